What follows belongs to an exercise in optimizing a design on an open flow for small area and a short achievable clock period; a production flow would make more cautious choices. Where RTL was checked, it was by simulation tests only, not by an equivalence proof against the original. The runs stand in the order in which they began. Some may have run side by side, so a run need not build on the results above it, and the first need not be the original design. Some runs may be left out. An edit can pass the tests and still lose a function that they never use. Function not checked in runs 5 to 11, 14, 15, 21, 23, 25 and 29: the RTL went through the layout flow alone. Power figures rest on the tool's default switching activity, not on a simulated workload.

### design/flow/config.mk
export PLATFORM = sky130hd
export DESIGN_NAME = QPU_V
export DESIGN_NICKNAME = QPU_V
export VERILOG_FILES = /design/flow/design.v
export SDC_FILE = /design/flow/constraint.sdc
export NUM_CORES = 4
export LEC_CHECK = 0
export CAP_MARGIN = 20
export CORE_MARGIN = 2
export CORE_UTILIZATION = 40
export SLEW_MARGIN = 20
### design/flow/run.sh
#!/bin/bash
# synth_recipe.tcl (not shown) runs the flow's synth.tcl, then flattens the netlist and writes it again
# the make line also repeats each setting of config.mk as NAME=value (left out here)
make -C /OpenROAD-flow-scripts/flow DESIGN_CONFIG=/design/flow/config.mk WORK_HOME=/design/flow/orfs CLKGATE_MAP_FILE= SYNTH_SCRIPT=/design/flow/synth_recipe.tcl finish
### design/flow/design.v
module QPU_V(
  input clk,reset,RDY,
  input [15:0]IR,
  input IRQ1,IRQ2,
  input [7:0] A_result,
  input A_vin,A_cin,
  input [7:0] M_Din,
  input I1,I2,I3,I4,
  output [11:0] pc_out,
  output [9:0]  W_AddrO,
  output [7:0]  W_DoutO,
  output [9:0]  M_AddrO,
  output M_WEO,M_IO,
  output A_adc_sbc,A_cout,
  output [7:0] Op1,Op2,
  output [7:0] ST,OPS,RA,RF,RSP
);
parameter [2:0] S0 = 3'b001,  
        S1 = 3'b010,  
        S2 = 3'b100;
parameter [7:0] OP_AND=8'b00000001,
                OP_ORL=8'b00000010,
                OP_XOR=8'b00000100,
                OP_ASC=8'b00001000,
                OP_SRI=8'b00010000,
                OP_LDR=8'b00100000,          
                OP_STR=8'b01000000,
                OP_TMP=8'b10000000,
                OP_NOP=8'b00000000;
reg [9:0] W_Addr,M_Addr;
reg [7:0] W_Dout;
reg [2:0]  st;
reg [11:0] pc,pc_next;
reg [9:0]  WAddr;
reg [15:0] SP,RX,RY;
reg [7:0]  OP_TYPE,LAB;
reg [2:0]  IR_TYPE,LIR_TYPE,COP_TYPE,LOP_TYPE;
reg COut,IOMode,MWE0,MWE1,OP_ADC_SBC,M_WE,C_NEXT,OP_PSH_POP,LOP_PSH_POP;
reg [7:0]  Acc,Flags,LAH;
reg [7:0]  OP1A,OP2A,OPB;
wire[7:0]  OP1,OP2;
reg [3:0]  LWx,LLWx;
reg[7:0]  OP_MUX;
reg F1,F2,LMWE0;
reg[1:0] FS;
wire[2:0]  IR_CMD;
wire[3:0]  IR_REG,PK_REG;
wire[3:0]  IR_REGB,PK_REGB;
reg [2:0]  n_st;
reg [11:0] n_pc,n_pc_next;
reg [9:0]  n_WAddr;
reg [15:0] n_SP,n_RX,n_RY;
reg [7:0]  n_OP_TYPE,n_LAB;
reg [2:0]  n_IR_TYPE,n_COP_TYPE;
reg n_COut,n_IOMode,n_MWE0,n_MWE1,n_OP_ADC_SBC,n_OP_PSH_POP;
reg [7:0]  n_Acc,n_Flags;
reg [7:0]  n_OP1A,n_OP2A,n_OPB;
reg [3:0]  n_LWx;
reg n_F1,n_F2;
assign IR_CMD=IR[14:12];
assign IR_REG=IR[11:8];
assign IR_REGB=IR[3:0];
assign PK_REG= (IR_REG >4'b1001)? 4'b1000:IR_REG;
assign PK_REGB=(IR_REGB>4'b1001)? 4'b1000:IR_REGB;
assign W_AddrO=W_Addr;
assign M_AddrO=M_Addr;
assign W_DoutO=W_Dout;
assign M_IO=IOMode;
assign pc_out=pc;
assign Op1=OP1;
assign Op2=OP2;
assign A_cout=Flags[0];
assign A_adc_sbc=OP_ADC_SBC;
assign ST= {LLWx,F2,LOP_TYPE}; 
assign OPS=OP_TYPE;
assign RA=Acc;
assign RF=Flags;
assign RSP=SP[7:0];
always @*
begin
    n_OPB=OPB;
    n_LAB=LAB;
    n_IR_TYPE=IR_TYPE;
    n_OP_ADC_SBC=OP_ADC_SBC;
    n_COut=COut;
    n_COP_TYPE=COP_TYPE;
    n_st=st;
    n_OP_TYPE=OP_TYPE;
    n_IOMode=IOMode;
    n_MWE0=MWE0;
    n_MWE1=MWE1;
    n_LWx=LWx;
    n_pc=pc;
    n_pc_next=pc_next;
    n_SP=SP;
    n_RX=RX;
    n_RY=RY;
    n_Flags=Flags;
    n_Acc=Acc;
    n_OP1A=OP1A;
    n_F1=F1;
    n_OP2A=OP2A;
    n_F2=F2;
    n_WAddr=WAddr;
    n_OP_PSH_POP=OP_PSH_POP;
    n_OPB=M_Din;
    n_LAB=IR[7:0];
    n_IR_TYPE=IR[10:8];
    n_OP_ADC_SBC=~IR[14];               
    n_COut=n_Flags[0];
    n_COP_TYPE=IR[14:12];
    if (reset)
    begin
        n_st=S0;
        n_OP_TYPE=OP_NOP;
        n_IOMode=1'b0;
        n_MWE0=1'b0;
        n_MWE1=1'b0;
        n_LWx=4'b1111;
        n_pc=12'd0;
        n_SP=16'h0100;
        n_RX=10'd0;
        n_RY=10'd0;
        n_Flags=8'd0;
        n_Acc=8'hA5;     
        n_pc_next=10'd0;      
    end
    else
    begin
    case(n_st) 
      S0:
      begin
        if (~IR[15])
        begin
            if (IR_CMD==3'b000)
                n_OP_TYPE=OP_AND;
            else if (IR_CMD==3'b001)
                n_OP_TYPE=OP_ORL;
            else if (IR_CMD==3'b010)
                n_OP_TYPE=OP_XOR;
            else if (IR_CMD==3'b011)
                n_OP_TYPE=OP_ASC;
            else if (IR_CMD==3'b100)
                n_OP_TYPE=OP_SRI;
            else if (IR_CMD==3'b101)
                n_OP_TYPE=OP_ASC;
            else if (IR_CMD==3'b110)
                n_OP_TYPE=OP_LDR;
            else  
                n_OP_TYPE=OP_STR;
            if (n_LWx==PK_REG)
            begin
                n_OP1A=OP_MUX;
                n_F1=1'b0;
            end                         
            else if(IR_REG==4'b1001)
            begin
                n_OP1A=n_Flags;
                n_F1=1'b0;
            end    
            else if((IR_REG[3])|(IR_CMD>=3'b110))
            begin
                n_OP1A=n_Acc;
                n_F1=1'b0;
            end        
            else
            begin        
                n_OP1A=8'd0; 
                n_F1=1'b1;
            end 
            if(IR_REG[3:1]==3'b101)
            begin
                if(n_LWx==PK_REGB)
                begin
                    n_OP2A=OP_MUX;
                    n_F2=1'b0;
                end                          
                else if(IR_REGB==4'b1001)
                begin
                    n_OP2A=n_Flags;
                    n_F2=1'b0;
                end
                else if(IR_REGB[3])
                begin
                    n_OP2A=n_Acc;
                    n_F2=1'b0;
                end
                else
                begin
                    n_OP2A=8'd0; 
                    n_F2=1'b1;
                end    
            end
            else
            begin
                n_OP2A=IR[7:0];
                n_F2=1'b0;
            end 
            if (IR_REG>=4'b1100)
            begin
                if (IR[9:8]==2'b00)      
                        n_WAddr={2'd0,IR[7:0]};
                else if (IR[9:8]==2'b01)
                begin
                        n_WAddr=n_SP-{IR[7],IR[7],IR[7],IR[7],IR[7],IR[7],IR[7:0]};
                end
                else if (IR[9:8]==2'b10)
                        n_WAddr=n_RX;
                else
                        n_WAddr=n_RY;
                n_OP_PSH_POP=(IR[9:7]==3'b010) & (IR_CMD>=3'b110);         
                n_IOMode=(IR[7:6]==2'b00);
                n_MWE1=(IR_CMD==3'b111);     
                n_MWE0=1'b0;
                n_LWx=4'b1000;
                n_st=S1;                
            end
            else
            begin
                n_WAddr=6'd0+PK_REG;
                n_OP_PSH_POP=1'b0;    
                n_IOMode=1'b0;
                n_MWE1=1'b0;
                if ((IR_CMD==3'b100)&(IR_REG>4'b1000))   
                begin
                    n_st=S1;
                    n_MWE0=1'b0;
                end
                else
                begin
                    n_MWE0=1'b1;
                    n_pc=n_pc+1;    
                end
                n_LWx=PK_REG; 
            end
            if (LMWE0)
            begin
                if (LLWx==4'b1001)
                    n_Flags=OP_MUX;
                else
                begin    
                    if (LLWx>=4'b1000)
                        n_Acc=OP_MUX;
                    n_Flags[0]=C_NEXT;
                    n_Flags[1]=(OP_MUX==8'd0);
                    if (n_OP_TYPE[3])            
                        n_Flags[2]=A_vin;
                    n_Flags[3]=OP_MUX[7];   
                end                    
            end
        end  
        else
        begin
            n_LWx=4'b1110;
            n_MWE0=1'b0;
            n_MWE1=1'b0;
            n_OP_TYPE=3'b000;
            n_pc=n_pc+1;
        end  
      end
      S1:
      begin    
          if(LOP_TYPE==4'b100)
          begin
              begin
              	  if (LIR_TYPE[2:1]==2'b01)
              	      n_SP={M_Din,n_Acc};
                  else if (LIR_TYPE==3'b101)
                      n_SP=n_SP-{IR[7],IR[7],IR[7],IR[7],IR[7],IR[7],IR[7:0]};
                  else if (LIR_TYPE==3'b110)
                      n_RX=n_RX-{IR[7],IR[7],IR[7],IR[7],IR[7],IR[7],IR[7:0]};
                  else if (LIR_TYPE==3'b111)
                      n_RY=n_RY-{IR[7],IR[7],IR[7],IR[7],IR[7],IR[7],IR[7:0]};
              end
              n_LWx=4'b1110;
              n_MWE0=1'b0;
              n_MWE1=1'b0;          
          end
          else if(LOP_TYPE<4'b110)
          begin
              n_WAddr=6'd0+4'b1000;
              n_LWx=4'b1000;
              n_MWE0=1'b1;
              n_MWE1=1'b0;              
          end   
          else 
          begin
              if(LOP_TYPE==4'b110)    
                  n_Acc=M_Din;
              n_LWx=4'b1110;
              n_MWE0=1'b0;
              n_MWE1=1'b0;                                
          end
          if((LOP_PSH_POP))  
          begin
              if (LOP_TYPE[0])   
                  n_SP=n_WAddr;
              else               
                  n_SP=n_SP+1;
          end 
          n_OP_PSH_POP=1'b0;
          n_IOMode=1'b0;
          n_pc=n_pc+1;              
          n_st=S0;    
      end
      default:
      begin
          n_st=S0;
          n_IOMode=1'b0;
          n_LWx=4'b1110;
          n_MWE0=1'b0;
          n_MWE1=1'b0;
          n_pc=12'd0;
      end
    endcase
    end
end
always @(posedge clk)
begin
    OPB<=n_OPB;
    LAB<=n_LAB;
    IR_TYPE<=n_IR_TYPE;
    OP_ADC_SBC<=n_OP_ADC_SBC;
    COut<=n_COut;
    COP_TYPE<=n_COP_TYPE;
    st<=n_st;
    OP_TYPE<=n_OP_TYPE;
    IOMode<=n_IOMode;
    MWE0<=n_MWE0;
    MWE1<=n_MWE1;
    LWx<=n_LWx;
    pc<=n_pc;
    pc_next<=n_pc_next;
    SP<=n_SP;
    RX<=n_RX;
    RY<=n_RY;
    Flags<=n_Flags;
    Acc<=n_Acc;
    OP1A<=n_OP1A;
    F1<=n_F1;
    OP2A<=n_OP2A;
    F2<=n_F2;
    WAddr<=n_WAddr;
    OP_PSH_POP<=n_OP_PSH_POP;
end
always @(negedge clk)
begin
    if (reset)
    begin
        LLWx=4'b1110;
        LOP_TYPE<=3'b000;
        LIR_TYPE<=3'b000;
        LMWE0=1'b0;
        LOP_PSH_POP<=1'b0;
    end
    else 
    begin
        LLWx=LWx;
        LOP_TYPE<=COP_TYPE;
        LIR_TYPE<=IR_TYPE;
        LMWE0=MWE0;
        LOP_PSH_POP<=OP_PSH_POP;
    end
end
assign M_WEO=MWE0 | MWE1;  
assign OP1=(F1)? OPB:OP1A;
assign OP2=(F2)? OPB:OP2A;
always @*
begin
        case(OP_TYPE) 
        OP_AND:
        begin
            OP_MUX=OP1 & OP2;
            C_NEXT=Flags[0];
        end
        OP_ORL:
        begin
            OP_MUX=OP1 | OP2;
            C_NEXT=Flags[0];
        end
        OP_XOR:
        begin
            OP_MUX=OP1 ^ OP2;
            C_NEXT=Flags[0];
        end
        OP_ASC:
        begin
            OP_MUX=A_result;
            C_NEXT=A_cin;
        end
        OP_SRI:
        begin
            if (~LAB[7])
            begin
                OP_MUX={Flags[0],OP1[7:1]};
                C_NEXT=OP1[0];
            end
            else
            begin
                OP_MUX=OP1+1;
                C_NEXT=Flags[0];
            end
        end        
        OP_LDR:
        begin
            OP_MUX=OP2;
            C_NEXT=Flags[0];
        end    
        default:
        begin 
            OP_MUX=Acc;
            C_NEXT=Flags[0];
        end
        endcase
    if(st==S0)
    begin
        if (IR_REG[3])  
            M_Addr={6'd0,PK_REGB};
        else
            M_Addr={6'd0,PK_REG};
        W_Addr=WAddr;
        W_Dout=OP_MUX;    
    end
    else
    begin
        W_Addr=WAddr;
        M_Addr=WAddr;
        W_Dout=Acc;
    end   
end
endmodule
### design/flow/constraint.sdc
create_clock -name core_clock -period 6.0 [get_ports {clk}]
set_input_delay 1.2000 -clock core_clock [delete_from_list [all_inputs] [get_ports {clk}]]
set_output_delay 1.2000 -clock core_clock [all_outputs]
set_load 0.01 [all_outputs]
==> impl_metrics.ini, run 1 <==
[yosys]
synth_cells = 1049
synth_fa_ha_area_share_pct = 7.49
synth_top_area_share_pct = 23.2
synth.area.mux_share_pct = 5.92
netlist_top_cells_area = dfxtp_1 23%, edfxtp_1 9.9%, ha_1 6.8%
synth.largest_area_cell = dfxtp_1
synth_simple_gate_area_share_pct = 21.8
synthArstFlopShare_pct = 0
synth-edff-count = 29
yosys.area_share.xor_xnor_pct = 3.18
synth-compound-area-share_pct = 23.3
yosysSeqAreaShare_pct = 33.0
syn_area_mm2 = 0.00882
avgSynthCellArea_um2 = 8.41
synthFlopType = dfxtp_1
ys_types = 92
yosysWarningCount = 1
synth-seq-cells = 131
synth_top_family_by_area = compound AO/OA/AOI/OAI gates

[worst_setup_path]
critPathBufInv = 1
critical-path-top-delay-family = buffers and inverters
max_stage_delay_ns = 0.66
cp-start-kind = flop
end_kind = primary output
path_class = flop to primary output
crit_slowest_cell = clkdlybuf4s50_1
required_ns = 4.80
crit_fanout = 6
path_cells = clkdlybuf4s50_1
worstPathArrival_ns = 4.57

[global_routing]
use_met2_pct = 39.3
grt_busiest_layer = met2
grt_max_degree = 35
grt_pass1_vias = 7875
grt_util_all_layers_pct = 24.8
grt_pass1_wl_um = 45400
grt_use_met1_pct = 35.3
grt_remaining_overflow = 0
use_met3_pct = 4.07
antenna_found_initial = 0

[drt]
vias = 8535
drt_iter0_markers = 847
finalWirelength_um = 29500
wl_per_cell_um = 20.0
firstDrtPassIters = 6
ant_nets = 0
avgViaCountPerCell = 5.80
post-route-drc-count = 0

[layout]
final_common_cell = clkdlybuf4s50_1
finalNetCount = 1273
num_antenna_cells = 0
fillers = 2069
final_util_pct = 50.8
final_cell_mix = 133 x clkdlybuf4s50_1, 105 x nand2_1, 102 x dfxtp_1
syn_to_final_growth_pct = 25.2
drive_gt1_share_pct = 8.98

[sta]
slew_headroom_pct = 32.2
worst_pin_slew_ns = 1.01
drv_slew = 0
finClkSkew_ns = 0.0349
fin_setup_tns_ns = 0
fin_hold_ws_ns = 0.477
setup_viol = 0
final_hold_viol_count = 0
rsz0062_at_grt = no

[power]
clkPwrFrac_pct = 42.0
p_per_area_mw_per_mm2 = 231
power_uw = 2550
irDropWorstVdd_mv = 0.171
power_frac_seq_pct = 38.7
swShare_pct = 32.4
power_switching_uw = 828
p_leak_uw = 0.00440
comb_power_share_pct = 19.3
p_int_uw = 1730

[die]
dieArea_mm2 = 0.0233
initial_utilization_pct = 40.5
rows = 54
io_pins = 143
fp.coreArea_mm2 = 0.0218
die_x_um = 152
die_y_um = 152

[placement]
io_buffers = 134
dp_hpwl_um = 22000
gp_congestion = 0.908

[run]
max_cap_viol_count = 0

[clock_tree]
clock-sinks = 131
cts-root-buf = clkbuf_16
path_clk_slew_ns = 0.07
cts_resized = 0
hold_buffers = 0
postCtsSetupBuffers = 0
cts_tree = done
cts_made_buffers = 17
clk_latency_ns = 0.46
htreeDepth = 4
cts.path.max_buffers = 2

[hold_path]
hold_class = flop to flop

[status]
status = finished clean
cells by family after synthesis:
| group | count (synthesis) |
|---|---|
| xor gates and xnor gates | 32 |
| adders and majority gates | 51 |
| DFF | 131 |
| muxes | 46 |
| other | 1 |
| buffers and inverters | 109 |
| AOI/OAI and AO/OA | 299 |
| and+or+nand+nor | 380 |
layer usage:
layer | wire, µm | up-vias
li1 | - | 4091
met1 | 13300 | 4046
met2 | 13500 | 371
met5 | 0 | -
met4 | 450 | 0
met3 | 2210 | 27
tightest hold or removal path, delay by kind of cell, from the launching register on:
kind,cells,cell delay [ns]
compound gates,1,0.05
flops,1,0.33
simple gates,1,0.06
synth_stat cells, types with 4 or more instances:
cell      instances
mux2i_1          33
or3_1             8
o31ai_1           6
xnor2_1          17
clkbuf_1         35
o21a_1            7
a31o_2            4
a22o_1           11
o21ai_0          68
a21o_1           11
or2_2             6
mux4_2            4
o22ai_1           8
nor3_1           21
edfxtp_1         29
xor2_1           15
a21oi_1          72
inv_1            51
mux2_2            8
a32o_1            5
ha_1             48
a221oi_1          9
a41oi_1           4
nor2_1           98
o211ai_1         11
nand3_1          30
a31oi_1          10
buf_4            12
dfxtp_1         102
nand2_1         105
nand2b_1         14
nand4_1           9
a32oi_1           4
and3_1           17
nand3b_1          5
nor4_1            6
a211oi_1         15
buf_1             8
a22oi_1          14
nor2b_1          35
stage by stage:
step	cells	instance area [µm²]	worst slack, ns
5_1_grt	1472	11000	0.192
6_report	1472	11000	0.230
2_1_floorplan	1049	8820	0.650
4_1_cts	1472	11000	0.207
3_5_place_dp	1429	10400	0.455
3_3_place_gp	1429	10400	0.494
sequential cells by signal, indices dropped and copies added, names as in the netlist, 2 cells and up:
register	cells
LWx	4
IR_TYPE	3
RY	10
COP_TYPE	3
OPB	8
OP2A	8
RX	10
Flags	8
st	2
WAddr	10
LOP_TYPE	3
OP_TYPE	7
SP	10
LLWx	4
pc	12
Acc	8
OP1A	8
LIR_TYPE	3
power by group through the flow:
stage / logic, µW / clock network, µW / registers [µW]
6_report: 493 / 1070 / 988
3_5_place_dp: 488 / 13.3 / 1010
4_1_cts: 491 / 1080 / 987
2_1_floorplan: 272 / 13.3 / 990
5_1_grt: 532 / 1130 / 992
3_3_place_gp: 484 / 13.3 / 1010
layout make-up:
cell class | instances | area [µm²] | area share, %
Multi-Input combinational cell | 809 | 5450 | 49.4
Sequential cell | 131 | 2910 | 26.4
Timing Repair Buffer | 158 | 1520 | 13.7
Clock buffer | 17 | 425 | 3.85
Tap cell | 280 | 350 | 3.17
Clock inverter | 27 | 196 | 1.78
Inverter | 50 | 188 | 1.70
final timing paths:
kind                            cells past startpoint            endpoint                    from  slack, ns
worst max-delay path                                1               ST[1]  LOP_TYPE[1]$_SDFF_NP0_       0.23
worst min-delay path                                2  RY[4]$_SDFFE_PP0P_      RY[4]$_SDFFE_PP0P_       0.48
worst max register to register                     10  SP[6]$_SDFFE_PP0P_  LOP_TYPE[2]$_SDFF_NP0_       0.40
worst min register to register                      2  RY[4]$_SDFFE_PP0P_      RY[4]$_SDFFE_PP0P_       0.48
==> run 2, diff against run 1 <==
==> design/flow/design.v (replaced) <==
module QPU_V(
  input clk,reset,RDY,
  input [15:0]IR,
  input IRQ1,IRQ2,
  input [7:0] A_result,
  input A_vin,A_cin,
  input [7:0] M_Din,
  input I1,I2,I3,I4,
  output [11:0] pc_out,
  output [9:0]  W_AddrO,
  output [7:0]  W_DoutO,
  output [9:0]  M_AddrO,
  output M_WEO,M_IO,
  output A_adc_sbc,A_cout,
  output [7:0] Op1,Op2,
  output [7:0] ST,OPS,RA,RF,RSP
);
reg        s1;
reg [6:0]  OP_TYPE;
reg        IOMode,MWE0,MWE1,OP_PSH_POP,OP_ADC_SBC,LAB7;
reg [3:0]  LWx;
reg [11:0] pc;
reg [9:0]  SP,RX,RY,WAddr;
reg [7:0]  Acc,Flags;
reg [7:0]  OP1R,OP2R;
reg        F1,F2;
reg [2:0]  COP_TYPE,IR_TYPE;
wire [2:0] IR_CMD = IR[14:12];
wire [3:0] IR_REG = IR[11:8];
wire [3:0] IR_REGB= IR[3:0];
wire [3:0] PK_REG = (IR_REG >4'b1001)? 4'b1000:IR_REG;
wire [3:0] PK_REGB= (IR_REGB>4'b1001)? 4'b1000:IR_REGB;
reg [7:0] OP_MUX;
reg       C_NEXT;
always @*
begin
    OP_MUX=Acc;
    C_NEXT=Flags[0];
    case (1'b1)
    OP_TYPE[0]: OP_MUX=OP1R & OP2R;
    OP_TYPE[1]: OP_MUX=OP1R | OP2R;
    OP_TYPE[2]: OP_MUX=OP1R ^ OP2R;
    OP_TYPE[3]: begin OP_MUX=A_result; C_NEXT=A_cin; end
    OP_TYPE[4]: if (~LAB7) begin OP_MUX={Flags[0],OP1R[7:1]}; C_NEXT=OP1R[0]; end
                else OP_MUX=OP1R+8'd1;
    OP_TYPE[5]: OP_MUX=OP2R;
    default: ;
    endcase
end
wire [9:0] PBASE = ~s1 ? SP : (IR_TYPE==3'b110) ? RX : (IR_TYPE==3'b111) ? RY : SP;
wire [9:0] PDIFF = PBASE - {{2{IR[7]}},IR[7:0]};
wire dec = ~s1 & ~IR[15];
reg [6:0]  n_OP_TYPE;
reg [7:0]  n_OP1,n_OP2;
reg        n_F1,n_F2;
always @*
begin
    case (IR_CMD)
    3'b000: n_OP_TYPE=7'b0000001;
    3'b001: n_OP_TYPE=7'b0000010;
    3'b010: n_OP_TYPE=7'b0000100;
    3'b011: n_OP_TYPE=7'b0001000;
    3'b100: n_OP_TYPE=7'b0010000;
    3'b101: n_OP_TYPE=7'b0001000;
    3'b110: n_OP_TYPE=7'b0100000;
    default: n_OP_TYPE=7'b1000000;
    endcase
    n_F1=1'b0;
    if (LWx==PK_REG)                      n_OP1=OP_MUX;
    else if (IR_REG==4'b1001)             n_OP1=Flags;
    else if (IR_REG[3] | (IR_CMD>=3'b110)) n_OP1=Acc;
    else begin n_OP1=8'd0; n_F1=1'b1; end
    n_F2=1'b0;
    if (IR_REG[3:1]==3'b101)
    begin
        if (LWx==PK_REGB)         n_OP2=OP_MUX;
        else if (IR_REGB==4'b1001) n_OP2=Flags;
        else if (IR_REGB[3])      n_OP2=Acc;
        else begin n_OP2=8'd0; n_F2=1'b1; end
    end
    else n_OP2=IR[7:0];
end
wire f1 = dec ? n_F1 : F1;
wire f2 = dec ? n_F2 : F2;
wire mem = (IR_REG>=4'b1100);
wire ext = (IR_CMD==3'b100) & (IR_REG>4'b1000);
always @(posedge clk)
begin
    LAB7<=IR[7];
    IR_TYPE<=IR[10:8];
    OP_ADC_SBC<=~IR[14];
    COP_TYPE<=IR[14:12];
    F1<=f1;
    F2<=f2;
    OP1R<= f1 ? M_Din : (dec ? n_OP1 : OP1R);
    OP2R<= f2 ? M_Din : (dec ? n_OP2 : OP2R);
    if (reset)
    begin
        s1<=1'b0;
        OP_TYPE<=7'd0;
        IOMode<=1'b0;
        MWE0<=1'b0;
        MWE1<=1'b0;
        LWx<=4'b1111;
        pc<=12'd0;
        SP<=10'h100;
        RX<=10'd0;
        RY<=10'd0;
        Flags<=8'd0;
        Acc<=8'hA5;
    end
    else if (~s1)
    begin
        if (~IR[15])
        begin
            OP_TYPE<=n_OP_TYPE;
            if (mem)
            begin
                case (IR[9:8])
                2'b00: WAddr<={2'd0,IR[7:0]};
                2'b01: WAddr<=PDIFF;
                2'b10: WAddr<=RX;
                2'b11: WAddr<=RY;
                endcase
                OP_PSH_POP<=(IR[9:7]==3'b010) & (IR_CMD>=3'b110);
                IOMode<=(IR[7:6]==2'b00);
                MWE1<=(IR_CMD==3'b111);
                MWE0<=1'b0;
                LWx<=4'b1000;
                s1<=1'b1;
            end
            else
            begin
                WAddr<={6'd0,PK_REG};
                OP_PSH_POP<=1'b0;
                IOMode<=1'b0;
                MWE1<=1'b0;
                MWE0<=~ext;
                s1<=ext;
                if (~ext) pc<=pc+12'd1;
                LWx<=PK_REG;
            end
            if (MWE0)
            begin
                if (LWx==4'b1001)
                    Flags<=OP_MUX;
                else
                begin
                    if (LWx>=4'b1000)
                        Acc<=OP_MUX;
                    Flags[0]<=C_NEXT;
                    Flags[1]<=(OP_MUX==8'd0);
                    if (n_OP_TYPE[3])
                        Flags[2]<=A_vin;
                    Flags[3]<=OP_MUX[7];
                end
            end
        end
        else
        begin
            LWx<=4'b1110;
            MWE0<=1'b0;
            MWE1<=1'b0;
            OP_TYPE<=7'd0;
            pc<=pc+12'd1;
        end
    end
    else
    begin
        if (COP_TYPE==3'b100)
        begin
            if (IR_TYPE[2:1]==2'b01)
                SP<={M_Din[1:0],Acc};
            else if (IR_TYPE==3'b101)
                SP<=PDIFF;
            else if (IR_TYPE==3'b110)
                RX<=PDIFF;
            else if (IR_TYPE==3'b111)
                RY<=PDIFF;
            LWx<=4'b1110;
            MWE0<=1'b0;
        end
        else if (COP_TYPE<3'b110)
        begin
            WAddr<=10'd8;
            LWx<=4'b1000;
            MWE0<=1'b1;
        end
        else
        begin
            if (COP_TYPE==3'b110)
                Acc<=M_Din;
            LWx<=4'b1110;
            MWE0<=1'b0;
        end
        MWE1<=1'b0;
        if (OP_PSH_POP)
        begin
            if (COP_TYPE[0])
                SP<=WAddr;
            else
                SP<=SP+10'd1;
        end
        OP_PSH_POP<=1'b0;
        IOMode<=1'b0;
        pc<=pc+12'd1;
        s1<=1'b0;
    end
end
assign pc_out=pc;
assign W_AddrO=WAddr;
assign M_AddrO= s1 ? WAddr : {6'd0, IR_REG[3] ? PK_REGB : PK_REG};
assign W_DoutO= s1 ? Acc : OP_MUX;
assign M_WEO=MWE0|MWE1;
assign M_IO=IOMode;
assign A_adc_sbc=OP_ADC_SBC;
assign A_cout=Flags[0];
assign Op1=OP1R;
assign Op2=OP2R;
assign ST={LWx,F2,COP_TYPE};
assign OPS={1'b0,OP_TYPE};
assign RA=Acc;
assign RF=Flags;
assign RSP=SP[7:0];
endmodule
==> run 2 against run 1 <==
Flip-flop and latch count shrank 21. Hold slack worse by 0.0074 ns. Via count decreased by 19%. Clock power down 39%. First-iteration DRC count down 38%. Critical path depth is 4 higher. Clock skew down 0.027 ns. Core utilization is 0.31 points lower. Critical endpoint is now M_AddrO[1].
==> impl_metrics.ini, run 2 <==
[status]
status = finished clean

[layout]
largest-register = pc
largest_reg_flops = 12
drive_gt1_share_pct = 7.76
syn_to_final_growth_pct = 22.8
final_cell_mix = 133 x clkdlybuf4s50_1, 98 x nand2_1, 83 x dfxtp_1
fin_cells = 1210
finalNetCount = 1047
final_util_pct = 50.4
final_common_cell = clkdlybuf4s50_1

[die]
die_x_um = 140
fp.coreArea_mm2 = 0.0181
io_pins = 143
rows = 49
die_y_um = 140
initial_utilization_pct = 41.1
dieArea_mm2 = 0.0197

[sta]
rsz0062_at_grt = no
slew_headroom_pct = 27.0
fmax_mhz = 221
final_hold_viol_count = 0
period_minus_slack_ns = 4.52
drv_slew = 0
fin_setup_tns_ns = 0
setup_viol = 0
finClkSkew_ns = 0.00831
worst_pin_slew_ns = 1.10
fin_ws_ns = 1.48
fin_crit_sh_pct = 75.3

[yosys]
ys_types = 78
synth_most_common_cell = nand2_1
avgSynthCellArea_um2 = 8.40
synth-compound-area-share_pct = 20.8
synthTopCellsByCount = 98 x nand2_1, 83 x dfxtp_1, 74 x nor2_1
synth_cells = 884
yosysWarningCount = 1
yosys.area_share.xor_xnor_pct = 3.66
synth_top_area_share_pct = 22.4
netlist_top_cells_area = dfxtp_1 22%, edfxtp_1 11%, nand2_1 5.0%
synth_fa_ha_area_share_pct = 4.99
synthArstFlopShare_pct = 0
synth-seq-cells = 110
synth.largest_area_cell = dfxtp_1
syn_area_mm2 = 0.00743
synth_simple_gate_area_share_pct = 20.4
yosysSeqAreaShare_pct = 33.3
synthFlopType = dfxtp_1
synth_top_family_by_area = compound AO/OA/AOI/OAI gates
synth-edff-count = 27
synth.area.mux_share_pct = 10.3

[drt]
wl_per_cell_um = 20.0
finalWirelength_um = 24200
drt_iter0_markers = 528
ant_nets = 0
avgViaCountPerCell = 5.73
vias = 6931
post-route-drc-count = 0
firstDrtPassIters = 5

[placement]
gp_congestion = 0.874
preCtsSetupSlack_ns = 1.51
dp_hpwl_um = 17900
dp.cells = 1193
io_buffers = 134

[worst_setup_path]
crit_fanout = 22
path_class = input port to primary output
required_ns = 4.80
r2r_cells = 12
reg2reg_slack_ns = 2.20
rr_startpoint = IR_TYPE[0]$_DFF_P_
end_kind = primary output
worstPathArrival_ns = 3.32
cp-start-kind = input port
worstReg2RegEnd = WAddr[6]$_SDFFCE_PP0P_

[hold_path]
hold_depth = 2
holdPathEnd = OP_TYPE[6]$_SDFFE_PP0N_
hold_class = flop to flop
holdCritStartpoint = OP_TYPE[6]$_SDFFE_PP0N_

[clock_tree]
clock-sinks = 110
path_clk_slew_ns = 0.08
postCtsSetupBuffers = 0
htreeDepth = 3
cts_tree = done
cts-root-buf = clkbuf_16
cts_made_buffers = 9
clk_latency_ns = 0.36
cts.path.max_buffers = 2
cts_resized = 0
hold_buffers = 0

[global_routing]
grt_util_all_layers_pct = 24.3
grt_pass1_vias = 6472
grt_pass1_wl_um = 37300
antenna_found_initial = 1
grt_max_degree = 47
grt_remaining_overflow = 0

[run]
max_cap_viol_count = 0

[power]
irDropWorstVdd_mv = 0.168
p_leak_uw = 0.00340
p_per_area_mw_per_mm2 = 205
[run 2: changes by cell type in the layout (fill, tap and decap cells not counted), moves of 10 or more]
cell and delta:
o21ai_0 -25, nor2_1 -24, ha_1 -20, dfxtp_1 -19, inv_1 -19, mux2_2 +18, buf_4 -16, nor2b_1 -16
and2_1 +11, nand3_1 -11, a21o_1 -10, and3_1 -10
[run 2: kinds of logic (layout without fill, tap and decap cells)]
kind of cell               count (synthesis)  in the layout
adders and majority gates                 29             29
xor gates and xnor gates                  31             31
and+or+nand+nor                          306            306
AOI/OAI and AO/OA                        233            233
muxes                                     67             67
buffers and inverters                    107            203
DFF                                      110            110
other                                      1              2
[run 2: report_power, final]
part / switching (µW) / internal [µW] / total (µW)
clock: 301 / 353 / 654
sequential: 55.8 / 793 / 849
combinational: 198 / 173 / 371
total: 555 / 1320 / 1870
[run 2: metrics by stage]
stage          hold slack, ns  power, µW  cell area [µm²]
6_report                0.470       1870             9120
3_3_place_gp            0.453       1230             8790
5_1_grt                 0.492       1950             9120
2_1_floorplan           0.442       1060             7430
3_5_place_dp            0.461       1230             8790
4_1_cts                 0.472       1880             9120
[run 2: area by class of cell]
| cell class | instances | area, µm² |
|---|---|---|
| Fill cell | 1761 | 8960 |
| Antenna cell | 1 | 2.50 |
| Inverter | 45 | 169 |
| Clock buffer | 12 | 289 |
| Sequential cell | 110 | 2470 |
| Clock inverter | 4 | 40.0 |
| Timing Repair Buffer | 142 | 1400 |
| Multi-Input combinational cell | 667 | 4470 |
| Tap cell | 229 | 287 |
[run 2: per-layer routing]
layer  track usage, %  wire length, µm
met5                0                0
met4             6.43              347
met3             4.31             1530
met2             38.6            10800
met1             34.3            11500
[run 2: worst max path at each step]
stage	cells after the start	start	endpoint
after floorplan	5	IR[9]	M_AddrO[1]
after global placement	5	IR[11]	M_AddrO[2]
after detailed placement	5	IR[11]	M_AddrO[1]
after CTS	5	IR[11]	M_AddrO[1]
after global routing	5	IR[11]	M_AddrO[1]
final	5	IR[11]	M_AddrO[1]
[run 2: critical path, stage by stage]
cell             delay [ns]
clkdlybuf4s50_1        0.99
nor2b_1                0.25
a21oi_1                0.11
o21ai_0                0.18
clkdlybuf4s50_1        0.57
==> run 3, diff against run 2 <==
--- a/design/flow/config.mk
+++ b/design/flow/config.mk
@@ -10,2 +10,3 @@
 export CORE_UTILIZATION = 40
+export SETUP_SLACK_MARGIN = 2.5
 export SLEW_MARGIN = 20
==> run 3 against run 2 <==
Combinational power rose by 25%. Fmax grew 26%. Clock skew about the same. Worst setup slack better by 0.93 ns. Non-clock buffer count up 57. Sequential power decreased by 0.5%. Global-route usage up 1.3 points.
==> impl_metrics.ini, run 3 <==
[drt]
finalWirelength_um = 25700
ant_nets = 0
wl_per_cell_um = 20.3
post-route-drc-count = 0
firstDrtPassIters = 5
drt_iter0_markers = 533
vias = 7304
avgViaCountPerCell = 5.77

[layout]
largest_reg_flops = 12
drive_gt1_share_pct = 18.0
seqCellArea_mm2 = 0.00248
fillers = 1723
multiInputGateArea_mm2 = 0.00461
num_antenna_cells = 0
largest-register = pc
design_area_mm2 = 0.00977
final_cell_mix = 105 x clkdlybuf4s50_1, 96 x nand2_1, 76 x dfxtp_1
final_common_cell = clkdlybuf4s50_1
finalNetCount = 1104
syn_to_final_growth_pct = 31.5

[yosys]
yosysSeqAreaShare_pct = 33.3
synth_most_common_cell = nand2_1
netlist_top_cells_area = dfxtp_1 22%, edfxtp_1 11%, nand2_1 5.0%
yosysWarningCount = 1
ys_types = 78
synth_cells = 884
syn_area_mm2 = 0.00743
synthArstFlopShare_pct = 0
synth-seq-cells = 110
synth.largest_area_cell = dfxtp_1
synthTopCellsByCount = 98 x nand2_1, 83 x dfxtp_1, 74 x nor2_1
synth-edff-count = 27
synth_top_area_share_pct = 22.4
avgSynthCellArea_um2 = 8.40
synthFlopType = dfxtp_1

[die]
rows = 49
die_y_um = 140
fp.coreArea_mm2 = 0.0181
io_pins = 143
initial_utilization_pct = 41.1
dieArea_mm2 = 0.0197
die_x_um = 140

[worst_setup_path]
worstPathArrival_ns = 3.87
path_class = flop to flop
reg2reg_slack_ns = 2.41
cp-start-kind = flop
required_ns = 6.29
rr_startpoint = OP1R[5]$_DFFE_PP_
worstReg2RegEnd = Acc[7]$_SDFFE_PP1P_
crit_fanout = 4
r2r_cells = 20
end_kind = flop

[placement]
gp_congestion = 0.874
placed_area_mm2 = 0.00879
dp_hpwl_um = 17900
io_buffers = 134
preCtsSetupSlack_ns = 1.51

[hold_path]
holdPathEnd = OP_TYPE[6]$_SDFFE_PP0N_
hold_class = flop to flop
holdCritStartpoint = OP_TYPE[6]$_SDFFE_PP0N_
hold_depth = 2

[clock_tree]
path_clk_slew_ns = 0.08
htreeDepth = 3
hold_buffers = 0
cts-root-buf = clkbuf_16
cts.path.max_buffers = 2
cts_tree = done
cts_made_buffers = 9
clk_latency_ns = 0.37
clock-sinks = 110

[power]
irDropWorstVdd_mv = 0.171
p_leak_uw = 0.00380
p_per_area_mw_per_mm2 = 201
power_uw = 1960

[sta]
period_minus_slack_ns = 3.59
worst_pin_slew_ns = 1.10
fmax_mhz = 279
setup_viol = 0
finClkSkew_ns = 0.00865
drv_slew = 0
fin_ws_ns = 2.41
fin_crit_sh_pct = 59.8
slew_headroom_pct = 26.3
final_hold_viol_count = 0
rsz0062_at_grt = yes
fin_setup_tns_ns = 0

[global_routing]
use_met3_pct = 4.00
grt_busiest_layer = met2
grt_use_met1_pct = 34.7
use_met2_pct = 42.3
grt_remaining_overflow = 0
grt_pass1_wl_um = 39300
grt_pass1_vias = 6907
grt_max_degree = 47
grt_util_all_layers_pct = 25.6
antenna_found_initial = 0

[status]
status = finished clean

[run]
max_cap_viol_count = 0
[run 3: critical path, cell delays in order, from the launching register on]
cell      delay (ns)
edfxtp_1        0.46
nand4_1         0.19
or3_1           0.35
a41o_1          0.24
a21oi_2         0.22
nand2_2         0.10
buf_4           0.17
buf_4           0.13
buf_4           0.12
buf_4           0.12
buf_4           0.12
buf_4           0.12
buf_4           0.13
buf_4           0.12
buf_4           0.13
buf_4           0.13
buf_4           0.13
buf_4           0.13
buf_4           0.12
buf_4           0.12
a22oi_1         0.16
[run 3: worst max-delay path by stage]
stage | start | end | cells after the start
floorplan | IR[9] | M_AddrO[1] | 5
global placement | IR[11] | M_AddrO[2] | 5
detailed placement | IR[11] | M_AddrO[1] | 5
CTS | IR[9] | M_AddrO[1] | 6
global route | A_result[7] | Acc[7]$_SDFFE_PP1P_ | 20
finish | OP1R[5]$_DFFE_PP_ | Acc[7]$_SDFFE_PP1P_ | 20
[run 3: metal layers]
metal	wire, µm	share of wire, %
met5	0	0
met4	579	2.3
met3	1460	5.7
met2	11800	46
met1	11800	46
[run 3: kinds of logic (layout without fill, tap and decap cells)]
kind of cell               count (synthesis)  after routing  synth area share [%]
muxes                                     67             67                  10.3
and+or+nand+nor                          306            306                  20.4
AOI/OAI and AO/OA                        233            233                  20.8
other                                      1              1                0.0505
buffers and inverters                    107            260                  6.55
adders and majority gates                 29             29                  4.99
DFF                                      110            110                  33.3
xor gates and xnor gates                  31             31                  3.66
[run 3: what timing repair did]
| item | CTS | global route |
|---|---|---|
| pin swaps | 19 | 8 |
| gates cloned | 2 | 0 |
| buffers inserted | 36 | 19 |
| endpoints found under the setup margin | 28 | 20 |
| gates resized for setup | 127 | 16 |
[run 3: stage by stage]
step           utilization [%]  hold WS [ns]  std cells
6_report                  54.0         0.469       1266
5_1_grt                   54.0         0.492       1266
4_1_cts                   53.0         0.472       1247
3_5_place_dp              48.6         0.461       1193
3_3_place_gp              48.6         0.453       1193
2_1_floorplan                -         0.442        884
[run 3: report_power, final]
| part | internal, µW | leakage (µW) | total, µW | switching [µW] |
|---|---|---|---|---|
| combinational | 232 | 0.00269 | 463 | 232 |
| clock | 353 | 0.000163 | 655 | 302 |
| sequential | 793 | 0.000946 | 845 | 51.8 |
| total | 1380 | 0.00380 | 1960 | 585 |
[run 3: layout make-up]
type / count / share of cell area, %
inverter: 45 / 1.74
multi-input combinational: 667 / 47.3
timing repair buffer: 199 / 19.3
clock inverter: 4 / 0.410
sequential: 110 / 25.4
clock buffer: 12 / 2.96
tap: 229 / 2.93
==> run 4, diff against run 3 <==
--- a/design/flow/config.mk
+++ b/design/flow/config.mk
@@ -10,3 +10,3 @@
 export CORE_UTILIZATION = 40
-export SETUP_SLACK_MARGIN = 2.5
+export SETUP_SLACK_MARGIN = 3.5
 export SLEW_MARGIN = 20
==> run 4 against run 3 <==
Still clean on timing, DRC and antenna. Non-clock buffer count is 95 higher. Clock-buffer cell count is 3 lower. Core utilization is 9.0 points higher. Total power is 2.3% higher. Clock skew is 0.0011 ns higher. Register-to-register slack better by 0.67 ns. Synthesized cell count stayed put. Design area is 17% higher. Largest power group unchanged.
==> impl_metrics.ini, run 4 <==
[status]
status = finished clean

[clock_tree]
htreeDepth = 3
hold_buffers = 0
cts_tree = done
cts_made_buffers = 9
cts-root-buf = clkbuf_16
cts.path.max_buffers = 2
clock-sinks = 110
path_clk_slew_ns = 0.08
clk_latency_ns = 0.37

[sta]
drv_slew = 0
final_hold_viol_count = 0
fin_setup_tns_ns = 0
rsz0062_at_grt = yes
worst_pin_slew_ns = 0.757
fin_crit_sh_pct = 57.4
fmax_mhz = 290
setup_viol = 0
finClkSkew_ns = 0.00972
slew_headroom_pct = 49.6
period_minus_slack_ns = 3.44

[yosys]
yosysSeqAreaShare_pct = 33.3
synth-edff-count = 27
ys_types = 78
synth.largest_area_cell = dfxtp_1
synth-seq-cells = 110
synth_cells = 884
synth_most_common_cell = nand2_1
syn_area_mm2 = 0.00743
netlist_top_cells_area = dfxtp_1 22%, edfxtp_1 11%, nand2_1 5.0%
synthTopCellsByCount = 98 x nand2_1, 83 x dfxtp_1, 74 x nor2_1
synthFlopType = dfxtp_1
avgSynthCellArea_um2 = 8.40
yosysWarningCount = 1
synthArstFlopShare_pct = 0
synth_top_area_share_pct = 22.4

[die]
fp.coreArea_mm2 = 0.0181
die_y_um = 140
io_pins = 143
dieArea_mm2 = 0.0197
rows = 49
initial_utilization_pct = 41.1
die_x_um = 140

[global_routing]
grt_max_degree = 56
grt_remaining_overflow = 0
grt_pass1_wl_um = 42500
grt_pass1_vias = 7438
grt_util_all_layers_pct = 27.6
antenna_found_initial = 0

[drt]
firstDrtPassIters = 5
ant_nets = 0
avgViaCountPerCell = 5.70
drt_iter0_markers = 488
wl_per_cell_um = 20.6
finalWirelength_um = 28100
vias = 7768
post-route-drc-count = 0

[placement]
dp_hpwl_um = 17700
placed_area_mm2 = 0.00904
io_buffers = 134
gp_congestion = 0.905

[worst_setup_path]
required_ns = 4.80
worstPathArrival_ns = 2.24
end_kind = primary output
path_cells = ha_1, mux2i_1, mux2_2, o211ai_1, nor2_1, a21oi_2, buf_2
setup.worst_path.start = OP1R[0]$_DFFE_PP_
crit_slowest_cell = edfxtp_1
path_class = flop to primary output
reg2reg_slack_ns = 3.08
cp-start-kind = flop
max_stage_delay_ns = 0.51
crit_fanout = 4
rr_startpoint = IR_TYPE[0]$_DFF_P_

[layout]
final_common_cell = buf_4
final_cell_mix = 119 x buf_4, 91 x nand2_1, 70 x nor2_1
syn_to_final_growth_pct = 53.3
design_area_mm2 = 0.0114
largest-register = pc
largest_reg_flops = 12
drive_gt1_share_pct = 36.8
finalNetCount = 1200
final_util_pct = 63.0
num_antenna_cells = 0
fillers = 1540

[hold_path]
holdCritStartpoint = OP_TYPE[6]$_SDFFE_PP0N_
hold_class = flop to flop

[power]
p_leak_uw = 0.00487
p_per_area_mw_per_mm2 = 176
comb_power_share_pct = 28.5
irDropWorstVdd_mv = 0.123
swShare_pct = 31.7
power_switching_uw = 636
p_int_uw = 1370
clkPwrFrac_pct = 30.2
power_frac_seq_pct = 41.3

[run]
max_cap_viol_count = 0
[run 4: cell counts after synthesis]
Identical to the previous run, type by type.
[run 4: worst paths after layout]
path | depth (start not counted) | to
max | 7 | W_DoutO[1]
min | 2 | OP_TYPE[6]$_SDFFE_PP0N_
max reg2reg | 11 | WAddr[6]$_SDFFCE_PP0P_
min reg2reg | 2 | OP_TYPE[6]$_SDFFE_PP0N_
[run 4: cells by family after synthesis]
family | Yosys count | synth area share, %
AO/OA/AOI/OAI | 233 | 20.8
XOR/XNOR | 31 | 3.66
adder cells (fa/ha/maj) | 29 | 4.99
buffers and inverters | 107 | 6.55
flip-flops | 110 | 33.3
multiplexers | 67 | 10.3
other | 1 | 0.0505
AND/OR/NAND/NOR | 306 | 20.4
[run 4: repair_timing]
item,in CTS,in global routing
resized for setup,372,117
gates cloned,3,1
setup endpoints to repair,206,86
pin swaps,55,44
hold endpoints to repair,0,0
setup buffers,116,33
[run 4: layer usage]
layer  GRT usage, %  wire length, µm  vias to the layer above
met2           47.8            13900                      296
li1               -                -                     3680
met5              0                0                        -
met1           35.5            11900                     3742
met4           10.4              696                        0
met3           3.08             1590                       50
[run 4: through the flow]
step	total power, µW	instances	hold WS, ns	worst slack (ns)
floorplan	1090	884	0.442	2.77
global placement	1250	1193	0.454	1.77
detailed placement	1250	1193	0.455	1.76
CTS	1950	1328	0.465	2.57
global route	2090	1362	0.492	2.49
finish	2010	1362	0.463	2.56
[run 4: layout make-up]
| type | instances | area [µm²] | share of cell area (%) |
|---|---|---|---|
| clock buffer | 9 | 225 | 1.98 |
| clock inverter | 7 | 62.6 | 0.549 |
| inverter | 45 | 179 | 1.57 |
| multi-input combinational | 668 | 5310 | 46.6 |
| sequential | 110 | 2580 | 22.6 |
| tap | 229 | 287 | 2.52 |
| timing repair buffer | 294 | 2750 | 24.1 |
[run 4: power groups by stage]
stage,combinational (µW),sequential [µW],clock (µW)
floorplan,237,850,0
global placement,385,864,0
detailed placement,387,864,0
CTS,511,826,612
global route,609,833,644
finish,572,829,608
[run 4: worst max-delay path, delay by kind of cell (launching register included)]
family          cells  cell delay, ns
flops               1            0.51
compound gates      2            0.46
mux                 2            0.33
fa+ha+maj           1            0.32
buf+inv             1            0.15
simple gates        1            0.11
==> run 5, diff against run 4 <==
--- a/design/flow/design.v
+++ b/design/flow/design.v
@@ -19,3 +19,3 @@
 reg [6:0]  OP_TYPE;
-reg        IOMode,MWE0,MWE1,OP_PSH_POP,OP_ADC_SBC,LAB7;
+reg        IOMode,MWE0,OP_ADC_SBC,LAB7;
 reg [3:0]  LWx;
@@ -27,2 +27,3 @@
 reg [2:0]  COP_TYPE,IR_TYPE;
+reg [7:0]  WSEL;
 wire [2:0] IR_CMD = IR[14:12];
@@ -32,19 +33,12 @@
 wire [3:0] PK_REGB= (IR_REGB>4'b1001)? 4'b1000:IR_REGB;
-reg [7:0] OP_MUX;
-reg       C_NEXT;
-always @*
-begin
-    OP_MUX=Acc;
-    C_NEXT=Flags[0];
-    case (1'b1)
-    OP_TYPE[0]: OP_MUX=OP1R & OP2R;
-    OP_TYPE[1]: OP_MUX=OP1R | OP2R;
-    OP_TYPE[2]: OP_MUX=OP1R ^ OP2R;
-    OP_TYPE[3]: begin OP_MUX=A_result; C_NEXT=A_cin; end
-    OP_TYPE[4]: if (~LAB7) begin OP_MUX={Flags[0],OP1R[7:1]}; C_NEXT=OP1R[0]; end
-                else OP_MUX=OP1R+8'd1;
-    OP_TYPE[5]: OP_MUX=OP2R;
-    default: ;
-    endcase
-end
+wire [7:0] OP_INC = OP1R+8'd1;
+wire [7:0] WD = ({8{WSEL[0]}} & (OP1R & OP2R))
+              | ({8{WSEL[1]}} & (OP1R | OP2R))
+              | ({8{WSEL[2]}} & (OP1R ^ OP2R))
+              | ({8{WSEL[3]}} & A_result)
+              | ({8{WSEL[4]}} & {Flags[0],OP1R[7:1]})
+              | ({8{WSEL[5]}} & OP_INC)
+              | ({8{WSEL[6]}} & OP2R)
+              | ({8{WSEL[7]}} & Acc);
+wire C_NEXT = WSEL[3] ? A_cin : WSEL[4] ? OP1R[0] : Flags[0];
 wire [9:0] PBASE = ~s1 ? SP : (IR_TYPE==3'b110) ? RX : (IR_TYPE==3'b111) ? RY : SP;
@@ -52,2 +46,4 @@
 wire dec = ~s1 & ~IR[15];
+wire MWE1 = s1 & (COP_TYPE==3'b111);
+wire OP_PSH_POP = (IR_TYPE[1:0]==2'b01) & ~LAB7 & COP_TYPE[2] & COP_TYPE[1];
 reg [6:0]  n_OP_TYPE;
@@ -68,3 +64,3 @@
     n_F1=1'b0;
-    if (LWx==PK_REG)                      n_OP1=OP_MUX;
+    if (LWx==PK_REG)                      n_OP1=WD;
     else if (IR_REG==4'b1001)             n_OP1=Flags;
@@ -75,3 +71,3 @@
     begin
-        if (LWx==PK_REGB)         n_OP2=OP_MUX;
+        if (LWx==PK_REGB)         n_OP2=WD;
         else if (IR_REGB==4'b1001) n_OP2=Flags;
@@ -86,2 +82,6 @@
 wire ext = (IR_CMD==3'b100) & (IR_REG>4'b1000);
+wire       n_s1  = ~reset & dec & (mem | ext);
+wire [6:0] n_OPT = reset ? 7'd0 : s1 ? OP_TYPE : IR[15] ? 7'd0 : n_OP_TYPE;
+wire [7:0] n_WSEL = n_s1 ? 8'b10000000 :
+                    {~|n_OPT[5:0], n_OPT[5], n_OPT[4]&IR[7], n_OPT[4]&~IR[7], n_OPT[3:0]};
 always @(posedge clk)
@@ -96,9 +96,9 @@
     OP2R<= f2 ? M_Din : (dec ? n_OP2 : OP2R);
+    s1<=n_s1;
+    OP_TYPE<=n_OPT;
+    WSEL<=n_WSEL;
     if (reset)
     begin
-        s1<=1'b0;
-        OP_TYPE<=7'd0;
         IOMode<=1'b0;
         MWE0<=1'b0;
-        MWE1<=1'b0;
         LWx<=4'b1111;
@@ -115,3 +115,2 @@
         begin
-            OP_TYPE<=n_OP_TYPE;
             if (mem)
@@ -124,8 +123,5 @@
                 endcase
-                OP_PSH_POP<=(IR[9:7]==3'b010) & (IR_CMD>=3'b110);
                 IOMode<=(IR[7:6]==2'b00);
-                MWE1<=(IR_CMD==3'b111);
                 MWE0<=1'b0;
                 LWx<=4'b1000;
-                s1<=1'b1;
             end
@@ -134,7 +130,4 @@
                 WAddr<={6'd0,PK_REG};
-                OP_PSH_POP<=1'b0;
                 IOMode<=1'b0;
-                MWE1<=1'b0;
                 MWE0<=~ext;
-                s1<=ext;
                 if (~ext) pc<=pc+12'd1;
@@ -145,3 +138,3 @@
                 if (LWx==4'b1001)
-                    Flags<=OP_MUX;
+                    Flags<=WD;
                 else
@@ -149,8 +142,8 @@
                     if (LWx>=4'b1000)
-                        Acc<=OP_MUX;
+                        Acc<=WD;
                     Flags[0]<=C_NEXT;
-                    Flags[1]<=(OP_MUX==8'd0);
+                    Flags[1]<=(WD==8'd0);
                     if (n_OP_TYPE[3])
                         Flags[2]<=A_vin;
-                    Flags[3]<=OP_MUX[7];
+                    Flags[3]<=WD[7];
                 end
@@ -162,4 +155,2 @@
             MWE0<=1'b0;
-            MWE1<=1'b0;
-            OP_TYPE<=7'd0;
             pc<=pc+12'd1;
@@ -195,3 +186,2 @@
         end
-        MWE1<=1'b0;
         if (OP_PSH_POP)
@@ -203,6 +193,4 @@
         end
-        OP_PSH_POP<=1'b0;
         IOMode<=1'b0;
         pc<=pc+12'd1;
-        s1<=1'b0;
     end
@@ -212,3 +200,3 @@
 assign M_AddrO= s1 ? WAddr : {6'd0, IR_REG[3] ? PK_REGB : PK_REG};
-assign W_DoutO= s1 ? Acc : OP_MUX;
+assign W_DoutO=WD;
 assign M_WEO=MWE0|MWE1;
--- a/design/flow/config.mk
+++ b/design/flow/config.mk
@@ -10,3 +10,3 @@
 export CORE_UTILIZATION = 40
-export SETUP_SLACK_MARGIN = 3.5
+export SETUP_SLACK_MARGIN = 2.5
 export SLEW_MARGIN = 20
==> run 5 against run 4 <==
Cell count shrank 9.3%. Hold slack gained 0.026 ns. Clock skew is essentially flat. Synthesized cell count shrank 2.8%. Critical path depth grew 2. First-iteration DRC count grew 60%. Clock-buffer cell count grew 13. Fmax shrank 1.5%. Flip-flop and latch count grew 6. Register-to-register slack lost 0.43 ns. Wire length shrank 8.9%. Design area shrank 15%. Critical path type is now input port to flop. Largest power group is now clock. Highest routed layer unchanged.
==> impl_metrics.ini, run 5 <==
[layout]
finalNetCount = 1066
largest-register = pc
final_cell_mix = 106 x clkdlybuf4s50_1, 90 x nand2_1, 88 x dfxtp_1
largest_reg_flops = 12
design_area_mm2 = 0.00972
final_common_cell = clkdlybuf4s50_1
drive_gt1_share_pct = 15.5
syn_to_final_growth_pct = 33.1
num_antenna_cells = 0

[drt]
drt_iter0_markers = 782
firstDrtPassIters = 7
vias = 7191
finalWirelength_um = 25600
wl_per_cell_um = 20.7
post-route-drc-count = 0
avgViaCountPerCell = 5.82
ant_nets = 0

[clock_tree]
cts_made_buffers = 17
cts-root-buf = clkbuf_16
cts_tree = done
clock-sinks = 116
htreeDepth = 4
cts.path.max_buffers = 2
hold_buffers = 0
clk_latency_ns = 0.43
path_clk_slew_ns = 0.06

[die]
dieArea_mm2 = 0.0194
initial_utilization_pct = 40.7
io_pins = 143
fp.coreArea_mm2 = 0.0180
die_y_um = 139
die_x_um = 139
rows = 49

[worst_setup_path]
cp-start-kind = input port
path_class = input port to flop
crit_fanout = 8
worstPathArrival_ns = 3.66
critPathBufInv = 3
critical-path-top-delay-family = simple AND/OR/NAND/NOR gates
crit_slowest_cell = or4_4
max_stage_delay_ns = 0.56
end_kind = flop
path_cells = clkdlybuf4s15_1, inv_1, ha_2, o21ai_2, buf_4, a31o_2, or4_4, mux4_2, nor2b_4
required_ns = 6.17

[yosys]
yosysSeqAreaShare_pct = 35.3
avgSynthCellArea_um2 = 8.51
synth.largest_area_cell = dfxtp_1
netlist_top_cells_area = dfxtp_1 25%, edfxtp_1 11%, mux2i_1 5.8%
yosysWarningCount = 1
synth-seq-cells = 116
synth-edff-count = 26
ys_types = 76
synth_top_area_share_pct = 24.7
synth_most_common_cell = nand2_1
synthTopCellsByCount = 91 x nand2_1, 90 x dfxtp_1, 84 x nor2_1
synthArstFlopShare_pct = 0
syn_area_mm2 = 0.00731
synth_cells = 859
synthFlopType = dfxtp_1

[sta]
slew_headroom_pct = 43.1
final_hold_viol_count = 0
drv_slew = 0
setup_viol = 0
fin_crit_sh_pct = 58.3
fin_setup_tns_ns = 0
rsz0062_at_grt = no
fin_hold_ws_ns = 0.488
fin_ws_ns = 2.50
worst_pin_slew_ns = 0.847
finClkSkew_ns = 0.00926
fmax_mhz = 286
period_minus_slack_ns = 3.50

[global_routing]
grt_util_all_layers_pct = 25.9
grt_pass1_wl_um = 39200
grt_remaining_overflow = 0
grt_max_degree = 46
grt_pass1_vias = 6545
antenna_found_initial = 0

[power]
p_int_uw = 1650
p_per_area_mw_per_mm2 = 238
p_leak_uw = 0.00377
clkPwrFrac_pct = 44.4
irDropWorstVdd_mv = 0.202
power_uw = 2320
power_switching_uw = 663
power_frac_seq_pct = 38.3
swShare_pct = 28.6
comb_power_share_pct = 17.3

[placement]
io_buffers = 134
preCtsSetupSlack_ns = 1.38
placed_area_mm2 = 0.00873
dp_hpwl_um = 18000
gp_congestion = 0.898

[status]
status = finished clean

[hold_path]
hold_class = flop to flop

[run]
max_cap_viol_count = 0
[run 5: changes by cell type after synthesis, sizes merged, moves of 7 or more]
cell    change
nor2       +10
dfxtp       +7
buf        -12
nand3       +8
a31oi       -8
a21oi      -26
nand2       -7
mux2i       +7
mux2       -17
nor2b       -7
a22oi      +15
clkbuf     +12
[run 5: area by class of cell]
| type | count | area, µm² |
|---|---|---|
| clock buffer | 22 | 528 |
| timing repair buffer | 178 | 1640 |
| sequential | 116 | 2590 |
| multi-input combinational | 636 | 4420 |
| tap | 229 | 287 |
| inverter | 45 | 176 |
| fill | 1680 | 8240 |
| clock inverter | 10 | 82.6 |
[run 5: layer usage]
layer	track usage (%)	share of wire (%)	wire (µm)	vias to the layer above
li1	-	-	-	3390
met1	37.4	46	11800	3466
met2	38.7	45	11400	282
met3	4.80	6.4	1640	53
met4	9.09	2.8	728	0
met5	0	0	0	-
[run 5: through the flow]
| step | util [%] | std cells |
|---|---|---|
| after CTS | 53.4 | 1227 |
| after floorplan | - | 859 |
| after global placement | 48.6 | 1170 |
| after detailed placement | 48.6 | 1170 |
| after global routing | 54.1 | 1236 |
| final | 54.1 | 1236 |
[run 5: final timing paths]
kind,from,endpoint,slack [ns],cells past startpoint
max,IR[5],WAddr[7]$_SDFFCE_PP0P_,2.50,9
min,OP_TYPE[6]$_SDFFE_PP0N_,OP_TYPE[6]$_SDFFE_PP0N_,0.49,2
max reg2reg,IR_TYPE[1]$_DFF_P_,WAddr[7]$_SDFFCE_PP0P_,2.65,10
min reg2reg,OP_TYPE[6]$_SDFFE_PP0N_,OP_TYPE[6]$_SDFFE_PP0N_,0.49,2
[run 5: cells by family after synthesis]
kind of cell / synth area share, %
flip-flops: 35.3
other: 0.0513
adder cells (fa/ha/maj): 5.07
AO/OA/AOI/OAI: 20.8
XOR/XNOR: 3.72
buffers and inverters: 6.20
AND/OR/NAND/NOR: 19.7
multiplexers: 9.14
[run 5: repair_timing]
action | 4_1_cts | 5_1_grt
resized for setup | 97 | 31
endpoints found under the setup margin | 42 | 26
buffers inserted | 25 | 9
pin swaps | 18 | 13
endpoints found under the hold margin | 0 | 0
[run 5: worst min-delay path: stages (launching register included)]
cell and delay [ns]:
dfxtp_1 0.32, a21oi_1 0.06, nor2_1 0.07
[run 5: power by group through the flow]
stage | logic [µW] | clock network [µW] | registers [µW]
detailed placement | 353 | 0 | 903
CTS | 380 | 1040 | 887
floorplan | 196 | 0 | 890
finish | 401 | 1030 | 886
global placement | 352 | 0 | 904
global route | 432 | 1070 | 891
==> run 6, diff against run 5 <==
--- a/design/flow/config.mk
+++ b/design/flow/config.mk
@@ -10,3 +10,3 @@
 export CORE_UTILIZATION = 40
-export SETUP_SLACK_MARGIN = 2.5
+export SETUP_SLACK_MARGIN = 3.0
 export SLEW_MARGIN = 20
==> run 6 against run 5 <==
Still clean. Wire length up 3.3%. Sequential share of layout area down 1.6 points. Flip-flop and latch count is the same. Core utilization up 3.6 points. Synthesized area is the same. Critical endpoint is now W_DoutO[4]. Largest cell class unchanged. Highest routed layer unchanged.
==> impl_metrics.ini, run 6 <==
[placement]
io_buffers = 134
preCtsSetupSlack_ns = 1.49
gp_congestion = 0.868
dp_hpwl_um = 18000

[worst_setup_path]
crit_path_frequent_cell = buf_6
path_cells = buf_6, a222oi_1, nand4_1, a21oi_2, inv_2, buf_6
critPathBufInv = 3
worstReg2RegEnd = WAddr[7]$_SDFFCE_PP0P_
path_class = input port to primary output
rr_startpoint = IR_TYPE[2]$_DFF_P_
max_stage_delay_ns = 0.20
required_ns = 4.80
r2r_cells = 9
end_kind = primary output
cp-start-kind = input port
reg2reg_slack_ns = 2.88
crit_slowest_cell = a222oi_1
worstPathArrival_ns = 2.04
crit_fanout = 2
critical-path-top-delay-family = compound AO/OA/AOI/OAI gates

[die]
fp.coreArea_mm2 = 0.0180
initial_utilization_pct = 40.7
die_x_um = 139
die_y_um = 139
rows = 49
dieArea_mm2 = 0.0194
io_pins = 143

[yosys]
avgSynthCellArea_um2 = 8.51
yosysSeqAreaShare_pct = 35.3
synthArstFlopShare_pct = 0
synth-edff-count = 26
synthFlopType = dfxtp_1
synth.largest_area_cell = dfxtp_1
synth_cells = 859
synth-seq-cells = 116
synth_most_common_cell = nand2_1
synth_top_area_share_pct = 24.7
netlist_top_cells_area = dfxtp_1 25%, edfxtp_1 11%, mux2i_1 5.8%
yosysWarningCount = 1
ys_types = 76
synthTopCellsByCount = 91 x nand2_1, 90 x dfxtp_1, 84 x nor2_1
syn_area_mm2 = 0.00731

[sta]
setup_viol = 0
rsz0062_at_grt = yes
period_minus_slack_ns = 3.24
drv_slew = 0
final_hold_viol_count = 0
fin_ws_ns = 2.76
finClkSkew_ns = 0.00836
worst_pin_slew_ns = 0.880
fmax_mhz = 309
fin_hold_ws_ns = 0.493
fin_crit_sh_pct = 54.0
slew_headroom_pct = 41.3
fin_setup_tns_ns = 0

[layout]
drive_gt1_share_pct = 22.9
final_common_cell = clkdlybuf4s50_1
final_util_pct = 57.7
fillers = 1636
largest-register = pc
final_cell_mix = 98 x clkdlybuf4s50_1, 89 x nand2_1, 85 x dfxtp_1
largest_reg_flops = 12
num_antenna_cells = 0
syn_to_final_growth_pct = 41.9
finalNetCount = 1099

[clock_tree]
htreeDepth = 4
cts.path.max_buffers = 2
cts_made_buffers = 17
cts_tree = done
path_clk_slew_ns = 0.05
cts-root-buf = clkbuf_16
clock-sinks = 116
clk_latency_ns = 0.41

[power]
p_per_area_mw_per_mm2 = 229
power_frac_seq_pct = 37.2
power_switching_uw = 636
clkPwrFrac_pct = 43.3
power_uw = 2370
p_leak_uw = 0.00400
p_int_uw = 1740
irDropWorstVdd_mv = 0.195
swShare_pct = 26.8
comb_power_share_pct = 19.5

[hold_path]
hold_class = flop to flop
hold_depth = 2
holdCritStartpoint = pc[1]$_SDFFE_PP0P_
holdPathEnd = pc[1]$_SDFFE_PP0P_

[run]
max_cap_viol_count = 0

[drt]
vias = 7417
post-route-drc-count = 0
wl_per_cell_um = 20.9
drt_iter0_markers = 753
finalWirelength_um = 26500
firstDrtPassIters = 5
avgViaCountPerCell = 5.85
ant_nets = 0

[global_routing]
grt_util_all_layers_pct = 26.3
grt_pass1_vias = 6629
grt_remaining_overflow = 0
grt_max_degree = 47
grt_pass1_wl_um = 39500
antenna_found_initial = 0

[status]
status = finished clean
==> run 6: cell counts after synthesis <==
Identical to the previous run, type by type.
==> run 6: worst max path at each step <==
stage | slack (ns) | cells past startpoint | start | to
after CTS | 2.73 | 6 | A_result[4] | W_DoutO[4]
final | 2.76 | 6 | A_result[4] | W_DoutO[4]
after global placement | 1.52 | 7 | IR[10] | OP2R[3]$_DFFE_PP_
after floorplan | 2.56 | 9 | IR[1] | WAddr[7]$_SDFFCE_PP0P_
after global routing | 2.67 | 6 | A_result[4] | W_DoutO[4]
after detailed placement | 1.49 | 7 | IR[10] | OP2R[0]$_DFFE_PP_
==> run 6: cell type report <==
type	count	area (µm²)	area share, %
Multi-Input combinational cell	637	4700	45.4
Clock buffer	25	549	5.30
Clock inverter	6	61.3	0.591
Inverter	45	201	1.94
Sequential cell	116	2600	25.0
Timing Repair Buffer	210	1970	19.0
Tap cell	229	287	2.76
==> run 6: what timing repair did <==
item | CTS | global route
hold buffers | 0 | 0
pin swaps | 35 | 31
buffers inserted | 41 | 24
gates resized for setup | 222 | 36
setup endpoints to repair | 88 | 37
cloned | 2 | 0
==> run 6: kinds of logic after synthesis <==
group / after synthesis / synth area share [%]
AOI/OAI and AO/OA: 220 / 20.8
xor gates and xnor gates: 31 / 3.72
adders and majority gates: 29 / 5.07
buffers and inverters: 107 / 6.20
DFF: 116 / 35.3
muxes: 58 / 9.14
other: 1 / 0.0513
and+or+nand+nor: 297 / 19.7
==> run 6: power by group through the flow <==
| stage | Clock [µW] | Combinational, µW | Sequential, µW |
|---|---|---|---|
| 5_1_grt | 1080 | 497 | 886 |
| 2_1_floorplan | 0 | 208 | 890 |
| 3_3_place_gp | 0 | 360 | 904 |
| 4_1_cts | 1040 | 426 | 881 |
| 6_report | 1030 | 464 | 883 |
| 3_5_place_dp | 0 | 362 | 904 |
==> run 6: through the flow <==
stage	std cells	instance area (µm²)
final	1268	10400
after detailed placement	1170	8840
after floorplan	859	7500
after global placement	1170	8840
after CTS	1244	10000
after global routing	1268	10400
==> run 6: layer usage <==
metal | up-vias | routed length, µm | part of all wire, % | GRT usage [%]
li1 | 3451 | - | - | -
met1 | 3563 | 11500 | 43 | 36.2
met2 | 360 | 12100 | 46 | 40.7
met3 | 43 | 2210 | 8.3 | 6.39
met4 | 0 | 643 | 2.4 | 8.61
met5 | - | 0 | 0 | 0
==> run 6: worst reg2reg max path, stage by stage (launching register included) <==
cell and delay, ns:
dfxtp_2 0.43, nand3_4 0.20, o21ai_2 0.27, ha_4 0.23, nor2b_4 0.12, o2111a_2 0.30, o21a_1 0.19, or4_4 0.52
mux4_2 0.48, nor2b_4 0.13
==> run 7, diff against run 6 <==
==> design/flow/flow/run.sh (new file) <==
#!/bin/bash
# Standard ORFS layout (standard.sh, unchanged synthesis), with the
# port buffers made as sky130_fd_sc_hd__buf_1 instead of the resizer's pick.
set -euo pipefail
cd "$(dirname "$0")/.."
bash standard.sh "BUFFER_PORTS_ARGS=-buffer_cell sky130_fd_sc_hd__buf_1" finish > flow_make.log 2>&1
==> design/flow/standard.sh (new file) <==
#!/bin/bash
# synth_recipe.tcl (not shown) runs the flow's synth.tcl, then flattens the netlist and writes it again
# the make line also repeats each setting of config.mk as NAME=value (left out here)
make -C /OpenROAD-flow-scripts/flow DESIGN_CONFIG=/design/flow/config.mk WORK_HOME=/design/flow/orfs CLKGATE_MAP_FILE= SYNTH_SCRIPT=/design/flow/synth_recipe.tcl "${@:-finish}"
--- a/design/flow/config.mk
+++ b/design/flow/config.mk
@@ -12 +12,2 @@
 export SLEW_MARGIN = 20
+export TNS_END_PERCENT = 0
removed: design/flow/run.sh
==> run 7 against run 6 <==
Still clean. First-iteration DRC count up 7.7%. Combinational power down 25%. Synthesized cell count unchanged. Sequential power about the same. Highest routed layer unchanged.
==> impl_metrics.ini, run 7 <==
[run]
max_cap_viol_count = 0

[sta]
fin_setup_tns_ns = 0
finClkSkew_ns = 0.00722
fmax_mhz = 301
final_hold_viol_count = 0
rsz0062_at_grt = yes
period_minus_slack_ns = 3.32
setup_viol = 0
fin_ws_ns = 2.68
drv_slew = 0
slew_headroom_pct = 39.1
fin_crit_sh_pct = 55.3
worst_pin_slew_ns = 0.912

[yosys]
avgSynthCellArea_um2 = 8.51
synth_top_area_share_pct = 24.7
synth_cells = 859
yosysWarningCount = 1
synth-compound-area-share_pct = 20.7
synthTopCellsByCount = 91 x nand2_1, 90 x dfxtp_1, 84 x nor2_1
ys_types = 76
synth-seq-cells = 116
synthFlopType = dfxtp_1
synth_top_family_by_area = compound AO/OA/AOI/OAI gates
synth_simple_gate_area_share_pct = 19.7
synth_fa_ha_area_share_pct = 5.07
synth-edff-count = 26
synthArstFlopShare_pct = 0
synth.largest_area_cell = dfxtp_1
netlist_top_cells_area = dfxtp_1 25%, edfxtp_1 11%, mux2i_1 5.8%
yosysSeqAreaShare_pct = 35.3
synth.area.mux_share_pct = 9.14
syn_area_mm2 = 0.00731
yosys.area_share.xor_xnor_pct = 3.72
synth_most_common_cell = nand2_1

[hold_path]
hold_class = flop to flop
holdCritStartpoint = pc[11]$_SDFFE_PP0P_
hold_depth = 2

[power]
clkPwrFrac_pct = 45.2
power_switching_uw = 622
swShare_pct = 27.6
power_frac_seq_pct = 39.3
p_per_area_mw_per_mm2 = 253
comb_power_share_pct = 15.4
irDropWorstVdd_mv = 0.205
p_leak_uw = 0.00338
p_int_uw = 1630

[drt]
post-route-drc-count = 0
drt_iter0_markers = 811
vias = 7116
firstDrtPassIters = 5
avgViaCountPerCell = 5.79
finalWirelength_um = 24500
ant_nets = 0
wl_per_cell_um = 19.9

[layout]
largest_reg_flops = 12
syn_to_final_growth_pct = 21.7
design_area_mm2 = 0.00890
fin_cells = 1230
num_antenna_cells = 0
final_common_cell = buf_1
largest-register = pc
finalNetCount = 1060
final_util_pct = 49.5
final_cell_mix = 123 x buf_1, 91 x nand2_1, 89 x dfxtp_1
drive_gt1_share_pct = 13.6

[status]
status = finished clean

[worst_setup_path]
crit_slowest_cell = or4_4
path_cells = buf_2, inv_4, ha_4, nor2b_4, o2111a_2, o21a_1, or4_4, mux4_2, nor2b_4
crit_fanout = 9
crit_path_frequent_cell = nor2b_4
r2r_cells = 9
rr_startpoint = IR_TYPE[0]$_DFF_P_
end_kind = flop
max_stage_delay_ns = 0.53
path_class = input port to flop
required_ns = 6.16
setup.worst_path.start = IR[1]
worstPathArrival_ns = 3.48
cp-start-kind = input port

[global_routing]
use_met2_pct = 37.9
grt_pass1_vias = 6493
grt_max_degree = 44
grt_pass1_wl_um = 37500
use_met3_pct = 5.32
grt_util_all_layers_pct = 24.7
grt_remaining_overflow = 0
grt_busiest_layer = met2
antenna_found_initial = 0
grt_use_met1_pct = 34.4

[placement]
preCtsSetupSlack_ns = 1.85
io_buffers = 134
dp_hpwl_um = 17800
dp.cells = 1170
placed_area_mm2 = 0.00794
gp_congestion = 0.870

[clock_tree]
cts_made_buffers = 17
htreeDepth = 4
clk_latency_ns = 0.42
clock-sinks = 116
cts_tree = done
cts-root-buf = clkbuf_16
cts.path.max_buffers = 2
path_clk_slew_ns = 0.06

[die]
dieArea_mm2 = 0.0194
fp.coreArea_mm2 = 0.0180
initial_utilization_pct = 40.7
die_x_um = 139
io_pins = 143
die_y_um = 139
rows = 49
[run 7: cell counts after synthesis]
No cell type changed its count.
[run 7: stage by stage]
stage,hold WS [ns],power [µW]
final,0.488,2250
after CTS,0.491,2240
after detailed placement,0.483,1200
after global placement,0.476,1200
after global routing,0.514,2340
after floorplan,0.463,1090
[run 7: cell type report]
class	instances	area [µm²]
inverters	45	178
clock inverters	8	98.8
multi-input cells	636	4430
fillers	1782	9070
repair buffers	172	830
clock buffers	24	492
flip-flops and latches	116	2590
well taps	229	287
[run 7: logic make-up after synthesis]
group                    Yosys count
multiplexers                      58
buffers and inverters            107
flip-flops                       116
adder cells (fa/ha/maj)           29
XOR/XNOR                          31
AO/OA/AOI/OAI                    220
other                              1
AND/OR/NAND/NOR                  297
[run 7: power by group through the flow]
| stage | Clock [µW] | Sequential [µW] | Combinational, µW |
|---|---|---|---|
| final | 1020 | 886 | 348 |
| after global routing | 1070 | 889 | 379 |
| after CTS | 1030 | 886 | 323 |
| after detailed placement | 0 | 903 | 299 |
| after global placement | 0 | 902 | 295 |
| after floorplan | 0 | 890 | 199 |
[run 7: critical path: cells and delay by family]
kind / cells / cell delay, ns
compound gates: 2 / 0.46
fa+ha+maj: 1 / 0.21
simple gates: 3 / 0.78
buf+inv: 2 / 0.34
mux: 1 / 0.48
[run 7: final timing paths]
kind / to / slack (ns)
setup / recovery: WAddr[7]$_SDFFCE_PP0P_ / 2.68
hold / removal: pc[11]$_SDFFE_PP0P_ / 0.49
setup reg to reg: WAddr[7]$_SDFFCE_PP0P_ / 2.76
hold reg to reg: pc[11]$_SDFFE_PP0P_ / 0.49
[run 7: per-layer routing]
layer	up-vias	share of wire [%]
met5	-	0
met3	43	6.7
met1	3415	45
met2	281	46
li1	3377	-
met4	0	2.4
[run 7: repair_timing]
| item | CTS | global route |
|---|---|---|
| setup endpoints to repair | 54 | 45 |
| gates resized for setup | 33 | 14 |
| hold buffers | 0 | 0 |
| pin swaps | 3 | 8 |
| cloned | 0 | 0 |
| setup buffers | 18 | 10 |
==> run 8, diff against run 7 <==
==> design/flow/run.sh (new file) <==
#!/bin/bash
# synth_recipe.tcl (not shown) runs the flow's synth.tcl, then flattens the netlist and writes it again
# the make line also repeats each setting of config.mk as NAME=value (left out here)
make -C /OpenROAD-flow-scripts/flow DESIGN_CONFIG=/design/flow/config.mk WORK_HOME=/design/flow/orfs CLKGATE_MAP_FILE= SYNTH_SCRIPT=/design/flow/synth_recipe.tcl finish
removed: design/flow/flow/run.sh
removed: design/flow/standard.sh
==> run 8 against run 7 <==
Clock power barely moved. Clock skew increased by 0.0024 ns. Register-to-register slack worse by 0.06 ns. Critical path type unchanged. Fmax fell by 0.38%. Combinational power grew 13%. Clock-buffer cell count is the same. Critical endpoint unchanged. Largest cell class unchanged. Wire length rose by 5.3%. Still clean. Global-route usage is 1.2 points higher.
==> impl_metrics.ini, run 8 <==
[worst_setup_path]
max_stage_delay_ns = 0.57
critical-path-top-delay-family = simple AND/OR/NAND/NOR gates
worstPathArrival_ns = 3.49
worstReg2RegEnd = WAddr[7]$_SDFFCE_PP0P_
crit_slowest_cell = or4_4
cp-start-kind = input port
critPathBufInv = 4
required_ns = 6.16
path_class = input port to flop
path_cells = dlygate4sd2_1, buf_6, clkinvlp_4, ha_4, buf_4, nor2_1, o21a_1, or4_4, mux4_2, nor2b_4
reg2reg_slack_ns = 2.70
end_kind = flop
r2r_cells = 9
crit_fanout = 4
rr_startpoint = IR_TYPE[0]$_DFF_P_
crit_cells = 10

[layout]
fillers = 1655
drive_gt1_share_pct = 15.1
num_antenna_cells = 0
largest_reg_flops = 12
finalNetCount = 1053
syn_to_final_growth_pct = 32.8
final_common_cell = clkdlybuf4s50_1
final_cell_mix = 102 x clkdlybuf4s50_1, 91 x nand2_1, 87 x dfxtp_1
fin_cells = 1223
largest-register = pc

[clock_tree]
hold_buffers = 0
clock-sinks = 116
cts.path.max_buffers = 2
cts-root-buf = clkbuf_16
cts_made_buffers = 17
clk_latency_ns = 0.42
htreeDepth = 4
cts_tree = done
path_clk_slew_ns = 0.06

[global_routing]
grt_util_all_layers_pct = 25.9
grt_pass1_wl_um = 39400
grt_pass1_vias = 6789
antenna_found_initial = 0
grt_max_degree = 45
grt_remaining_overflow = 0

[drt]
vias = 7228
ant_nets = 0
firstDrtPassIters = 7
post-route-drc-count = 0
drt_iter0_markers = 686
finalWirelength_um = 25800
avgViaCountPerCell = 5.91
wl_per_cell_um = 21.1

[hold_path]
holdPathEnd = OP_TYPE[6]$_SDFFE_PP0N_
hold_class = flop to flop
hold_depth = 2
holdCritStartpoint = OP_TYPE[6]$_SDFFE_PP0N_

[sta]
finClkSkew_ns = 0.00967
drv_slew = 0
slew_headroom_pct = 45.8
rsz0062_at_grt = yes
worst_pin_slew_ns = 0.807
fmax_mhz = 300
period_minus_slack_ns = 3.33
final_hold_viol_count = 0
fin_setup_tns_ns = 0
setup_viol = 0
fin_crit_sh_pct = 55.5

[yosys]
synth_top_area_share_pct = 24.7
synth_most_common_cell = nand2_1
synthFlopType = dfxtp_1
synth_top_family_by_area = compound AO/OA/AOI/OAI gates
synth.largest_area_cell = dfxtp_1
synth-edff-count = 26
syn_area_mm2 = 0.00731
yosysSeqAreaShare_pct = 35.3
synthTopCellsByCount = 91 x nand2_1, 90 x dfxtp_1, 84 x nor2_1
synth.area.mux_share_pct = 9.14
yosys.area_share.xor_xnor_pct = 3.72
synth_cells = 859
netlist_top_cells_area = dfxtp_1 25%, edfxtp_1 11%, mux2i_1 5.8%
avgSynthCellArea_um2 = 8.51
synth_fa_ha_area_share_pct = 5.07
synth-seq-cells = 116
synth_simple_gate_area_share_pct = 19.7
synth-compound-area-share_pct = 20.7
yosysWarningCount = 1
ys_types = 76
synthArstFlopShare_pct = 0

[die]
rows = 49
initial_utilization_pct = 40.7
die_y_um = 139
dieArea_mm2 = 0.0194
die_x_um = 139
io_pins = 143
fp.coreArea_mm2 = 0.0180

[placement]
io_buffers = 134
dp_hpwl_um = 18100
dp.cells = 1170
gp_congestion = 0.927

[power]
p_per_area_mw_per_mm2 = 238
p_leak_uw = 0.00372
power_uw = 2310
irDropWorstVdd_mv = 0.205

[run]
max_cap_viol_count = 0

[status]
status = finished clean
==> run 8: logic make-up after synthesis <==
| family | after synthesis |
|---|---|
| AND/OR/NAND/NOR | 297 |
| AO/OA/AOI/OAI | 220 |
| flip-flops | 116 |
| buffers and inverters | 107 |
| multiplexers | 58 |
| XOR/XNOR | 31 |
| adder cells (fa/ha/maj) | 29 |
| other | 1 |
==> run 8: tightest hold or removal path, stage by stage (launching register included) <==
cell and delay [ns]:
dfxtp_1 0.32, a21oi_1 0.06, nor2_1 0.07
==> run 8: cell type report <==
class | count | area, µm² | area share [%]
Multi-Input combinational cell | 637 | 4470 | 46.1
Sequential cell | 116 | 2590 | 26.7
Timing Repair Buffer | 164 | 1560 | 16.1
Clock buffer | 24 | 557 | 5.74
Tap cell | 229 | 287 | 2.95
Inverter | 45 | 181 | 1.87
Clock inverter | 8 | 55.1 | 0.567
==> run 8: how the worst max path moves through the flow <==
stage / from / to / slack [ns]
6_report: IR[7] / WAddr[7]$_SDFFCE_PP0P_ / 2.67
5_1_grt: A_result[4] / W_DoutO[4] / 2.66
4_1_cts: A_result[4] / W_DoutO[4] / 2.69
3_5_place_dp: IR[11] / M_AddrO[1] / 1.39
3_3_place_gp: IR[11] / M_AddrO[1] / 1.35
2_1_floorplan: IR[1] / WAddr[7]$_SDFFCE_PP0P_ / 2.55
==> run 8: metrics by stage <==
stage / hold WS [ns] / worst slack [ns] / cell area [µm²] / utilization, %
after floorplan: 0.463 / 2.55 / 7380 / -
after global placement: 0.479 / 1.35 / 8760 / 48.8
after detailed placement: 0.490 / 1.39 / 8770 / 48.8
after CTS: 0.501 / 2.69 / 9610 / 53.5
after global routing: 0.541 / 2.66 / 9700 / 54.0
final: 0.491 / 2.67 / 9700 / 54.0
==> run 8: per-layer routing <==
layer | vias up | routed length [µm] | part of all wire, % | GRT usage, %
li1 | 3357 | - | - | -
met1 | 3520 | 11500 | 44 | 36.0
met2 | 303 | 11900 | 46 | 40.5
met3 | 48 | 1820 | 7.1 | 5.35
met4 | 0 | 637 | 2.5 | 8.29
met5 | - | 0 | 0 | 0
==> run 8: repair_timing <==
action                                  4_1_cts  5_1_grt
resized for setup                           151       14
pin swaps                                    15        8
cloned                                        0        2
buffers inserted                             16        3
endpoints found under the setup margin       88       73
==> run 8: power breakdown <==
group	switching, µW	internal, µW	leakage [µW]
Sequential	53.9	834	0.000990
Combinational	209	184	0.00242
Clock	379	651	0.000304
Total	642	1670	0.00372
==> run 9, diff against run 8 <==
--- a/design/flow/design.v
+++ b/design/flow/design.v
@@ -34,10 +34,11 @@
 wire [7:0] OP_INC = OP1R+8'd1;
-wire [7:0] WD = ({8{WSEL[0]}} & (OP1R & OP2R))
-              | ({8{WSEL[1]}} & (OP1R | OP2R))
-              | ({8{WSEL[2]}} & (OP1R ^ OP2R))
-              | ({8{WSEL[3]}} & A_result)
-              | ({8{WSEL[4]}} & {Flags[0],OP1R[7:1]})
-              | ({8{WSEL[5]}} & OP_INC)
-              | ({8{WSEL[6]}} & OP2R)
-              | ({8{WSEL[7]}} & Acc);
+wire [7:0] WD_REST = ({8{WSEL[0]}} & (OP1R & OP2R))
+                   | ({8{WSEL[1]}} & (OP1R | OP2R))
+                   | ({8{WSEL[2]}} & (OP1R ^ OP2R))
+                   | ({8{WSEL[4]}} & {Flags[0],OP1R[7:1]})
+                   | ({8{WSEL[5]}} & OP_INC)
+                   | ({8{WSEL[6]}} & OP2R)
+                   | ({8{WSEL[7]}} & Acc);
+wire [7:0] WD;
+QPU_V_wdsel u_wdsel(.a(A_result), .s(WSEL[3]), .rest(WD_REST), .y(WD));
 wire C_NEXT = WSEL[3] ? A_cin : WSEL[4] ? OP1R[0] : Flags[0];
@@ -199,3 +200,3 @@
 assign W_AddrO=WAddr;
-assign M_AddrO= s1 ? WAddr : {6'd0, IR_REG[3] ? PK_REGB : PK_REG};
+QPU_V_maddr u_maddr(.s1(s1), .wa(WAddr), .ra(IR[11:8]), .rb(IR[3:0]), .y(M_AddrO));
 assign W_DoutO=WD;
@@ -213 +214,9 @@
 endmodule
+module QPU_V_wdsel(input [7:0] a, input s, input [7:0] rest, output [7:0] y);
+assign y = ({8{s}} & a) | rest;
+endmodule
+module QPU_V_maddr(input s1, input [9:0] wa, input [3:0] ra, input [3:0] rb, output [9:0] y);
+wire [3:0] pa = (ra>4'b1001) ? 4'b1000 : ra;
+wire [3:0] pb = (rb>4'b1001) ? 4'b1000 : rb;
+assign y = s1 ? wa : {6'd0, ra[3] ? pb : pa};
+endmodule
==> design/flow/flow/run.sh (new file) <==
#!/bin/bash
# Standard ORFS layout (standard.sh, unchanged synthesis), with the
# port buffers made as sky130_fd_sc_hd__buf_1 instead of the resizer's pick,
# and a clock tree of clkbuf_8 without dummy loads.
set -euo pipefail
cd "$(dirname "$0")/.."
bash standard.sh "BUFFER_PORTS_ARGS=-buffer_cell sky130_fd_sc_hd__buf_1" \
  "CTS_ARGS=-sink_clustering_enable -repair_clock_nets -dont_use_dummy_load -buf_list sky130_fd_sc_hd__clkbuf_8 -root_buf sky130_fd_sc_hd__clkbuf_8" \
  finish > flow_make.log 2>&1
==> design/flow/standard.sh (new file) <==
#!/bin/bash
# synth_recipe.tcl (not shown) runs the flow's synth.tcl, then flattens the netlist and writes it again
# the make line also repeats each setting of config.mk as NAME=value (left out here)
make -C /OpenROAD-flow-scripts/flow DESIGN_CONFIG=/design/flow/config.mk WORK_HOME=/design/flow/orfs CLKGATE_MAP_FILE= SYNTH_SCRIPT=/design/flow/synth_recipe.tcl "${@:-finish}"
--- a/design/flow/config.mk
+++ b/design/flow/config.mk
@@ -12,2 +12,4 @@
 export SLEW_MARGIN = 20
+export SYNTH_HIERARCHICAL = 1
+export SYNTH_MINIMUM_KEEP_SIZE = 0
 export TNS_END_PERCENT = 0
removed: design/flow/run.sh
==> run 9 against run 8 <==
Synthesized cell count decreased by 0.81%. Worst setup slack improved by 0.13 ns. Design area shrank 12%. Non-clock buffer count increased by 2. Critical endpoint is now W_DoutO[0]. Largest power group is now registers.
==> impl_metrics.ini, run 9 <==
[sta]
worst_pin_slew_ns = 0.964
fin_setup_tns_ns = 0
fin_crit_sh_pct = 53.4
final_hold_viol_count = 0
drv_slew = 0
slew_headroom_pct = 35.4
finClkSkew_ns = 0.0178
fmax_mhz = 312
period_minus_slack_ns = 3.20
setup_viol = 0
rsz0062_at_grt = yes

[hold_path]
hold_class = flop to flop

[global_routing]
antenna_found_initial = 0
grt_max_degree = 51
grt_pass1_vias = 6339
grt_pass1_wl_um = 36200
grt_util_all_layers_pct = 23.7
grt_remaining_overflow = 0

[clock_tree]
cts_tree = done
htreeDepth = 4
cts_made_buffers = 17
clk_latency_ns = 0.44
cts-root-buf = clkbuf_8
clock-sinks = 116
path_clk_slew_ns = 0.07
cts.path.max_buffers = 2

[power]
p_leak_uw = 0.00319
irDropWorstVdd_mv = 0.128
p_per_area_mw_per_mm2 = 205

[drt]
avgViaCountPerCell = 5.75
post-route-drc-count = 0
vias = 6923
wl_per_cell_um = 19.7
finalWirelength_um = 23700
drt_iter0_markers = 714
firstDrtPassIters = 5
ant_nets = 0

[die]
io_pins = 143
die_y_um = 140
fp.coreArea_mm2 = 0.0180
initial_utilization_pct = 40.8
dieArea_mm2 = 0.0195
rows = 49
die_x_um = 140

[yosys]
synth_most_common_cell = nand2_1
synth-seq-cells = 116
yosysSeqAreaShare_pct = 35.1
avgSynthCellArea_um2 = 8.64
netlist_top_cells_area = dfxtp_1 24%, edfxtp_1 11%, nand2_1 5.5%
yosysWarningCount = 7
synth_top_family_by_area = simple AND/OR/NAND/NOR gates
synth_fa_ha_area_share_pct = 5.03
synthFlopType = dfxtp_1
synth-compound-area-share_pct = 18.0
synth-edff-count = 26
synth.largest_area_cell = dfxtp_1
yosys.area_share.xor_xnor_pct = 4.40
synth.area.mux_share_pct = 10.5
ys_types = 78
synth_simple_gate_area_share_pct = 20.6
synthTopCellsByCount = 107 x nand2_1, 90 x dfxtp_1, 56 x nor2_1
syn_area_mm2 = 0.00736
synth_cells = 852
synth_top_area_share_pct = 24.5
synthArstFlopShare_pct = 0

[layout]
largest_reg_flops = 12
syn_to_final_growth_pct = 16.0
fillers = 1845
drive_gt1_share_pct = 12.8
largest-register = pc
num_antenna_cells = 0
final_cell_mix = 122 x buf_1, 107 x nand2_1, 87 x dfxtp_1
final_util_pct = 47.4
fin_cells = 1204
finalNetCount = 1049
design_area_mm2 = 0.00854
final_common_cell = buf_1

[worst_setup_path]
cp-start-kind = flop
crit_fanout = 3
worstPathArrival_ns = 2.00
required_ns = 4.80
end_kind = primary output
path_class = flop to primary output

[placement]
placed_area_mm2 = 0.00795
io_buffers = 134
gp_congestion = 0.872
dp_hpwl_um = 17000
dp.cells = 1164

[run]
max_cap_viol_count = 0

[status]
status = finished clean
run 9: changes by cell type in the layout (fill, tap and decap cells not counted), sizes merged, moves of 11 or more:
cell           delta
nor2             -27
nand2            +16
nor3             +11
buf             +116
clkdlybuf4s50   -102
o211ai           -11
run 9: what timing repair did:
| action | CTS | global route |
|---|---|---|
| cloned | 1 | 0 |
| resized for setup | 45 | 4 |
| endpoints found under the setup margin | 66 | 48 |
| buffers inserted | 19 | 3 |
| pin swaps | 7 | 4 |
| hold buffers | 0 | 0 |
run 9: area by class of cell:
cell class | count | area (µm²) | share of cell area (%)
clock buffer | 17 | 234 | 2.74
tap | 229 | 287 | 3.36
inverter | 43 | 163 | 1.91
timing repair buffer | 166 | 820 | 9.60
multi-input combinational | 633 | 4450 | 52.1
sequential | 116 | 2590 | 30.3
run 9: worst max-delay path, cell delays in order (launching register included):
cell and delay [ns]:
edfxtp_1 0.43, inv_2 0.15, ha_4 0.15, inv_2 0.03, a222oi_1 0.34, nand3_1 0.15
a21o_4 0.21, buf_6 0.11
run 9: modules after synthesis, one instance, submodules excluded:
module | flip-flops and latches | cells inside | cell area (µm²) | times used
QPU_V | 116 | 819 | 7150 | 1
QPU_V_maddr | 0 | 24 | 135 | 1
QPU_V_wdsel | 0 | 9 | 71.3 | 1
run 9: through the flow:
stage | hold slack [ns] | total power [µW] | setup slack [ns]
final | 0.466 | 1750 | 2.80
after global placement | 0.444 | 1200 | 2.08
after floorplan | 0.446 | 1090 | 2.95
after detailed placement | 0.464 | 1200 | 2.06
after CTS | 0.472 | 1750 | 2.84
after global routing | 0.491 | 1840 | 2.72
run 9: logic make-up after synthesis:
| kind of cell | count (synthesis) |
|---|---|
| flip-flops | 116 |
| other | 1 |
| buffers and inverters | 103 |
| AO/OA/AOI/OAI | 198 |
| AND/OR/NAND/NOR | 305 |
| XOR/XNOR | 37 |
| adder cells (fa/ha/maj) | 29 |
| multiplexers | 63 |
run 9: power breakdown:
group | internal (µW) | total [µW] | switching [µW] | leakage, µW
combinational | 146 | 357 | 211 | 0.00208
sequential | 834 | 877 | 43.1 | 0.000990
clock | 248 | 519 | 271 | 0.000122
run 9: worst paths after layout:
| path | from | endpoint | slack, ns | depth (start not counted) |
|---|---|---|---|---|
| max | OP1R[0]$_DFFE_PP_ | W_DoutO[0] | 2.80 | 7 |
| min | OP_TYPE[6]$_SDFFE_PP0N_ | OP_TYPE[6]$_SDFFE_PP0N_ | 0.47 | 2 |
| max reg2reg | IR_TYPE[1]$_DFF_P_ | WAddr[7]$_SDFFCE_PP0P_ | 2.99 | 9 |
| min reg2reg | OP_TYPE[6]$_SDFFE_PP0N_ | OP_TYPE[6]$_SDFFE_PP0N_ | 0.47 | 2 |
run 9: routing by layer:
metal	track usage (%)	routed length [µm]
met5	0	0
met4	8.95	598
met3	4.51	1660
met2	39.0	11200
met1	31.2	10200
==> run 10, diff against run 9 <==
==> design/flow/flow/run.sh (replaced) <==
#!/bin/bash
# Standard ORFS layout (standard.sh, unchanged synthesis), with the
# port buffers made as sky130_fd_sc_hd__buf_1 instead of the resizer's pick.
set -euo pipefail
cd "$(dirname "$0")/.."
bash standard.sh "BUFFER_PORTS_ARGS=-buffer_cell sky130_fd_sc_hd__buf_1" finish > flow_make.log 2>&1
==> run 10 against run 9 <==
Still clean on timing, DRC and antenna. Wire length rose by 0.90%. Clock-buffer cell count rose by 11. Core utilization rose by 2.3 points. Synthesized area did not move. Clock skew fell by 0.013 ns. First-iteration DRC count fell by 8.5%. Critical path depth did not move. Via count rose by 0.95%. Critical endpoint unchanged. Largest cell class unchanged.
==> impl_metrics.ini, run 10 <==
[status]
status = finished clean

[clock_tree]
htreeDepth = 4
cts_tree = done
clock-sinks = 116
path_clk_slew_ns = 0.05
hold_buffers = 0
cts_made_buffers = 17
clk_latency_ns = 0.43
cts.path.max_buffers = 2
cts-root-buf = clkbuf_16

[sta]
rsz0062_at_grt = yes
finClkSkew_ns = 0.00458
drv_slew = 0
fin_setup_tns_ns = 0
slew_headroom_pct = 35.9
setup_viol = 0
fin_crit_sh_pct = 53.1
period_minus_slack_ns = 3.18
worst_pin_slew_ns = 0.957
fmax_mhz = 314
final_hold_viol_count = 0

[yosys]
synthFlopType = dfxtp_1
synth-seq-cells = 116
synth_most_common_cell = nand2_1
synth_simple_gate_area_share_pct = 20.6
yosysWarningCount = 7
netlist_top_cells_area = dfxtp_1 24%, edfxtp_1 11%, nand2_1 5.5%
syn_area_mm2 = 0.00736
synth.area.mux_share_pct = 10.5
synthArstFlopShare_pct = 0
synth-compound-area-share_pct = 18.0
synthTopCellsByCount = 107 x nand2_1, 90 x dfxtp_1, 56 x nor2_1
yosys.area_share.xor_xnor_pct = 4.40
synth_top_area_share_pct = 24.5
synth.largest_area_cell = dfxtp_1
ys_types = 78
synth_fa_ha_area_share_pct = 5.03
avgSynthCellArea_um2 = 8.64
yosysSeqAreaShare_pct = 35.1
synth_top_family_by_area = simple AND/OR/NAND/NOR gates
synth_cells = 852
synth-edff-count = 26

[layout]
largest-register = pc
fillers = 1794
finalNetCount = 1050
largest_reg_flops = 12
num_antenna_cells = 0
syn_to_final_growth_pct = 21.5
final_cell_mix = 123 x buf_1, 107 x nand2_1, 87 x dfxtp_1
fin_cells = 1220
final_common_cell = buf_1
drive_gt1_share_pct = 14.1

[power]
p_leak_uw = 0.00340
p_per_area_mw_per_mm2 = 259
irDropWorstVdd_mv = 0.203

[die]
dieArea_mm2 = 0.0195
initial_utilization_pct = 40.8
die_y_um = 140
rows = 49
fp.coreArea_mm2 = 0.0180
die_x_um = 140
io_pins = 143

[drt]
wl_per_cell_um = 19.6
avgViaCountPerCell = 5.73
ant_nets = 0
firstDrtPassIters = 7
drt_iter0_markers = 653
post-route-drc-count = 0
vias = 6989
finalWirelength_um = 23900

[global_routing]
grt_util_all_layers_pct = 23.9
grt_remaining_overflow = 0
antenna_found_initial = 0
grt_pass1_vias = 6428
grt_pass1_wl_um = 36400
grt_max_degree = 51

[worst_setup_path]
setup.worst_path.start = OP1R[0]$_DFFE_PP_
end_kind = primary output
required_ns = 4.80
rr_startpoint = IR_TYPE[0]$_DFF_P_
cp-start-kind = flop
path_class = flop to primary output
crit_fanout = 3
worstPathArrival_ns = 1.98

[run]
max_cap_viol_count = 0

[placement]
dp.cells = 1164
gp_congestion = 0.872
io_buffers = 134
dp_hpwl_um = 17000

[hold_path]
holdCritStartpoint = RY[6]$_SDFFE_PP0P_
hold_class = flop to flop
run 10: cell counts after synthesis:
No cell type changed its count.
run 10: repair_timing:
action / in CTS / in global routing
cloned: 1 / 0
endpoints found under the setup margin: 67 / 40
pin swaps: 7 / 3
endpoints found under the hold margin: 0 / 0
resized for setup: 40 / 8
setup buffers: 21 / 2
run 10: final timing paths:
kind / endpoint / slack, ns / cells after the start
max: W_DoutO[0] / 2.82 / 7
min: RY[6]$_SDFFE_PP0P_ / 0.47 / 2
max reg2reg: WAddr[4]$_SDFFCE_PP0P_ / 2.95 / 11
min reg2reg: RY[6]$_SDFFE_PP0P_ / 0.47 / 2
run 10: layout make-up:
cell class                 instances  area [µm²]  area share (%)
inverter                          43         163            1.82
clock buffer                      28         601            6.71
sequential                       116        2590            28.9
timing repair buffer             167         823            9.20
clock inverter                     4        47.5           0.532
tap                              229         287            3.20
multi-input combinational        633        4440            49.6
run 10: cells by family (layout without fill, tap and decap cells):
kind of cell	count (synthesis)	after routing
buf+inv	103	242
compound gates	198	198
other cells	1	1
xor+xnor	37	37
flops	116	116
simple gates	305	305
mux	63	63
fa+ha+maj	29	29
run 10: Yosys stat by module, one instance, submodules excluded:
| module | flops+latches | cells inside | area, µm² | copies in the design |
|---|---|---|---|---|
| QPU_V_maddr | 0 | 24 | 135 | 1 |
| QPU_V_wdsel | 0 | 9 | 71.3 | 1 |
| QPU_V | 116 | 819 | 7150 | 1 |
run 10: metrics by stage:
step | area [µm²] | utilization [%] | setup WS (ns) | hold slack, ns | total power (µW)
3_3_place_gp | 7950 | 44.1 | 2.08 | 0.444 | 1200
5_1_grt | 8940 | 49.6 | 2.77 | 0.489 | 2390
3_5_place_dp | 7950 | 44.1 | 2.06 | 0.464 | 1200
6_report | 8940 | 49.6 | 2.82 | 0.467 | 2310
2_1_floorplan | 7390 | - | 2.95 | 0.446 | 1090
4_1_cts | 8900 | 49.4 | 2.85 | 0.472 | 2320
run 10: report_power, final:
| part | switching, µW | internal, µW |
|---|---|---|
| sequential | 43.8 | 835 |
| combinational | 210 | 143 |
| clock | 360 | 721 |
run 10: critical path, cell delays in order (launching register included):
cell	delay [ns]
edfxtp_1	0.42
inv_2	0.14
ha_1	0.16
inv_1	0.05
a222oi_1	0.33
nand3_1	0.15
a21o_4	0.20
buf_1	0.12
run 10: metal layers:
layer	routed length (µm)	GRT usage (%)	up-vias
li1	-	-	3318
met1	10300	31.0	3314
met2	11200	39.3	296
met3	1630	4.20	61
met4	708	10.0	0
met5	0	0	-
==> run 11, diff against run 10 <==
--- a/design/flow/design.v
+++ b/design/flow/design.v
@@ -19,3 +19,3 @@
 reg [6:0]  OP_TYPE;
-reg        IOMode,MWE0,OP_ADC_SBC,LAB7;
+reg        IOMode,MWE0,MWEO,OP_ADC_SBC,LAB7;
 reg [3:0]  LWx;
@@ -47,3 +47,2 @@
 wire dec = ~s1 & ~IR[15];
-wire MWE1 = s1 & (COP_TYPE==3'b111);
 wire OP_PSH_POP = (IR_TYPE[1:0]==2'b01) & ~LAB7 & COP_TYPE[2] & COP_TYPE[1];
@@ -104,2 +103,3 @@
         MWE0<=1'b0;
+        MWEO<=1'b0;
         LWx<=4'b1111;
@@ -126,2 +126,3 @@
                 MWE0<=1'b0;
+                MWEO<=(IR_CMD==3'b111);
                 LWx<=4'b1000;
@@ -133,2 +134,3 @@
                 MWE0<=~ext;
+                MWEO<=~ext;
                 if (~ext) pc<=pc+12'd1;
@@ -156,2 +158,3 @@
             MWE0<=1'b0;
+            MWEO<=1'b0;
             pc<=pc+12'd1;
@@ -173,2 +176,3 @@
             MWE0<=1'b0;
+            MWEO<=1'b0;
         end
@@ -179,2 +183,3 @@
             MWE0<=1'b1;
+            MWEO<=1'b1;
         end
@@ -186,2 +191,3 @@
             MWE0<=1'b0;
+            MWEO<=1'b0;
         end
@@ -202,3 +208,3 @@
 assign W_DoutO=WD;
-assign M_WEO=MWE0|MWE1;
+assign M_WEO=MWEO;
 assign M_IO=IOMode;
==> design/flow/flow/run.sh (replaced) <==
#!/bin/bash
# Standard ORFS layout (standard.sh, unchanged synthesis), with the
# port buffers made as sky130_fd_sc_hd__buf_1 instead of the resizer's pick,
# and a clock tree of clkbuf_8 without dummy loads.
set -euo pipefail
cd "$(dirname "$0")/.."
bash standard.sh "BUFFER_PORTS_ARGS=-buffer_cell sky130_fd_sc_hd__buf_1" \
  "CTS_ARGS=-sink_clustering_enable -repair_clock_nets -dont_use_dummy_load -buf_list sky130_fd_sc_hd__clkbuf_8 -root_buf sky130_fd_sc_hd__clkbuf_8" \
  finish > flow_make.log 2>&1
==> run 11 against run 10 <==
Non-clock buffer count decreased by 6. Flip-flop and latch count is 1 higher. Core utilization down 3.3 points. Via count is 1.7% lower. Critical endpoint is now W_DoutO[7]. Combinational power barely moved. Register-to-register slack barely moved. Clock power fell by 52%. Critical path depth rose by 1. Fmax grew 0.99%. Largest power group is now registers. Sequential power increased by 0.6%. Total power shrank 24%. Clock-buffer cell count decreased by 11.
==> impl_metrics.ini, run 11 <==
[status]
status = finished clean

[sta]
finClkSkew_ns = 0.0227
period_minus_slack_ns = 3.15
slew_headroom_pct = 38.2
worst_pin_slew_ns = 0.928
final_hold_viol_count = 0
drv_slew = 0
fin_ws_ns = 2.85
fin_crit_sh_pct = 52.5
setup_viol = 0
rsz0062_at_grt = yes
fin_setup_tns_ns = 0
fmax_mhz = 317

[power]
comb_power_share_pct = 20.0
power_switching_uw = 524
irDropWorstVdd_mv = 0.129
power_frac_seq_pct = 50.3
clkPwrFrac_pct = 29.8
p_leak_uw = 0.00326
p_int_uw = 1230
p_per_area_mw_per_mm2 = 204
swShare_pct = 29.8

[layout]
largest_reg_flops = 12
num_antenna_cells = 0
fillers = 1835
final_common_cell = buf_1
drive_gt1_share_pct = 12.1
largest-register = pc
fin_cells = 1228
finalNetCount = 1068
syn_to_final_growth_pct = 14.5
final_cell_mix = 124 x buf_1, 106 x nand2_1, 89 x dfxtp_1

[drt]
finalWirelength_um = 23300
drt_iter0_markers = 447
post-route-drc-count = 0
firstDrtPassIters = 5
vias = 6872
wl_per_cell_um = 19.0
avgViaCountPerCell = 5.60
ant_nets = 0

[clock_tree]
hold_buffers = 0
clk_latency_ns = 0.45
cts.path.max_buffers = 2
cts_made_buffers = 17
path_clk_slew_ns = 0.06
cts-root-buf = clkbuf_8
clock-sinks = 117
htreeDepth = 4
cts_tree = done

[yosys]
netlist_top_cells_area = dfxtp_1 24%, edfxtp_1 10%, nand2_1 5.3%
synth_top_area_share_pct = 24.2
synthFlopType = dfxtp_1
synth_cells = 878
ys_types = 76
synth-seq-cells = 117
synthArstFlopShare_pct = 0
synthTopCellsByCount = 106 x nand2_1, 91 x dfxtp_1, 56 x nor2_1
synth_most_common_cell = nand2_1
yosysWarningCount = 7
avgSynthCellArea_um2 = 8.56
syn_area_mm2 = 0.00752
yosysSeqAreaShare_pct = 34.6
synth.largest_area_cell = dfxtp_1
synth-edff-count = 26

[worst_setup_path]
critPathBufInv = 2
end_kind = primary output
max_stage_delay_ns = 0.37
path_class = flop to primary output
worstPathArrival_ns = 1.95
crit_slowest_cell = edfxtp_1
required_ns = 4.80
critical-path-top-delay-family = simple AND/OR/NAND/NOR gates
path_cells = inv_1, nor3_4, nand3_1, xnor2_1, nand2_1, nand4_1, a21o_1, buf_1
crit_fanout = 3
cp-start-kind = flop

[die]
rows = 50
die_y_um = 141
initial_utilization_pct = 40.5
fp.coreArea_mm2 = 0.0186
io_pins = 143
dieArea_mm2 = 0.0199
die_x_um = 141

[placement]
gp_congestion = 0.923
dp.cells = 1193
preCtsSetupSlack_ns = 2.10
dp_hpwl_um = 17200
io_buffers = 134

[global_routing]
antenna_found_initial = 0
grt_pass1_vias = 6499
grt_pass1_wl_um = 36200
grt_util_all_layers_pct = 23.3
grt_max_degree = 57
grt_remaining_overflow = 0

[run]
max_cap_viol_count = 0

[hold_path]
hold_class = flop to flop
[run 11: cell count changes after synthesis, moves of 7 or more]
cell      before  now
o21ai_0       34   44
buf_2         17    9
mux2_2        10   18
o221ai_1       7    0
mux2_4         8    0
xnor2_1       23   16
[run 11: tightest hold or removal path: cells and delay by family, from the launching register on]
kind	cells	cell delay, ns
AND/OR/NAND/NOR	1	0.05
AO/OA/AOI/OAI	1	0.05
flip-flops	1	0.31
[run 11: power groups by stage]
stage               clock network [µW]  logic (µW)  registers, µW
finish                             523         351            884
global route                       563         385            887
CTS                                533         344            882
detailed placement                   0         307            906
global placement                     0         302            905
floorplan                            0         207            899
[run 11: final timing paths]
path	from	end	slack, ns	cells past startpoint
setup reg to reg	IR_TYPE[0]$_DFF_P_	WAddr[7]$_SDFFCE_PP0P_	2.95	9
hold reg to reg	RY[7]$_SDFFE_PP0P_	RY[7]$_SDFFE_PP0P_	0.46	2
hold / removal	RY[7]$_SDFFE_PP0P_	RY[7]$_SDFFE_PP0P_	0.46	2
setup / recovery	OP1R[1]$_DFFE_PP_	W_DoutO[7]	2.85	8
[run 11: area by class of cell]
cell class | instances | area, µm² | area share, %
Tap cell | 234 | 293 | 3.40
Inverter | 38 | 143 | 1.66
Clock buffer | 17 | 234 | 2.72
Timing Repair Buffer | 161 | 773 | 8.98
Sequential cell | 117 | 2610 | 30.3
Multi-Input combinational cell | 661 | 4560 | 53.0
[run 11: routing by layer]
metal | GRT usage (%) | part of all wire (%) | vias to the layer above
met1 | 30.4 | 45 | 3213
li1 | - | - | 3364
met3 | 4.79 | 5.6 | 40
met5 | 0 | 0 | -
met2 | 37.9 | 47 | 255
met4 | 8.79 | 2.5 | 0
[run 11: timing repair]
item | CTS | global route
endpoints found under the setup margin | 45 | 45
setup buffers | 16 | 2
pin swaps | 4 | 5
resized for setup | 43 | 7
[run 11: per-stage QoR]
step / hold WS (ns) / area, µm² / power [µW] / util (%)
after floorplan: 0.444 / 7570 / 1110 / -
after global placement: 0.449 / 8100 / 1210 / 43.6
after detailed placement: 0.459 / 8100 / 1210 / 43.6
after CTS: 0.468 / 8570 / 1760 / 46.1
after global routing: 0.488 / 8610 / 1840 / 46.3
final: 0.464 / 8610 / 1760 / 46.3
[run 11: modules after synthesis, one instance, submodules excluded]
module | copies in the design | area [µm²]
QPU_V | 1 | 7310
QPU_V_wdsel | 1 | 71.3
QPU_V_maddr | 1 | 135
[run 11: logic make-up (layout without fill, tap and decap cells)]
logic type,count (synthesis),count (layout),synth area share [%]
adders and majority gates,29,29,4.93
muxes,65,65,10.3
and+or+nand+nor,320,320,21.4
buffers and inverters,100,216,6.17
other,1,1,0.0499
AOI/OAI and AO/OA,211,211,18.4
xor gates and xnor gates,35,35,4.08
DFF,117,117,34.6
==> run 12, diff against run 11 <==
--- a/design/flow/design.v
+++ b/design/flow/design.v
@@ -49,4 +49,2 @@
 reg [6:0]  n_OP_TYPE;
-reg [7:0]  n_OP1,n_OP2;
-reg        n_F1,n_F2;
 always @*
@@ -63,19 +61,26 @@
     endcase
-    n_F1=1'b0;
-    if (LWx==PK_REG)                      n_OP1=WD;
-    else if (IR_REG==4'b1001)             n_OP1=Flags;
-    else if (IR_REG[3] | (IR_CMD>=3'b110)) n_OP1=Acc;
-    else begin n_OP1=8'd0; n_F1=1'b1; end
-    n_F2=1'b0;
-    if (IR_REG[3:1]==3'b101)
-    begin
-        if (LWx==PK_REGB)         n_OP2=WD;
-        else if (IR_REGB==4'b1001) n_OP2=Flags;
-        else if (IR_REGB[3])      n_OP2=Acc;
-        else begin n_OP2=8'd0; n_F2=1'b1; end
-    end
-    else n_OP2=IR[7:0];
 end
-wire f1 = dec ? n_F1 : F1;
-wire f2 = dec ? n_F2 : F2;
+wire eq1  = (LWx==PK_REG);
+wire eq2  = (LWx==PK_REGB);
+wire r1f  = (IR_REG==4'b1001);
+wire r1a  = IR_REG[3] | (IR_CMD>=3'b110);
+wire r2   = (IR_REG[3:1]==3'b101);
+wire r2f  = (IR_REGB==4'b1001);
+wire r2a  = IR_REGB[3];
+wire f1 = dec ? (~eq1 & ~r1f & ~r1a) : F1;
+wire f2 = dec ? (r2 & ~eq2 & ~r2f & ~r2a) : F2;
+wire [4:0] s_op1 = {~dec & ~F1,
+                    dec & ~eq1 & ~r1f & r1a,
+                    dec & ~eq1 & r1f,
+                    dec & eq1,
+                    f1};
+wire [5:0] s_op2 = {~dec & ~F2,
+                    dec & ~r2,
+                    dec & r2 & ~eq2 & ~r2f & r2a,
+                    dec & r2 & ~eq2 & r2f,
+                    dec & r2 & eq2,
+                    f2};
+wire [7:0] n_OP1R, n_OP2R;
+QPU_V_ao5 u_op1(.s(s_op1), .d0(M_Din), .d1(WD), .d2(Flags), .d3(Acc), .d4(OP1R), .y(n_OP1R));
+QPU_V_ao6 u_op2(.s(s_op2), .d0(M_Din), .d1(WD), .d2(Flags), .d3(Acc), .d4(IR[7:0]), .d5(OP2R), .y(n_OP2R));
 wire mem = (IR_REG>=4'b1100);
@@ -94,4 +99,4 @@
     F2<=f2;
-    OP1R<= f1 ? M_Din : (dec ? n_OP1 : OP1R);
-    OP2R<= f2 ? M_Din : (dec ? n_OP2 : OP2R);
+    OP1R<= n_OP1R;
+    OP2R<= n_OP2R;
     s1<=n_s1;
@@ -228 +233,7 @@
 endmodule
+module QPU_V_ao5(input [4:0] s, input [7:0] d0, d1, d2, d3, d4, output [7:0] y);
+assign y = ({8{s[0]}} & d0) | ({8{s[1]}} & d1) | ({8{s[2]}} & d2) | ({8{s[3]}} & d3) | ({8{s[4]}} & d4);
+endmodule
+module QPU_V_ao6(input [5:0] s, input [7:0] d0, d1, d2, d3, d4, d5, output [7:0] y);
+assign y = ({8{s[0]}} & d0) | ({8{s[1]}} & d1) | ({8{s[2]}} & d2) | ({8{s[3]}} & d3) | ({8{s[4]}} & d4) | ({8{s[5]}} & d5);
+endmodule
==> run 12 against run 11 <==
Non-clock buffer count down 12. Design area is 4.2% lower. Die area fell by 3.5%. Clock power increased by 1%. Fmax down 0.80%. Register-to-register slack about the same. Clock-buffer cell count did not move. Flip-flop and latch count stayed put. Critical path depth fell by 2. Hold slack gained 0.0094 ns. Critical path type is now input port to primary output.
==> impl_metrics.ini, run 12 <==
[placement]
io_buffers = 134
dp_hpwl_um = 17200
placed_area_mm2 = 0.00774
gp_congestion = 0.878

[clock_tree]
cts_tree = done
htreeDepth = 4
cts.path.max_buffers = 2
hold_buffers = 0
cts_made_buffers = 17
cts-root-buf = clkbuf_8
clock-sinks = 117
path_clk_slew_ns = 0.08
clk_latency_ns = 0.46

[yosys]
syn_area_mm2 = 0.00725
synthTopCellsByCount = 107 x dfxtp_1, 101 x nand2_1, 66 x nor2_1
synth.largest_area_cell = dfxtp_1
netlist_top_cells_area = dfxtp_1 30%, nand2_1 5.2%, ha_1 4.8%
synth_top_area_share_pct = 29.6
synth-seq-cells = 117
ys_types = 76
avgSynthCellArea_um2 = 8.33
synth_most_common_cell = dfxtp_1
yosysSeqAreaShare_pct = 33.7
yosysWarningCount = 7
synthFlopType = dfxtp_1
synth_cells = 870
synth-edff-count = 10
synthArstFlopShare_pct = 0

[layout]
largest_reg_flops = 12
finalNetCount = 1043
largest-register = pc
final_common_cell = buf_1
final_cell_mix = 120 x buf_1, 101 x nand2_1, 97 x dfxtp_1
syn_to_final_growth_pct = 13.9
design_area_mm2 = 0.00825
drive_gt1_share_pct = 11.4

[sta]
worst_pin_slew_ns = 1.01
fin_hold_ws_ns = 0.474
finClkSkew_ns = 0.0326
period_minus_slack_ns = 3.18
drv_slew = 0
slew_headroom_pct = 32.8
fin_crit_sh_pct = 53.0
rsz0062_at_grt = yes
setup_viol = 0
final_hold_viol_count = 0
fmax_mhz = 315
fin_setup_tns_ns = 0

[worst_setup_path]
rr_startpoint = IR_TYPE[1]$_DFF_P_
reg2reg_slack_ns = 2.96
r2r_cells = 11
required_ns = 4.80
worstPathArrival_ns = 1.98
path_class = input port to primary output
cp-start-kind = input port
end_kind = primary output
worstReg2RegEnd = WAddr[6]$_SDFFCE_PP0P_
crit_fanout = 2

[global_routing]
grt_remaining_overflow = 0
grt_pass1_vias = 6236
antenna_found_initial = 1
grt_pass1_wl_um = 35600
grt_max_degree = 51
grt_util_all_layers_pct = 23.6

[run]
max_cap_viol_count = 0

[drt]
wl_per_cell_um = 19.5
drt_iter0_markers = 667
firstDrtPassIters = 5
post-route-drc-count = 0
ant_nets = 0
vias = 6934
finalWirelength_um = 23300
avgViaCountPerCell = 5.78

[hold_path]
hold_class = flop to flop
hold_depth = 2
holdPathEnd = RY[1]$_SDFFE_PP0P_
holdCritStartpoint = RY[1]$_SDFFE_PP0P_

[power]
p_per_area_mw_per_mm2 = 213
irDropWorstVdd_mv = 0.148
power_uw = 1760
p_leak_uw = 0.00306

[die]
die_y_um = 139
initial_utilization_pct = 40.6
dieArea_mm2 = 0.0192
io_pins = 143
rows = 49
die_x_um = 139
fp.coreArea_mm2 = 0.0178

[status]
status = finished clean
==> run 12: cell count changes after synthesis, moves of 10 or more <==
cell | before | now
nor2_1 | 56 | 66
dfxtp_1 | 91 | 107
mux2_2 | 18 | 3
a22oi_1 | 19 | 44
edfxtp_1 | 26 | 10
mux2i_1 | 39 | 24
==> run 12: per-stage QoR <==
step	utilization [%]	std cells	setup WS (ns)
floorplan	-	870	2.99
global placement	43.3	1172	2.10
detailed placement	43.4	1172	2.10
CTS	46.0	1197	2.84
global route	46.3	1199	2.78
finish	46.3	1199	2.82
==> run 12: final cells by class <==
type,count,area (µm²)
Antenna cell,1,2.50
Clock buffer,17,234
Fill cell,1819,9590
Inverter,35,131
Multi-Input combinational cell,651,4400
Sequential cell,117,2470
Tap cell,229,287
Timing Repair Buffer,149,722
==> run 12: kinds of logic (layout without fill, tap and decap cells) <==
family | count (synthesis) | in the layout | share of synthesized area, %
fa+ha+maj | 29 | 29 | 5.11
other cells | 1 | 2 | 0.0517
simple gates | 316 | 316 | 21.6
mux | 31 | 31 | 5.02
xor+xnor | 32 | 32 | 3.87
buf+inv | 102 | 201 | 7.18
compound gates | 242 | 242 | 23.5
flops | 117 | 117 | 33.7
==> run 12: Yosys stat by module, one instance, submodules excluded <==
module / flip-flops and latches / cells / copies in the design / area, µm²
QPU_V_ao5: 0 / 28 / 1 / 193
QPU_V: 117 / 771 / 1 / 6510
QPU_V_maddr: 0 / 24 / 1 / 135
QPU_V_ao6: 0 / 38 / 1 / 340
QPU_V_wdsel: 0 / 9 / 1 / 71.3
==> run 12: per-layer routing <==
layer / wire [µm] / GRT usage [%] / part of all wire [%] / vias to the layer above
li1: - / - / - / 3322
met1: 10800 / 33.2 / 46 / 3320
met2: 10400 / 35.1 / 45 / 246
met3: 1480 / 4.94 / 6.3 / 46
met4: 660 / 9.83 / 2.8 / 0
met5: 0 / 0 / 0 / -
==> run 12: critical path, cell delays in order <==
cell and delay [ns]:
buf_8 0.10, buf_12 0.11, nor2b_1 0.12, a311oi_1 0.20
a21oi_1 0.07, buf_2 0.18
==> run 12: power by group <==
| part | switching (µW) | internal [µW] | leakage, µW | total, µW |
|---|---|---|---|---|
| clock | 281 | 248 | 0.000122 | 529 |
| sequential | 62.9 | 827 | 0.000975 | 890 |
| combinational | 204 | 133 | 0.00197 | 337 |
| total | 548 | 1210 | 0.00306 | 1760 |
==> run 12: what timing repair did <==
item / CTS / global route
endpoints found under the setup margin: 60 / 40
cloned: 1 / 0
resized for setup: 58 / 9
pin swaps: 4 / 1
buffers inserted: 7 / 1
==> run 12: worst max-delay path by stage <==
stage / start / end / slack (ns)
finish: IR[8] / M_AddrO[0] / 2.82
global route: IR[8] / M_AddrO[0] / 2.78
CTS: IR[8] / M_AddrO[0] / 2.84
detailed placement: IR[11] / OP1R[4]$_DFF_P_ / 2.10
global placement: IR[11] / OP2R[4]$_DFF_P_ / 2.10
floorplan: IR[0] / WAddr[4]$_SDFFCE_PP0P_ / 2.99
==> run 13, diff against run 12 <==
--- a/design/flow/config.mk
+++ b/design/flow/config.mk
@@ -9,3 +9,3 @@
 export CORE_MARGIN = 2
-export CORE_UTILIZATION = 40
+export CORE_UTILIZATION = 60
 export SETUP_SLACK_MARGIN = 3.0
==> run 13 against run 12 <==
Highest routed layer unchanged. Synthesized area is the same. Core utilization grew 23 points. Sequential power is essentially flat. Clock skew shrank 0.013 ns. Register-to-register slack is essentially flat. Total power grew 0.75%. Non-clock buffer count grew 6. First-iteration DRC count grew 54%. Synthesized cell count is the same. Combinational power grew 5%.
==> impl_metrics.ini, run 13 <==
[clock_tree]
hold_buffers = 0
cts_tree = done
cts_made_buffers = 17
cts.path.max_buffers = 2
htreeDepth = 4
cts-root-buf = clkbuf_8
clock-sinks = 117
clk_latency_ns = 0.45
path_clk_slew_ns = 0.05

[layout]
final_cell_mix = 121 x buf_1, 101 x nand2_1, 97 x dfxtp_1
multiInputGateArea_mm2 = 0.00442
drive_gt1_share_pct = 12.3
finalNetCount = 1049
num_antenna_cells = 0
syn_to_final_growth_pct = 13.1
fillers = 1021
seqCellArea_mm2 = 0.00247
fin_cells = 1122
largest_reg_flops = 12
final_common_cell = buf_1
largest-register = pc

[yosys]
synth_cells = 870
synth-seq-cells = 117
synth-edff-count = 10
synth_top_area_share_pct = 29.6
yosysSeqAreaShare_pct = 33.7
synth.largest_area_cell = dfxtp_1
avgSynthCellArea_um2 = 8.33
synthArstFlopShare_pct = 0
syn_area_mm2 = 0.00725
ys_types = 76
yosysWarningCount = 7
synthFlopType = dfxtp_1
netlist_top_cells_area = dfxtp_1 30%, nand2_1 5.2%, ha_1 4.8%
synthTopCellsByCount = 107 x dfxtp_1, 101 x nand2_1, 66 x nor2_1
synth_most_common_cell = dfxtp_1

[global_routing]
grt_busiest_layer = met2
grt_pass1_vias = 6514
grt_pass1_wl_um = 35100
use_met3_pct = 7.01
grt_use_met1_pct = 50.5
antenna_found_initial = 0
grt_remaining_overflow = 0
grt_max_degree = 82
grt_util_all_layers_pct = 35.3
use_met2_pct = 53.3

[sta]
rsz0062_at_grt = yes
setup_viol = 0
final_hold_viol_count = 0
worst_pin_slew_ns = 1.03
fin_ws_ns = 2.80
fin_hold_ws_ns = 0.472
fmax_mhz = 313
period_minus_slack_ns = 3.20
fin_crit_sh_pct = 53.3
finClkSkew_ns = 0.0200
slew_headroom_pct = 30.9
fin_setup_tns_ns = 0
drv_slew = 0

[worst_setup_path]
path_class = input port to primary output
cp-start-kind = input port
crit_fanout = 7
end_kind = primary output
reg2reg_slack_ns = 2.97
required_ns = 4.80
worstPathArrival_ns = 2.00
setup.worst_path.start = IR[11]
rr_startpoint = IR_TYPE[1]$_DFF_P_

[power]
irDropWorstVdd_mv = 0.171
p_leak_uw = 0.00311
p_per_area_mw_per_mm2 = 216

[drt]
wl_per_cell_um = 20.7
drt_iter0_markers = 1026
ant_nets = 0
avgViaCountPerCell = 6.54
finalWirelength_um = 23300
post-route-drc-count = 0
firstDrtPassIters = 11
vias = 7338

[die]
fp.coreArea_mm2 = 0.0119
die_y_um = 114
dieArea_mm2 = 0.0130
initial_utilization_pct = 60.8
io_pins = 143
rows = 40
die_x_um = 114

[placement]
io_buffers = 134
dp_hpwl_um = 16500
preCtsSetupSlack_ns = 2.15
dp.cells = 1091
gp_congestion = 0.870

[hold_path]
holdCritStartpoint = RX[8]$_SDFFE_PP0P_
hold_class = flop to flop

[run]
max_cap_viol_count = 0

[status]
status = finished clean
==> run 13: cell counts after synthesis <==
No cell type changed its count.
==> run 13: final cells by class <==
class | instances | area share (%)
Clock buffer | 17 | 2.85
Inverter | 35 | 1.60
Tap cell | 147 | 2.24
Sequential cell | 117 | 30.2
Multi-Input combinational cell | 651 | 53.9
Timing Repair Buffer | 155 | 9.29
==> run 13: cells by family (layout without fill, tap and decap cells) <==
group                      after synthesis  count (layout)  share of synthesized area [%]
AOI/OAI and AO/OA                      242             242                           23.5
xor gates and xnor gates                32              32                           3.87
adders and majority gates               29              29                           5.11
buffers and inverters                  102             207                           7.18
DFF                                    117             117                           33.7
muxes                                   31              31                           5.02
other                                    1               1                         0.0517
and+or+nand+nor                        316             316                           21.6
==> run 13: Yosys stat by module, one instance, submodules excluded <==
module       cells inside  copies in the design  cell area, µm²  flip-flops and latches
QPU_V                 771                     1            6510                     117
QPU_V_maddr            24                     1             135                       0
QPU_V_ao5              28                     1             193                       0
QPU_V_wdsel             9                     1            71.3                       0
QPU_V_ao6              38                     1             340                       0
==> run 13: final timing paths <==
kind,to,cells past startpoint
hold reg to reg,RX[8]$_SDFFE_PP0P_,2
hold / removal,RX[8]$_SDFFE_PP0P_,2
setup / recovery,M_AddrO[1],6
setup reg to reg,WAddr[7]$_SDFFCE_PP0P_,10
==> run 13: routing by layer <==
layer / vias to the layer above / wire length (µm) / part of all wire [%]
li1: 3335 / - / -
met4: 0 / 598 / 2.6
met3: 51 / 2330 / 10
met5: - / 0 / 0
met2: 466 / 10400 / 45
met1: 3486 / 9950 / 43
==> run 13: report_power, final <==
part           switching, µW  total (µW)  internal (µW)
Combinational            213         354            141
Clock                    275         523            248
Sequential              65.5         893            827
==> run 13: stage by stage <==
| step | util [%] | power (µW) | area (µm²) |
|---|---|---|---|
| 6_report | 68.8 | 1770 | 8200 |
| 5_1_grt | 68.8 | 1830 | 8200 |
| 4_1_cts | 68.0 | 1740 | 8100 |
| 3_5_place_dp | 64.1 | 1210 | 7640 |
| 3_3_place_gp | 64.0 | 1200 | 7630 |
| 2_1_floorplan | - | 1100 | 7280 |
==> run 13: critical path, stage by stage <==
cell,delay (ns)
buf_6,0.10
buf_6,0.12
and2b_2,0.21
a21oi_2,0.12
o21ai_1,0.08
buf_2,0.17
==> run 13: repair_timing <==
item / CTS / global route
buffers inserted: 8 / 4
endpoints found under the setup margin: 60 / 63
gates resized for setup: 45 / 20
cloned: 2 / 0
pin swaps: 5 / 3
hold endpoints to repair: 0 / 0
==> run 14, diff against run 13 <==
--- a/design/flow/design.v
+++ b/design/flow/design.v
@@ -18,4 +18,4 @@
 reg        s1;
-reg [6:0]  OP_TYPE;
-reg        IOMode,MWE0,MWEO,OP_ADC_SBC,LAB7;
+reg        OPSTR;
+reg        IOMode,MWE0,MWEO,LAB7;
 reg [3:0]  LWx;
@@ -33,10 +33,4 @@
 wire [3:0] PK_REGB= (IR_REGB>4'b1001)? 4'b1000:IR_REGB;
-wire [7:0] OP_INC = OP1R+8'd1;
-wire [7:0] WD_REST = ({8{WSEL[0]}} & (OP1R & OP2R))
-                   | ({8{WSEL[1]}} & (OP1R | OP2R))
-                   | ({8{WSEL[2]}} & (OP1R ^ OP2R))
-                   | ({8{WSEL[4]}} & {Flags[0],OP1R[7:1]})
-                   | ({8{WSEL[5]}} & OP_INC)
-                   | ({8{WSEL[6]}} & OP2R)
-                   | ({8{WSEL[7]}} & Acc);
+wire [7:0] WD_REST;
+QPU_V_alu u_alu(.sel(WSEL), .a(OP1R), .b(OP2R), .c(Flags[0]), .acc(Acc), .y(WD_REST));
 wire [7:0] WD;
@@ -45,3 +39,4 @@
 wire [9:0] PBASE = ~s1 ? SP : (IR_TYPE==3'b110) ? RX : (IR_TYPE==3'b111) ? RY : SP;
-wire [9:0] PDIFF = PBASE - {{2{IR[7]}},IR[7:0]};
+wire [9:0] PDIFF;
+QPU_V_psub u_psub(.a(PBASE), .b(IR[7:0]), .y(PDIFF));
 wire dec = ~s1 & ~IR[15];
@@ -49,15 +44,16 @@
 reg [6:0]  n_OP_TYPE;
-always @*
-begin
-    case (IR_CMD)
-    3'b000: n_OP_TYPE=7'b0000001;
-    3'b001: n_OP_TYPE=7'b0000010;
-    3'b010: n_OP_TYPE=7'b0000100;
-    3'b011: n_OP_TYPE=7'b0001000;
-    3'b100: n_OP_TYPE=7'b0010000;
-    3'b101: n_OP_TYPE=7'b0001000;
-    3'b110: n_OP_TYPE=7'b0100000;
-    default: n_OP_TYPE=7'b1000000;
+function [6:0] optype(input [2:0] cmd);
+    case (cmd)
+    3'b000: optype=7'b0000001;
+    3'b001: optype=7'b0000010;
+    3'b010: optype=7'b0000100;
+    3'b011: optype=7'b0001000;
+    3'b100: optype=7'b0010000;
+    3'b101: optype=7'b0001000;
+    3'b110: optype=7'b0100000;
+    default: optype=7'b1000000;
     endcase
-end
+endfunction
+always @* n_OP_TYPE=optype(IR_CMD);
+wire [6:0] OP_TYPE = s1 ? optype(COP_TYPE) : {OPSTR, WSEL[6], WSEL[5]|WSEL[4], WSEL[3:0]};
 wire eq1  = (LWx==PK_REG);
@@ -88,3 +84,3 @@
 wire       n_s1  = ~reset & dec & (mem | ext);
-wire [6:0] n_OPT = reset ? 7'd0 : s1 ? OP_TYPE : IR[15] ? 7'd0 : n_OP_TYPE;
+wire [6:0] n_OPT = reset ? 7'd0 : s1 ? optype(COP_TYPE) : IR[15] ? 7'd0 : n_OP_TYPE;
 wire [7:0] n_WSEL = n_s1 ? 8'b10000000 :
@@ -95,3 +91,2 @@
     IR_TYPE<=IR[10:8];
-    OP_ADC_SBC<=~IR[14];
     COP_TYPE<=IR[14:12];
@@ -102,3 +97,3 @@
     s1<=n_s1;
-    OP_TYPE<=n_OPT;
+    OPSTR<=~n_s1 & n_OPT[6];
     WSEL<=n_WSEL;
@@ -215,3 +210,3 @@
 assign M_IO=IOMode;
-assign A_adc_sbc=OP_ADC_SBC;
+assign A_adc_sbc=~COP_TYPE[2];
 assign A_cout=Flags[0];
@@ -239 +234,14 @@
 endmodule
+module QPU_V_alu(input [7:0] sel, input [7:0] a, input [7:0] b, input c, input [7:0] acc, output [7:0] y);
+wire [7:0] inc = a+8'd1;
+assign y = ({8{sel[0]}} & (a & b))
+         | ({8{sel[1]}} & (a | b))
+         | ({8{sel[2]}} & (a ^ b))
+         | ({8{sel[4]}} & {c,a[7:1]})
+         | ({8{sel[5]}} & inc)
+         | ({8{sel[6]}} & b)
+         | ({8{sel[7]}} & acc);
+endmodule
+module QPU_V_psub(input [9:0] a, input [7:0] b, output [9:0] y);
+assign y = a - {{2{b[7]}},b};
+endmodule
--- a/design/flow/config.mk
+++ b/design/flow/config.mk
@@ -9,3 +9,3 @@
 export CORE_MARGIN = 2
-export CORE_UTILIZATION = 60
+export CORE_UTILIZATION = 40
 export SETUP_SLACK_MARGIN = 3.0
==> run 14 against run 13 <==
Worst setup slack improved by 0.0099 ns. First-iteration DRC count decreased by 22%. Flip-flop and latch count decreased by 7. Combinational power increased by 9.9%. Total power decreased by 7.9%. Hold slack improved by 0.036 ns. Via count decreased by 3.0%. Sequential power decreased by 4.0%. Register-to-register slack improved by 0.06 ns. Synthesized area unchanged.
==> impl_metrics.ini, run 14 <==
[layout]
final_cell_mix = 120 x buf_1, 78 x dfxtp_1, 77 x nand2_1, 77 x nor2_1
num_antenna_cells = 0
syn_to_final_growth_pct = 16.3
largest-register = pc
finalNetCount = 1050
largest_reg_flops = 12
drive_gt1_share_pct = 15.2
final_common_cell = buf_1

[sta]
final_hold_viol_count = 0
fin_ws_ns = 2.81
worst_pin_slew_ns = 1.06
drv_slew = 0
period_minus_slack_ns = 3.19
fmax_mhz = 314
finClkSkew_ns = 0.0203
fin_setup_tns_ns = 0
slew_headroom_pct = 29.1
rsz0062_at_grt = yes
setup_viol = 0
fin_crit_sh_pct = 53.1

[global_routing]
grt_pass1_vias = 6297
grt_max_degree = 50
antenna_found_initial = 0
grt_util_all_layers_pct = 24.9
grt_remaining_overflow = 0
grt_pass1_wl_um = 37500

[worst_setup_path]
required_ns = 4.80
end_kind = primary output
cp-start-kind = input port
worstReg2RegEnd = WAddr[8]$_SDFFCE_PP0P_
r2r_cells = 15
rr_startpoint = IR_TYPE[1]$_DFF_P_
crit_fanout = 8
path_class = input port to primary output
reg2reg_slack_ns = 3.03
worstPathArrival_ns = 1.99

[yosys]
synth_cells = 868
ys_types = 77
synthFlopType = dfxtp_1
synth_top_area_share_pct = 27.6
yosysWarningCount = 7
netlist_top_cells_area = dfxtp_1 28%, mux2i_1 5.9%, ha_1 4.8%
yosysSeqAreaShare_pct = 31.8
synth-seq-cells = 110
synth.largest_area_cell = dfxtp_1
synth_most_common_cell = dfxtp_1
synthTopCellsByCount = 100 x dfxtp_1, 78 x nor2_1, 77 x nand2_1
synth-edff-count = 10
avgSynthCellArea_um2 = 8.35
synthArstFlopShare_pct = 0
syn_area_mm2 = 0.00725

[die]
dieArea_mm2 = 0.0192
fp.coreArea_mm2 = 0.0178
die_y_um = 139
initial_utilization_pct = 40.6
io_pins = 143
rows = 49
die_x_um = 139

[power]
irDropWorstVdd_mv = 0.114
p_leak_uw = 0.00313
p_per_area_mw_per_mm2 = 193

[clock_tree]
cts_tree = done
hold_buffers = 0
cts.path.max_buffers = 2
cts_made_buffers = 9
path_clk_slew_ns = 0.09
clk_latency_ns = 0.39
clock-sinks = 110
cts-root-buf = clkbuf_8
htreeDepth = 3

[placement]
dp_hpwl_um = 17500
gp_congestion = 0.902
io_buffers = 134
preCtsSetupSlack_ns = 2.13

[drt]
firstDrtPassIters = 6
avgViaCountPerCell = 5.91
finalWirelength_um = 25200
post-route-drc-count = 0
ant_nets = 0
wl_per_cell_um = 20.9
vias = 7120
drt_iter0_markers = 804

[run]
max_cap_viol_count = 0

[hold_path]
hold_class = flop to flop
holdPathEnd = Flags[4]$_SDFFE_PP0P_
holdCritStartpoint = Flags[4]$_SDFFE_PP0P_
hold_depth = 2

[status]
status = finished clean
-- run 14: cell count changes after synthesis, sizes merged, moves of 7 or more --
cell,delta
nand2,-24
inv,+11
clkbuf,+11
dfxtp,-7
nor3,+8
a21oi,-15
nor2b,-7
buf,-9
mux2i,+19
nor2,+14
-- run 14: worst max-delay path: stages --
cell,delay [ns]
buf_6,0.12
o21ai_1,0.09
a311oi_2,0.35
a21oi_1,0.07
buf_2,0.15
-- run 14: per-module statistics from Yosys, one instance, submodules excluded --
module / flip-flops and latches / cell area (µm²) / cells
QPU_V_ao5: 0 / 193 / 28
QPU_V_alu: 0 / 692 / 97
QPU_V: 110 / 5380 / 611
QPU_V_wdsel: 0 / 71.3 / 9
QPU_V_ao6: 0 / 340 / 38
QPU_V_psub: 0 / 440 / 61
QPU_V_maddr: 0 / 135 / 24
-- run 14: where the power goes --
part           internal (µW)  total [µW]  switching [µW]  leakage [µW]
sequential               780         857            76.7      0.000922
combinational            166         389             223       0.00215
clock                    136         384             248     0.0000647
total                   1080        1630             548       0.00313
-- run 14: per-stage QoR --
stage | std cells | power (µW) | instance area [µm²] | hold WS (ns) | util, %
3_5_place_dp | 1169 | 1190 | 7750 | 0.499 | 43.4
2_1_floorplan | 868 | 1060 | 7270 | 0.474 | -
4_1_cts | 1187 | 1590 | 8120 | 0.511 | 45.5
6_report | 1205 | 1630 | 8430 | 0.508 | 47.3
5_1_grt | 1205 | 1700 | 8430 | 0.528 | 47.3
3_3_place_gp | 1169 | 1190 | 7740 | 0.490 | 43.4
-- run 14: how the worst max path moves through the flow --
stage | from | endpoint | slack, ns | depth (start not counted)
after floorplan | IR[1] | WAddr[7]$_SDFFCE_PP0P_ | 2.90 | 9
after global placement | IR[8] | M_AddrO[0] | 2.15 | 5
after detailed placement | IR[8] | M_AddrO[0] | 2.13 | 5
after CTS | OP2R[6]$_DFF_P_ | W_DoutO[6] | 2.78 | 7
after global routing | OP1R[3]$_DFF_P_ | W_DoutO[3] | 2.75 | 6
final | IR[2] | M_AddrO[0] | 2.81 | 5
-- run 14: cell families after synthesis --
kind of cell	after synthesis	share of synthesized area, %
other cells	1	0.0517
fa+ha+maj	29	5.11
xor+xnor	31	3.75
flops	110	31.8
mux	55	8.89
compound gates	214	21.2
simple gates	312	21.7
buf+inv	116	7.58
-- run 14: timing repair --
item,4_1_cts,5_1_grt
pin swaps,7,12
hold endpoints to repair,0,0
gates cloned,0,3
buffers inserted,9,15
endpoints found under the setup margin,78,59
gates resized for setup,72,39
-- run 14: cell type report --
type,instances,area (µm²)
inverters,47,181
well taps,229,287
repair buffers,167,890
fillers,1764,9410
clock buffers,9,124
multi-input cells,643,4580
flip-flops and latches,110,2360
-- run 14: routing by layer --
layer / share of wire, % / vias to the layer above / GRT usage, %
li1: - / 3341 / -
met1: 45 / 3385 / 36.2
met2: 44 / 358 / 38.0
met3: 8.8 / 36 / 4.28
met4: 1.9 / 0 / 6.87
met5: 0 / - / 0
==> run 15, diff against run 14 <==
--- a/design/flow/design.v
+++ b/design/flow/design.v
@@ -33,4 +33,10 @@
 wire [3:0] PK_REGB= (IR_REGB>4'b1001)? 4'b1000:IR_REGB;
-wire [7:0] WD_REST;
-QPU_V_alu u_alu(.sel(WSEL), .a(OP1R), .b(OP2R), .c(Flags[0]), .acc(Acc), .y(WD_REST));
+wire [7:0] OP_INC = OP1R+8'd1;
+wire [7:0] WD_REST = ({8{WSEL[0]}} & (OP1R & OP2R))
+                   | ({8{WSEL[1]}} & (OP1R | OP2R))
+                   | ({8{WSEL[2]}} & (OP1R ^ OP2R))
+                   | ({8{WSEL[4]}} & {Flags[0],OP1R[7:1]})
+                   | ({8{WSEL[5]}} & OP_INC)
+                   | ({8{WSEL[6]}} & OP2R)
+                   | ({8{WSEL[7]}} & Acc);
 wire [7:0] WD;
@@ -39,4 +45,3 @@
 wire [9:0] PBASE = ~s1 ? SP : (IR_TYPE==3'b110) ? RX : (IR_TYPE==3'b111) ? RY : SP;
-wire [9:0] PDIFF;
-QPU_V_psub u_psub(.a(PBASE), .b(IR[7:0]), .y(PDIFF));
+wire [9:0] PDIFF = PBASE - {{2{IR[7]}},IR[7:0]};
 wire dec = ~s1 & ~IR[15];
@@ -234,14 +239 @@
 endmodule
-module QPU_V_alu(input [7:0] sel, input [7:0] a, input [7:0] b, input c, input [7:0] acc, output [7:0] y);
-wire [7:0] inc = a+8'd1;
-assign y = ({8{sel[0]}} & (a & b))
-         | ({8{sel[1]}} & (a | b))
-         | ({8{sel[2]}} & (a ^ b))
-         | ({8{sel[4]}} & {c,a[7:1]})
-         | ({8{sel[5]}} & inc)
-         | ({8{sel[6]}} & b)
-         | ({8{sel[7]}} & acc);
-endmodule
-module QPU_V_psub(input [9:0] a, input [7:0] b, output [9:0] y);
-assign y = a - {{2{b[7]}},b};
-endmodule
==> run 15 against run 14 <==
Synthesized area decreased by 2.3%. Die area decreased by 2.2%. Critical path type unchanged. Clock-buffer cell count unchanged. Non-clock buffer count decreased by 6. Fmax decreased by 0.27%. Critical path depth increased by 1. Highest routed layer unchanged. Global-route usage increased by 0.79 points. Wire length decreased by 1.5%. Clock power decreased by 2%.
==> impl_metrics.ini, run 15 <==
[power]
swShare_pct = 33.1
p_leak_uw = 0.00302
power_frac_seq_pct = 53.4
p_int_uw = 1060
comb_power_share_pct = 23.0
clkPwrFrac_pct = 23.6
power_switching_uw = 526
irDropWorstVdd_mv = 0.0988
p_per_area_mw_per_mm2 = 196
power_uw = 1590

[sta]
fmax_mhz = 313
slew_headroom_pct = 27.3
worst_pin_slew_ns = 1.08
final_hold_viol_count = 0
finClkSkew_ns = 0.0260
fin_crit_sh_pct = 53.3
fin_setup_tns_ns = 0
period_minus_slack_ns = 3.20
rsz0062_at_grt = yes
drv_slew = 0
setup_viol = 0

[worst_setup_path]
setup.worst_path.start = IR[11]
rr_startpoint = IR_TYPE[0]$_DFF_P_
path_class = input port to primary output
crit_fanout = 6
reg2reg_slack_ns = 3.01
worstReg2RegEnd = WAddr[7]$_SDFFCE_PP0P_
required_ns = 4.80
endpoint = M_AddrO[1]
end_kind = primary output
worstPathArrival_ns = 2.00
r2r_cells = 9
cp-start-kind = input port

[drt]
ant_nets = 0
finalWirelength_um = 24800
vias = 6960
drt_iter0_markers = 756
post-route-drc-count = 0
avgViaCountPerCell = 5.84
firstDrtPassIters = 6
wl_per_cell_um = 20.8

[status]
status = finished clean

[yosys]
synth-edff-count = 10
synth.largest_area_cell = dfxtp_1
ys_types = 77
synthArstFlopShare_pct = 0
synth_cells = 863
yosysSeqAreaShare_pct = 32.5
synth_top_area_share_pct = 28.3
avgSynthCellArea_um2 = 8.21
synthFlopType = dfxtp_1
yosysWarningCount = 7
synthTopCellsByCount = 109 x nand2_1, 100 x dfxtp_1, 61 x nor2_1
synth-seq-cells = 110
netlist_top_cells_area = dfxtp_1 28%, nand2_1 5.8%, ha_1 4.9%
syn_area_mm2 = 0.00708
synth_most_common_cell = nand2_1

[global_routing]
grt_remaining_overflow = 0
antenna_found_initial = 0
grt_max_degree = 71
grt_util_all_layers_pct = 25.6
grt_pass1_vias = 6081
grt_pass1_wl_um = 36300

[layout]
drive_gt1_share_pct = 13.0
final_cell_mix = 121 x buf_1, 109 x nand2_1, 81 x dfxtp_1
finalNetCount = 1041
multiInputGateArea_mm2 = 0.00442
largest-register = pc
design_area_mm2 = 0.00811
syn_to_final_growth_pct = 14.5
fillers = 1780
final_common_cell = buf_1
largest_reg_flops = 12
seqCellArea_mm2 = 0.00235
num_antenna_cells = 0

[hold_path]
hold_class = flop to flop

[clock_tree]
path_clk_slew_ns = 0.09
htreeDepth = 3
cts_tree = done
cts_made_buffers = 9
clk_latency_ns = 0.39
cts.path.max_buffers = 2
clock-sinks = 110
cts-root-buf = clkbuf_8

[die]
die_y_um = 137
die_x_um = 137
io_pins = 143
fp.coreArea_mm2 = 0.0173
dieArea_mm2 = 0.0188
rows = 48
initial_utilization_pct = 40.9

[placement]
gp_congestion = 0.899
placed_area_mm2 = 0.00759
io_buffers = 134
dp_hpwl_um = 17500

[run]
max_cap_viol_count = 0
[run 15: cell count changes in the layout (fill, tap and decap cells not counted), sizes merged, moves of 7 or more]
cell	before	now
mux2i	43	30
xor2	11	23
a22oi	50	40
nand2	77	109
nor2	80	61
nor2b	7	14
nand3	34	49
and2	16	9
o21ai	42	52
nor4	9	2
[run 15: kinds of logic (layout without fill, tap and decap cells)]
kind of cell             after synthesis  in the layout  share of synthesized area (%)
AND/OR/NAND/NOR                      313            313                           21.5
buffers and inverters                107            211                           7.24
XOR/XNOR                              37             37                           4.58
multiplexers                          36             36                           5.99
AO/OA/AOI/OAI                        230            230                           22.9
other                                  1              1                         0.0530
flip-flops                           110            110                           32.5
adder cells (fa/ha/maj)               29             29                           5.23
[run 15: worst min-delay path by stage]
stage	start	end	depth (start not counted)
3_5_place_dp	RX[5]$_SDFFE_PP0P_	RX[5]$_SDFFE_PP0P_	2
2_1_floorplan	RX[2]$_SDFFE_PP0P_	RX[2]$_SDFFE_PP0P_	2
4_1_cts	RX[5]$_SDFFE_PP0P_	RX[5]$_SDFFE_PP0P_	2
6_report	RY[6]$_SDFFE_PP0P_	RY[6]$_SDFFE_PP0P_	2
5_1_grt	RX[6]$_SDFFE_PP0P_	RX[6]$_SDFFE_PP0P_	2
3_3_place_gp	RX[4]$_SDFFE_PP0P_	RX[4]$_SDFFE_PP0P_	2
[run 15: per-layer routing]
layer / part of all wire, % / wire (µm) / vias to the layer above / track usage (%)
met2: 42 / 10500 / 324 / 35.8
met3: 8.7 / 2170 / 42 / 5.59
met5: 0 / 0 / - / 0
met1: 47 / 11600 / 3291 / 38.3
li1: - / - / 3303 / -
met4: 2.4 / 589 / 0 / 9.05
[run 15: modules after synthesis (local to each module, per instance)]
| module | cell area, µm² | flops+latches | cells inside | copies in the design |
|---|---|---|---|---|
| QPU_V_wdsel | 71.3 | 0 | 9 | 1 |
| QPU_V_ao5 | 193 | 0 | 28 | 1 |
| QPU_V_ao6 | 340 | 0 | 38 | 1 |
| QPU_V | 6340 | 110 | 764 | 1 |
| QPU_V_maddr | 135 | 0 | 24 | 1 |
[run 15: power groups by stage]
stage               Clock [µW]  Combinational (µW)  Sequential [µW]
finish                     375                 366              849
global route               412                 401              853
floorplan                    0                 204              842
global placement             0                 305              860
detailed placement           0                 309              860
CTS                        386                 329              847
[run 15: layout make-up]
class / count / share of cell area (%)
clock buffers: 9 / 1.53
flip-flops and latches: 110 / 29.0
inverters: 41 / 1.93
repair buffers: 161 / 9.52
well taps: 225 / 3.47
multi-input cells: 646 / 54.5
[run 15: metrics by stage]
| step | setup slack (ns) | hold slack, ns | cells | utilization, % |
|---|---|---|---|---|
| floorplan | 2.96 | 0.446 | 863 | - |
| global placement | 2.20 | 0.457 | 1162 | 43.9 |
| detailed placement | 2.20 | 0.466 | 1162 | 43.9 |
| CTS | 2.78 | 0.480 | 1179 | 45.7 |
| global route | 2.73 | 0.496 | 1192 | 46.9 |
| finish | 2.80 | 0.478 | 1192 | 46.9 |
[run 15: worst max-delay path, cell delays in order]
cell and delay [ns]:
buf_8 0.10, buf_6 0.11, and2b_2 0.21, a21oi_4 0.16, o21ai_1 0.07, buf_2 0.15
[run 15: repair_timing]
item | in CTS | in global routing
pin swaps | 1 | 8
hold buffers | 0 | 0
cloned | 1 | 0
setup buffers | 7 | 13
gates resized for setup | 55 | 32
endpoints found under the setup margin | 44 | 51
==> run 16, diff against run 15 <==
--- a/design/flow/design.v
+++ b/design/flow/design.v
@@ -18,4 +18,4 @@
 reg        s1;
-reg        OPSTR;
-reg        IOMode,MWE0,MWEO,LAB7;
+reg [6:0]  OP_TYPE;
+reg        IOMode,MWE0,MWEO,OP_ADC_SBC,LAB7;
 reg [3:0]  LWx;
@@ -49,16 +49,15 @@
 reg [6:0]  n_OP_TYPE;
-function [6:0] optype(input [2:0] cmd);
-    case (cmd)
-    3'b000: optype=7'b0000001;
-    3'b001: optype=7'b0000010;
-    3'b010: optype=7'b0000100;
-    3'b011: optype=7'b0001000;
-    3'b100: optype=7'b0010000;
-    3'b101: optype=7'b0001000;
-    3'b110: optype=7'b0100000;
-    default: optype=7'b1000000;
+always @*
+begin
+    case (IR_CMD)
+    3'b000: n_OP_TYPE=7'b0000001;
+    3'b001: n_OP_TYPE=7'b0000010;
+    3'b010: n_OP_TYPE=7'b0000100;
+    3'b011: n_OP_TYPE=7'b0001000;
+    3'b100: n_OP_TYPE=7'b0010000;
+    3'b101: n_OP_TYPE=7'b0001000;
+    3'b110: n_OP_TYPE=7'b0100000;
+    default: n_OP_TYPE=7'b1000000;
     endcase
-endfunction
-always @* n_OP_TYPE=optype(IR_CMD);
-wire [6:0] OP_TYPE = s1 ? optype(COP_TYPE) : {OPSTR, WSEL[6], WSEL[5]|WSEL[4], WSEL[3:0]};
+end
 wire eq1  = (LWx==PK_REG);
@@ -89,3 +88,3 @@
 wire       n_s1  = ~reset & dec & (mem | ext);
-wire [6:0] n_OPT = reset ? 7'd0 : s1 ? optype(COP_TYPE) : IR[15] ? 7'd0 : n_OP_TYPE;
+wire [6:0] n_OPT = reset ? 7'd0 : s1 ? OP_TYPE : IR[15] ? 7'd0 : n_OP_TYPE;
 wire [7:0] n_WSEL = n_s1 ? 8'b10000000 :
@@ -96,2 +95,3 @@
     IR_TYPE<=IR[10:8];
+    OP_ADC_SBC<=~IR[14];
     COP_TYPE<=IR[14:12];
@@ -102,3 +102,3 @@
     s1<=n_s1;
-    OPSTR<=~n_s1 & n_OPT[6];
+    OP_TYPE<=n_OPT;
     WSEL<=n_WSEL;
@@ -215,3 +215,3 @@
 assign M_IO=IOMode;
-assign A_adc_sbc=~COP_TYPE[2];
+assign A_adc_sbc=OP_ADC_SBC;
 assign A_cout=Flags[0];
--- a/design/flow/config.mk
+++ b/design/flow/config.mk
@@ -10,3 +10,3 @@
 export CORE_UTILIZATION = 40
-export SETUP_SLACK_MARGIN = 3.0
+export SETUP_SLACK_MARGIN = 2.6
 export SLEW_MARGIN = 20
==> run 16 against run 15 <==
Global-route usage is 1.8 points lower. Synthesized cell count is 0.81% higher. Clock-buffer cell count is 8 higher. Sequential power is 4.5% higher. Hold slack worse by 0.011 ns. Synthesized area is 2.3% higher. Non-clock buffer count is 19 lower. Fmax is 7.1% lower. Flip-flop and latch count is 7 higher. Register-to-register slack worse by 0.26 ns. Die area is 2.3% higher. Core utilization is 2.1 points lower.
==> impl_metrics.ini, run 16 <==
[yosys]
ys_types = 76
synthArstFlopShare_pct = 0
synth.largest_area_cell = dfxtp_1
synth-seq-cells = 117
synthFlopType = dfxtp_1
synth-edff-count = 10
synthTopCellsByCount = 107 x dfxtp_1, 101 x nand2_1, 66 x nor2_1
syn_area_mm2 = 0.00725
synth_cells = 870
synth_most_common_cell = dfxtp_1
yosysWarningCount = 7
synth_top_area_share_pct = 29.6
yosysSeqAreaShare_pct = 33.7
avgSynthCellArea_um2 = 8.33
netlist_top_cells_area = dfxtp_1 30%, nand2_1 5.2%, ha_1 4.8%

[placement]
dp_hpwl_um = 17100
gp_congestion = 0.871
dp.cells = 1174
io_buffers = 134
placed_area_mm2 = 0.00772

[power]
irDropWorstVdd_mv = 0.149
p_leak_uw = 0.00295
p_per_area_mw_per_mm2 = 216
power_uw = 1730

[drt]
post-route-drc-count = 0
ant_nets = 0
firstDrtPassIters = 5
wl_met1_um = 10700
met2WireLength_um = 10400
finalWirelength_um = 23200
wl_met3_um = 1650
vias = 6885
avgViaCountPerCell = 5.78
drt_iter0_markers = 672
maxUsedRoutingLayer = met4
wl_per_cell_um = 19.5

[die]
rows = 49
initial_utilization_pct = 40.6
fp.coreArea_mm2 = 0.0178
die_x_um = 139
die_y_um = 139
io_pins = 143
dieArea_mm2 = 0.0192

[worst_setup_path]
worstPathArrival_ns = 2.24
path_class = flop to primary output
required_ns = 4.80
end_kind = primary output
cp-start-kind = flop
worstReg2RegEnd = WAddr[8]$_SDFFCE_PP0P_
max_stage_delay_ns = 0.50
critPathBufInv = 2
r2r_cells = 12
reg2reg_slack_ns = 2.75
critical-path-top-delay-family = simple AND/OR/NAND/NOR gates
endpoint = W_DoutO[7]
crit_slowest_cell = dfxtp_1
rr_startpoint = IR_TYPE[0]$_DFF_P_
path_cells = inv_1, nor3_1, nand3_1, xnor2_1, nand2_1, nand4_1, a21o_2, buf_1
crit_fanout = 7
setup.worst_path.start = OP1R[4]$_DFF_P_
crit_cells = 8

[sta]
slew_headroom_pct = 31.2
fmax_mhz = 291
period_minus_slack_ns = 3.44
rsz0062_at_grt = yes
fin_crit_sh_pct = 57.3
final_hold_viol_count = 0
worst_pin_slew_ns = 1.03
drv_slew = 0
setup_viol = 0
fin_setup_tns_ns = 0
finClkSkew_ns = 0.0227

[layout]
finalNetCount = 1036
fin_cells = 1191
drive_gt1_share_pct = 7.80
design_area_mm2 = 0.00799
final_util_pct = 44.8
final_cell_mix = 129 x buf_1, 103 x dfxtp_1, 101 x nand2_1
final_common_cell = buf_1
syn_to_final_growth_pct = 10.2
largest_reg_flops = 12
num_antenna_cells = 0
largest-register = pc

[hold_path]
hold_class = flop to flop
hold_depth = 2
holdCritStartpoint = RY[8]$_SDFFE_PP0P_

[clock_tree]
clock-sinks = 117
htreeDepth = 4
hold_buffers = 0
path_clk_slew_ns = 0.05
cts.path.max_buffers = 2
cts_tree = done
clk_latency_ns = 0.45
cts-root-buf = clkbuf_8
cts_made_buffers = 17

[global_routing]
antenna_found_initial = 0
grt_util_all_layers_pct = 23.9
grt_pass1_vias = 6289
grt_pass1_wl_um = 36300
grt_max_degree = 51
grt_remaining_overflow = 0

[run]
max_cap_viol_count = 0

[status]
status = finished clean
[run 16: cell types whose count changed after synthesis, moves of 6 or more]
cell | previous run | this run
a22oi_1 | 31 | 44
nor4_1 | 2 | 8
a211oi_1 | 11 | 22
nand2_1 | 109 | 101
clkbuf_1 | 33 | 26
a221oi_1 | 8 | 1
nand3_1 | 48 | 37
dfxtp_1 | 100 | 107
a21oi_1 | 40 | 55
mux2i_1 | 30 | 24
xor2_1 | 23 | 16
[run 16: layout make-up]
| type | instances | area, µm² |
|---|---|---|
| fillers | 1840 | 9850 |
| multi-input cells | 651 | 4320 |
| flip-flops and latches | 117 | 2450 |
| repair buffers | 142 | 569 |
| well taps | 229 | 287 |
| clock buffers | 17 | 234 |
| inverters | 35 | 131 |
[run 16: where the power goes]
part | leakage, µW | switching [µW] | internal (µW) | total, µW
logic | 0.00186 | 199 | 115 | 314
registers | 0.000972 | 62.8 | 825 | 887
clock network | 0.000122 | 279 | 248 | 527
total | 0.00295 | 541 | 1190 | 1730
[run 16: worst min-delay path by stage]
stage	endpoint	slack [ns]
after floorplan	RX[3]$_SDFFE_PP0P_	0.45
after global placement	RY[3]$_SDFFE_PP0P_	0.46
after detailed placement	RY[8]$_SDFFE_PP0P_	0.46
after CTS	RY[8]$_SDFFE_PP0P_	0.47
after global routing	RX[4]$_SDFFE_PP0P_	0.49
final	RY[8]$_SDFFE_PP0P_	0.47
[run 16: worst min-delay path: stages, from the launching register on]
cell	delay (ns)
dfxtp_1	0.32
nand2_1	0.05
a21oi_1	0.05
[run 16: kinds of logic (layout without fill, tap and decap cells)]
group           after synthesis  in the layout  share of synthesized area, %
other cells                   1              1                        0.0517
buf+inv                     102            194                          7.18
flops                       117            117                          33.7
xor+xnor                     32             32                          3.87
mux                          31             31                          5.02
simple gates                316            316                          21.6
fa+ha+maj                    29             29                          5.11
compound gates              242            242                          23.5
[run 16: Yosys stat by module (local to each module, per instance)]
module       cells  flip-flops and latches  area [µm²]  times used
QPU_V_maddr     24                       0         135           1
QPU_V_wdsel      9                       0        71.3           1
QPU_V          771                     117        6510           1
QPU_V_ao5       28                       0         193           1
QPU_V_ao6       38                       0         340           1
[run 16: metal layers]
layer  global-route usage, %  vias to the layer above
li1                        -                     3303
met1                    33.8                     3286
met2                    35.9                      262
met3                    5.15                       34
met4                    8.49                        0
met5                       0                        -
[run 16: repair_timing]
action                     in CTS  in global routing
resized for setup               5                  8
setup endpoints to repair      15                 26
setup buffers                   0                  0
[run 16: metrics by stage]
| step | hold WS (ns) | setup slack [ns] |
|---|---|---|
| final | 0.467 | 2.56 |
| after global routing | 0.489 | 2.43 |
| after CTS | 0.473 | 2.48 |
| after global placement | 0.456 | 2.16 |
| after detailed placement | 0.465 | 2.19 |
| after floorplan | 0.445 | 2.82 |
==> run 17, diff against run 16 <==
--- a/design/flow/design.v
+++ b/design/flow/design.v
@@ -18,4 +18,4 @@
 reg        s1;
-reg [6:0]  OP_TYPE;
-reg        IOMode,MWE0,MWEO,OP_ADC_SBC,LAB7;
+reg        OPSTR;
+reg        IOMode,MWE0,MWEO,LAB7;
 reg [3:0]  LWx;
@@ -28,2 +28,3 @@
 reg [7:0]  WSEL;
+reg [2:0]  TT;
 wire [2:0] IR_CMD = IR[14:12];
@@ -33,10 +34,4 @@
 wire [3:0] PK_REGB= (IR_REGB>4'b1001)? 4'b1000:IR_REGB;
-wire [7:0] OP_INC = OP1R+8'd1;
-wire [7:0] WD_REST = ({8{WSEL[0]}} & (OP1R & OP2R))
-                   | ({8{WSEL[1]}} & (OP1R | OP2R))
-                   | ({8{WSEL[2]}} & (OP1R ^ OP2R))
-                   | ({8{WSEL[4]}} & {Flags[0],OP1R[7:1]})
-                   | ({8{WSEL[5]}} & OP_INC)
-                   | ({8{WSEL[6]}} & OP2R)
-                   | ({8{WSEL[7]}} & Acc);
+wire [7:0] WD_REST;
+QPU_V_alu u_alu(.tt(TT), .sh(WSEL[4]), .in(WSEL[5]), .ac(WSEL[7]), .a(OP1R), .b(OP2R), .c(Flags[0]), .acc(Acc), .y(WD_REST));
 wire [7:0] WD;
@@ -49,15 +44,16 @@
 reg [6:0]  n_OP_TYPE;
-always @*
-begin
-    case (IR_CMD)
-    3'b000: n_OP_TYPE=7'b0000001;
-    3'b001: n_OP_TYPE=7'b0000010;
-    3'b010: n_OP_TYPE=7'b0000100;
-    3'b011: n_OP_TYPE=7'b0001000;
-    3'b100: n_OP_TYPE=7'b0010000;
-    3'b101: n_OP_TYPE=7'b0001000;
-    3'b110: n_OP_TYPE=7'b0100000;
-    default: n_OP_TYPE=7'b1000000;
+function [6:0] optype(input [2:0] cmd);
+    case (cmd)
+    3'b000: optype=7'b0000001;
+    3'b001: optype=7'b0000010;
+    3'b010: optype=7'b0000100;
+    3'b011: optype=7'b0001000;
+    3'b100: optype=7'b0010000;
+    3'b101: optype=7'b0001000;
+    3'b110: optype=7'b0100000;
+    default: optype=7'b1000000;
     endcase
-end
+endfunction
+always @* n_OP_TYPE=optype(IR_CMD);
+wire [6:0] OP_TYPE = s1 ? optype(COP_TYPE) : {OPSTR, TT[2]&TT[0]&~TT[1], WSEL[5]|WSEL[4], WSEL[3], ~TT[2]&TT[1], TT[2]&TT[1], TT[2]&~TT[0]};
 wire eq1  = (LWx==PK_REG);
@@ -88,3 +84,3 @@
 wire       n_s1  = ~reset & dec & (mem | ext);
-wire [6:0] n_OPT = reset ? 7'd0 : s1 ? OP_TYPE : IR[15] ? 7'd0 : n_OP_TYPE;
+wire [6:0] n_OPT = reset ? 7'd0 : s1 ? optype(COP_TYPE) : IR[15] ? 7'd0 : n_OP_TYPE;
 wire [7:0] n_WSEL = n_s1 ? 8'b10000000 :
@@ -95,3 +91,2 @@
     IR_TYPE<=IR[10:8];
-    OP_ADC_SBC<=~IR[14];
     COP_TYPE<=IR[14:12];
@@ -102,4 +97,5 @@
     s1<=n_s1;
-    OP_TYPE<=n_OPT;
+    OPSTR<=~n_s1 & n_OPT[6];
     WSEL<=n_WSEL;
+    TT<={n_WSEL[0]|n_WSEL[1]|n_WSEL[6], n_WSEL[1]|n_WSEL[2], n_WSEL[1]|n_WSEL[2]|n_WSEL[6]};
     if (reset)
@@ -215,3 +211,3 @@
 assign M_IO=IOMode;
-assign A_adc_sbc=OP_ADC_SBC;
+assign A_adc_sbc=~COP_TYPE[2];
 assign A_cout=Flags[0];
@@ -239 +235,11 @@
 endmodule
+module QPU_V_alu(input [2:0] tt, input sh, input in, input ac, input [7:0] a, input [7:0] b, input c, input [7:0] acc, output [7:0] y);
+wire [7:0] cy = {&a[6:0], &a[5:0], &a[4:0], &a[3:0], &a[2:0], &a[1:0], a[0], 1'b1};
+genvar i;
+generate for (i=0; i<8; i=i+1) begin : g
+    assign y[i] = (a[i] ? (b[i] ? tt[2] : tt[1]) : (b[i] & tt[0]))
+                | (sh & ((i==7) ? c : a[(i+1)%8]))
+                | (in & (a[i] ^ cy[i]))
+                | (ac & acc[i]);
+end endgenerate
+endmodule
--- a/design/flow/config.mk
+++ b/design/flow/config.mk
@@ -10,3 +10,3 @@
 export CORE_UTILIZATION = 40
-export SETUP_SLACK_MARGIN = 2.6
+export SETUP_SLACK_MARGIN = 3.4
 export SLEW_MARGIN = 20
==> run 17 against run 16 <==
Critical path depth down 3. Non-clock buffer count up 17. Clock-buffer cell count down 8. Worst setup slack better by 0.18 ns. Sequential share of layout area down 1.3 points. Cell count down 3.7%. Sequential power down 5.4%. Flip-flop and latch count down 8. Fmax up 5.5%.
==> impl_metrics.ini, run 17 <==
[clock_tree]
cts.path.max_buffers = 2
cts_tree = done
clock-sinks = 109
hold_buffers = 0
cts-root-buf = clkbuf_8
htreeDepth = 3
cts_made_buffers = 9
path_clk_slew_ns = 0.08
clk_latency_ns = 0.40

[global_routing]
antenna_found_initial = 0
grt_pass1_vias = 5829
grt_pass1_wl_um = 34700
grt_remaining_overflow = 0
grt_max_degree = 58
grt_util_all_layers_pct = 24.8

[yosys]
netlist_top_cells_area = dfxtp_1 29%, mux2i_1 5.1%, nand2_1 4.8%
synth_cells = 820
synth_top_area_share_pct = 28.6
yosysWarningCount = 7
synth.largest_area_cell = dfxtp_1
yosysSeqAreaShare_pct = 32.9
synthTopCellsByCount = 99 x dfxtp_1, 88 x nand2_1, 71 x nor2_1
synth_most_common_cell = dfxtp_1
ys_types = 75
synth-edff-count = 10
syn_area_mm2 = 0.00693
synthFlopType = dfxtp_1
synthArstFlopShare_pct = 0
avgSynthCellArea_um2 = 8.45
synth-seq-cells = 109

[placement]
dp_hpwl_um = 16200
placed_area_mm2 = 0.00741
dp.cells = 1123
preCtsSetupSlack_ns = 2.18
io_buffers = 134
gp_congestion = 0.899

[worst_setup_path]
end_kind = primary output
path_class = input port to primary output
worstPathArrival_ns = 2.06
critPathBufInv = 2
max_stage_delay_ns = 0.36
required_ns = 4.80
cp-start-kind = input port
path_cells = buf_6, o21ai_0, a311oi_2, a21oi_1, buf_2
critical-path-top-delay-family = compound AO/OA/AOI/OAI gates
crit_fanout = 9
crit_slowest_cell = a311oi_2

[layout]
fin_cells = 1147
drive_gt1_share_pct = 12.0
num_antenna_cells = 0
syn_to_final_growth_pct = 13.2
final_common_cell = buf_1
design_area_mm2 = 0.00784
seqCellArea_mm2 = 0.00230
final_cell_mix = 121 x buf_1, 88 x dfxtp_1, 88 x nand2_1
largest-register = pc
fillers = 1732
multiInputGateArea_mm2 = 0.00425
largest_reg_flops = 12
finalNetCount = 982

[sta]
rsz0062_at_grt = yes
fin_ws_ns = 2.74
drv_slew = 0
slew_headroom_pct = 30.4
period_minus_slack_ns = 3.26
finClkSkew_ns = 0.0297
fin_crit_sh_pct = 54.3
final_hold_viol_count = 0
fin_setup_tns_ns = 0
fin_hold_ws_ns = 0.476
setup_viol = 0
worst_pin_slew_ns = 1.04
fmax_mhz = 307

[die]
fp.coreArea_mm2 = 0.0171
die_y_um = 136
rows = 48
dieArea_mm2 = 0.0184
io_pins = 143
initial_utilization_pct = 40.5
die_x_um = 136

[hold_path]
hold_class = flop to flop

[status]
status = finished clean

[power]
p_leak_uw = 0.00286
p_per_area_mw_per_mm2 = 201
irDropWorstVdd_mv = 0.105

[drt]
avgViaCountPerCell = 5.76
ant_nets = 0
post-route-drc-count = 0
firstDrtPassIters = 5
drt_iter0_markers = 707
wl_per_cell_um = 20.1
vias = 6612
finalWirelength_um = 23000

[run]
max_cap_viol_count = 0
-- run 17: cell types whose count changed after synthesis, moves of 8 or more --
| cell | previous run | this run |
|---|---|---|
| a22oi_1 | 44 | 28 |
| a21o_1 | 12 | 20 |
| inv_1 | 35 | 25 |
| mux2i_1 | 24 | 35 |
| ha_1 | 28 | 14 |
| nand2_1 | 101 | 88 |
| xor2_1 | 16 | 24 |
| dfxtp_1 | 107 | 99 |
| nand3_1 | 37 | 22 |
-- run 17: worst register-to-register path: cells and delay by family, from the launching register on --
family          cells  cell delay (ns)
flops               1             0.48
xor+xnor            1             0.43
compound gates      4             0.68
fa+ha+maj           1             0.36
buf+inv             1             0.21
simple gates        4             0.64
-- run 17: what timing repair did --
action / CTS / global route
pin swaps: 8 / 7
resized for setup: 45 / 11
cloned: 1 / 1
endpoints found under the setup margin: 85 / 101
buffers inserted: 9 / 4
-- run 17: worst paths after layout --
kind / start / to / slack, ns / depth (start not counted)
worst max-delay path: IR[3] / M_AddrO[0] / 2.74 / 5
worst min-delay path: RY[3]$_SDFFE_PP0P_ / RY[3]$_SDFFE_PP0P_ / 0.48 / 2
worst max register to register: IR_TYPE[1]$_DFF_P_ / WAddr[8]$_SDFFCE_PP0P_ / 2.92 / 11
worst min register to register: RY[3]$_SDFFE_PP0P_ / RY[3]$_SDFFE_PP0P_ / 0.48 / 2
-- run 17: area by class of cell --
class,count,area share (%)
multi-input cells,619,54.2
well taps,225,3.59
clock buffers,9,1.58
flip-flops and latches,109,29.3
repair buffers,159,9.99
inverters,26,1.28
-- run 17: cell families after synthesis --
kind of cell    synth area share [%]
simple gates                    21.0
flops                           32.9
other cells                   0.0541
compound gates                  23.6
buf+inv                         7.06
fa+ha+maj                       2.82
mux                             8.15
xor+xnor                        4.43
-- run 17: layer usage --
metal  up-vias  track usage (%)  wire length, µm
met1      3130             37.6            10800
met3        28             5.27             2080
li1       3164                -                -
met5         -                0                0
met4         0             7.58              426
met2       290             34.7             9690
-- run 17: modules after synthesis (local to each module, per instance) --
module       cells  copies in the design  area, µm²
QPU_V_alu       56                     1        423
QPU_V_ao5       28                     1        193
QPU_V_wdsel      9                     1       71.3
QPU_V          665                     1       5760
QPU_V_ao6       38                     1        340
QPU_V_maddr     24                     1        135
-- run 17: where the power goes --
part	leakage [µW]	switching, µW	internal [µW]
combinational	0.00189	211	145
clock	0.0000647	246	136
sequential	0.000909	67.1	772
total	0.00286	524	1050
-- run 17: stage by stage --
stage,util (%),total power (µW)
floorplan,-,1050
CTS,45.3,1560
finish,45.8,1580
global route,45.8,1640
global placement,43.3,1160
detailed placement,43.3,1160
==> run 18, diff against run 17 <==
--- a/design/flow/config.mk
+++ b/design/flow/config.mk
@@ -10,3 +10,3 @@
 export CORE_UTILIZATION = 40
-export SETUP_SLACK_MARGIN = 3.4
+export SETUP_SLACK_MARGIN = 3.0
 export SLEW_MARGIN = 20
==> run 18 against run 17 <==
Still clean on timing, DRC and antenna. Cell count is the same. Sequential share of layout area is the same. Flip-flop and latch count is the same. Clock power is essentially flat. Core utilization is the same. Sequential power is essentially flat. Clock-buffer cell count is the same. First-iteration DRC count is the same. Largest cell class unchanged. Largest power group unchanged.
==> impl_metrics.ini, run 18 <==
[status]
status = finished clean

[yosys]
synth-edff-count = 10
netlist_top_cells_area = dfxtp_1 29%, mux2i_1 5.1%, nand2_1 4.8%
synth-seq-cells = 109
synth.largest_area_cell = dfxtp_1
avgSynthCellArea_um2 = 8.45
synth_most_common_cell = dfxtp_1
synth_cells = 820
synthArstFlopShare_pct = 0
synth_top_area_share_pct = 28.6
synthFlopType = dfxtp_1
ys_types = 75
synthTopCellsByCount = 99 x dfxtp_1, 88 x nand2_1, 71 x nor2_1
yosysSeqAreaShare_pct = 32.9
syn_area_mm2 = 0.00693
yosysWarningCount = 7

[sta]
rsz0062_at_grt = yes
setup_viol = 0
fmax_mhz = 307
fin_crit_sh_pct = 54.3
finClkSkew_ns = 0.0297
fin_hold_ws_ns = 0.476
final_hold_viol_count = 0
worst_pin_slew_ns = 1.04
period_minus_slack_ns = 3.26
fin_setup_tns_ns = 0
slew_headroom_pct = 30.4
drv_slew = 0

[drt]
post-route-drc-count = 0
finalWirelength_um = 23000
vias = 6612
ant_nets = 0
wl_per_cell_um = 20.1
avgViaCountPerCell = 5.76
drt_iter0_markers = 707
firstDrtPassIters = 5

[power]
p_leak_uw = 0.00286
irDropWorstVdd_mv = 0.105
p_per_area_mw_per_mm2 = 201

[placement]
dp_hpwl_um = 16200
gp_congestion = 0.899
dp.cells = 1123
placed_area_mm2 = 0.00741
io_buffers = 134

[worst_setup_path]
crit_fanout = 9
reg2reg_slack_ns = 2.92
end_kind = primary output
rr_startpoint = IR_TYPE[1]$_DFF_P_
worstPathArrival_ns = 2.06
required_ns = 4.80
cp-start-kind = input port
critical-path-top-delay-family = compound AO/OA/AOI/OAI gates
r2r_cells = 11
setup.worst_path.start = IR[3]
critPathBufInv = 2
crit_cells = 5
path_cells = buf_6, o21ai_0, a311oi_2, a21oi_1, buf_2
max_stage_delay_ns = 0.36
worstReg2RegEnd = WAddr[8]$_SDFFCE_PP0P_
endpoint = M_AddrO[0]
path_class = input port to primary output
crit_slowest_cell = a311oi_2

[die]
io_pins = 143
die_y_um = 136
die_x_um = 136
fp.coreArea_mm2 = 0.0171
dieArea_mm2 = 0.0184
initial_utilization_pct = 40.5
rows = 48

[global_routing]
grt_util_all_layers_pct = 24.8
grt_pass1_vias = 5829
grt_pass1_wl_um = 34700
antenna_found_initial = 0
grt_remaining_overflow = 0
grt_max_degree = 58

[layout]
largest-register = pc
largest_reg_flops = 12
syn_to_final_growth_pct = 13.2
finalNetCount = 982
design_area_mm2 = 0.00784
final_cell_mix = 121 x buf_1, 88 x dfxtp_1, 88 x nand2_1
final_util_pct = 45.8
num_antenna_cells = 0
drive_gt1_share_pct = 12.0
final_common_cell = buf_1
fin_cells = 1147

[hold_path]
hold_class = flop to flop

[clock_tree]
cts-root-buf = clkbuf_8
path_clk_slew_ns = 0.08
cts_made_buffers = 9
cts_tree = done
htreeDepth = 3
hold_buffers = 0
clk_latency_ns = 0.40
cts.path.max_buffers = 2
clock-sinks = 109

[run]
max_cap_viol_count = 0
==> run 18: cell counts after synthesis <==
Identical to the previous run, type by type.
==> run 18: Yosys stat by module, one instance, submodules excluded <==
module | flip-flops and latches | area, µm² | cells inside
QPU_V_wdsel | 0 | 71.3 | 9
QPU_V_ao5 | 0 | 193 | 28
QPU_V_ao6 | 0 | 340 | 38
QPU_V_alu | 0 | 423 | 56
QPU_V_maddr | 0 | 135 | 24
QPU_V | 109 | 5760 | 665
==> run 18: worst min-delay path by stage <==
| stage | to | cells past startpoint | start |
|---|---|---|---|
| 2_1_floorplan | RY[3]$_SDFFE_PP0P_ | 2 | RY[3]$_SDFFE_PP0P_ |
| 3_3_place_gp | RY[5]$_SDFFE_PP0P_ | 2 | RY[5]$_SDFFE_PP0P_ |
| 3_5_place_dp | RY[5]$_SDFFE_PP0P_ | 2 | RY[5]$_SDFFE_PP0P_ |
| 4_1_cts | RY[5]$_SDFFE_PP0P_ | 2 | RY[5]$_SDFFE_PP0P_ |
| 5_1_grt | RY[6]$_SDFFE_PP0P_ | 2 | RY[6]$_SDFFE_PP0P_ |
| 6_report | RY[3]$_SDFFE_PP0P_ | 2 | RY[3]$_SDFFE_PP0P_ |
==> run 18: through the flow <==
step                setup WS, ns  total power, µW
detailed placement          2.18             1160
CTS                         2.76             1560
global placement            2.09             1160
finish                      2.74             1580
global route                2.67             1640
floorplan                   2.94             1050
==> run 18: worst min-delay path, stage by stage, from the launching register on <==
cell	delay, ns
dfxtp_1	0.33
nand2_1	0.06
a21oi_1	0.05
==> run 18: timing repair <==
action	in CTS	in global routing
setup endpoints to repair	45	63
pin swaps	8	7
gates resized for setup	45	11
buffers inserted	9	4
cloned	1	1
==> run 18: layout make-up <==
class	count	area, µm²
multi-input cells	619	4250
repair buffers	159	783
flip-flops and latches	109	2300
inverters	26	100
fillers	1732	9270
well taps	225	282
clock buffers	9	124
==> run 18: report_power, final <==
part | switching (µW) | internal, µW
Clock | 246 | 136
Sequential | 67.1 | 772
Combinational | 211 | 145
Total | 524 | 1050
==> run 18: logic make-up after synthesis <==
| logic type | share of synthesized area, % |
|---|---|
| compound gates | 23.6 |
| xor+xnor | 4.43 |
| buf+inv | 7.06 |
| simple gates | 21.0 |
| mux | 8.15 |
| flops | 32.9 |
| other cells | 0.0541 |
| fa+ha+maj | 2.82 |
==> run 18: routing by layer <==
metal	wire length, µm	up-vias	GRT usage [%]	share of wire (%)
met5	0	-	0	0
met4	426	0	7.58	1.9
met3	2080	28	5.27	9.0
met2	9690	290	34.7	42
met1	10800	3130	37.6	47
li1	-	3164	-	-
==> run 19, diff against run 18 <==
--- a/design/flow/design.v
+++ b/design/flow/design.v
@@ -39,6 +39,8 @@
 wire C_NEXT = WSEL[3] ? A_cin : WSEL[4] ? OP1R[0] : Flags[0];
+wire OP_PSH_POP = (IR_TYPE[1:0]==2'b01) & ~LAB7 & COP_TYPE[2] & COP_TYPE[1];
 wire [9:0] PBASE = ~s1 ? SP : (IR_TYPE==3'b110) ? RX : (IR_TYPE==3'b111) ? RY : SP;
-wire [9:0] PDIFF = PBASE - {{2{IR[7]}},IR[7:0]};
+wire       POP   = s1 & OP_PSH_POP & ~COP_TYPE[0];
+wire [7:0] POFF  = IR[7:0] | {8{POP}};
+wire [9:0] PDIFF = PBASE - {{2{POFF[7]}},POFF};
 wire dec = ~s1 & ~IR[15];
-wire OP_PSH_POP = (IR_TYPE[1:0]==2'b01) & ~LAB7 & COP_TYPE[2] & COP_TYPE[1];
 reg [6:0]  n_OP_TYPE;
@@ -199,3 +201,3 @@
             else
-                SP<=SP+10'd1;
+                SP<=PDIFF;
         end
--- a/design/flow/config.mk
+++ b/design/flow/config.mk
@@ -10,2 +10,3 @@
 export CORE_UTILIZATION = 40
+export PLACE_DENSITY = 0.8
 export SETUP_SLACK_MARGIN = 3.0
==> run 19 against run 18 <==
Still clean. Design area is 3.7% lower. Clock-buffer cell count stayed put. Non-clock buffer count is 10 lower. Die area is 2.9% lower. Combinational power is 7.6% lower. Critical path depth stayed put. Register-to-register slack worse by 0.13 ns. Synthesized cell count is 2.8% lower. Synthesized area is 3.0% lower. Clock skew is 0.0083 ns lower. Critical path type unchanged. Critical endpoint unchanged.
==> impl_metrics.ini, run 19 <==
[placement]
dp.cells = 1089
placed_area_mm2 = 0.00720
gp_congestion = 0.988
dp_hpwl_um = 16200
io_buffers = 134

[global_routing]
grt_remaining_overflow = 0
use_met2_pct = 38.5
antenna_found_initial = 0
grt_use_met1_pct = 33.1
grt_max_degree = 59
grt_busiest_layer = met2
grt_pass1_wl_um = 33800
use_met3_pct = 4.98
grt_util_all_layers_pct = 24.1
grt_pass1_vias = 6061

[yosys]
synth_most_common_cell = dfxtp_1
synth_fa_ha_area_share_pct = 2.72
synth-compound-area-share_pct = 25.6
synth_top_area_share_pct = 29.5
ys_types = 74
synthArstFlopShare_pct = 0
synth_simple_gate_area_share_pct = 20.2
synth.largest_area_cell = dfxtp_1
netlist_top_cells_area = dfxtp_1 30%, mux2i_1 5.4%, nand2_1 4.9%
syn_area_mm2 = 0.00672
synthFlopType = dfxtp_1
synthTopCellsByCount = 99 x dfxtp_1, 87 x nand2_1, 59 x nor2_1
synth_cells = 797
avgSynthCellArea_um2 = 8.43
synth_top_family_by_area = compound AO/OA/AOI/OAI gates
synth-seq-cells = 109
synth-edff-count = 10
yosysSeqAreaShare_pct = 34.0
synth.area.mux_share_pct = 7.26
yosys.area_share.xor_xnor_pct = 3.52
yosysWarningCount = 7

[sta]
rsz0062_at_grt = yes
fmax_mhz = 308
period_minus_slack_ns = 3.24
fin_crit_sh_pct = 54.0
slew_headroom_pct = 21.2
setup_viol = 0
fin_setup_tns_ns = 0
worst_pin_slew_ns = 1.17
finClkSkew_ns = 0.0214
drv_slew = 0
final_hold_viol_count = 0
fin_hold_ws_ns = 0.476

[worst_setup_path]
reg2reg_slack_ns = 2.79
crit_fanout = 20
path_class = input port to primary output
setup.worst_path.start = IR[8]
worstPathArrival_ns = 2.04
cp-start-kind = input port
end_kind = primary output
rr_startpoint = COP_TYPE[1]$_DFF_P_
required_ns = 4.80

[power]
power_switching_uw = 503
power_frac_seq_pct = 54.4
p_int_uw = 1040
comb_power_share_pct = 21.4
swShare_pct = 32.7
irDropWorstVdd_mv = 0.163
power_uw = 1540
p_leak_uw = 0.00271
p_per_area_mw_per_mm2 = 204
clkPwrFrac_pct = 24.2

[die]
fp.coreArea_mm2 = 0.0165
die_y_um = 134
dieArea_mm2 = 0.0178
initial_utilization_pct = 40.7
rows = 47
io_pins = 143
die_x_um = 134

[drt]
post-route-drc-count = 0
firstDrtPassIters = 9
avgViaCountPerCell = 6.06
ant_nets = 0
drt_iter0_markers = 1154
finalWirelength_um = 22000
wl_per_cell_um = 19.8
vias = 6706

[hold_path]
holdCritStartpoint = RY[8]$_SDFFE_PP0P_
hold_class = flop to flop

[clock_tree]
clk_latency_ns = 0.38
path_clk_slew_ns = 0.10
cts_tree = done
cts-root-buf = clkbuf_8
htreeDepth = 3
clock-sinks = 109
hold_buffers = 0
cts.path.max_buffers = 2
cts_made_buffers = 9

[layout]
largest-register = pc
fin_cells = 1107
syn_to_final_growth_pct = 12.4
finalNetCount = 946
num_antenna_cells = 0
fillers = 1648
largest_reg_flops = 12
final_common_cell = buf_1
final_cell_mix = 124 x buf_1, 87 x dfxtp_1, 87 x nand2_1
drive_gt1_share_pct = 10.9
design_area_mm2 = 0.00755

[status]
status = finished clean

[run]
max_cap_viol_count = 0
==> run 19: cell count changes after synthesis, sizes merged, moves of 7 or more <==
cell	delta
nor2	-9
a21o	-7
nand2b	-7
inv	-9
nand3	+8
==> run 19: critical path, stage by stage <==
cell and delay, ns:
buf_4 0.19, nor2b_1 0.16, a311oi_1 0.27, a21oi_1 0.09
buf_1 0.14
==> run 19: area by class of cell <==
type | instances | area (µm²) | area share [%]
multi-input combinational | 603 | 4110 | 54.4
tap | 220 | 275 | 3.64
clock buffer | 9 | 124 | 1.64
sequential | 109 | 2310 | 30.6
timing repair buffer | 149 | 669 | 8.86
inverter | 17 | 66.3 | 0.878
==> run 19: power groups by stage <==
stage / combinational (µW) / sequential, µW / clock, µW
6_report: 329 / 838 / 373
5_1_grt: 357 / 842 / 400
4_1_cts: 322 / 835 / 375
3_5_place_dp: 301 / 850 / 0
3_3_place_gp: 296 / 849 / 0
2_1_floorplan: 203 / 837 / 0
==> run 19: modules after synthesis, one instance, submodules excluded <==
module	area (µm²)	cells inside	flip-flops and latches
QPU_V_alu	423	56	0
QPU_V_ao6	340	38	0
QPU_V_wdsel	71.3	9	0
QPU_V_maddr	135	24	0
QPU_V	5560	642	109
QPU_V_ao5	193	28	0
==> run 19: metal layers <==
layer  vias up  routed length [µm]
met5         -                   0
met4         0                 617
met3        42                2180
met2       394               10000
met1      3149                9170
li1       3121                   -
==> run 19: kinds of logic after synthesis <==
group | count (synthesis)
AND/OR/NAND/NOR | 276
AO/OA/AOI/OAI | 242
flip-flops | 109
buffers and inverters | 85
multiplexers | 43
XOR/XNOR | 27
adder cells (fa/ha/maj) | 14
other | 1
==> run 19: final timing paths <==
path | to | depth (start not counted)
worst min register to register | RY[8]$_SDFFE_PP0P_ | 2
worst min-delay path | RY[8]$_SDFFE_PP0P_ | 2
worst max register to register | WAddr[8]$_SDFFCE_PP0P_ | 12
worst max-delay path | M_AddrO[0] | 5
==> run 19: stage by stage <==
stage	worst slack, ns	utilization (%)
after detailed placement	2.08	43.6
after CTS	2.76	45.5
after global placement	2.15	43.6
after floorplan	2.81	-
final	2.76	45.7
after global routing	2.67	45.7
==> run 19: what timing repair did <==
| item | CTS | global route |
|---|---|---|
| endpoints found under the setup margin | 65 | 52 |
| pin swaps | 7 | 3 |
| buffers inserted | 7 | 2 |
| resized for setup | 54 | 6 |
==> run 20, diff against run 19 <==
--- a/design/flow/config.mk
+++ b/design/flow/config.mk
@@ -10,3 +10,2 @@
 export CORE_UTILIZATION = 40
-export PLACE_DENSITY = 0.8
 export SETUP_SLACK_MARGIN = 3.0
==> run 20 against run 19 <==
Still clean. Register-to-register slack barely moved. Fmax fell by 0.56%. Synthesized cell count did not move. Non-clock buffer count rose by 5. Worst setup slack got worse by 0.018 ns. Die area did not move. Flip-flop and latch count did not move. Sequential power barely moved. Total power rose by 0.38%. Core utilization rose by 0.33 points. Largest power group unchanged.
==> impl_metrics.ini, run 20 <==
[status]
status = finished clean

[placement]
placed_area_mm2 = 0.00723
gp_congestion = 0.919
io_buffers = 134
dp_hpwl_um = 16700

[yosys]
yosysSeqAreaShare_pct = 34.0
ys_types = 74
synthFlopType = dfxtp_1
synth_top_area_share_pct = 29.5
avgSynthCellArea_um2 = 8.43
synth_most_common_cell = dfxtp_1
synth.largest_area_cell = dfxtp_1
netlist_top_cells_area = dfxtp_1 30%, mux2i_1 5.4%, nand2_1 4.9%
synthArstFlopShare_pct = 0
synth_cells = 797
syn_area_mm2 = 0.00672
synth-seq-cells = 109
synth-edff-count = 10
synthTopCellsByCount = 99 x dfxtp_1, 87 x nand2_1, 59 x nor2_1
yosysWarningCount = 7

[layout]
final_cell_mix = 124 x buf_1, 91 x dfxtp_1, 87 x nand2_1
num_antenna_cells = 0
final_common_cell = buf_1
design_area_mm2 = 0.00761
syn_to_final_growth_pct = 13.3
finalNetCount = 951
seqCellArea_mm2 = 0.00230
drive_gt1_share_pct = 11.0
largest-register = pc
largest_reg_flops = 12
fillers = 1667
multiInputGateArea_mm2 = 0.00412

[sta]
fin_crit_sh_pct = 54.3
fmax_mhz = 307
slew_headroom_pct = 22.4
fin_setup_tns_ns = 0
rsz0062_at_grt = yes
drv_slew = 0
worst_pin_slew_ns = 1.16
fin_hold_ws_ns = 0.479
finClkSkew_ns = 0.0310
final_hold_viol_count = 0
period_minus_slack_ns = 3.26
setup_viol = 0

[worst_setup_path]
cp-start-kind = input port
path_cells = buf_1, buf_6, and2b_2, a21oi_1, o21ai_1, buf_2
end_kind = primary output
required_ns = 4.80
worstPathArrival_ns = 2.06
crit_slowest_cell = buf_6
path_class = input port to primary output
crit_fanout = 21
critPathBufInv = 3
max_stage_delay_ns = 0.20
critical-path-top-delay-family = buffers and inverters

[power]
p_int_uw = 1040
clkPwrFrac_pct = 24.0
irDropWorstVdd_mv = 0.121
p_leak_uw = 0.00274
power_switching_uw = 505
power_frac_seq_pct = 54.1
comb_power_share_pct = 21.9
swShare_pct = 32.7
p_per_area_mw_per_mm2 = 203

[drt]
post-route-drc-count = 0
firstDrtPassIters = 5
vias = 6546
avgViaCountPerCell = 5.89
ant_nets = 0
drt_iter0_markers = 651
finalWirelength_um = 22800
wl_per_cell_um = 20.5

[clock_tree]
hold_buffers = 0
clock-sinks = 109
cts_tree = done
cts.path.max_buffers = 2
htreeDepth = 3
cts-root-buf = clkbuf_8
path_clk_slew_ns = 0.09
clk_latency_ns = 0.41
cts_made_buffers = 9

[die]
die_y_um = 134
dieArea_mm2 = 0.0178
fp.coreArea_mm2 = 0.0165
io_pins = 143
rows = 47
die_x_um = 134
initial_utilization_pct = 40.7

[global_routing]
grt_pass1_wl_um = 35400
grt_pass1_vias = 6076
grt_util_all_layers_pct = 25.6
antenna_found_initial = 0
grt_max_degree = 51
grt_remaining_overflow = 0

[run]
max_cap_viol_count = 0

[hold_path]
hold_class = flop to flop
## run 20: cell counts after synthesis
Identical to the previous run, type by type.
## run 20: worst min-delay path, cell delays in order, from the launching register on
cell and delay [ns]:
dfxtp_1 0.33, nand2_1 0.06, a21oi_1 0.05
## run 20: area by class of cell
cell class / count / area share (%)
Tap cell: 220 / 3.62
Timing Repair Buffer: 154 / 9.44
Clock buffer: 9 / 1.63
Multi-Input combinational cell: 603 / 54.2
Sequential cell: 109 / 30.3
Inverter: 17 / 0.872
## run 20: Yosys stat by module (local to each module, per instance)
module       flops+latches  copies in the design  cell area [µm²]
QPU_V                  109                     1             5560
QPU_V_alu                0                     1              423
QPU_V_ao5                0                     1              193
QPU_V_ao6                0                     1              340
QPU_V_maddr              0                     1              135
QPU_V_wdsel              0                     1             71.3
## run 20: final timing paths
kind | from | end | slack [ns] | depth (start not counted)
setup reg to reg | COP_TYPE[1]$_DFF_P_ | WAddr[5]$_SDFFCE_PP0P_ | 2.78 | 12
hold reg to reg | SP[0]$_SDFFE_PP0P_ | SP[0]$_SDFFE_PP0P_ | 0.48 | 2
hold / removal | SP[0]$_SDFFE_PP0P_ | SP[0]$_SDFFE_PP0P_ | 0.48 | 2
setup / recovery | IR[11] | M_AddrO[2] | 2.74 | 6
## run 20: metrics by stage
stage,utilization [%],std cells,total power [µW],setup WS [ns]
after floorplan,-,797,1040,2.81
after global placement,43.7,1092,1160,2.16
after detailed placement,43.7,1092,1160,2.19
after CTS,45.7,1108,1550,2.75
after global routing,46.0,1112,1610,2.64
final,46.0,1112,1550,2.74
## run 20: what timing repair did
action                     in CTS  in global routing
buffers inserted                7                  4
pin swaps                       6                  4
setup endpoints to repair      68                 54
resized for setup              48                  3
hold endpoints to repair        0                  0
gates cloned                    0                  0
## run 20: logic make-up after synthesis
group / synth area share [%]
compound gates: 25.6
buf+inv: 6.67
simple gates: 20.2
mux: 7.26
flops: 34.0
fa+ha+maj: 2.72
xor+xnor: 3.52
other cells: 0.0558
## run 20: routing by layer
| layer | global-route usage [%] | routed length (µm) | vias up |
|---|---|---|---|
| li1 | - | - | 3125 |
| met3 | 5.06 | 1630 | 30 |
| met4 | 7.27 | 356 | 0 |
| met1 | 35.7 | 10400 | 3147 |
| met5 | 0 | 0 | - |
| met2 | 40.3 | 10300 | 244 |
## run 20: power by group through the flow
stage               combinational [µW]  sequential (µW)  clock, µW
floorplan                          203              837          0
global placement                   303              853          0
CTS                                330              835        382
detailed placement                 303              853          0
global route                       369              842        403
finish                             338              836        371
==> run 21, diff against run 20 <==
--- a/design/flow/design.v
+++ b/design/flow/design.v
@@ -19,2 +19,3 @@
 reg        OPSTR;
+reg        POP;
 reg        IOMode,MWE0,MWEO,LAB7;
@@ -41,3 +42,2 @@
 wire [9:0] PBASE = ~s1 ? SP : (IR_TYPE==3'b110) ? RX : (IR_TYPE==3'b111) ? RY : SP;
-wire       POP   = s1 & OP_PSH_POP & ~COP_TYPE[0];
 wire [7:0] POFF  = IR[7:0] | {8{POP}};
@@ -100,2 +100,3 @@
     OPSTR<=~n_s1 & n_OPT[6];
+    POP<=n_s1 & (IR[9:7]==3'b010) & (IR_CMD==3'b110);
     WSEL<=n_WSEL;
==> run 21 against run 20 <==
Clock power up 1%. Flip-flop and latch count increased by 1. Clock skew grew 0.00099 ns. Die area grew 3.5%. Combinational power shrank 2%. Critical endpoint is now WAddr[6]$_SDFFCE_PP0P_.
==> impl_metrics.ini, run 21 <==
[yosys]
synthArstFlopShare_pct = 0
ys_types = 83
synth.largest_area_cell = dfxtp_1
yosysSeqAreaShare_pct = 33.1
synth_most_common_cell = dfxtp_1
yosysWarningCount = 7
syn_area_mm2 = 0.00696
avgSynthCellArea_um2 = 8.63
synth-seq-cells = 110
synthFlopType = dfxtp_1
synth_cells = 806
netlist_top_cells_area = dfxtp_1 29%, mux2i_1 6.5%, edfxtp_1 4.3%
synth-edff-count = 10
synth_top_area_share_pct = 28.8
synthTopCellsByCount = 100 x dfxtp_1, 79 x nor2_1, 76 x nand2_1

[global_routing]
grt_max_degree = 52
grt_remaining_overflow = 0
grt_pass1_vias = 5774
antenna_found_initial = 0
grt_pass1_wl_um = 33800
grt_util_all_layers_pct = 23.7

[clock_tree]
htreeDepth = 3
clock-sinks = 110
cts.path.max_buffers = 2
cts_tree = done
clk_latency_ns = 0.40
cts-root-buf = clkbuf_8
path_clk_slew_ns = 0.08
cts_made_buffers = 9

[sta]
drv_slew = 0
fin_ws_ns = 2.73
rsz0062_at_grt = yes
slew_headroom_pct = 27.7
worst_pin_slew_ns = 1.08
fmax_mhz = 306
fin_crit_sh_pct = 54.4
finClkSkew_ns = 0.0320
final_hold_viol_count = 0
fin_setup_tns_ns = 0
setup_viol = 0
period_minus_slack_ns = 3.27

[power]
power_uw = 1550
irDropWorstVdd_mv = 0.114
p_leak_uw = 0.00290
p_per_area_mw_per_mm2 = 202

[worst_setup_path]
cp-start-kind = input port
path_class = input port to flop
required_ns = 6.14
worstPathArrival_ns = 3.41
crit_fanout = 7
end_kind = flop

[placement]
placed_area_mm2 = 0.00739
dp_hpwl_um = 16300
preCtsSetupSlack_ns = 2.14
io_buffers = 134
dp.cells = 1101
gp_congestion = 0.927

[die]
die_y_um = 136
fp.coreArea_mm2 = 0.0172
dieArea_mm2 = 0.0185
die_x_um = 136
io_pins = 143
rows = 48
initial_utilization_pct = 40.5

[drt]
drt_iter0_markers = 551
ant_nets = 0
post-route-drc-count = 0
avgViaCountPerCell = 5.80
wl_per_cell_um = 19.7
firstDrtPassIters = 5
vias = 6468
finalWirelength_um = 22000

[layout]
fin_cells = 1116
finalNetCount = 950
final_cell_mix = 124 x buf_1, 92 x dfxtp_1, 79 x nor2_1
num_antenna_cells = 0
syn_to_final_growth_pct = 10.1
design_area_mm2 = 0.00766
largest_reg_flops = 12
drive_gt1_share_pct = 10.9
final_common_cell = buf_1
largest-register = pc

[hold_path]
hold_class = flop to flop

[status]
status = finished clean

[run]
max_cap_viol_count = 0
run 21: cell count changes after synthesis, moves of 9 or more:
cell / previous run / this run
nor2_1: 59 / 79
nand2b_1: 6 / 15
o21ai_0: 41 / 32
nand2_1: 87 / 76
mux2i_1: 36 / 45
run 21: cell families after synthesis:
family,Yosys count,synth area share (%)
other,1,0.0539
multiplexers,56,9.28
adder cells (fa/ha/maj),14,2.63
buffers and inverters,88,6.91
flip-flops,110,33.1
XOR/XNOR,29,3.65
AND/OR/NAND/NOR,292,21.6
AO/OA/AOI/OAI,216,22.8
run 21: power by group:
group          internal [µW]  switching [µW]
Sequential               778            65.2
Combinational            132             198
Clock                    136             240
Total                   1050             503
run 21: per-stage QoR:
| stage | utilization [%] | hold slack [ns] |
|---|---|---|
| after floorplan | - | 0.445 |
| after global placement | 43.0 | 0.470 |
| after detailed placement | 43.0 | 0.461 |
| after CTS | 44.6 | 0.473 |
| after global routing | 44.6 | 0.513 |
| final | 44.6 | 0.474 |
run 21: cell type report:
type | instances | area [µm²]
clock buffer | 9 | 124
fill | 1775 | 9520
inverter | 17 | 66.3
multi-input combinational | 608 | 4230
sequential | 110 | 2320
tap | 225 | 282
timing repair buffer | 147 | 638
run 21: per-module statistics from Yosys, one instance, submodules excluded:
module       cell area (µm²)  flip-flops and latches  times used
QPU_V                   5790                     110           1
QPU_V_alu                423                       0           1
QPU_V_ao6                340                       0           1
QPU_V_ao5                193                       0           1
QPU_V_maddr              135                       0           1
QPU_V_wdsel             71.3                       0           1
run 21: worst paths after layout:
check                                         endpoint               start  cells after the start  slack, ns
worst min-delay path                SP[1]$_SDFFE_PP0P_  SP[1]$_SDFFE_PP0P_                      2       0.47
worst max register to register  WAddr[6]$_SDFFCE_PP0P_  IR_TYPE[0]$_DFF_P_                     11       2.84
worst max-delay path            WAddr[6]$_SDFFCE_PP0P_               IR[0]                     10       2.73
worst min register to register      SP[1]$_SDFFE_PP0P_  SP[1]$_SDFFE_PP0P_                      2       0.47
run 21: critical path: stages:
cell and delay, ns:
buf_2 0.16, or2_4 0.25, ha_4 0.17, fa_2 0.39, nor2b_4 0.15, o2111ai_2 0.19
nand3b_1 0.15, xor2_1 0.10, mux4_2 0.47, and2_1 0.16
run 21: routing by layer:
metal | routed length, µm | GRT usage, % | vias to the layer above
met5 | 0 | 0 | -
met4 | 336 | 5.56 | 0
met3 | 1680 | 5.59 | 22
met2 | 10000 | 36.6 | 245
met1 | 9990 | 33.6 | 3110
li1 | - | - | 3091
run 21: what timing repair did:
item                       in CTS  in global routing
pin swaps                       4                  2
hold endpoints to repair        0                  0
setup endpoints to repair      50                 43
gates cloned                    0                  0
hold buffers                    0                  0
resized for setup              35                  1
buffers inserted                6                  0
==> run 22, diff against run 21 <==
--- a/design/flow/design.v
+++ b/design/flow/design.v
@@ -89,4 +89,15 @@
                     {~|n_OPT[5:0], n_OPT[5], n_OPT[4]&IR[7], n_OPT[4]&~IR[7], n_OPT[3:0]};
+wire       w_ld8 = s1 & (COP_TYPE!=3'b100) & (COP_TYPE<3'b110);
+wire [6:0] s_wa  = {~dec & ~w_ld8,
+                    w_ld8,
+                    dec & ~mem,
+                    dec & mem & (IR[9:8]==2'b11),
+                    dec & mem & (IR[9:8]==2'b10),
+                    dec & mem & (IR[9:8]==2'b01),
+                    dec & mem & (IR[9:8]==2'b00)};
+wire [9:0] n_WAddr;
+QPU_V_ao7w u_wa(.s(s_wa), .d0({2'd0,IR[7:0]}), .d1(PDIFF), .d2(RX), .d3(RY), .d4({6'd0,PK_REG}), .d5(10'd8), .d6(WAddr), .y(n_WAddr));
 always @(posedge clk)
 begin
+    WAddr<=n_WAddr;
     LAB7<=IR[7];
@@ -122,8 +133,2 @@
             begin
-                case (IR[9:8])
-                2'b00: WAddr<={2'd0,IR[7:0]};
-                2'b01: WAddr<=PDIFF;
-                2'b10: WAddr<=RX;
-                2'b11: WAddr<=RY;
-                endcase
                 IOMode<=(IR[7:6]==2'b00);
@@ -135,3 +140,2 @@
             begin
-                WAddr<={6'd0,PK_REG};
                 IOMode<=1'b0;
@@ -184,3 +188,2 @@
         begin
-            WAddr<=10'd8;
             LWx<=4'b1000;
@@ -248 +251,5 @@
 endmodule
+module QPU_V_ao7w(input [6:0] s, input [9:0] d0, d1, d2, d3, d4, d5, d6, output [9:0] y);
+assign y = ({10{s[0]}} & d0) | ({10{s[1]}} & d1) | ({10{s[2]}} & d2) | ({10{s[3]}} & d3)
+         | ({10{s[4]}} & d4) | ({10{s[5]}} & d5) | ({10{s[6]}} & d6);
+endmodule
==> run 22 against run 21 <==
Register-to-register slack is essentially flat. Largest power group unchanged. Die area shrank 5.0%. Critical path depth shrank 5. Critical path type is now input port to primary output. Core utilization grew 1.9 points. First-iteration DRC count grew 17%. Clock power grew 1%. Non-clock buffer count grew 4. Sequential share of layout area shrank 0.47 points. Worst setup slack lost 0.045 ns. Synthesized area shrank 5.2%. Cell count grew 1.4%. Via count grew 0.57%.
==> impl_metrics.ini, run 22 <==
[status]
status = finished clean

[sta]
fin_crit_sh_pct = 55.2
finClkSkew_ns = 0.0339
fin_setup_tns_ns = 0
drv_slew = 0
slew_headroom_pct = 25.5
final_hold_viol_count = 0
setup_viol = 0
fmax_mhz = 302
worst_pin_slew_ns = 1.11
rsz0062_at_grt = yes
period_minus_slack_ns = 3.31

[yosys]
synth.largest_area_cell = dfxtp_1
yosysSeqAreaShare_pct = 33.4
synth_top_area_share_pct = 33.4
synthTopCellsByCount = 110 x dfxtp_1, 96 x nand2_1, 75 x nor2_1
synth_cells = 810
synthArstFlopShare_pct = 0
syn_area_mm2 = 0.00660
netlist_top_cells_area = dfxtp_1 33%, nand2_1 5.5%, a22oi_1 5.0%
synth-edff-count = 0
synth-seq-cells = 110
synthFlopType = dfxtp_1
yosysWarningCount = 7
ys_types = 73
synth_most_common_cell = dfxtp_1
avgSynthCellArea_um2 = 8.14

[power]
p_leak_uw = 0.00277
irDropWorstVdd_mv = 0.0959
p_per_area_mw_per_mm2 = 215

[drt]
vias = 6505
finalWirelength_um = 22300
drt_iter0_markers = 643
met2WireLength_um = 10700
firstDrtPassIters = 5
avgViaCountPerCell = 5.75
wl_per_cell_um = 19.7
post-route-drc-count = 0
ant_nets = 0
wl_met3_um = 1210
maxUsedRoutingLayer = met4
wl_met1_um = 9870

[worst_setup_path]
worstPathArrival_ns = 2.11
end_kind = primary output
max_stage_delay_ns = 0.33
path_cells = buf_2, and2b_2, a21oi_1, o21ai_1, buf_1
required_ns = 4.80
cp-start-kind = input port
crit_slowest_cell = buf_2
path_class = input port to primary output
crit_fanout = 21

[global_routing]
grt_pass1_wl_um = 34300
grt_max_degree = 37
antenna_found_initial = 0
grt_remaining_overflow = 0
grt_util_all_layers_pct = 24.9
grt_pass1_vias = 5944

[layout]
final_common_cell = buf_1
largest_reg_flops = 12
final_cell_mix = 125 x buf_1, 104 x dfxtp_1, 96 x nand2_1
finalNetCount = 975
syn_to_final_growth_pct = 12.8
largest-register = pc
fin_cells = 1132
drive_gt1_share_pct = 8.19
num_antenna_cells = 0

[hold_path]
hold_class = flop to flop

[die]
io_pins = 143
die_x_um = 132
dieArea_mm2 = 0.0175
rows = 46
fp.coreArea_mm2 = 0.0160
initial_utilization_pct = 41.2
die_y_um = 132

[clock_tree]
clock-sinks = 110
clk_latency_ns = 0.40
path_clk_slew_ns = 0.09
cts.path.max_buffers = 2
cts_tree = done
htreeDepth = 3
hold_buffers = 0
cts_made_buffers = 9
cts-root-buf = clkbuf_8

[placement]
dp_hpwl_um = 16300
gp_congestion = 0.857
dp.cells = 1114
io_buffers = 134

[run]
max_cap_viol_count = 0
-- run 22: timing repair --
item | 4_1_cts | 5_1_grt
gates cloned | 1 | 0
gates resized for setup | 36 | 3
setup buffers | 7 | 1
pin swaps | 5 | 2
setup endpoints to repair | 62 | 61
-- run 22: area by class of cell --
type / instances / area (µm²)
sequential: 110 / 2220
clock buffer: 9 / 124
tap: 216 / 270
inverter: 17 / 68.8
multi-input combinational: 629 / 4070
timing repair buffer: 151 / 692
fill: 1705 / 8560
-- run 22: metrics by stage --
step | util, % | setup WS, ns | area [µm²] | total power, µW | hold WS, ns
after floorplan | - | 2.88 | 6680 | 1070 | 0.443
after global placement | 44.4 | 2.20 | 7110 | 1200 | 0.450
after detailed placement | 44.4 | 2.21 | 7110 | 1200 | 0.462
after CTS | 46.4 | 2.70 | 7420 | 1590 | 0.475
after global routing | 46.5 | 2.60 | 7440 | 1660 | 0.491
final | 46.5 | 2.69 | 7440 | 1600 | 0.476
-- run 22: cell families (layout without fill, tap and decap cells) --
kind of cell / Yosys count / in the layout / synth area share (%)
DFF: 110 / 110 / 33.4
adders and majority gates: 14 / 14 / 2.77
muxes: 29 / 29 / 4.44
other: 2 / 19 / 0.114
xor gates and xnor gates: 31 / 31 / 4.12
and+or+nand+nor: 289 / 289 / 20.7
AOI/OAI and AO/OA: 247 / 247 / 27.3
buffers and inverters: 88 / 177 / 7.17
-- run 22: critical path: cells and delay by family --
family	cells	cell delay [ns]
and+or+nand+nor	1	0.22
AOI/OAI and AO/OA	2	0.19
buffers and inverters	2	0.49
-- run 22: report_power, final --
| group | internal (µW) | switching [µW] | leakage [µW] |
|---|---|---|---|
| registers | 775 | 85.6 | 0.000904 |
| clock network | 136 | 244 | 0.0000647 |
| logic | 143 | 213 | 0.00180 |
-- run 22: Yosys stat by module, one instance, submodules excluded --
| module | cell area, µm² | cells | flip-flops and latches | times used |
|---|---|---|---|---|
| QPU_V_ao6 | 340 | 38 | 0 | 1 |
| QPU_V | 5090 | 608 | 110 | 1 |
| QPU_V_ao7w | 344 | 47 | 0 | 1 |
| QPU_V_ao5 | 193 | 28 | 0 | 1 |
| QPU_V_wdsel | 71.3 | 9 | 0 | 1 |
| QPU_V_alu | 423 | 56 | 0 | 1 |
| QPU_V_maddr | 135 | 24 | 0 | 1 |
-- run 22: routing by layer --
metal	vias up	track usage [%]
li1	3162	-
met1	3082	34.1
met2	228	41.1
met3	33	2.99
met4	0	8.12
met5	-	0
-- run 22: path summary, 6_finish.rpt --
path / startpoint / to / slack [ns] / cells past startpoint
worst max-delay path: IR[11] / M_AddrO[1] / 2.69 / 5
worst min-delay path: SP[3]$_SDFFE_PP0P_ / SP[3]$_SDFFE_PP0P_ / 0.48 / 2
worst max register to register: IR_TYPE[0]$_DFF_P_ / SP[8]$_SDFFE_PP1P_ / 2.84 / 12
worst min register to register: SP[3]$_SDFFE_PP0P_ / SP[3]$_SDFFE_PP0P_ / 0.48 / 2
==> run 23, diff against run 22 <==
--- a/design/flow/design.v
+++ b/design/flow/design.v
@@ -231,5 +231,10 @@
 module QPU_V_maddr(input s1, input [9:0] wa, input [3:0] ra, input [3:0] rb, output [9:0] y);
-wire [3:0] pa = (ra>4'b1001) ? 4'b1000 : ra;
 wire [3:0] pb = (rb>4'b1001) ? 4'b1000 : rb;
-assign y = s1 ? wa : {6'd0, ra[3] ? pb : pa};
+wire [3:0] ya = s1 ? wa[3:0] : {1'b0, ra[2:0]};
+wire [3:0] yb = s1 ? wa[3:0] : pb;
+QPU_V_mx4 u_mx(.s(ra[3]), .a(ya), .b(yb), .y(y[3:0]));
+assign y[9:4] = s1 ? wa[9:4] : 6'd0;
+endmodule
+module QPU_V_mx4(input s, input [3:0] a, input [3:0] b, output [3:0] y);
+assign y = s ? b : a;
 endmodule
==> run 23 against run 22 <==
Synthesized cell count up 0.86%. Hold slack worse by 0.0045 ns. First-iteration DRC count down 5.8%. Highest routed layer unchanged. Design area up 2.3%. Synthesized area up 3.8%.
==> impl_metrics.ini, run 23 <==
[status]
status = finished clean

[run]
max_cap_viol_count = 0

[drt]
wl_met3_um = 1370
ant_nets = 0
drt_iter0_markers = 606
vias = 6584
finalWirelength_um = 21900
wl_met1_um = 9940
met2WireLength_um = 9980
avgViaCountPerCell = 5.80
wl_per_cell_um = 19.3
maxUsedRoutingLayer = met4
post-route-drc-count = 0
firstDrtPassIters = 5

[sta]
fmax_mhz = 307
final_hold_viol_count = 0
finClkSkew_ns = 0.0308
fin_crit_sh_pct = 54.3
drv_slew = 0
rsz0062_at_grt = yes
slew_headroom_pct = 29.9
period_minus_slack_ns = 3.26
worst_pin_slew_ns = 1.05
setup_viol = 0
fin_setup_tns_ns = 0

[layout]
fillers = 1723
largest_reg_flops = 12
syn_to_final_growth_pct = 11.2
final_cell_mix = 123 x buf_1, 100 x dfxtp_1, 82 x nand2_1
fin_cells = 1136
largest-register = pc
num_antenna_cells = 0
final_common_cell = buf_1
drive_gt1_share_pct = 11.6
finalNetCount = 975

[global_routing]
grt_remaining_overflow = 0
grt_pass1_wl_um = 34100
antenna_found_initial = 0
grt_max_degree = 48
grt_pass1_vias = 5934
grt_util_all_layers_pct = 24.1

[yosys]
netlist_top_cells_area = dfxtp_1 32%, a22oi_1 4.8%, mux2i_1 4.7%
synthFlopType = dfxtp_1
synth_most_common_cell = dfxtp_1
synth-compound-area-share_pct = 26.6
synth.area.mux_share_pct = 6.32
synthArstFlopShare_pct = 0
synth_fa_ha_area_share_pct = 2.67
synth_cells = 817
syn_area_mm2 = 0.00685
synth_top_family_by_area = compound AO/OA/AOI/OAI gates
yosysSeqAreaShare_pct = 32.2
synth_top_area_share_pct = 32.2
ys_types = 76
synth_simple_gate_area_share_pct = 21.0
avgSynthCellArea_um2 = 8.38
synth-edff-count = 0
yosysWarningCount = 7
synth-seq-cells = 110
synth.largest_area_cell = dfxtp_1
synthTopCellsByCount = 110 x dfxtp_1, 82 x nand2_1, 74 x nor2_1
yosys.area_share.xor_xnor_pct = 3.45

[hold_path]
hold_class = flop to flop
hold_depth = 2

[worst_setup_path]
worstPathArrival_ns = 2.06
critPathBufInv = 2
max_stage_delay_ns = 0.40
path_cells = buf_2, mux2_2, buf_1
cp-start-kind = input port
crit_slowest_cell = mux2_2
crit_fanout = 19
crit_cells = 3
critical-path-top-delay-family = buffers and inverters
path_class = input port to primary output
required_ns = 4.80
r2r_cells = 12
end_kind = primary output

[die]
rows = 47
die_x_um = 135
dieArea_mm2 = 0.0182
fp.coreArea_mm2 = 0.0166
io_pins = 143
initial_utilization_pct = 41.1
die_y_um = 135

[placement]
dp_hpwl_um = 15900
io_buffers = 134
gp_congestion = 0.882
dp.cells = 1122

[power]
p_per_area_mw_per_mm2 = 208
p_leak_uw = 0.00282
irDropWorstVdd_mv = 0.102

[clock_tree]
cts_tree = done
cts-root-buf = clkbuf_8
htreeDepth = 3
clock-sinks = 110
path_clk_slew_ns = 0.09
cts_made_buffers = 9
clk_latency_ns = 0.40
hold_buffers = 0
cts.path.max_buffers = 2
run 23: cell count changes after synthesis, sizes merged, moves of 7 or more:
| cell | delta |
|---|---|
| nand2 | -14 |
| buf | +13 |
| clkbuf | -12 |
| a21oi | -11 |
| inv | +8 |
| mux2 | +8 |
| xor2 | -7 |
run 23: logic make-up (layout without fill, tap and decap cells):
family / after synthesis / count (layout)
other: 2 / 19
flip-flops: 110 / 110
XOR/XNOR: 27 / 27
AND/OR/NAND/NOR: 283 / 283
adder cells (fa/ha/maj): 14 / 14
buffers and inverters: 97 / 179
AO/OA/AOI/OAI: 242 / 242
multiplexers: 42 / 42
run 23: worst paths after layout:
path / startpoint / to / slack [ns]
max reg2reg: IR_TYPE[2]$_DFF_P_ / WAddr[9]$_DFF_P_ / 2.95
min: SP[8]$_SDFFE_PP1P_ / SP[8]$_SDFFE_PP1P_ / 0.47
max: IR[11] / M_AddrO[3] / 2.74
min reg2reg: SP[8]$_SDFFE_PP1P_ / SP[8]$_SDFFE_PP1P_ / 0.47
run 23: per-layer routing:
metal  track usage (%)  vias to the layer above
li1                  -                     3184
met1              33.3                     3133
met2              37.9                      232
met3              3.94                       35
met4              9.18                        0
met5                 0                        -
run 23: modules after synthesis (local to each module, per instance):
module | area [µm²] | flops+latches | times used
QPU_V_ao5 | 193 | 0 | 1
QPU_V_maddr | 161 | 0 | 1
QPU_V_ao6 | 340 | 0 | 1
QPU_V_wdsel | 71.3 | 0 | 1
QPU_V_mx4 | 45.0 | 0 | 1
QPU_V_alu | 423 | 0 | 1
QPU_V | 5270 | 110 | 1
QPU_V_ao7w | 344 | 0 | 1
run 23: per-stage QoR:
stage | hold WS [ns] | power, µW | setup slack (ns) | util (%) | area [µm²]
floorplan | 0.433 | 1080 | 2.96 | - | 6950
global placement | 0.446 | 1200 | 2.20 | 44.2 | 7350
detailed placement | 0.450 | 1200 | 2.20 | 44.2 | 7350
CTS | 0.471 | 1590 | 2.73 | 45.6 | 7580
global route | 0.499 | 1660 | 2.67 | 45.7 | 7610
finish | 0.471 | 1580 | 2.74 | 45.7 | 7610
run 23: area by class of cell:
type / count / area, µm² / area share [%]
sequential: 110 / 2220 / 29.2
timing repair buffer: 145 / 617 / 8.10
clock buffer: 9 / 124 / 1.63
tap: 220 / 275 / 3.62
multi-input combinational: 627 / 4280 / 56.2
inverter: 25 / 96.3 / 1.27
run 23: power by group:
group	internal (µW)	switching [µW]	total [µW]
logic	138	211	349
clock network	136	241	377
registers	775	80.8	856
run 23: repair_timing:
action                     in CTS  in global routing
resized for setup              33                  9
buffers inserted                4                  1
pin swaps                       4                  4
setup endpoints to repair      57                 38
run 23: worst reg2reg max path: stages, from the launching register on:
cell and delay (ns):
dfxtp_1 0.48, nand3_1 0.12, buf_4 0.22, o21ai_0 0.38, ha_1 0.30, nor2b_1 0.14, o2111ai_1 0.22, nand2_1 0.13
a41oi_1 0.31, xnor2_1 0.25, inv_1 0.07, a22oi_1 0.20, nand3_1 0.09
==> run 24, diff against run 23 <==
--- a/design/flow/design.v
+++ b/design/flow/design.v
@@ -231,10 +231,5 @@
 module QPU_V_maddr(input s1, input [9:0] wa, input [3:0] ra, input [3:0] rb, output [9:0] y);
+wire [3:0] pa = (ra>4'b1001) ? 4'b1000 : ra;
 wire [3:0] pb = (rb>4'b1001) ? 4'b1000 : rb;
-wire [3:0] ya = s1 ? wa[3:0] : {1'b0, ra[2:0]};
-wire [3:0] yb = s1 ? wa[3:0] : pb;
-QPU_V_mx4 u_mx(.s(ra[3]), .a(ya), .b(yb), .y(y[3:0]));
-assign y[9:4] = s1 ? wa[9:4] : 6'd0;
-endmodule
-module QPU_V_mx4(input s, input [3:0] a, input [3:0] b, output [3:0] y);
-assign y = s ? b : a;
+assign y = s1 ? wa : {6'd0, ra[3] ? pb : pa};
 endmodule
--- a/design/flow/config.mk
+++ b/design/flow/config.mk
@@ -10,2 +10,3 @@
 export CORE_UTILIZATION = 40
+export PLACE_DENSITY = 0.8
 export SETUP_SLACK_MARGIN = 3.0
==> run 24 against run 23 <==
Global-route usage increased by 0.43 points. Core utilization is 0.62 points higher. Worst setup slack got worse by 0.040 ns. Sequential power hardly changed. Via count increased by 2.0%. Non-clock buffer count increased by 1. Wire length increased by 0.18%. Synthesized cell count shrank 0.86%. Critical path depth increased by 3.
==> impl_metrics.ini, run 24 <==
[status]
status = finished clean

[yosys]
synth_cells = 810
synth.largest_area_cell = dfxtp_1
yosysSeqAreaShare_pct = 33.4
synth-edff-count = 0
synthTopCellsByCount = 110 x dfxtp_1, 96 x nand2_1, 75 x nor2_1
synth-seq-cells = 110
netlist_top_cells_area = dfxtp_1 33%, nand2_1 5.5%, a22oi_1 5.0%
syn_area_mm2 = 0.00660
synth_most_common_cell = dfxtp_1
synth_top_area_share_pct = 33.4
yosysWarningCount = 7
synthArstFlopShare_pct = 0
ys_types = 73
avgSynthCellArea_um2 = 8.14
synthFlopType = dfxtp_1

[global_routing]
grt_util_all_layers_pct = 24.6
grt_remaining_overflow = 0
grt_use_met1_pct = 32.4
grt_pass1_wl_um = 34400
grt_max_degree = 71
grt_busiest_layer = met2
use_met3_pct = 5.44
antenna_found_initial = 0
grt_pass1_vias = 6233
use_met2_pct = 39.7

[hold_path]
holdPathEnd = RX[4]$_SDFFE_PP0P_
hold_depth = 2
hold_class = flop to flop
holdCritStartpoint = RX[4]$_SDFFE_PP0P_

[placement]
gp_congestion = 0.963
io_buffers = 134
dp_hpwl_um = 15800

[layout]
drive_gt1_share_pct = 8.34
fillers = 1606
largest-register = pc
num_antenna_cells = 0
final_cell_mix = 123 x buf_1, 101 x dfxtp_1, 96 x nand2_1
final_common_cell = buf_1
syn_to_final_growth_pct = 12.4
finalNetCount = 970
largest_reg_flops = 12

[die]
dieArea_mm2 = 0.0175
io_pins = 143
fp.coreArea_mm2 = 0.0160
rows = 46
die_x_um = 132
die_y_um = 132
initial_utilization_pct = 41.2

[sta]
fin_crit_sh_pct = 54.9
worst_pin_slew_ns = 1.03
fin_setup_tns_ns = 0
rsz0062_at_grt = yes
setup_viol = 0
slew_headroom_pct = 30.6
period_minus_slack_ns = 3.30
fmax_mhz = 303
drv_slew = 0
finClkSkew_ns = 0.0325
final_hold_viol_count = 0

[worst_setup_path]
required_ns = 4.80
worstReg2RegEnd = SP[8]$_SDFFE_PP1P_
path_class = flop to primary output
end_kind = primary output
crit_fanout = 6
rr_startpoint = IR_TYPE[0]$_DFF_P_
cp-start-kind = flop
reg2reg_slack_ns = 2.88
r2r_cells = 12
worstPathArrival_ns = 2.10

[run]
max_cap_viol_count = 0

[clock_tree]
path_clk_slew_ns = 0.12
clock-sinks = 110
cts_tree = done
hold_buffers = 0
cts.path.max_buffers = 2
htreeDepth = 3
cts_made_buffers = 9
cts-root-buf = clkbuf_8
clk_latency_ns = 0.41

[power]
power_uw = 1590
swShare_pct = 33.9
p_per_area_mw_per_mm2 = 214
p_int_uw = 1050
p_leak_uw = 0.00275
clkPwrFrac_pct = 23.9
irDropWorstVdd_mv = 0.107
power_frac_seq_pct = 54.1
comb_power_share_pct = 22.1
power_switching_uw = 539

[drt]
firstDrtPassIters = 6
wl_per_cell_um = 19.4
ant_nets = 0
post-route-drc-count = 0
drt_iter0_markers = 980
avgViaCountPerCell = 5.96
vias = 6716
finalWirelength_um = 21900
-- run 24: logic make-up (layout without fill, tap and decap cells) --
| logic type | Yosys count | in the layout | synth area share [%] |
|---|---|---|---|
| compound gates | 247 | 247 | 27.3 |
| flops | 110 | 110 | 33.4 |
| buf+inv | 88 | 172 | 7.17 |
| simple gates | 289 | 289 | 20.7 |
| fa+ha+maj | 14 | 14 | 2.77 |
| xor+xnor | 31 | 31 | 4.12 |
| other cells | 2 | 19 | 0.114 |
| mux | 29 | 29 | 4.44 |
-- run 24: worst max-delay path: stages, from the launching register on --
cell	delay, ns
dfxtp_4	0.38
ha_4	0.15
nand3_4	0.09
or4b_1	0.51
nand3_1	0.10
a21o_1	0.26
buf_1	0.19
-- run 24: layer usage --
layer	up-vias	wire length (µm)
met5	-	0
met4	0	638
met3	58	2330
met2	371	9790
met1	3139	9150
li1	3148	-
-- run 24: power by group through the flow --
stage | logic, µW | registers, µW | clock network [µW]
6_report | 350 | 859 | 379
4_1_cts | 345 | 854 | 380
5_1_grt | 385 | 864 | 407
2_1_floorplan | 213 | 853 | 0
3_5_place_dp | 321 | 869 | 0
3_3_place_gp | 315 | 867 | 0
-- run 24: timing repair --
item,in CTS,in global routing
buffers inserted,5,0
pin swaps,5,1
setup endpoints to repair,54,59
resized for setup,34,6
gates cloned,1,0
hold endpoints to repair,0,0
-- run 24: through the flow --
stage          worst slack [ns]  util, %  instance area (µm²)  hold WS [ns]  instances
2_1_floorplan              2.88        -                 6680         0.443        827
3_3_place_gp               2.24     44.4                 7100         0.449       1112
3_5_place_dp               2.22     44.4                 7100         0.455       1112
4_1_cts                    2.72     46.3                 7400         0.472       1127
5_1_grt                    2.62     46.4                 7420         0.486       1127
6_report                   2.70     46.4                 7420         0.475       1127
-- run 24: final cells by class --
| type | instances | area (µm²) | area share, % |
|---|---|---|---|
| multi-input combinational | 629 | 4070 | 54.9 |
| clock buffer | 9 | 124 | 1.67 |
| timing repair buffer | 146 | 662 | 8.92 |
| sequential | 110 | 2220 | 29.9 |
| tap | 216 | 270 | 3.64 |
| inverter | 17 | 66.3 | 0.894 |
-- run 24: how the worst max path moves through the flow --
stage	from	endpoint	slack (ns)	cells after the start
CTS	OP1R[1]$_DFF_P_	W_DoutO[5]	2.72	9
finish	OP1R[1]$_DFF_P_	W_DoutO[6]	2.70	6
global placement	IR[0]	SP[8]$_SDFFE_PP1P_	2.24	11
detailed placement	IR[0]	SP[8]$_SDFFE_PP1P_	2.22	11
floorplan	IR[0]	SP[8]$_SDFFE_PP1P_	2.88	9
global route	OP1R[1]$_DFF_P_	W_DoutO[5]	2.62	9
-- run 24: modules after synthesis (local to each module, per instance) --
module,times used,area [µm²],flops+latches,cells
QPU_V_ao7w,1,344,0,47
QPU_V_ao5,1,193,0,28
QPU_V,1,5090,110,608
QPU_V_wdsel,1,71.3,0,9
QPU_V_maddr,1,135,0,24
QPU_V_ao6,1,340,0,38
QPU_V_alu,1,423,0,56
==> run 25, diff against run 24 <==
--- a/design/flow/design.v
+++ b/design/flow/design.v
@@ -99,2 +99,10 @@
 QPU_V_ao7w u_wa(.s(s_wa), .d0({2'd0,IR[7:0]}), .d1(PDIFF), .d2(RX), .d3(RY), .d4({6'd0,PK_REG}), .d5(10'd8), .d6(WAddr), .y(n_WAddr));
+wire       p_ld  = s1 & (COP_TYPE==3'b100);
+wire [9:0] PD_R  = reset ? 10'd0 : PDIFF;
+always @(posedge clk)
+    if (reset | (p_ld & (IR_TYPE==3'b110)))
+        RX<=PD_R;
+always @(posedge clk)
+    if (reset | (p_ld & (IR_TYPE==3'b111)))
+        RY<=PD_R;
 always @(posedge clk)
@@ -122,4 +130,2 @@
         SP<=10'h100;
-        RX<=10'd0;
-        RY<=10'd0;
         Flags<=8'd0;
@@ -179,5 +185,5 @@
             else if (IR_TYPE==3'b110)
-                RX<=PDIFF;
+                ;
             else if (IR_TYPE==3'b111)
-                RY<=PDIFF;
+                ;
             LWx<=4'b1110;
==> run 25 against run 24 <==
Fmax rose by 0.27%. Clock power fell by 2%. Combinational power rose by 7.4%. Critical path depth fell by 1. Critical endpoint is now M_AddrO[0]. Worst setup slack improved by 0.0090 ns. Die area rose by 0.98%. Non-clock buffer count fell by 2. Still clean on timing, DRC and antenna.
==> impl_metrics.ini, run 25 <==
[clock_tree]
clock-sinks = 110
cts_made_buffers = 9
cts_tree = done
cts.path.max_buffers = 2
htreeDepth = 3
path_clk_slew_ns = 0.08
hold_buffers = 0
clk_latency_ns = 0.40
cts-root-buf = clkbuf_8

[layout]
largest-register = pc
syn_to_final_growth_pct = 12.5
final_util_pct = 45.7
final_cell_mix = 123 x buf_1, 79 x dfxtp_1, 76 x nand2_1
drive_gt1_share_pct = 9.08
final_common_cell = buf_1
finalNetCount = 940
fillers = 1627
largest_reg_flops = 12
fin_cells = 1103

[drt]
drt_iter0_markers = 1146
firstDrtPassIters = 6
post-route-drc-count = 0
wl_per_cell_um = 20.5
vias = 6787
avgViaCountPerCell = 6.15
ant_nets = 0
finalWirelength_um = 22600

[global_routing]
antenna_found_initial = 2
grt_pass1_vias = 6204
grt_util_all_layers_pct = 24.9
grt_remaining_overflow = 0
grt_pass1_wl_um = 34700
grt_max_degree = 47

[yosys]
ys_types = 73
synthArstFlopShare_pct = 0
synthFlopType = dfxtp_1
synth_top_area_share_pct = 27.0
synth_simple_gate_area_share_pct = 21.2
synthTopCellsByCount = 90 x dfxtp_1, 76 x nand2_1, 66 x nor2_1
netlist_top_cells_area = dfxtp_1 27%, edfxtp_1 9.0%, a22oi_1 5.3%
synth-edff-count = 20
yosysWarningCount = 7
yosysSeqAreaShare_pct = 36.1
synth_fa_ha_area_share_pct = 2.74
yosys.area_share.xor_xnor_pct = 3.15
synth_cells = 777
avgSynthCellArea_um2 = 8.57
synth-compound-area-share_pct = 25.6
synth.area.mux_share_pct = 4.39
syn_area_mm2 = 0.00666
synth_most_common_cell = dfxtp_1
synth.largest_area_cell = dfxtp_1
synth_top_family_by_area = compound AO/OA/AOI/OAI gates
synth-seq-cells = 110

[die]
io_pins = 143
rows = 47
die_x_um = 133
dieArea_mm2 = 0.0177
initial_utilization_pct = 40.6
die_y_um = 133
fp.coreArea_mm2 = 0.0164

[status]
status = finished clean

[sta]
finClkSkew_ns = 0.0320
period_minus_slack_ns = 3.29
fmax_mhz = 304
worst_pin_slew_ns = 1.04
setup_viol = 0
fin_crit_sh_pct = 54.8
rsz0062_at_grt = yes
drv_slew = 0
final_hold_viol_count = 0
fin_setup_tns_ns = 0
slew_headroom_pct = 30.7

[placement]
gp_congestion = 0.919
dp.cells = 1087
dp_hpwl_um = 15700
io_buffers = 134

[power]
irDropWorstVdd_mv = 0.117
p_leak_uw = 0.00279
p_per_area_mw_per_mm2 = 220

[worst_setup_path]
required_ns = 4.80
path_class = input port to primary output
worstPathArrival_ns = 2.09
end_kind = primary output
crit_fanout = 8
cp-start-kind = input port

[hold_path]
hold_class = flop to flop

[run]
max_cap_viol_count = 0
## run 25: cell types whose count changed after synthesis, moves of 7 or more
cell,previous run,this run
dfxtp_1,110,90
edfxtp_1,0,20
nand2_1,96,76
a21oi_1,53,38
a211oi_1,15,5
clkbuf_1,36,26
nor2_1,75,66
nor3_1,10,18
xnor2_1,12,5
## run 25: report_power, final
group | internal [µW] | switching (µW) | total (µW)
sequential | 810 | 91.3 | 901
combinational | 147 | 228 | 376
clock | 136 | 237 | 373
## run 25: final timing paths
| kind | startpoint | to | slack (ns) | cells after the start |
|---|---|---|---|---|
| worst max register to register | s1$_DFF_P_ | WAddr[8]$_DFF_P_ | 2.92 | 12 |
| worst min-delay path | pc[11]$_SDFFE_PP0P_ | pc[11]$_SDFFE_PP0P_ | 0.49 | 2 |
| worst min register to register | pc[11]$_SDFFE_PP0P_ | pc[11]$_SDFFE_PP0P_ | 0.49 | 2 |
| worst max-delay path | IR[2] | M_AddrO[0] | 2.71 | 5 |
## run 25: logic make-up after synthesis
kind of cell	after synthesis
fa+ha+maj	14
simple gates	285
flops	110
compound gates	229
buf+inv	84
mux	29
xor+xnor	24
other cells	2
## run 25: timing repair
item                                    CTS  global route
gates resized for setup                  34            11
pin swaps                                 3             0
endpoints found under the setup margin   82            44
buffers inserted                          5             0
## run 25: layer usage
metal	GRT usage, %	up-vias	wire [µm]
met5	0	-	8
met4	11.6	2	855
met3	5.86	92	2750
met2	38.3	482	10200
met1	33.0	3128	8860
li1	-	3083	-
## run 25: layout make-up
class                   instances  area (µm²)  share of cell area, %
inverters                      18        67.6                  0.901
repair buffers                144         618                   8.25
flip-flops and latches        110        2420                   32.3
clock buffers                   9         124                   1.65
diodes                          2        5.00                 0.0668
well taps                     220         275                   3.67
multi-input cells             600        3980                   53.1
## run 25: critical path: stages
cell      delay (ns)
clkbuf_4        0.18
o21ai_1         0.14
a311oi_1        0.10
a21oi_1         0.27
buf_2           0.20
## run 25: Yosys stat by module, one instance, submodules excluded
module | flip-flops and latches | times used | area [µm²] | cells inside
QPU_V | 110 | 1 | 5160 | 575
QPU_V_ao6 | 0 | 1 | 340 | 38
QPU_V_wdsel | 0 | 1 | 71.3 | 9
QPU_V_ao7w | 0 | 1 | 344 | 47
QPU_V_maddr | 0 | 1 | 135 | 24
QPU_V_alu | 0 | 1 | 423 | 56
QPU_V_ao5 | 0 | 1 | 193 | 28
## run 25: through the flow
| stage | worst slack [ns] | hold slack [ns] | area [µm²] | total power, µW |
|---|---|---|---|---|
| 2_1_floorplan | 2.93 | 0.478 | 6740 | 1120 |
| 3_3_place_gp | 2.05 | 0.466 | 7180 | 1240 |
| 3_5_place_dp | 1.85 | 0.479 | 7190 | 1250 |
| 4_1_cts | 2.74 | 0.493 | 7460 | 1640 |
| 5_1_grt | 2.72 | 0.509 | 7490 | 1720 |
| 6_report | 2.71 | 0.488 | 7500 | 1650 |
==> run 26, diff against run 25 <==
--- a/design/flow/design.v
+++ b/design/flow/design.v
@@ -99,10 +99,2 @@
 QPU_V_ao7w u_wa(.s(s_wa), .d0({2'd0,IR[7:0]}), .d1(PDIFF), .d2(RX), .d3(RY), .d4({6'd0,PK_REG}), .d5(10'd8), .d6(WAddr), .y(n_WAddr));
-wire       p_ld  = s1 & (COP_TYPE==3'b100);
-wire [9:0] PD_R  = reset ? 10'd0 : PDIFF;
-always @(posedge clk)
-    if (reset | (p_ld & (IR_TYPE==3'b110)))
-        RX<=PD_R;
-always @(posedge clk)
-    if (reset | (p_ld & (IR_TYPE==3'b111)))
-        RY<=PD_R;
 always @(posedge clk)
@@ -130,2 +122,4 @@
         SP<=10'h100;
+        RX<=10'd0;
+        RY<=10'd0;
         Flags<=8'd0;
@@ -185,5 +179,5 @@
             else if (IR_TYPE==3'b110)
-                ;
+                RX<=PDIFF;
             else if (IR_TYPE==3'b111)
-                ;
+                RY<=PDIFF;
             LWx<=4'b1110;
--- a/design/flow/config.mk
+++ b/design/flow/config.mk
@@ -9,4 +9,4 @@
 export CORE_MARGIN = 2
-export CORE_UTILIZATION = 40
-export PLACE_DENSITY = 0.8
+export CORE_UTILIZATION = 50
+export PLACE_DENSITY = 0.9
 export SETUP_SLACK_MARGIN = 3.0
@@ -15,2 +15,2 @@
 export SYNTH_MINIMUM_KEEP_SIZE = 0
-export TNS_END_PERCENT = 0
+export TNS_END_PERCENT = 10
==> run 26 against run 25 <==
Clock power hardly changed. Synthesized cell count increased by 4.2%. Hold slack got worse by 0.012 ns. Register-to-register slack got worse by 0.04 ns. Combinational power fell by 3%. Sequential share of layout area down 2.7 points. Core utilization grew 13 points. Fmax is 0.24% higher. Non-clock buffer count increased by 13. Total power shrank 3.5%. Still clean on timing, DRC and antenna.
==> impl_metrics.ini, run 26 <==
[drt]
ant_nets = 0
wl_per_cell_um = 19.7
firstDrtPassIters = 7
drt_iter0_markers = 907
avgViaCountPerCell = 6.35
finalWirelength_um = 21600
vias = 6942
post-route-drc-count = 0

[die]
die_x_um = 119
initial_utilization_pct = 51.6
dieArea_mm2 = 0.0141
rows = 41
die_y_um = 119
fp.coreArea_mm2 = 0.0128
io_pins = 143

[yosys]
syn_area_mm2 = 0.00660
synth_cells = 810
synthArstFlopShare_pct = 0
yosysSeqAreaShare_pct = 33.4
synth-seq-cells = 110
ys_types = 73
netlist_top_cells_area = dfxtp_1 33%, nand2_1 5.5%, a22oi_1 5.0%
synthTopCellsByCount = 110 x dfxtp_1, 96 x nand2_1, 75 x nor2_1
synth_most_common_cell = dfxtp_1
synth_top_area_share_pct = 33.4
synth.largest_area_cell = dfxtp_1
synth-edff-count = 0
synthFlopType = dfxtp_1
avgSynthCellArea_um2 = 8.14
yosysWarningCount = 7

[worst_setup_path]
end_kind = primary output
cp-start-kind = flop
worstPathArrival_ns = 2.08
r2r_cells = 11
reg2reg_slack_ns = 2.88
path_class = flop to primary output
setup.worst_path.start = OP1R[1]$_DFF_P_
endpoint = W_DoutO[4]
rr_startpoint = s1$_DFF_P_
crit_fanout = 3
required_ns = 4.80
worstReg2RegEnd = SP[8]$_SDFFE_PP1P_

[run]
max_cap_viol_count = 0

[sta]
final_hold_viol_count = 0
slew_headroom_pct = 20.2
worst_pin_slew_ns = 1.19
setup_viol = 0
fmax_mhz = 305
drv_slew = 0
rsz0062_at_grt = yes
fin_crit_sh_pct = 54.7
finClkSkew_ns = 0.0388
fin_setup_tns_ns = 0
fin_ws_ns = 2.72
period_minus_slack_ns = 3.28

[placement]
io_buffers = 134
preCtsSetupSlack_ns = 1.83
gp_congestion = 0.974
dp_hpwl_um = 14900

[clock_tree]
path_clk_slew_ns = 0.10
cts_tree = done
hold_buffers = 0
htreeDepth = 3
cts-root-buf = clkbuf_8
cts.path.max_buffers = 2
cts_made_buffers = 9
clock-sinks = 110
clk_latency_ns = 0.39

[hold_path]
hold_class = flop to flop

[global_routing]
grt_pass1_wl_um = 33300
grt_util_all_layers_pct = 29.3
grt_max_degree = 71
grt_remaining_overflow = 0
antenna_found_initial = 0
grt_pass1_vias = 6403

[layout]
final_common_cell = buf_1
fillers = 1133
final_cell_mix = 121 x buf_1, 99 x dfxtp_1, 96 x nand2_1
largest-register = pc
largest_reg_flops = 12
finalNetCount = 981
syn_to_final_growth_pct = 14.2
drive_gt1_share_pct = 10.6
num_antenna_cells = 0

[power]
p_leak_uw = 0.00284
irDropWorstVdd_mv = 0.116
p_per_area_mw_per_mm2 = 211

[status]
status = finished clean
[run 26: what timing repair did]
| action | CTS | global route |
|---|---|---|
| pin swaps | 8 | 2 |
| gates resized for setup | 41 | 36 |
| setup endpoints to repair | 76 | 49 |
| setup buffers | 10 | 5 |
| gates cloned | 0 | 1 |
[run 26: worst max-delay path, stage by stage (launching register included)]
cell and delay [ns]:
dfxtp_4 0.37, ha_4 0.15, nand3_4 0.10, inv_4 0.08, ha_4 0.19, a222oi_1 0.36
nand2_1 0.13, a21o_4 0.21, buf_6 0.11
[run 26: Yosys stat by module (local to each module, per instance)]
module       flops+latches  times used  cell area, µm²
QPU_V_wdsel              0           1            71.3
QPU_V_ao6                0           1             340
QPU_V_maddr              0           1             135
QPU_V                  110           1            5090
QPU_V_ao5                0           1             193
QPU_V_alu                0           1             423
QPU_V_ao7w               0           1             344
[run 26: cell type report]
| type | count | area, µm² | share of cell area (%) |
|---|---|---|---|
| Multi-Input combinational cell | 629 | 4100 | 54.4 |
| Sequential cell | 110 | 2230 | 29.6 |
| Timing Repair Buffer | 157 | 795 | 10.5 |
| Tap cell | 172 | 215 | 2.86 |
| Clock buffer | 9 | 124 | 1.64 |
| Inverter | 17 | 68.8 | 0.913 |
[run 26: cell families (layout without fill, tap and decap cells)]
logic type / count (synthesis) / after routing / share of synthesized area (%)
buffers and inverters: 88 / 183 / 7.17
adders and majority gates: 14 / 14 / 2.77
DFF: 110 / 110 / 33.4
AOI/OAI and AO/OA: 247 / 247 / 27.3
xor gates and xnor gates: 31 / 31 / 4.12
other: 2 / 19 / 0.114
muxes: 29 / 29 / 4.44
and+or+nand+nor: 289 / 289 / 20.7
[run 26: routing by layer]
metal / wire length (µm) / share of wire [%] / GRT usage [%]
met4: 918 / 4.3 / 14.0
met5: 0 / 0 / 0
met1: 8400 / 39 / 37.4
met2: 9920 / 46 / 47.7
met3: 2360 / 11 / 5.36
[run 26: where the power goes]
part           switching [µW]  internal, µW
combinational             215           148
clock                     239           136
sequential               80.1           775
[run 26: through the flow]
stage	total power, µW	area, µm²	hold WS [ns]	std cells	utilization (%)
2_1_floorplan	1070	6680	0.443	827	-
3_5_place_dp	1180	7050	0.461	1069	55.2
5_1_grt	1650	7530	0.503	1094	59.0
6_report	1590	7530	0.476	1094	59.0
3_3_place_gp	1170	7050	0.451	1069	55.2
4_1_cts	1560	7370	0.475	1088	57.7
[run 26: worst min-delay path by stage]
stage | endpoint | from | slack [ns] | depth (start not counted)
finish | RY[5]$_SDFFE_PP0P_ | RY[5]$_SDFFE_PP0P_ | 0.48 | 2
global placement | SP[8]$_SDFFE_PP1P_ | SP[8]$_SDFFE_PP1P_ | 0.45 | 1
CTS | RX[5]$_SDFFE_PP0P_ | RX[5]$_SDFFE_PP0P_ | 0.48 | 2
global route | RX[8]$_SDFFE_PP0P_ | RX[8]$_SDFFE_PP0P_ | 0.50 | 2
floorplan | SP[8]$_SDFFE_PP1P_ | SP[8]$_SDFFE_PP1P_ | 0.44 | 1
detailed placement | SP[8]$_SDFFE_PP1P_ | SP[8]$_SDFFE_PP1P_ | 0.46 | 1
==> run 27, diff against run 26 <==
--- a/design/flow/config.mk
+++ b/design/flow/config.mk
@@ -9,3 +9,3 @@
 export CORE_MARGIN = 2
-export CORE_UTILIZATION = 50
+export CORE_UTILIZATION = 60
 export PLACE_DENSITY = 0.9
@@ -15,2 +15,2 @@
 export SYNTH_MINIMUM_KEEP_SIZE = 0
-export TNS_END_PERCENT = 10
+export TNS_END_PERCENT = 0
==> run 27 against run 26 <==
Still clean. Design area fell by 2.6%. Register-to-register slack barely moved. Fmax rose by 0.74%. Wire length fell by 3.6%. Synthesized cell count did not move.
==> impl_metrics.ini, run 27 <==
[drt]
wl_per_cell_um = 19.7
finalWirelength_um = 20800
drt_iter0_markers = 1208
ant_nets = 0
firstDrtPassIters = 8
post-route-drc-count = 0
avgViaCountPerCell = 6.58
vias = 6948

[power]
p_int_uw = 1050
p_per_area_mw_per_mm2 = 214
power_switching_uw = 519
comb_power_share_pct = 22.4
p_leak_uw = 0.00277
irDropWorstVdd_mv = 0.122
clkPwrFrac_pct = 23.3
swShare_pct = 33.1
power_frac_seq_pct = 54.3

[yosys]
yosys.area_share.xor_xnor_pct = 4.12
synth-compound-area-share_pct = 27.3
synth_most_common_cell = dfxtp_1
synth_fa_ha_area_share_pct = 2.77
synth_top_family_by_area = compound AO/OA/AOI/OAI gates
synthArstFlopShare_pct = 0
netlist_top_cells_area = dfxtp_1 33%, nand2_1 5.5%, a22oi_1 5.0%
yosysWarningCount = 7
synth.area.mux_share_pct = 4.44
syn_area_mm2 = 0.00660
synthFlopType = dfxtp_1
synthTopCellsByCount = 110 x dfxtp_1, 96 x nand2_1, 75 x nor2_1
synth-seq-cells = 110
avgSynthCellArea_um2 = 8.14
ys_types = 73
synth_simple_gate_area_share_pct = 20.7
yosysSeqAreaShare_pct = 33.4
synth_top_area_share_pct = 33.4
synth.largest_area_cell = dfxtp_1
synth_cells = 810
synth-edff-count = 0

[sta]
final_hold_viol_count = 0
slew_headroom_pct = 9.31
fmax_mhz = 307
drv_slew = 0
finClkSkew_ns = 0.0283
rsz0062_at_grt = yes
fin_setup_tns_ns = 0
worst_pin_slew_ns = 1.36
fin_crit_sh_pct = 54.3
period_minus_slack_ns = 3.26
setup_viol = 0

[worst_setup_path]
path_class = input port to primary output
worstPathArrival_ns = 2.06
required_ns = 4.80
crit_fanout = 8
cp-start-kind = input port
end_kind = primary output

[placement]
placed_area_mm2 = 0.00702
gp_congestion = 0.977
io_buffers = 134
dp_hpwl_um = 14300

[layout]
design_area_mm2 = 0.00734
fillers = 876
largest_reg_flops = 12
drive_gt1_share_pct = 8.95
final_util_pct = 68.0
largest-register = pc
syn_to_final_growth_pct = 11.2
final_common_cell = buf_1
final_cell_mix = 123 x buf_1, 100 x dfxtp_1, 96 x nand2_1
finalNetCount = 975
num_antenna_cells = 0

[die]
initial_utilization_pct = 61.1
dieArea_mm2 = 0.0118
io_pins = 143
die_y_um = 109
fp.coreArea_mm2 = 0.0108
rows = 38
die_x_um = 109

[clock_tree]
htreeDepth = 3
path_clk_slew_ns = 0.08
clock-sinks = 110
cts.path.max_buffers = 2
cts-root-buf = clkbuf_8
cts_tree = done
clk_latency_ns = 0.38
hold_buffers = 0
cts_made_buffers = 9

[run]
max_cap_viol_count = 0

[global_routing]
antenna_found_initial = 0
grt_pass1_wl_um = 31600
grt_pass1_vias = 6262
grt_util_all_layers_pct = 34.2
grt_max_degree = 71
grt_remaining_overflow = 0

[hold_path]
hold_class = flop to flop

[status]
status = finished clean
[run 27: logic make-up (layout without fill, tap and decap cells)]
| logic type | after synthesis | count (layout) |
|---|---|---|
| and+or+nand+nor | 289 | 289 |
| AOI/OAI and AO/OA | 247 | 247 |
| DFF | 110 | 110 |
| buffers and inverters | 88 | 177 |
| xor gates and xnor gates | 31 | 31 |
| muxes | 29 | 29 |
| adders and majority gates | 14 | 14 |
| other | 2 | 19 |
[run 27: metal layers]
layer  GRT usage (%)  part of all wire (%)  vias up
met5               0                     0        -
met4            19.2                   5.2        0
met3            6.28                    12      103
met2            56.5                    45      505
met1            42.0                    38     3172
li1                -                     -     3168
[run 27: final timing paths]
path                                      endpoint  slack [ns]               start  cells after the start
worst max register to register  SP[8]$_SDFFE_PP1P_        2.87          s1$_DFF_P_                     11
worst max-delay path                    M_AddrO[3]        2.74              IR[11]                      5
worst min-delay path            RY[6]$_SDFFE_PP0P_        0.48  RY[6]$_SDFFE_PP0P_                      2
worst min register to register  RY[6]$_SDFFE_PP0P_        0.48  RY[6]$_SDFFE_PP0P_                      2
[run 27: Yosys stat by module (local to each module, per instance)]
module / times used / cells inside / flops+latches
QPU_V: 1 / 608 / 110
QPU_V_alu: 1 / 56 / 0
QPU_V_ao7w: 1 / 47 / 0
QPU_V_ao6: 1 / 38 / 0
QPU_V_ao5: 1 / 28 / 0
QPU_V_maddr: 1 / 24 / 0
QPU_V_wdsel: 1 / 9 / 0
[run 27: power groups by stage]
stage                     combinational [µW]  clock [µW]  sequential [µW]
after detailed placement                 315           0              864
final                                    351         365              852
after floorplan                          213           0              853
after global placement                   308           0              862
after CTS                                340         361              847
after global routing                     380         394              857
[run 27: what timing repair did]
item                       4_1_cts  5_1_grt
pin swaps                        3        0
buffers inserted                 8        0
gates cloned                     1        0
resized for setup               38        4
setup endpoints to repair       63       46
[run 27: layout make-up]
| type | instances | area [µm²] | share of cell area [%] |
|---|---|---|---|
| Sequential cell | 110 | 2220 | 30.3 |
| Clock buffer | 9 | 124 | 1.69 |
| Tap cell | 140 | 175 | 2.39 |
| Inverter | 17 | 68.8 | 0.938 |
| Multi-Input combinational cell | 629 | 4080 | 55.5 |
| Timing Repair Buffer | 151 | 669 | 9.12 |
[run 27: through the flow]
| step | std cells | hold WS, ns | setup WS, ns | total power, µW |
|---|---|---|---|---|
| final | 1056 | 0.475 | 2.74 | 1570 |
| after global routing | 1056 | 0.500 | 2.71 | 1630 |
| after CTS | 1056 | 0.475 | 2.80 | 1550 |
| after detailed placement | 1038 | 0.463 | 1.77 | 1180 |
| after global placement | 1038 | 0.456 | 1.88 | 1170 |
| after floorplan | 827 | 0.443 | 2.88 | 1070 |
[run 27: critical path: stages]
cell and delay (ns):
buf_1 0.14, buf_6 0.15, nand2_1 0.05, o21ai_0 0.32, buf_1 0.19
==> run 28, diff against run 27 <==
--- a/design/flow/config.mk
+++ b/design/flow/config.mk
@@ -9,3 +9,3 @@
 export CORE_MARGIN = 2
-export CORE_UTILIZATION = 60
+export CORE_UTILIZATION = 50
 export PLACE_DENSITY = 0.9
==> run 28 against run 27 <==
Still clean. Register-to-register slack worse by 0.08 ns. Die area grew 19%. Hold slack is essentially flat. Worst setup slack got worse by 0.032 ns. Cell count rose by 2.8%. Clock-buffer cell count unchanged. Via count decreased by 0.75%. Core utilization decreased by 11 points. Sequential share of layout area shrank 0.056 points. Critical path depth unchanged. Sequential power barely moved. Total power grew 0.46%. Critical path type unchanged.
==> impl_metrics.ini, run 28 <==
[status]
status = finished clean

[sta]
period_minus_slack_ns = 3.29
fin_setup_tns_ns = 0
final_hold_viol_count = 0
slew_headroom_pct = 21.5
setup_viol = 0
worst_pin_slew_ns = 1.17
finClkSkew_ns = 0.0387
fmax_mhz = 304
drv_slew = 0
rsz0062_at_grt = yes
fin_crit_sh_pct = 54.8
fin_hold_ws_ns = 0.476

[drt]
vias = 6896
post-route-drc-count = 0
drt_iter0_markers = 876
ant_nets = 0
firstDrtPassIters = 7
wl_per_cell_um = 19.6
avgViaCountPerCell = 6.35
finalWirelength_um = 21300

[yosys]
ys_types = 73
synth_most_common_cell = dfxtp_1
synth_cells = 810
yosysSeqAreaShare_pct = 33.4
synthTopCellsByCount = 110 x dfxtp_1, 96 x nand2_1, 75 x nor2_1
yosysWarningCount = 7
synthArstFlopShare_pct = 0
synth-edff-count = 0
synth-seq-cells = 110
synth.largest_area_cell = dfxtp_1
synth_top_area_share_pct = 33.4
synthFlopType = dfxtp_1
avgSynthCellArea_um2 = 8.14
syn_area_mm2 = 0.00660
netlist_top_cells_area = dfxtp_1 33%, nand2_1 5.5%, a22oi_1 5.0%

[die]
die_y_um = 119
die_x_um = 119
dieArea_mm2 = 0.0141
fp.coreArea_mm2 = 0.0128
initial_utilization_pct = 51.6
rows = 41
io_pins = 143

[global_routing]
grt_remaining_overflow = 0
grt_pass1_vias = 6374
grt_max_degree = 71
antenna_found_initial = 0
grt_util_all_layers_pct = 29.0
grt_pass1_wl_um = 33000

[power]
irDropWorstVdd_mv = 0.117
p_per_area_mw_per_mm2 = 215
p_int_uw = 1050
swShare_pct = 33.5
power_switching_uw = 528
clkPwrFrac_pct = 23.6
power_frac_seq_pct = 54.2
comb_power_share_pct = 22.2
p_leak_uw = 0.00275

[clock_tree]
cts-root-buf = clkbuf_8
htreeDepth = 3
cts.path.max_buffers = 2
hold_buffers = 0
clock-sinks = 110
cts_made_buffers = 9
path_clk_slew_ns = 0.10
cts_tree = done
clk_latency_ns = 0.38

[layout]
finalNetCount = 973
final_common_cell = buf_1
num_antenna_cells = 0
syn_to_final_growth_pct = 11.2
seqCellArea_mm2 = 0.00222
largest_reg_flops = 12
drive_gt1_share_pct = 8.21
final_cell_mix = 124 x buf_1, 101 x dfxtp_1, 96 x nand2_1
fillers = 1175
largest-register = pc
multiInputGateArea_mm2 = 0.00406

[worst_setup_path]
cp-start-kind = input port
required_ns = 4.80
crit_fanout = 7
crit_slowest_cell = a311oi_1
path_class = input port to primary output
end_kind = primary output
max_stage_delay_ns = 0.29
critPathBufInv = 2
critical-path-top-delay-family = compound AO/OA/AOI/OAI gates
worstPathArrival_ns = 2.09
path_cells = buf_2, o21ai_0, a311oi_1, a21oi_1, buf_1

[hold_path]
hold_class = flop to flop

[placement]
dp_hpwl_um = 14900
gp_congestion = 0.974
io_buffers = 134

[run]
max_cap_viol_count = 0
run 28: logic make-up (layout without fill, tap and decap cells):
family | count (synthesis) | in the layout | synth area share, %
compound gates | 247 | 247 | 27.3
xor+xnor | 31 | 31 | 4.12
fa+ha+maj | 14 | 14 | 2.77
buf+inv | 88 | 175 | 7.17
flops | 110 | 110 | 33.4
mux | 29 | 29 | 4.44
other cells | 2 | 19 | 0.114
simple gates | 289 | 289 | 20.7
run 28: worst paths after layout:
check	slack (ns)	depth (start not counted)	startpoint	end
min reg2reg	0.48	2	RX[8]$_SDFFE_PP0P_	RX[8]$_SDFFE_PP0P_
max	2.71	5	IR[2]	M_AddrO[0]
max reg2reg	2.79	12	IR_TYPE[0]$_DFF_P_	SP[8]$_SDFFE_PP1P_
min	0.48	2	RX[8]$_SDFFE_PP0P_	RX[8]$_SDFFE_PP0P_
run 28: power groups by stage:
stage	logic [µW]	registers [µW]	clock network, µW
floorplan	213	853	0
global placement	309	864	0
detailed placement	317	866	0
CTS	338	850	369
global route	378	858	398
finish	350	854	372
run 28: worst min-delay path, delay by kind of cell (launching register included):
family / cells / cell delay, ns
DFF: 1 / 0.33
and+or+nand+nor: 1 / 0.06
AOI/OAI and AO/OA: 1 / 0.05
run 28: Yosys stat by module (local to each module, per instance):
module / cells inside / cell area [µm²]
QPU_V: 608 / 5090
QPU_V_alu: 56 / 423
QPU_V_ao7w: 47 / 344
QPU_V_ao6: 38 / 340
QPU_V_ao5: 28 / 193
QPU_V_maddr: 24 / 135
QPU_V_wdsel: 9 / 71.3
run 28: metal layers:
layer  vias to the layer above  track usage [%]  wire length (µm)
li1                       3159                -                 -
met3                        86             5.22              2390
met5                         -                0                 0
met4                         0             13.4               901
met2                       488             47.1              9770
met1                      3163             37.3              8250
run 28: per-stage QoR:
step	total power, µW	setup slack [ns]	utilization, %	cell area [µm²]	instances
global placement	1170	1.90	55.2	7050	1069
finish	1580	2.71	57.4	7340	1086
floorplan	1070	2.88	-	6680	827
CTS	1560	2.76	57.3	7320	1085
detailed placement	1180	1.83	55.2	7050	1069
global route	1630	2.67	57.4	7340	1086
run 28: repair_timing:
| action | CTS | global route |
|---|---|---|
| gates resized for setup | 32 | 4 |
| setup buffers | 7 | 1 |
| endpoints found under the hold margin | 0 | 0 |
| pin swaps | 3 | 0 |
| setup endpoints to repair | 76 | 59 |
run 28: final cells by class:
type | instances | share of cell area, %
multi-input combinational | 629 | 55.3
sequential | 110 | 30.3
timing repair buffer | 149 | 8.87
tap | 172 | 2.93
clock buffer | 9 | 1.69
inverter | 17 | 0.938
==> run 29, diff against run 28 <==
--- a/design/flow/design.v
+++ b/design/flow/design.v
@@ -99,2 +99,10 @@
 QPU_V_ao7w u_wa(.s(s_wa), .d0({2'd0,IR[7:0]}), .d1(PDIFF), .d2(RX), .d3(RY), .d4({6'd0,PK_REG}), .d5(10'd8), .d6(WAddr), .y(n_WAddr));
+wire       p_ld  = s1 & (COP_TYPE==3'b100);
+wire [9:0] PD_R  = reset ? 10'd0 : PDIFF;
+always @(posedge clk)
+    if (reset | (p_ld & (IR_TYPE==3'b110)))
+        RX<=PD_R;
+always @(posedge clk)
+    if (reset | (p_ld & (IR_TYPE==3'b111)))
+        RY<=PD_R;
 always @(posedge clk)
@@ -122,4 +130,2 @@
         SP<=10'h100;
-        RX<=10'd0;
-        RY<=10'd0;
         Flags<=8'd0;
@@ -179,5 +185,5 @@
             else if (IR_TYPE==3'b110)
-                RX<=PDIFF;
+                ;
             else if (IR_TYPE==3'b111)
-                RY<=PDIFF;
+                ;
             LWx<=4'b1110;
==> run 29 against run 28 <==
Core utilization decreased by 0.72 points. Still clean. Via count about the same. Critical endpoint is now M_AddrO[1]. First-iteration DRC count increased by 33%.
==> impl_metrics.ini, run 29 <==
[global_routing]
grt_use_met1_pct = 38.7
grt_pass1_vias = 6266
grt_util_all_layers_pct = 30.2
grt_max_degree = 48
grt_remaining_overflow = 0
use_met2_pct = 47.7
use_met3_pct = 8.24
grt_pass1_wl_um = 33900
antenna_found_initial = 1
grt_busiest_layer = met2

[yosys]
synthFlopType = dfxtp_1
synth-seq-cells = 110
synth-edff-count = 20
synthTopCellsByCount = 90 x dfxtp_1, 76 x nand2_1, 66 x nor2_1
netlist_top_cells_area = dfxtp_1 27%, edfxtp_1 9.0%, a22oi_1 5.3%
yosysSeqAreaShare_pct = 36.1
synth_cells = 777
yosysWarningCount = 7
synth_top_area_share_pct = 27.0
avgSynthCellArea_um2 = 8.57
synth_most_common_cell = dfxtp_1
synth.largest_area_cell = dfxtp_1
ys_types = 73
synthArstFlopShare_pct = 0
syn_area_mm2 = 0.00666

[placement]
gp_congestion = 0.952
dp.cells = 1042
io_buffers = 134
preCtsSetupSlack_ns = 2.01
dp_hpwl_um = 15000

[sta]
fin_ws_ns = 2.71
drv_slew = 0
period_minus_slack_ns = 3.29
rsz0062_at_grt = yes
finClkSkew_ns = 0.0287
final_hold_viol_count = 0
fin_crit_sh_pct = 54.8
worst_pin_slew_ns = 1.11
fin_setup_tns_ns = 0
fin_hold_ws_ns = 0.505
setup_viol = 0
slew_headroom_pct = 25.6
fmax_mhz = 304

[layout]
seqCellArea_mm2 = 0.00242
finalNetCount = 941
final_cell_mix = 122 x buf_1, 79 x dfxtp_1, 76 x nand2_1
fillers = 1188
multiInputGateArea_mm2 = 0.00398
fin_cells = 1059
largest-register = pc
syn_to_final_growth_pct = 11.9
drive_gt1_share_pct = 9.07
largest_reg_flops = 12
final_common_cell = buf_1

[clock_tree]
cts_tree = done
hold_buffers = 0
clk_latency_ns = 0.40
cts-root-buf = clkbuf_8
cts_made_buffers = 9
path_clk_slew_ns = 0.08
htreeDepth = 3
cts.path.max_buffers = 2
clock-sinks = 110

[hold_path]
hold_class = flop to flop

[drt]
avgViaCountPerCell = 6.51
wl_per_cell_um = 20.8
ant_nets = 0
finalWirelength_um = 22000
post-route-drc-count = 0
firstDrtPassIters = 9
drt_iter0_markers = 1166
vias = 6891

[die]
rows = 42
dieArea_mm2 = 0.0143
fp.coreArea_mm2 = 0.0131
initial_utilization_pct = 50.7
die_x_um = 119
io_pins = 143
die_y_um = 119

[worst_setup_path]
crit_fanout = 11
crit_slowest_cell = and2b_2
required_ns = 4.80
path_cells = buf_4, and2b_2, a21oi_2, o21ai_1, buf_2
end_kind = primary output
worstPathArrival_ns = 2.09
max_stage_delay_ns = 0.26
path_class = input port to primary output
cp-start-kind = input port

[status]
status = finished clean

[power]
p_per_area_mw_per_mm2 = 221
p_leak_uw = 0.00280
irDropWorstVdd_mv = 0.118

[run]
max_cap_viol_count = 0
==> run 29: cell types whose count changed after synthesis, sizes merged, moves of 7 or more <==
cell,change
a211oi,-10
nor3,+8
edfxtp,+20
a21oi,-15
nand2,-20
nor2,-9
xnor2,-7
dfxtp,-20
clkbuf,-9
==> run 29: modules after synthesis (local to each module, per instance), a selection <==
module	cells inside	area, µm²	flops+latches
QPU_V	575	5160	110
QPU_V_alu	56	423	0
QPU_V_ao5	28	193	0
QPU_V_ao6	38	340	0
QPU_V_ao7w	47	344	0
QPU_V_wdsel	9	71.3	0
==> run 29: cell families after synthesis <==
group | count (synthesis) | synth area share (%)
AOI/OAI and AO/OA | 229 | 25.6
xor gates and xnor gates | 24 | 3.15
adders and majority gates | 14 | 2.74
buffers and inverters | 84 | 6.69
DFF | 110 | 36.1
muxes | 29 | 4.39
other | 2 | 0.113
and+or+nand+nor | 285 | 21.2
==> run 29: power breakdown <==
group,switching (µW),internal [µW]
logic,227,148
registers,89.9,810
clock network,238,136
==> run 29: path summary, 6_finish.rpt <==
check | start | to | slack [ns] | depth (start not counted)
worst max-delay path | IR[3] | M_AddrO[1] | 2.71 | 5
worst min-delay path | pc[11]$_SDFFE_PP0P_ | pc[11]$_SDFFE_PP0P_ | 0.51 | 2
worst max register to register | s1$_DFF_P_ | WAddr[8]$_DFF_P_ | 2.98 | 11
worst min register to register | pc[11]$_SDFFE_PP0P_ | pc[11]$_SDFFE_PP0P_ | 0.51 | 2
==> run 29: area by class of cell <==
class | count | area share [%]
Timing Repair Buffer | 145 | 8.48
Clock buffer | 9 | 1.66
Multi-Input combinational cell | 600 | 53.4
Tap cell | 176 | 2.95
Antenna cell | 1 | 0.0336
Inverter | 18 | 0.940
Sequential cell | 110 | 32.5
==> run 29: through the flow <==
step                      power (µW)  util, %  cell area [µm²]
final                           1650     56.7             7450
after detailed placement        1250     54.2             7120
after CTS                       1620     56.3             7390
after global routing            1710     56.7             7450
after floorplan                 1120        -             6740
after global placement          1240     54.2             7120
==> run 29: worst max-delay path: cells and delay by family <==
kind                   cells  cell delay [ns]
AND/OR/NAND/NOR            1             0.26
buffers and inverters      2             0.35
AO/OA/AOI/OAI              2             0.28
==> run 29: repair_timing <==
action                                  in CTS  in global routing
buffers inserted                             5                  2
endpoints found under the setup margin      82                 72
resized for setup                           39                  9
pin swaps                                    6                  3
==> run 29: metal layers <==
| layer | part of all wire, % | vias to the layer above | wire, µm |
|---|---|---|---|
| li1 | - | 3088 | - |
| met1 | 36 | 3162 | 7940 |
| met2 | 46 | 547 | 10100 |
| met3 | 14 | 94 | 3010 |
| met4 | 4.2 | 0 | 921 |
| met5 | 0 | - | 0 |
==> run 30, diff against run 29 <==
--- a/design/flow/design.v
+++ b/design/flow/design.v
@@ -99,10 +99,2 @@
 QPU_V_ao7w u_wa(.s(s_wa), .d0({2'd0,IR[7:0]}), .d1(PDIFF), .d2(RX), .d3(RY), .d4({6'd0,PK_REG}), .d5(10'd8), .d6(WAddr), .y(n_WAddr));
-wire       p_ld  = s1 & (COP_TYPE==3'b100);
-wire [9:0] PD_R  = reset ? 10'd0 : PDIFF;
-always @(posedge clk)
-    if (reset | (p_ld & (IR_TYPE==3'b110)))
-        RX<=PD_R;
-always @(posedge clk)
-    if (reset | (p_ld & (IR_TYPE==3'b111)))
-        RY<=PD_R;
 always @(posedge clk)
@@ -130,2 +122,4 @@
         SP<=10'h100;
+        RX<=10'd0;
+        RY<=10'd0;
         Flags<=8'd0;
@@ -185,5 +179,5 @@
             else if (IR_TYPE==3'b110)
-                ;
+                RX<=PDIFF;
             else if (IR_TYPE==3'b111)
-                ;
+                RY<=PDIFF;
             LWx<=4'b1110;
--- a/design/flow/config.mk
+++ b/design/flow/config.mk
@@ -7,2 +7,3 @@
 export LEC_CHECK = 0
+export ABC_AREA = 1
 export CAP_MARGIN = 20
==> run 30 against run 29 <==
Synthesized cell count grew 60%. Synthesized area grew 13%. Register-to-register slack better by 0.08 ns. Largest power group unchanged. Via count grew 24%. Clock skew increased by 0.0036 ns. Sequential share of layout area is 5.6 points lower. Critical path type unchanged. Still clean. First-iteration DRC count decreased by 18%.
==> impl_metrics.ini, run 30 <==
[yosys]
ys_types = 47
netlist_top_cells_area = dfxtp_1 29%, nand2_1 22%, inv_1 7.6%
synth_most_common_cell = nand2_1
synthFlopType = dfxtp_1
synthArstFlopShare_pct = 0
yosysSeqAreaShare_pct = 29.2
synth_top_family_by_area = simple AND/OR/NAND/NOR gates
synth.largest_area_cell = dfxtp_1
synth_cells = 1244
synth-edff-count = 0
synth-seq-cells = 110
synth_simple_gate_area_share_pct = 36.7
synth-compound-area-share_pct = 15.7
yosysWarningCount = 7
avgSynthCellArea_um2 = 6.06
synth.area.mux_share_pct = 0
synth_top_area_share_pct = 29.2
synth_fa_ha_area_share_pct = 2.42
yosys.area_share.xor_xnor_pct = 1.61
syn_area_mm2 = 0.00753
synthTopCellsByCount = 436 x nand2_1, 152 x inv_1, 130 x nor2_1

[layout]
final_cell_mix = 431 x nand2_1, 149 x inv_1, 130 x nor2_1
drive_gt1_share_pct = 7.30
largest-register = pc
seqCellArea_mm2 = 0.00221
num_antenna_cells = 0
finalNetCount = 1416
fillers = 1476
final_common_cell = nand2_1
syn_to_final_growth_pct = 9.27
multiInputGateArea_mm2 = 0.00443
largest_reg_flops = 12

[power]
p_per_area_mw_per_mm2 = 199
p_int_uw = 1050
power_switching_uw = 590
swShare_pct = 36.1
p_leak_uw = 0.00417
comb_power_share_pct = 25.3
power_frac_seq_pct = 52.0
power_uw = 1640
irDropWorstVdd_mv = 0.0976
clkPwrFrac_pct = 22.8

[placement]
io_buffers = 134
dp_hpwl_um = 18100
gp_congestion = 0.969

[drt]
avgViaCountPerCell = 5.55
wl_per_cell_um = 15.8
vias = 8559
finalWirelength_um = 24300
post-route-drc-count = 0
drt_iter0_markers = 960
ant_nets = 0
firstDrtPassIters = 5

[die]
initial_utilization_pct = 51.4
dieArea_mm2 = 0.0161
rows = 44
fp.coreArea_mm2 = 0.0146
die_y_um = 127
io_pins = 143
die_x_um = 127

[worst_setup_path]
max_stage_delay_ns = 0.18
end_kind = primary output
worstReg2RegEnd = SP[7]$_SDFFE_PP0P_
path_cells = clkbuf_2, o21ai_1, nand2_1, a21oi_1, clkbuf_2
critPathBufInv = 2
rr_startpoint = IR_TYPE[2]$_DFF_P_
crit_fanout = 7
critical-path-top-delay-family = buffers and inverters
crit_path_frequent_cell = clkbuf_2
crit_slowest_cell = clkbuf_2
endpoint = M_AddrO[0]
worstPathArrival_ns = 1.95
reg2reg_slack_ns = 3.06
path_class = input port to primary output
cp-start-kind = input port
setup.worst_path.start = IR[1]
required_ns = 4.80
crit_cells = 5
r2r_cells = 16

[global_routing]
grt_pass1_wl_um = 38100
grt_util_all_layers_pct = 29.7
grt_remaining_overflow = 0
antenna_found_initial = 0
grt_pass1_vias = 7680
grt_max_degree = 46

[clock_tree]
clock-sinks = 110
cts.path.max_buffers = 2
cts_made_buffers = 9
cts-root-buf = clkbuf_8
path_clk_slew_ns = 0.07
cts_tree = done
htreeDepth = 3
clk_latency_ns = 0.40
hold_buffers = 0

[sta]
drv_slew = 0
setup_viol = 0
slew_headroom_pct = 43.4
finClkSkew_ns = 0.0323
fmax_mhz = 318
fin_crit_sh_pct = 52.5
period_minus_slack_ns = 3.15
rsz0062_at_grt = yes
worst_pin_slew_ns = 0.850
final_hold_viol_count = 0
fin_setup_tns_ns = 0

[run]
max_cap_viol_count = 0

[hold_path]
hold_class = flop to flop

[status]
status = finished clean
## run 30: cell types whose count changed in the layout (fill, tap and decap cells not counted), moves of 26 or more
cell / change
dfxtp_1: +26
mux2i_1: -27
o21ai_0: +57
a22oi_1: -44
inv_1: +132
nand2_1: +355
nor2_1: +65
## run 30: power by group through the flow
stage	clock network (µW)	registers [µW]	logic, µW
final	373	851	413
after global routing	399	855	458
after CTS	378	845	395
after detailed placement	0	862	379
after global placement	0	861	368
after floorplan	0	854	254
## run 30: cell families after synthesis
logic type,count (synthesis)
xor+xnor,13
other cells,2
flops,110
simple gates,674
buf+inv,224
compound gates,207
fa+ha+maj,14
## run 30: worst min path at each step
stage	startpoint	endpoint	slack [ns]	cells after the start
2_1_floorplan	SP[8]$_SDFFE_PP1P_	SP[8]$_SDFFE_PP1P_	0.44	2
3_3_place_gp	pc[11]$_SDFFE_PP0P_	pc[11]$_SDFFE_PP0P_	0.45	2
3_5_place_dp	SP[8]$_SDFFE_PP1P_	SP[8]$_SDFFE_PP1P_	0.46	2
4_1_cts	pc[9]$_SDFFE_PP0P_	pc[9]$_SDFFE_PP0P_	0.48	2
5_1_grt	IOMode$_SDFFE_PP0N_	IOMode$_SDFFE_PP0N_	0.50	2
6_report	pc[9]$_SDFFE_PP0P_	pc[9]$_SDFFE_PP0P_	0.47	2
## run 30: Yosys stat by module (local to each module, per instance), a selection
module | flip-flops and latches | cells | copies in the design
QPU_V_ao7w | 0 | 147 | 1
QPU_V_ao5 | 0 | 93 | 1
QPU_V_alu | 0 | 95 | 1
QPU_V | 110 | 745 | 1
QPU_V_wdsel | 0 | 25 | 1
QPU_V_maddr | 0 | 37 | 1
## run 30: area by class of cell
cell class | instances | area share [%]
multi-input combinational | 927 | 53.8
tap | 184 | 2.80
inverter | 167 | 7.68
timing repair buffer | 144 | 7.37
sequential | 110 | 26.9
clock buffer | 9 | 1.50
## run 30: timing repair
item                       4_1_cts  5_1_grt
setup buffers                    4        1
gates resized for setup         19       25
gates cloned                     0        0
pin swaps                        2        3
setup endpoints to repair       35       69
## run 30: stage by stage
| step | setup slack (ns) | instances | hold slack (ns) | cell area [µm²] | utilization (%) |
|---|---|---|---|---|---|
| final | 2.85 | 1541 | 0.474 | 8230 | 56.2 |
| after floorplan | 3.20 | 1261 | 0.442 | 7600 | - |
| after CTS | 2.83 | 1540 | 0.477 | 8140 | 55.6 |
| after global placement | 2.29 | 1527 | 0.450 | 7930 | 54.1 |
| after global routing | 2.81 | 1541 | 0.502 | 8230 | 56.2 |
| after detailed placement | 2.50 | 1527 | 0.462 | 7930 | 54.2 |
## run 30: worst min-delay path: cells and delay by family, from the launching register on
kind                   cells  cell delay (ns)
AO/OA/AOI/OAI              1             0.05
buffers and inverters      1             0.05
flip-flops                 1             0.33
## run 30: per-layer routing
layer	track usage [%]	part of all wire [%]
met1	36.6	41
met2	48.5	46
met3	3.80	8.0
met4	20.2	5.9
met5	0	0
==> run 31, diff against run 30 <==
--- a/design/flow/config.mk
+++ b/design/flow/config.mk
@@ -7,3 +7,2 @@
 export LEC_CHECK = 0
-export ABC_AREA = 1
 export CAP_MARGIN = 20
@@ -12,3 +11,3 @@
 export PLACE_DENSITY = 0.9
-export SETUP_SLACK_MARGIN = 3.0
+export SETUP_SLACK_MARGIN = 3.3
 export SLEW_MARGIN = 20
==> run 31 against run 30 <==
Clock-buffer cell count unchanged. Sequential share of layout area increased by 3.4 points. Via count decreased by 19%. Non-clock buffer count increased by 5. Clock power about the same. Cell count decreased by 30%. Clock skew increased by 0.0064 ns. Global-route usage decreased by 0.71 points. First-iteration DRC count decreased by 8.8%.
==> impl_metrics.ini, run 31 <==
[status]
status = finished clean

[die]
rows = 41
dieArea_mm2 = 0.0141
io_pins = 143
initial_utilization_pct = 51.6
die_y_um = 119
die_x_um = 119
fp.coreArea_mm2 = 0.0128

[yosys]
yosysSeqAreaShare_pct = 33.4
synth-seq-cells = 110
synth_most_common_cell = dfxtp_1
synth_top_area_share_pct = 33.4
synth.largest_area_cell = dfxtp_1
ys_types = 73
syn_area_mm2 = 0.00660
synthFlopType = dfxtp_1
yosysWarningCount = 7
netlist_top_cells_area = dfxtp_1 33%, nand2_1 5.5%, a22oi_1 5.0%
synth_cells = 810
avgSynthCellArea_um2 = 8.14
synthTopCellsByCount = 110 x dfxtp_1, 96 x nand2_1, 75 x nor2_1
synthArstFlopShare_pct = 0
synth-edff-count = 0

[layout]
largest_reg_flops = 12
multiInputGateArea_mm2 = 0.00406
finalNetCount = 973
fillers = 1175
drive_gt1_share_pct = 8.21
num_antenna_cells = 0
largest-register = pc
syn_to_final_growth_pct = 11.2
final_common_cell = buf_1
seqCellArea_mm2 = 0.00222
design_area_mm2 = 0.00734
final_cell_mix = 124 x buf_1, 101 x dfxtp_1, 96 x nand2_1

[drt]
drt_iter0_markers = 876
wl_per_cell_um = 19.6
finalWirelength_um = 21300
vias = 6896
post-route-drc-count = 0
firstDrtPassIters = 7
avgViaCountPerCell = 6.35
ant_nets = 0

[global_routing]
grt_remaining_overflow = 0
grt_util_all_layers_pct = 29.0
grt_pass1_wl_um = 33000
grt_pass1_vias = 6374
antenna_found_initial = 0
grt_max_degree = 71

[worst_setup_path]
crit_slowest_cell = a311oi_1
end_kind = primary output
crit_fanout = 7
required_ns = 4.80
worstPathArrival_ns = 2.09
cp-start-kind = input port
path_class = input port to primary output
path_cells = buf_2, o21ai_0, a311oi_1, a21oi_1, buf_1
max_stage_delay_ns = 0.29

[power]
power_uw = 1580
irDropWorstVdd_mv = 0.117
power_frac_seq_pct = 54.2
p_per_area_mw_per_mm2 = 215
p_int_uw = 1050
swShare_pct = 33.5
comb_power_share_pct = 22.2
power_switching_uw = 528
p_leak_uw = 0.00275
clkPwrFrac_pct = 23.6

[sta]
worst_pin_slew_ns = 1.17
setup_viol = 0
slew_headroom_pct = 21.5
fin_crit_sh_pct = 54.8
fin_setup_tns_ns = 0
finClkSkew_ns = 0.0387
rsz0062_at_grt = yes
period_minus_slack_ns = 3.29
fmax_mhz = 304
final_hold_viol_count = 0
drv_slew = 0

[run]
max_cap_viol_count = 0

[clock_tree]
path_clk_slew_ns = 0.10
hold_buffers = 0
cts_made_buffers = 9
htreeDepth = 3
cts_tree = done
cts.path.max_buffers = 2
clk_latency_ns = 0.38
cts-root-buf = clkbuf_8
clock-sinks = 110

[placement]
dp_hpwl_um = 14900
io_buffers = 134
placed_area_mm2 = 0.00705
gp_congestion = 0.974

[hold_path]
hold_class = flop to flop
[run 31: changes by cell type in the layout (fill, tap and decap cells not counted), sizes merged, moves of 23 or more]
| cell | previous run | this run |
|---|---|---|
| mux2i | 0 | 27 |
| a22oi | 3 | 53 |
| a222oi | 0 | 23 |
| nand2 | 450 | 96 |
| nor2 | 142 | 75 |
| inv | 163 | 17 |
| o21ai | 92 | 35 |
[run 31: stage by stage]
stage          instances  setup WS [ns]  utilization (%)  hold slack [ns]
5_1_grt             1086           2.67             57.4            0.503
3_5_place_dp        1069           1.83             55.2            0.461
4_1_cts             1085           2.76             57.3            0.475
2_1_floorplan        827           2.88                -            0.443
6_report            1086           2.71             57.4            0.476
3_3_place_gp        1069           1.90             55.2            0.451
[run 31: routing by layer]
| metal | part of all wire (%) | track usage, % | vias to the layer above | wire length [µm] |
|---|---|---|---|---|
| met5 | 0 | 0 | - | 0 |
| met3 | 11 | 5.22 | 86 | 2390 |
| met1 | 39 | 37.3 | 3163 | 8250 |
| li1 | - | - | 3159 | - |
| met4 | 4.2 | 13.4 | 0 | 901 |
| met2 | 46 | 47.1 | 488 | 9770 |
[run 31: layout make-up]
type / instances / share of cell area (%)
inverters: 17 / 0.938
clock buffers: 9 / 1.69
well taps: 172 / 2.93
repair buffers: 149 / 8.87
flip-flops and latches: 110 / 30.3
multi-input cells: 629 / 55.3
[run 31: modules after synthesis (local to each module, per instance)]
module / area (µm²) / cells inside / times used
QPU_V_wdsel: 71.3 / 9 / 1
QPU_V_maddr: 135 / 24 / 1
QPU_V_ao5: 193 / 28 / 1
QPU_V: 5090 / 608 / 1
QPU_V_ao6: 340 / 38 / 1
QPU_V_ao7w: 344 / 47 / 1
QPU_V_alu: 423 / 56 / 1
[run 31: what timing repair did]
| item | CTS | global route |
|---|---|---|
| setup buffers | 7 | 1 |
| setup endpoints to repair | 100 | 86 |
| gates resized for setup | 32 | 4 |
| pin swaps | 3 | 0 |
[run 31: worst max-delay path: cells and delay by family]
| family | cells | cell delay (ns) |
|---|---|---|
| buffers and inverters | 2 | 0.39 |
| AO/OA/AOI/OAI | 3 | 0.49 |
[run 31: path summary, 6_finish.rpt]
path,cells past startpoint,endpoint,startpoint,slack [ns]
worst min register to register,2,RX[8]$_SDFFE_PP0P_,RX[8]$_SDFFE_PP0P_,0.48
worst min-delay path,2,RX[8]$_SDFFE_PP0P_,RX[8]$_SDFFE_PP0P_,0.48
worst max register to register,12,SP[8]$_SDFFE_PP1P_,IR_TYPE[0]$_DFF_P_,2.79
worst max-delay path,5,M_AddrO[0],IR[2],2.71
[run 31: power groups by stage]
stage	registers [µW]	clock network [µW]	logic, µW
after floorplan	853	0	213
after global placement	864	0	309
after detailed placement	866	0	317
after CTS	850	369	338
after global routing	858	398	378
final	854	372	350
[run 31: cell families after synthesis]
| group | count (synthesis) | share of synthesized area, % |
|---|---|---|
| other | 2 | 0.114 |
| XOR/XNOR | 31 | 4.12 |
| flip-flops | 110 | 33.4 |
| buffers and inverters | 88 | 7.17 |
| AO/OA/AOI/OAI | 247 | 27.3 |
| AND/OR/NAND/NOR | 289 | 20.7 |
| adder cells (fa/ha/maj) | 14 | 2.77 |
| multiplexers | 29 | 4.44 |

## separate check: timing with driven ports
The results above use ideal ports. As a check the final layouts listed here were re-extracted and re-timed, cells and wires unchanged.
Step 1 (the two cells are an assumption about what drives the block):
set clk [get_ports {clk}]
set_driving_cell -lib_cell sky130_fd_sc_hd__clkbuf_16 $clk
set_driving_cell -lib_cell sky130_fd_sc_hd__buf_2 [delete_from_list [all_inputs] $clk]
Step 2 times the ports against the registers' clock, not the clock port: input delays grow and output delays shrink by t, the midpoint of the rising clock arrivals with the driver on.
Slacks: ideal / step 1 / step 2; pairs: ideal / step 1.
run | t (ns) | setup slack, ns | hold slack, ns | latest minus earliest clock arrival (ns)
run 2 | 0.402 | 1.481 / 1.443 / 1.443 | 0.470 / 0.470 / 0.470 | 0.010 / 0.010
run 3 | 0.406 | 2.413 / 2.413 / 2.033 | 0.469 / 0.469 / 0.469 | 0.010 / 0.010
run 4 | 0.408 | 2.556 / 2.510 / 2.528 | 0.463 / 0.463 / 0.463 | 0.010 / 0.010
run 5 | 0.470 | 2.504 / 2.477 / 2.051 | 0.488 / 0.488 / 0.488 | 0.009 / 0.010
run 6 | 0.457 | 2.763 / 2.730 / 2.392 | 0.493 / 0.493 / 0.493 | 0.011 / 0.012
run 7 | 0.461 | 2.681 / 2.651 / 2.247 | 0.488 / 0.488 / 0.488 | 0.009 / 0.009
run 8 | 0.459 | 2.668 / 2.663 / 2.230 | 0.491 / 0.491 / 0.491 | 0.010 / 0.009
run 9 | 0.474 | 2.797 / 2.756 / 2.369 | 0.466 / 0.466 / 0.466 | 0.018 / 0.017
run 10 | 0.469 | 2.817 / 2.774 / 2.449 | 0.467 / 0.467 / 0.467 | 0.005 / 0.005
run 11 | 0.476 | 2.848 / 2.754 / 2.435 | 0.464 / 0.464 / 0.464 | 0.023 / 0.022
run 12 | 0.485 | 2.822 / 2.775 / 2.494 | 0.474 / 0.474 / 0.474 | 0.033 / 0.033
run 13 | 0.471 | 2.804 / 2.771 / 2.480 | 0.472 / 0.472 / 0.472 | 0.021 / 0.021
run 14 | 0.417 | 2.813 / 2.705 / 2.472 | 0.508 / 0.508 / 0.508 | 0.022 / 0.021
run 15 | 0.413 | 2.805 / 2.765 / 2.469 | 0.478 / 0.478 / 0.478 | 0.027 / 0.027
run 16 | 0.480 | 2.559 / 2.520 / 2.123 | 0.467 / 0.467 / 0.467 | 0.029 / 0.030
run 17 | 0.426 | 2.739 / 2.688 / 2.425 | 0.476 / 0.476 / 0.476 | 0.030 / 0.031
run 18 | 0.426 | 2.739 / 2.688 / 2.425 | 0.476 / 0.476 / 0.476 | 0.030 / 0.031
run 19 | 0.409 | 2.758 / 2.727 / 2.416 | 0.476 / 0.476 / 0.476 | 0.035 / 0.035
run 20 | 0.435 | 2.739 / 2.705 / 2.400 | 0.479 / 0.479 / 0.479 | 0.031 / 0.031
run 21 | 0.421 | 2.733 / 2.725 / 2.327 | 0.474 / 0.474 / 0.474 | 0.032 / 0.032
run 22 | 0.420 | 2.688 / 2.654 / 2.350 | 0.476 / 0.476 / 0.476 | 0.036 / 0.035
run 23 | 0.417 | 2.743 / 2.722 / 2.451 | 0.471 / 0.471 / 0.471 | 0.030 / 0.031
run 24 | 0.433 | 2.703 / 2.665 / 2.370 | 0.475 / 0.475 / 0.475 | 0.033 / 0.033
run 25 | 0.413 | 2.712 / 2.674 / 2.393 | 0.488 / 0.488 / 0.488 | 0.033 / 0.032
run 26 | 0.402 | 2.720 / 2.685 / 2.457 | 0.476 / 0.476 / 0.476 | 0.039 / 0.039
run 27 | 0.400 | 2.744 / 2.721 / 2.393 | 0.475 / 0.475 / 0.475 | 0.028 / 0.028
run 28 | 0.400 | 2.711 / 2.687 / 2.408 | 0.476 / 0.476 / 0.476 | 0.039 / 0.039
run 29 | 0.418 | 2.713 / 2.685 / 2.432 | 0.505 / 0.505 / 0.505 | 0.031 / 0.030
run 30 | 0.421 | 2.852 / 2.827 / 2.593 | 0.474 / 0.474 / 0.474 | 0.033 / 0.033
run 31 | 0.400 | 2.711 / 2.687 / 2.408 | 0.476 / 0.476 / 0.476 | 0.039 / 0.039
After both steps every run listed still meets setup and hold. The setup slack of run 5, which loses most, moves by -0.027 ns with the drivers and by -0.453 ns with both steps.
